What follows belongs to an exercise in optimizing a design on an open flow for small area; a production flow would make more cautious choices.
Where RTL was checked, it was by simulation tests only, not by an equivalence proof against the original.
Order is by start time. A run may have started before the one above it ended, and the first run may already hold edits.
The series may have gaps, and a smaller design here may also do less where the tests do not look.
The RTL of runs 8 to 10 and 17 was laid out without a check of its function.

File: config.mk
export PLATFORM = sky130hd
export DESIGN_NAME = lcd_top
export DESIGN_NICKNAME = lcd_top
export VERILOG_FILES = /design/flow/design.v
export SDC_FILE = /design/flow/constraint.sdc
export NUM_CORES = 4
export LEC_CHECK = 0
export CAP_MARGIN = 20
export CORE_MARGIN = 2
export CORE_UTILIZATION = 40
export SLEW_MARGIN = 20
File: design.v
`timescale 1ns / 1ps
module lcd_controller(
    input clk,
    input rst,
    input en,
    input cmd,
    input [7:0] data,
    output reg [7:4] DB,
    output reg LCD_E,
    output reg LCD_RS,
    output LCD_RW,
    output reg busy
    );
	assign LCD_RW = 0;
  wire buffer_write;
  reg buffer_read;
  reg [7:0] buffer_data;
  reg buffer_cmd;
  wire buffer_full;
  wire buffer_empty;
  reg [8:0] memory [0:31];
  reg [4:0] head, tail;
  always @ (negedge clk, posedge rst)
    if (rst)
      tail <= 0;
    else
      if (buffer_write)
        tail <= tail + 1;
  always @ (posedge clk)
    if (buffer_write)
      memory[tail - 5'd1] <= {cmd, data};
  always @ (negedge clk, posedge rst)
    if (rst)
      head <= 0;
    else
      if (buffer_read)
        head <= head + 1;
  always @ (posedge clk, posedge rst)
    if (rst)
      {buffer_cmd, buffer_data} <= 0;
    else
      if (buffer_read)
        {buffer_cmd, buffer_data} <= memory[head - 5'd1];
  reg [6:0] count;
  always @ (posedge clk, posedge rst)
    if (rst)
      count <= 0;
    else
      case ({buffer_write, buffer_read})
        2'b10: count <= count + 1;
        2'b01: count <= count - 1;
      endcase
  assign buffer_empty = (count == 0) ? 1'b1 : 0;
  assign buffer_full = (count == 7'd31) ? 1'b1 : 0;
  reg [24:0] init_seq_count;
  reg [3:0] init_seq_state;
	reg mode_state;
	parameter INIT_MODE = 1'b0;
	parameter NORMAL_MODE = 1'b1;
  reg [7:0] data_init;
  parameter IDLE = 4'd0;
  parameter FIFTEENMS = 4'd1;
  parameter ONE = 4'd2;
  parameter TWO = 4'd3;
  parameter THREE = 4'd4;
  parameter FOUR = 4'd5;
  parameter FIVE = 4'd6;
  parameter SIX = 4'd7;
  parameter SEVEN = 4'd8;
  parameter EIGHT = 4'd9;
  parameter DONE_POWER_INIT = 4'd10;
  always @ (posedge clk, posedge rst)
    if (rst)
      init_seq_state <= IDLE;
    else
      case (init_seq_state)
        IDLE: init_seq_state <= FIFTEENMS;
        FIFTEENMS:
          if (init_seq_count == (25'd750000 - 25'd1)) init_seq_state <= ONE;
          else init_seq_state <= FIFTEENMS;
        ONE:
          if (init_seq_count == (25'd12 - 25'd1)) init_seq_state <= TWO;
          else init_seq_state <= ONE;
        TWO:
          if (init_seq_count == (25'd205000 - 25'd1)) init_seq_state <= THREE;
          else init_seq_state <= TWO;
        THREE:
          if (init_seq_count == (25'd12 - 25'd1)) init_seq_state <= FOUR;
          else init_seq_state <= THREE;
        FOUR:
          if (init_seq_count == (25'd5000 - 25'd1)) init_seq_state <= FIVE;
          else init_seq_state <= FOUR;
        FIVE:
          if (init_seq_count == (25'd12 - 25'd1)) init_seq_state <= SIX;
          else init_seq_state <= FIVE;
        SIX:
          if (init_seq_count == (25'd2000 - 25'd1)) init_seq_state <= SEVEN;
          else init_seq_state <= SIX;
        SEVEN:
          if (init_seq_count == (25'd12 - 25'd1)) init_seq_state <= EIGHT;
          else init_seq_state <= SEVEN;
        EIGHT:
          if (init_seq_count == (25'd2000 - 25'd1)) init_seq_state <= DONE_POWER_INIT;
          else init_seq_state <= EIGHT;
        default: init_seq_state <= DONE_POWER_INIT;
      endcase
  always @ (posedge clk, posedge rst)
    if (rst)
      init_seq_count <= 0;
    else
      case (init_seq_state)
        FIFTEENMS:
          if (init_seq_count == (25'd750000 - 25'd1)) init_seq_count <= 0;
          else init_seq_count <= init_seq_count + 1;
        ONE, THREE, FIVE, SEVEN:
          if (init_seq_count == (25'd12 - 25'd1)) init_seq_count <= 0;
          else init_seq_count <= init_seq_count + 1;
        TWO:
          if (init_seq_count == (25'd205000 - 25'd1)) init_seq_count <= 0;
          else init_seq_count <= init_seq_count + 1;
        FOUR:
          if (init_seq_count == (25'd5000 - 25'd1)) init_seq_count <= 0;
          else init_seq_count <= init_seq_count + 1;
        SIX, EIGHT:
          if (init_seq_count == (25'd2000 - 25'd1)) init_seq_count <= 0;
          else init_seq_count <= init_seq_count + 1;
      endcase
  reg [3:0] timing_seq_state;
  reg [16:0] timing_count;
  parameter INIT_TIMING = 4'd0;
  parameter HIGH_SETUP = 4'd1;
  parameter HIGH_HOLD = 4'd2;
  parameter ONEUS = 4'd3;
  parameter LOW_SETUP = 4'd4;
  parameter LOW_HOLD = 4'd5;
  parameter FORTYUS = 4'd6;
  parameter CLEAR_HOME_PAUSE = 4'd7;
  parameter DONE_WRITE = 4'd8;
  parameter CLEAR_CMD = 8'h01;
  parameter HOME_CMD = 7'h01;
	reg tx_init;
  always @ (posedge clk, posedge rst)
    if (rst)
      timing_seq_state <= 0;
    else
      case (timing_seq_state)
        INIT_TIMING:
          if (tx_init) timing_seq_state <= HIGH_SETUP;
          else timing_seq_state <= INIT_TIMING;
        HIGH_SETUP:
          if (timing_count == 17'd2 - 17'd1) timing_seq_state <= HIGH_HOLD;
          else timing_seq_state <= HIGH_SETUP;
        HIGH_HOLD:
          if (timing_count == 17'd12 - 17'd1) timing_seq_state <= ONEUS;
          else timing_seq_state <= HIGH_HOLD;
        ONEUS:
          if (timing_count == 17'd50 - 17'd1) timing_seq_state <= LOW_SETUP;
          else timing_seq_state <= ONEUS;
        LOW_SETUP:
          if (timing_count == 17'd2 - 17'd1) timing_seq_state <= LOW_HOLD;
          else timing_seq_state <= LOW_SETUP;
        LOW_HOLD:
          if (timing_count == 17'd12 - 17'd1) timing_seq_state <= FORTYUS;
          else timing_seq_state <= LOW_HOLD;
        FORTYUS:
          if (timing_count == 17'd2000 - 17'd1)
            case (mode_state)
              INIT_MODE:
                if ( (data_init == CLEAR_CMD) || (data_init[7:1] == HOME_CMD) )
                  timing_seq_state <= CLEAR_HOME_PAUSE;
                else
                  timing_seq_state <= DONE_WRITE;
              NORMAL_MODE:
                if ( (buffer_data == CLEAR_CMD ) || (buffer_data[7:1] == HOME_CMD) )
                  timing_seq_state <= CLEAR_HOME_PAUSE;
                else
                  timing_seq_state <= DONE_WRITE;
              default: timing_seq_state <= DONE_WRITE;
            endcase
          else
            timing_seq_state <= FORTYUS;
        CLEAR_HOME_PAUSE:
          if (timing_count == 17'd82000 - 17'd1) timing_seq_state <= DONE_WRITE;
          else timing_seq_state <= CLEAR_HOME_PAUSE;
        DONE_WRITE: timing_seq_state <= INIT_TIMING;
      endcase
  always @ (posedge clk, posedge rst)
    if (rst)
      timing_count <= 0;
    else
      case (timing_seq_state)
        HIGH_SETUP, LOW_SETUP:
          if (timing_count == 17'd2 - 17'd1) timing_count <= 0;
          else timing_count <= timing_count + 1;
        HIGH_HOLD, LOW_HOLD:
          if (timing_count == 17'd12 - 17'd1) timing_count <= 0;
          else timing_count <= timing_count + 1;
        ONEUS:
          if (timing_count == 17'd50 - 17'd1) timing_count <= 0;
          else timing_count <= timing_count + 1;
        FORTYUS:
          if (timing_count == 17'd2000 - 17'd1) timing_count <= 0;
          else timing_count <= timing_count + 1;
        CLEAR_HOME_PAUSE:
          if (timing_count == 17'd82000 - 17'd1) timing_count <= 0;
          else timing_count <= timing_count + 1;
      endcase
  reg [5:0] init_mode_state;
  reg [25:0] main_counter;
  parameter INIT = 6'd0;
  parameter FUNCTION_SET = 6'd1;
  parameter ENTRY_SET = 6'd2;
  parameter SET_DISPLAY = 6'd3;
  parameter CLEAR_DISPLAY = 6'd4;
  parameter SET_ADDR = 6'd5;
  parameter CHAR_L = 6'd6;
  parameter CHAR_C = 6'd7;
  parameter CHAR_D1 = 6'd8;
  parameter CHAR_SPACE = 6'd9;
  parameter CHAR_R = 6'd10;
  parameter CHAR_E = 6'd11;
  parameter CHAR_A = 6'd12;
  parameter CHAR_D2 = 6'd13;
  parameter CHAR_Y = 6'd14;
  parameter ONESEC = 6'd15;
  parameter CLEAR_LCD_READY = 6'd16;
  parameter DONE_INIT_MODE = 6'd17;
  parameter TIMEONESEC = 26'd500000;
  always @ (posedge clk, posedge rst)
    if (rst)
      init_mode_state <= 0;
    else
      case (init_mode_state)
        INIT:
          if (init_seq_state == DONE_POWER_INIT) init_mode_state <= FUNCTION_SET;
          else init_mode_state <= INIT;
        FUNCTION_SET:
          if (timing_seq_state == DONE_WRITE) init_mode_state <= ENTRY_SET;
          else init_mode_state <= FUNCTION_SET;
        ENTRY_SET:
          if (timing_seq_state == DONE_WRITE) init_mode_state <= SET_DISPLAY;
          else init_mode_state <= ENTRY_SET;
        SET_DISPLAY:
          if (timing_seq_state == DONE_WRITE) init_mode_state <= CLEAR_DISPLAY;
          else init_mode_state <= SET_DISPLAY;
        CLEAR_DISPLAY:
          if (timing_seq_state == DONE_WRITE) init_mode_state <= SET_ADDR;
          else init_mode_state <= CLEAR_DISPLAY;
        SET_ADDR:
          if (timing_seq_state == DONE_WRITE) init_mode_state <= CHAR_L;
          else init_mode_state <= SET_ADDR;
        CHAR_L:
          if (timing_seq_state == DONE_WRITE) init_mode_state <= CHAR_C;
          else init_mode_state <= CHAR_L;
        CHAR_C:
          if (timing_seq_state == DONE_WRITE) init_mode_state <= CHAR_D1;
          else init_mode_state <= CHAR_C;
        CHAR_D1:
          if (timing_seq_state == DONE_WRITE) init_mode_state <= CHAR_SPACE;
          else init_mode_state <= CHAR_D1;
        CHAR_SPACE:
          if (timing_seq_state == DONE_WRITE) init_mode_state <= CHAR_R;
          else init_mode_state <= CHAR_SPACE;
        CHAR_R:
          if (timing_seq_state == DONE_WRITE) init_mode_state <= CHAR_E;
          else init_mode_state <= CHAR_R;
        CHAR_E:
          if (timing_seq_state == DONE_WRITE) init_mode_state <= CHAR_A;
          else init_mode_state <= CHAR_E;
        CHAR_A:
          if (timing_seq_state == DONE_WRITE) init_mode_state <= CHAR_D2;
          else init_mode_state <= CHAR_A;
        CHAR_D2:
          if (timing_seq_state == DONE_WRITE) init_mode_state <= CHAR_Y;
          else init_mode_state <= CHAR_D2;
        CHAR_Y:
          if (timing_seq_state == DONE_WRITE) init_mode_state <= ONESEC;
          else init_mode_state <= CHAR_Y;
        ONESEC:
          if (main_counter == TIMEONESEC - 26'd1) init_mode_state <= CLEAR_LCD_READY;
          else init_mode_state <= ONESEC;
        CLEAR_LCD_READY:
          if (timing_seq_state == DONE_WRITE) init_mode_state <= DONE_INIT_MODE;
          else init_mode_state <= CLEAR_LCD_READY;
        default:
          init_mode_state <= DONE_INIT_MODE;
      endcase
  always @ (posedge clk, posedge rst)
    if (rst)
      main_counter <= 0;
    else
      case (init_mode_state)
        ONESEC:
          if (main_counter == TIMEONESEC - 26'd1) main_counter <= 0;
          else main_counter <= main_counter + 1;
        default: main_counter <= 0;
      endcase
	always @ (posedge clk, posedge rst)
		if (rst)
			mode_state <= 0;
		else
			case (mode_state)
				INIT_MODE:
					if (init_mode_state == DONE_INIT_MODE) mode_state <= NORMAL_MODE;
					else mode_state <= INIT_MODE;
				default: mode_state <= NORMAL_MODE;
			endcase
	reg normal_mode_state;
  parameter NORMAL_MODE_IDLE = 1'd0;
  parameter WRITE_DATA = 1'd1;
  always @ (posedge clk, posedge rst)
    if (rst)
      normal_mode_state <= 0;
    else
      case (normal_mode_state)
        NORMAL_MODE_IDLE:
          if (!buffer_empty)
            normal_mode_state <= WRITE_DATA;
          else
            normal_mode_state <= NORMAL_MODE_IDLE;
        WRITE_DATA:
          if (timing_seq_state == DONE_WRITE) normal_mode_state <= NORMAL_MODE_IDLE;
          else normal_mode_state <= WRITE_DATA;
        default: normal_mode_state <= NORMAL_MODE_IDLE;
      endcase
  always @ (*) begin
  	case (mode_state)
  		INIT_MODE:
        case (init_mode_state)
          FUNCTION_SET, ENTRY_SET, SET_DISPLAY, CLEAR_DISPLAY, SET_ADDR,
          CHAR_L, CHAR_C, CHAR_D1, CHAR_SPACE, CHAR_R, CHAR_E, CHAR_A, CHAR_D2,
          CHAR_Y, CLEAR_LCD_READY:
            tx_init <= 1'b1;
          default:
            tx_init <= 0;
        endcase
  		NORMAL_MODE:
  			case (normal_mode_state)
          WRITE_DATA:
  					tx_init <= 1'b1;
  				default:
  					tx_init <= 0;
  			endcase
  	endcase
  end
  always @ (*)
		case (mode_state)
			INIT_MODE:
				case (init_mode_state)
				  CHAR_L, CHAR_C, CHAR_D1, CHAR_SPACE, CHAR_R, CHAR_E, CHAR_A,
				  CHAR_D2, CHAR_Y:
            LCD_RS <= 1'b1;
				  default:
            LCD_RS <= 0;
				endcase
			NORMAL_MODE:
				case (normal_mode_state)
          WRITE_DATA:
            LCD_RS <= ~buffer_cmd;
					default:
            LCD_RS <= 0;
				endcase
		endcase
  always @ (*)
		case (init_mode_state)
		  FUNCTION_SET: data_init <= 8'h28;
		  ENTRY_SET: data_init <= 8'h06;
		  SET_DISPLAY: data_init <= 8'h0D;
		  CLEAR_DISPLAY, CLEAR_LCD_READY: data_init <= 8'h01;
		  SET_ADDR: data_init <= 8'h80;
		  CHAR_L: data_init <= 8'h4C;
		  CHAR_C: data_init <= 8'h43;
		  CHAR_D1: data_init <= 8'h44;
		  CHAR_SPACE: data_init <= 8'h20;
		  CHAR_R: data_init <= 8'h72;
		  CHAR_E: data_init <= 8'h65;
		  CHAR_A: data_init <= 8'h61;
		  CHAR_D2: data_init <= 8'h64;
		  CHAR_Y: data_init <= 8'h79;
		  default: data_init <= 0;
		endcase
  always @ (*)
		case (mode_state)
			INIT_MODE:
				case (init_mode_state)
				  INIT:
            case (init_seq_state)
              ONE, THREE, FIVE:
                DB <= 4'h3;
              SEVEN:
                DB <= 4'h2;
              default: DB <= 0;
            endcase
				  default:
            case (timing_seq_state)
              HIGH_SETUP, HIGH_HOLD: DB <= data_init[7:4];
              LOW_SETUP, LOW_HOLD: DB <= data_init[3:0];
              default: DB <= 0;
            endcase
				endcase
			NORMAL_MODE:
        case (normal_mode_state)
          WRITE_DATA:
            case (timing_seq_state)
              HIGH_SETUP, HIGH_HOLD: DB <= buffer_data[7:4];
              LOW_SETUP, LOW_HOLD: DB <= buffer_data[3:0];
              default: DB <= 0;
            endcase
          default: DB <= 0;
        endcase
		endcase
  always @ (*)
		case (mode_state)
			INIT_MODE:
				case (init_mode_state)
				  INIT:
            case (init_seq_state)
              ONE, THREE, FIVE, SEVEN:
                LCD_E <= 1'b1;
              default: LCD_E <= 0;
            endcase
				  default:
            case (timing_seq_state)
              HIGH_SETUP, LOW_SETUP: LCD_E <= 0;
              HIGH_HOLD, LOW_HOLD: LCD_E <= 1'b1;
              default: LCD_E <= 0;
            endcase
				endcase
			NORMAL_MODE:
				case (timing_seq_state)
					HIGH_SETUP, LOW_SETUP: LCD_E <= 0;
					HIGH_HOLD, LOW_HOLD: LCD_E <= 1'b1;
					default: LCD_E <= 0;
				 endcase
		endcase
  always @ (*)
		case (mode_state)
			INIT_MODE:
				case (init_mode_state)
				  DONE_INIT_MODE: busy <= 1'b0;
				  default: busy <= 1'b1;
				endcase
			NORMAL_MODE:
        if (buffer_full) busy <= 1'b1;
        else busy <= 1'b0;
		endcase
  assign buffer_write = ((en) && (!buffer_full)) ? 1'b1 : 0;
  always @ (posedge clk, posedge rst)
    if (rst)
      buffer_read <= 0;
    else
      case (mode_state)
        NORMAL_MODE:
          case (normal_mode_state)
            NORMAL_MODE_IDLE:
              if (!buffer_empty) buffer_read <= 1'b1;
              else buffer_read <= 0;
            default: buffer_read <= 0;
          endcase
        default:
          buffer_read <= 0;
      endcase
endmodule
`timescale 1ns / 1ps
module snaptest(
  input clk,
  input rst,
  input busy,
  input PS2_CLK,
  input PS2_DATA,
  output reg en,
  output reg cmd,
  output reg [7:0] data,
  output reg [7:0] LED
  );
  reg ps2cf;
  reg ps2df;
  wire en_sr_clk_filter;
  wire en_sr_data_filter;
  wire [7:0] ps2_clk_filter;
  wire [7:0] ps2_data_filter;
  shift_register_8bit S1 (
    .clk(clk),
    .rst(rst),
    .en(en_sr_clk_filter),
    .din(PS2_CLK),
    .sr(ps2_clk_filter)
    );
  shift_register_8bit S2 (
    .clk(clk),
    .rst(rst),
    .en(en_sr_data_filter),
    .din(PS2_DATA),
    .sr(ps2_data_filter)
    );
  assign en_sr_clk_filter = 1'b1;
  always @ (posedge clk, posedge rst)
    if (rst)
      ps2cf <= 1'b1;   
    else
      if (ps2_clk_filter == 8'hff) ps2cf <= 1'b1;
      else if (ps2_clk_filter == 8'h00) ps2cf <= 0;
  assign en_sr_data_filter = 1'b1;
  always @ (posedge clk, posedge rst)
    if (rst)
      ps2df <= 1'b1;   
    else
      if (ps2_data_filter == 8'hff) ps2df <= 1'b1;
      else if (ps2_data_filter == 8'h00) ps2df <= 0;
  wire en_sr_keyval1;
  wire en_sr_keyval2;
  wire en_sr_keyval3;
  wire [10:0] sr_val1;
  wire [10:0] sr_val2;
  wire [10:0] sr_val3;
  reg [7:0] keyval1;
  reg [7:0] keyval2;
  reg [7:0] keyval3;
  shift_register_11bit SE1 (
    .clk(clk),
    .rst(rst),
    .en(en_sr_keyval1),
    .din(ps2df),
    .sr(sr_val1)
    );
  shift_register_11bit SE2 (
    .clk(clk),
    .rst(rst),
    .en(en_sr_keyval2),
    .din(ps2df),
    .sr(sr_val2)
    );
  shift_register_11bit SE3 (
    .clk(clk),
    .rst(rst),
    .en(en_sr_keyval3),
    .din(ps2df),
    .sr(sr_val3)
    );
  reg [4:0] state;
  reg [3:0] bit_count;
  parameter IDLE = 5'd0;
  parameter WTCLKLO1 = 5'd1;
  parameter SHIFT1_IN = 5'd2;
  parameter WTCLKHI1 = 5'd3;
  parameter GETKEY1 = 5'd4;
  parameter WTCLKLO2 = 5'd5;
  parameter SHIFT2_IN = 5'd6;
  parameter WTCLKHI2 = 5'd7;
  parameter GETKEY2 = 5'd8;
  parameter BREAKEY = 5'd9;
  parameter WTCLKLO3 = 5'd10;
  parameter SHIFT3_IN = 5'd11;
  parameter WTCLKHI3 = 5'd12;
  parameter GETKEY3 = 5'd13;
  parameter SENDDATA = 5'd14;
  parameter SENDASCII = 5'd15;
  parameter SENDBACKSPACE = 5'd16;
  parameter SENDARROWKEY = 5'd17;
  parameter SENDCAPSLOCK = 5'd18;
  always @ (posedge clk, posedge rst) begin
    if (rst) begin
      state <= 0;
    end
    else begin
      case (state)
        IDLE:
          if (ps2df) state <= IDLE;
          else state <= WTCLKLO1;
        WTCLKLO1:
          case (ps2cf)
            1'b0: state <= SHIFT1_IN;
            1'b1:
              if (bit_count == 11) state <= GETKEY1;
              else state <= WTCLKLO1;
          endcase
        SHIFT1_IN: state <= WTCLKHI1;
        WTCLKHI1:
          if (ps2cf) state <= WTCLKLO1;
          else state <= WTCLKHI1;
        GETKEY1: state <= WTCLKLO2;
		    WTCLKLO2:
          case (ps2cf)
            1'b0: state <= SHIFT2_IN;
            1'b1:
              if (bit_count == 11) state <= GETKEY2;
              else state <= WTCLKLO2;
          endcase
        SHIFT2_IN: state <= WTCLKHI2;
        WTCLKHI2:
          if (ps2cf) state <= WTCLKLO2;
          else state <= WTCLKHI2;
        GETKEY2: state <= BREAKEY;
        BREAKEY:
          if (keyval2 == 8'hF0)
            state <= WTCLKLO3;
          else if (keyval1 == 8'hE0)
            state <= WTCLKLO1;
          else if ((keyval1 == 8'hF0) && ((keyval2 == 8'h12) || (keyval2 == 8'h59)))  
            state <= IDLE;
          else
            state <= WTCLKLO2;
        WTCLKLO3:
          case (ps2cf)
            1'b0: state <= SHIFT3_IN;
            1'b1:
              if (bit_count == 11) state <= GETKEY3;
              else state <= WTCLKLO3;
          endcase
        SHIFT3_IN: state <= WTCLKHI3;
        WTCLKHI3:
          if (ps2cf) state <= WTCLKLO3;
          else state <= WTCLKHI3;
        GETKEY3: state <= SENDDATA;
		    SENDDATA:
    			case (keyval3)
    				8'h66: state <= SENDBACKSPACE;
    				8'h75, 8'h6B, 8'h72, 8'h74: state <= SENDARROWKEY;
            8'h12, 8'h59: state <= IDLE;  
            8'h58: state <= SENDCAPSLOCK;
    				default: state <= SENDASCII;
    			endcase
        SENDASCII:
          if (keyval1 == 8'h12)
            state <= WTCLKLO2;
          else
            state <= IDLE;
		    SENDARROWKEY, SENDBACKSPACE, SENDCAPSLOCK: state <= IDLE;
		endcase
    end
  end
  always @ (posedge clk, posedge rst) begin
    if (rst) begin
      bit_count <= 0;
    end
    else begin
      case (state)
        WTCLKHI1, WTCLKHI2, WTCLKHI3:
          if (ps2cf) bit_count <= bit_count + 1;
        GETKEY1, GETKEY2, GETKEY3:
          bit_count <= 0;
        default:
          bit_count <= bit_count;
      endcase
    end
  end
  assign en_sr_keyval1 = (state == SHIFT1_IN) ? 1'b1 : 0;
  assign en_sr_keyval2 = (state == SHIFT2_IN) ? 1'b1 : 0;
  assign en_sr_keyval3 = (state == SHIFT3_IN) ? 1'b1 : 0;
  always @ (posedge clk, posedge rst) begin
    if (rst)
      keyval1 <= 0;
    else
      if (state == GETKEY1)
        keyval1 <= sr_val1[9:1];
  end
  always @ (posedge clk, posedge rst) begin
    if (rst)
      keyval2 <= 0;
    else
      if (state == GETKEY2)
        keyval2 <= sr_val2[9:1];
  end
  always @ (posedge clk, posedge rst) begin
    if (rst)
      keyval3 <= 0;
    else
      if (state == GETKEY3)
        keyval3 <= sr_val3[9:1];
  end
	reg data_ready;
	always @ (*)
		if (state == SENDDATA)
			data_ready <= 1'b1;
		else
			data_ready <= 0;
	reg [7:0] ascii;
	reg ascii_read;
	reg backspace_read;
	reg arrowkey_read;
  reg shiftkey_read;
  reg capslock_read;
  always @ (*)
    if (state == SENDCAPSLOCK)
      capslock_read <= 1'b1;
    else
      capslock_read <= 0;
  always @ (*)
    if ((state == SENDASCII) && ((keyval1 == 8'h12) || (keyval1 == 8'h59)))
      shiftkey_read <= 1'b1;
    else
      shiftkey_read <= 0;
  always @ (*)
    if (state == SENDASCII)
      ascii_read <= 1'b1;
    else
      ascii_read <= 0;
  always @ (*)
    if (state == SENDBACKSPACE)
      backspace_read <= 1'b1;
    else
      backspace_read <= 0;
  always @ (*)
    if (state == SENDARROWKEY)
      arrowkey_read <= 1'b1;
    else
      arrowkey_read <= 0;
  parameter caps_small_base = 8'h61;
	parameter caps_large_base = 8'h41;
	reg [7:0] caps_base;
	always @ (posedge clk, posedge rst)
    if (rst)
      caps_base <= caps_small_base;
    else
      if (capslock_read)
        case (caps_base)
          caps_small_base:
            if (keyval3 == 8'h58) caps_base <= caps_large_base;
            else caps_base <= caps_small_base;
          caps_large_base:
            if (keyval3 == 8'h58) caps_base <= caps_small_base;
            else caps_base <= caps_large_base;
        endcase
	always @ (posedge clk, posedge rst) begin
		if (rst) begin
			ascii <= 0;
		end
		else begin
			if (state == SENDASCII) begin
				case (keyval3)
					8'h1C:
            if (shiftkey_read)
              case (caps_base)
                caps_small_base: ascii <= (caps_large_base + 0);
                caps_large_base: ascii <= (caps_small_base + 0);
              endcase
            else
              ascii <= (caps_base + 0);	 
					8'h32:
            if (shiftkey_read)
              case (caps_base)
                caps_small_base: ascii <= (caps_large_base + 1);
                caps_large_base: ascii <= (caps_small_base + 1);
              endcase
            else
              ascii <= (caps_base + 1);	 
					8'h21:
            if (shiftkey_read)
              case (caps_base)
                caps_small_base: ascii <= (caps_large_base + 2);
                caps_large_base: ascii <= (caps_small_base + 2);
              endcase
            else
              ascii <= (caps_base + 2);	 
					8'h23:
            if (shiftkey_read)
              case (caps_base)
                caps_small_base: ascii <= (caps_large_base + 3);
                caps_large_base: ascii <= (caps_small_base + 3);
              endcase
            else
              ascii <= (caps_base + 3);	 
					8'h24:
            if (shiftkey_read)
              case (caps_base)
                caps_small_base: ascii <= (caps_large_base + 4);
                caps_large_base: ascii <= (caps_small_base + 4);
              endcase
            else
              ascii <= (caps_base + 4);	 
					8'h2B:
            if (shiftkey_read)
              case (caps_base)
                caps_small_base: ascii <= (caps_large_base + 5);
                caps_large_base: ascii <= (caps_small_base + 5);
              endcase
            else
              ascii <= (caps_base + 5);	 
					8'h34:
            if (shiftkey_read)
              case (caps_base)
                caps_small_base: ascii <= (caps_large_base + 6);
                caps_large_base: ascii <= (caps_small_base + 6);
              endcase
            else
              ascii <= (caps_base + 6);	 
					8'h33:
            if (shiftkey_read)
              case (caps_base)
                caps_small_base: ascii <= (caps_large_base + 7);
                caps_large_base: ascii <= (caps_small_base + 7);
              endcase
            else
              ascii <= (caps_base + 7);	 
					8'h43:
            if (shiftkey_read)
              case (caps_base)
                caps_small_base: ascii <= (caps_large_base + 8);
                caps_large_base: ascii <= (caps_small_base + 8);
              endcase
            else
              ascii <= (caps_base + 8);	 
					8'h3B:
            if (shiftkey_read)
              case (caps_base)
                caps_small_base: ascii <= (caps_large_base + 9);
                caps_large_base: ascii <= (caps_small_base + 9);
              endcase
            else
              ascii <= (caps_base + 9);	 
					8'h42:
            if (shiftkey_read)
              case (caps_base)
                caps_small_base: ascii <= (caps_large_base + 10);
                caps_large_base: ascii <= (caps_small_base + 10);
              endcase
            else
              ascii <= (caps_base + 10);	 
					8'h4B:
            if (shiftkey_read)
              case (caps_base)
                caps_small_base: ascii <= (caps_large_base + 11);
                caps_large_base: ascii <= (caps_small_base + 11);
              endcase
            else
              ascii <= (caps_base + 11);	 
					8'h3A:
            if (shiftkey_read)
              case (caps_base)
                caps_small_base: ascii <= (caps_large_base + 12);
                caps_large_base: ascii <= (caps_small_base + 12);
              endcase
            else
              ascii <= (caps_base + 12);	 
					8'h31:
            if (shiftkey_read)
              case (caps_base)
                caps_small_base: ascii <= (caps_large_base + 13);
                caps_large_base: ascii <= (caps_small_base + 13);
              endcase
            else
              ascii <= (caps_base + 13);	 
					8'h44:
            if (shiftkey_read)
              case (caps_base)
                caps_small_base: ascii <= (caps_large_base + 14);
                caps_large_base: ascii <= (caps_small_base + 14);
              endcase
            else
              ascii <= (caps_base + 14);	 
					8'h4D:
            if (shiftkey_read)
              case (caps_base)
                caps_small_base: ascii <= (caps_large_base + 15);
                caps_large_base: ascii <= (caps_small_base + 15);
              endcase
            else
              ascii <= (caps_base + 15);	 
					8'h15:
            if (shiftkey_read)
              case (caps_base)
                caps_small_base: ascii <= (caps_large_base + 16);
                caps_large_base: ascii <= (caps_small_base + 16);
              endcase
            else
              ascii <= (caps_base + 16);	 
					8'h2D:
            if (shiftkey_read)
              case (caps_base)
                caps_small_base: ascii <= (caps_large_base + 17);
                caps_large_base: ascii <= (caps_small_base + 17);
              endcase
            else
              ascii <= (caps_base + 17);	 
					8'h1B:
            if (shiftkey_read)
              case (caps_base)
                caps_small_base: ascii <= (caps_large_base + 18);
                caps_large_base: ascii <= (caps_small_base + 18);
              endcase
            else
              ascii <= (caps_base + 18);	 
					8'h2C:
            if (shiftkey_read)
              case (caps_base)
                caps_small_base: ascii <= (caps_large_base + 19);
                caps_large_base: ascii <= (caps_small_base + 19);
              endcase
            else
              ascii <= (caps_base + 19);	 
					8'h3C:
            if (shiftkey_read)
              case (caps_base)
                caps_small_base: ascii <= (caps_large_base + 20);
                caps_large_base: ascii <= (caps_small_base + 20);
              endcase
            else
              ascii <= (caps_base + 20);	 
					8'h2A:
            if (shiftkey_read)
              case (caps_base)
                caps_small_base: ascii <= (caps_large_base + 21);
                caps_large_base: ascii <= (caps_small_base + 21);
              endcase
            else
              ascii <= (caps_base + 21);	 
					8'h1D:
            if (shiftkey_read)
              case (caps_base)
                caps_small_base: ascii <= (caps_large_base + 22);
                caps_large_base: ascii <= (caps_small_base + 22);
              endcase
            else
              ascii <= (caps_base + 22);	 
					8'h22:
            if (shiftkey_read)
              case (caps_base)
                caps_small_base: ascii <= (caps_large_base + 23);
                caps_large_base: ascii <= (caps_small_base + 23);
              endcase
            else
              ascii <= (caps_base + 23);	 
					8'h35:
            if (shiftkey_read)
              case (caps_base)
                caps_small_base: ascii <= (caps_large_base + 24);
                caps_large_base: ascii <= (caps_small_base + 24);
              endcase
            else
              ascii <= (caps_base + 24);	 
					8'h1A:
            if (shiftkey_read)
              case (caps_base)
                caps_small_base: ascii <= (caps_large_base + 25);
                caps_large_base: ascii <= (caps_small_base + 25);
              endcase
            else
              ascii <= (caps_base + 25);	 
					8'h45, 8'h70: ascii <= 8'h30;	 
					8'h16, 8'h69: ascii <= 8'h31;	 
					8'h1E, 8'h72: ascii <= 8'h32;	 
					8'h26, 8'h7A: ascii <= 8'h33;	 
					8'h25, 8'h6B: ascii <= 8'h34;	 
					8'h2E, 8'h73: ascii <= 8'h35;	 
					8'h36, 8'h74: ascii <= 8'h36;	 
					8'h3D, 8'h6C: ascii <= 8'h37;	 
					8'h3E, 8'h75: ascii <= 8'h38;	 
					8'h46, 8'h7D: ascii <= 8'h39;	 
					8'h29: ascii <= 8'h20;
					default: ascii <= 8'h41;
				endcase
			end
		end
	end
	assign caps_lock_make_code = (keyval3 == 8'h58) ? 1'b1 : 0;
  parameter S_IDLE = 5'd0;
  parameter S_2 = 5'd2;
  parameter S_ASCII = 5'd3;
  parameter S_WRASCII1 = 5'd4;
  parameter S_WRASCII2 = 5'd5;
  parameter S_WRASCII3 = 5'd6;
  parameter S_CNT16 = 5'd7;
  parameter S_CNT32 = 5'd8;
  parameter S_BACKSPACE = 5'd9;
  parameter S_MOVEADDRLOWRIGHTA = 5'd10;
  parameter S_MOVEADDRLOWRIGHTB = 5'd11;
  parameter S_MOVEADDRLEFTA = 5'd12;
  parameter S_WRSPACE = 5'd13;
  parameter S_MOVEADDRLEFTB = 5'd14;
  parameter S_ARROWKEY = 5'd15;
  parameter S_MOVEADDRARWUP = 5'd16;
  parameter S_MOVEADDRARWDOWN = 5'd17;
  parameter S_MOVEADDRARWLEFT = 5'd18;
  parameter S_MOVEADDRARWRIGHT = 5'd19;
  reg [4:0] data_controller_state;
  reg [5:0] char_count;
  always @ (posedge clk, posedge rst)
    if (rst)
      data_controller_state <= S_IDLE;
    else
      case(data_controller_state)
        S_IDLE:
    			if (!caps_lock_make_code)
            if (char_count == 6'd32)
              data_controller_state <= S_CNT32;
            else
      				case ({busy, data_ready})
      					2'b10: data_controller_state <= S_IDLE;
      					2'b01: data_controller_state <= S_2;
      					default: data_controller_state <= S_IDLE;
      				endcase
    			else
    				data_controller_state <= S_IDLE;
        S_2:
    			if (backspace_read)
    				data_controller_state <= S_BACKSPACE;
    			else if (ascii_read)
    				data_controller_state <= S_ASCII;
    			else if (arrowkey_read)
    				data_controller_state <= S_ARROWKEY;
        S_ASCII:
          if (char_count == 6'd16)
            data_controller_state <= S_CNT16;
          else
            data_controller_state <= S_WRASCII1;
  		  S_WRASCII1: data_controller_state <= S_WRASCII2;
  		  S_WRASCII2:
    			if (!busy)
    				data_controller_state <= S_WRASCII3;
    			else
    				data_controller_state <= S_WRASCII2;
  		  S_WRASCII3: data_controller_state <= S_IDLE;
  		  S_CNT16: data_controller_state <= S_WRASCII1;
  		  S_CNT32: data_controller_state <= S_IDLE;
  		  S_BACKSPACE:
    			if (char_count == 0)
    				data_controller_state <= S_MOVEADDRLOWRIGHTA;
    			else
    				data_controller_state <= S_MOVEADDRLEFTA;
  		  S_MOVEADDRLEFTA: data_controller_state <= S_WRSPACE;
  		  S_MOVEADDRLOWRIGHTA: data_controller_state <= S_WRSPACE;
  		  S_WRSPACE:
    			if (char_count == 0)
    				data_controller_state <= S_MOVEADDRLOWRIGHTB;
    			else
    				data_controller_state <= S_MOVEADDRLEFTB;
  		  S_MOVEADDRLEFTB: data_controller_state <= S_IDLE;
  		  S_MOVEADDRLOWRIGHTB: data_controller_state <= S_IDLE;
  		  S_ARROWKEY:
          case (keyval3)
            8'h75: data_controller_state <= S_MOVEADDRARWUP;
            8'h72: data_controller_state <= S_MOVEADDRARWDOWN;
            8'h6B: data_controller_state <= S_MOVEADDRARWLEFT;
            8'h74: data_controller_state <= S_MOVEADDRARWRIGHT;
          endcase
        S_MOVEADDRARWUP: data_controller_state <= S_IDLE;
        S_MOVEADDRARWDOWN: data_controller_state <= S_IDLE;
        S_MOVEADDRARWLEFT: data_controller_state <= S_IDLE;
        S_MOVEADDRARWRIGHT: data_controller_state <= S_IDLE;
		endcase
  reg [5:0] char_count_sub;
  reg line_bit;
	always @ (*)
    if (char_count <= 6'd16)
      line_bit <= 0;
    else
      line_bit <= 1'b1;
	always @ (*)
    if (char_count <= 6'd16)
      char_count_sub <= 6'd1;
    else
      char_count_sub <= 6'd17;
  always @ (posedge clk, posedge rst)
    if (rst)
      {cmd,data} <= 0;
    else
  		case (data_controller_state)
  			S_WRASCII3: {cmd,data} <= {1'b0, ascii};
  			S_CNT16: {cmd,data} <= {1'b1, 8'hC0};
  			S_CNT32: {cmd,data} <= {1'b1, 8'h80};
  			S_MOVEADDRLEFTA,
        S_MOVEADDRLEFTB:
          {cmd, data} <= {1'b1, 1'b1, line_bit, char_count[5:0] - char_count_sub};
  			S_WRSPACE: {cmd, data} <= {1'b0, 8'h20};
  			S_MOVEADDRLOWRIGHTA, S_MOVEADDRLOWRIGHTB:
  				{cmd, data} <= {1'b1, 8'hCF};
        S_MOVEADDRARWUP, S_MOVEADDRARWDOWN:
          if (line_bit)
            {cmd, data} <= {1'b1, 1'b1, ~line_bit, char_count[5:0] - char_count_sub + 6'd1};
          else
            {cmd, data} <= {1'b1, 1'b1, ~line_bit, char_count[5:0]};
        S_MOVEADDRARWLEFT:
          if (char_count == 6'd16)
            {cmd, data} <= {1'b1, 8'h8F};
          else if (char_count == 6'd0)
            {cmd, data} <= {1'b1, 8'hCF};
          else
            {cmd, data} <= {1'b1, 1'b1, line_bit, char_count[5:0] - char_count_sub};
        S_MOVEADDRARWRIGHT:
          if (char_count == 6'd15)
            {cmd, data} <= {1'b1, 8'hC0};
          else if (char_count == 6'd31)
            {cmd, data} <= {1'b1, 8'h80};
          else
            {cmd, data} <= {1'b1, 1'b1, line_bit, char_count[5:0] - char_count_sub + 6'd2};
  		endcase
  always @ (posedge clk)
    if (rst)
      en <= 0;
    else
  		case (data_controller_state)
  			S_WRASCII3,
        S_CNT16,
        S_CNT32,
        S_MOVEADDRLEFTA,
        S_MOVEADDRLEFTB,
  			S_WRSPACE,
        S_MOVEADDRLOWRIGHTA,
        S_MOVEADDRLOWRIGHTB,
        S_MOVEADDRARWUP,
        S_MOVEADDRARWDOWN,
        S_MOVEADDRARWLEFT,
        S_MOVEADDRARWRIGHT:
  				en <= 1'b1;
  			default:
  				en <= 0;
		  endcase
	always @ (posedge clk, posedge rst) begin
		if (rst)
			char_count <= 0;
		else
			case (data_controller_state)
				S_WRASCII3: char_count <= char_count + 1;
				S_CNT32: char_count <= 0;
				S_MOVEADDRLEFTB: char_count <= char_count - 1;
        S_MOVEADDRLOWRIGHTB: char_count <= 6'd31;
        S_MOVEADDRARWUP,
        S_MOVEADDRARWDOWN:
          if (char_count > 16)
            char_count <= char_count - 6'd16;
          else
            char_count <= char_count + 6'd16;
        S_MOVEADDRARWLEFT:
          if (char_count == 6'd0)
            char_count <= 6'd31;
          else
            char_count <= char_count - 1;
        S_MOVEADDRARWRIGHT:
          if (char_count == 6'd31)
            char_count <= 0;
          else
            char_count <= char_count + 1;
			endcase
	end
	always @ (posedge clk, posedge rst) begin
    if (rst)
      LED <= 0;
    else
		  LED <= keyval1;
  end
endmodule
module shift_register_11bit(
  input clk,
  input rst,
  input en,
  input din,
  output reg [10:0] sr
  );
  always @ (posedge clk, posedge rst)
    if (rst)
      sr <= 0;
    else
      if (en)
        sr <= {din, sr[10:1]};
endmodule
module shift_register_8bit(
  input clk,
  input rst,
  input en,
  input din,
  output reg [7:0] sr
  );
  always @ (posedge clk, posedge rst)
    if (rst)
      sr <= 8'hff;
    else
      if (en)
        sr <= {din, sr[7:1]};
endmodule
`timescale 1ns / 1ps
module lcd_top(
  input clk,
  input rst,
  input PS2_CLK,
  input PS2_DATA,
  output [7:4] DB,
  output LCD_E,
  output LCD_RS,
  output LCD_RW,
  output [7:0] LED
  );
  wire busy;
  wire cmd;
  wire en;
  wire [7:0] data;
  snaptest LD1 (
    .clk(clk),
    .rst(rst),
    .busy(busy),
	 .PS2_CLK(PS2_CLK),
	 .PS2_DATA(PS2_DATA),
    .cmd(cmd),
    .en(en),
    .data(data),
	 .LED(LED)
    );
  lcd_controller LC1 (
    .clk(clk),
    .rst(rst),
    .en(en),
    .cmd(cmd),
    .data(data),
    .DB(DB),
    .LCD_E(LCD_E),
    .LCD_RS(LCD_RS),
    .LCD_RW(LCD_RW),
    .busy(busy)
    );
endmodule
File: run.sh
#!/bin/bash
# synth_recipe.tcl (not shown) runs the flow's synth.tcl, then flattens the netlist and writes it again
# the make line also repeats each setting of config.mk as NAME=value (left out here)
make -C /OpenROAD-flow-scripts/flow DESIGN_CONFIG=/design/flow/config.mk WORK_HOME=/design/flow/orfs CLKGATE_MAP_FILE= SYNTH_SCRIPT=/design/flow/synth_recipe.tcl finish
File: constraint.sdc
create_clock -name core_clock -period 20.0 [get_ports {clk}]
set_input_delay 4.0000 -clock core_clock [delete_from_list [all_inputs] [get_ports {clk}]]
set_output_delay 4.0000 -clock core_clock [all_outputs]
set_load 0.01 [all_outputs]
==> summary.md, run 1 <==
| Metric | Value |
|---|---|
| Status | `finished clean` |
| Cell Area, Synth | `~25000 sq um` |
| # DRC | `0` |
| Least-Margin Pin Slew | `between 900 and 1000 ps` |
| Netlist cell types | `93` |
| Setup TNS Final | `0 ps` |
| Slowest CP cell | `inv_8` |
| Initial DRC Count | `around 1500` |
| Cell row count | `91` |
| Die X | `253.4 um` |
| Synth Net Count | `2043` |
| Yosys top cell area share | `34.77%` |
| Warnings, synthesis | `5` |
| Core area | `61600 sq um` |
| Largest stage delay, worst path | `610 ps` |
| Vias/cell | `5.621` |
| I/O Pins | `19` |
| Worst Setup Path Type | `in2async` |
| Fillers | `around 5500` |
| Final RePlAce weighted congestion | `0.8439` |
| Starting density of the core | `approximately 40%` |
| Number of setup buffers added after CTS | `0` |
| Post-DP Area | `~26000 sq um` |
| Critical-path cell list | `clkdlybuf4s50_1, inv_8` |
| Clock root buffer | `clkbuf_16` |
| Remaining Overflow, GRT | `0` |
| Hold Path Class | `reg2reg` |
| Vias | `about 16000` |
| CTS clk-pin slew, worst paths | `60 ps` |
| TritonCTS clock tree | `yes` |
| CP delay by family, top | `buffers and inverters` |
| I/O Buffers | `17` |
| Maximum root-to-sink buffer count | `3` |
| Clk Latency, worst-skew pair | `just over 600 ps` |
| Ratio of cells with drive above 1 in the final layout | `~15%` |
| Aggregate global-route resource usage | `16.58%` |
| Most common cell in the netlist | `edfxtp_1` |
| # hold bufs at CTS | `0` |
| Largest area contributor in the netlist | `edfxtp_1` |
| Worst-case clock skew | `46.24 ps` |
| Final setup vio count | `0` |
| Vias in the first global route | `between 15000 and 20000` |
| List of most frequent post-synthesis cells | `288 x edfxtp_1, 214 x nor2_1, 198 x dfrtp_1` |
| Critical path peak fanout | `121` |
| Synth-to-layout area growth | `10.97%` |
| Worst path buffer plus inverter count | `2` |
| Die Y | `around 250 um` |
| Max-slew violation count | `0` |
| CTS H-tree depth | `2` |
| Top FF cell, synth | `edfxtp_1` |
| Worst slew margin | `33.35%` |
| DP HPWL | `34810 um` |
| Resize count post-CTS | `0` |
| CP startpoint kind | `input pin` |
| Worst setup EP type | `asynchronous set/reset pin` |
| Cts bufs inserted | `53` |
| Final ANT Viol Nets | `0` |
| First-pass GRT wire length | `between 80000 and 90000 um` |
| Nets | `2017` |
| Unrepaired setup endpoints after global routing | `no` |
| Post-synth EDFFs | `288` |
| Drt total wl | `52310 um` |
| Leading post-synthesis cells by cell area | `edfxtp_1 35%, dfrtp_1 20%, mux4_2 8.1%, nor2_1 3.2%, mux2_2 2.8%` |
| Post-synthesis sequential area ratio | `between 50 and 60%` |
| Largest net degree at the start of global routing | `122` |
| Worst path required time | `10680 ps` |
| Placement Setup Slack | `between 4000 and 5000 ps` |
| Setup ws final | `5454 ps` |
| Seq cells post-synth | `516` |
| Final Instance Area | `roughly 28000 sq um` |
| CTS sink count | `516` |
| Pre-antenna DRT Iters | `6` |
| Share of flip-flops with an asynchronous set or reset | `43.99%` |
| Wire per inst | `18.30 um` |
| Post-Syn Instances | `2003` |
| Initial antenna violation count | `1` |
| Mean post-synth cell area | `12.42 sq um` |
| Max Cap Viol | `0` |
| Die area | `64190 sq um` |
| Final hold violations | `0` |
| Critical path data arrival time | `approximately 5200 ps` |
-- final cells by class --
class                           instances  area [sq um]  share of cell area [%]
Tap cell                              837          1047                   3.794
Clock buffer                           67          1430                   5.182
Inverter                               51         198.9                  0.7208
Timing Repair Buffer                   28         269.0                  0.9747
Antenna cell                            1         2.502                0.009067
Sequential cell                       516         14380                   52.11
Clock inverter                         31         381.6                   1.383
Multi-Input combinational cell       1327          9887                   35.82
-- worst paths after layout --
check,end,from,slack [ps],cells after the start
max in group core_clock,LC1.buffer_data[6],LC1.head[0],6490,7
hold / removal,LD1.S2.sr[3],LD1.S2.sr[4],360,0
setup / recovery,LC1.head[1],rst,5450,2
hold reg to reg,LD1.S2.sr[3],LD1.S2.sr[4],360,0
setup reg to reg,LC1.buffer_data[6],LC1.head[0],6490,7
min in group asynchronous,LD1.ascii[1],rst,3990,2
-- cells by family (layout without fill, tap and decap cells) --
family                     count (synthesis)  after routing  share of synthesized area, %
AOI/OAI and AO/OA                        329            329                         8.804
DFF                                      516            516                         57.79
buffers and inverters                    160            177                         2.626
muxes                                    166            166                         11.54
xor gates and xnor gates                  89             89                         3.134
other                                      1              2                       0.01508
and+or+nand+nor                          705            705                         14.21
adders and majority gates                 37             37                         1.881
-- layout by cell type (no fill, tap or decap), drive strengths merged, types with 33 or more instances in the layout --
master    n
a21oi    85
clkbuf   67
dfrtp   198
edfxtp  288
ha       35
inv      53
mux2     63
mux4     90
nand2   148
nand3    68
nand4    33
nor2    215
nor3     50
o21ai    74
xnor2    45
xor2     44
-- sequential cells by signal (all words and copies together), names as in the netlist, 7 cells and up --
register            flops
LC1.memory            288
LC1.buffer_data         8
LD1.SE1.sr             10
LD1.keyval2             8
LD1.LED                 8
LD1.keyval1             8
LD1.SE2.sr             10
LC1.main_counter       26
LD1.SE3.sr             10
LD1.keyval3             8
LD1.S2.sr               8
LD1.data                8
LD1.ascii               7
LC1.timing_count       17
LC1.count               7
LC1.init_seq_count     25
LD1.S1.sr               8
-- metal layers --
metal  GRT usage, %  share of wire [%]  vias to the layer above  wire length, um
met4          5.511                3.0                        0             1552
met1          22.76                 44                     8002            23260
met3          2.580                5.1                      110             2660
met2          26.94                 47                      457            24830
li1               -                  -                     7497                -
met5              0                  0                        -                0
-- worst register-to-register path: cells and delay by family (launching register included) --
kind | cells | cell delay [ps]
adders and majority gates | 1 | 970
muxes | 3 | 1210
buffers and inverters | 2 | 690
AOI/OAI and AO/OA | 1 | 100
DFF | 1 | 430
-- per-stage QoR --
step                hold slack, ps  util, %  cells
finish                       364.7    44.81   2858
global route                 370.9    44.80   2857
CTS                          366.7    44.75   2856
detailed placement           356.4    41.81   2758
global placement             358.6    41.80   2758
floorplan                    351.8        -   2003
Power of run 1 is not shown: the default activity estimate is doubtful for this run.
==> run 2, diff against run 1 <==
==> design.v (replaced) <==
`timescale 1ns / 1ps
module lcd_controller(
    input clk,
    input rst,
    input en,
    input [6:0] code,
    output reg [7:4] DB,
    output reg LCD_E,
    output reg LCD_RS,
    output LCD_RW,
    output reg busy
    );
  assign LCD_RW = 1'b0;
  reg [216:0] fifo;
  reg [4:0] idx;         
  wire empty = &idx;
  wire full = (idx == 5'd30);
  wire wr = en && !full;
  wire rd;
  always @ (posedge clk)
    if (wr)
      fifo <= {fifo[209:0], code};
  always @ (posedge clk, posedge rst)
    if (rst)
      idx <= 5'd31;
    else if (wr && !rd)
      idx <= idx + 5'd1;
    else if (rd && !wr)
      idx <= idx - 5'd1;
  reg [6:5] bhi;
  reg [4:0] blo;
  always @ (posedge clk, posedge rst)
    if (rst)
      bhi <= 2'b11;
    else if (rd)
      bhi <= fifo[idx*7+5 +: 2];
  always @ (posedge clk)
    if (rd)
      blo <= fifo[idx*7 +: 5];
  wire [6:0] bc = {bhi, blo};
  wire bsp91 = !bc[6] && bc[5] && !bc[4] && bc[0];           
  wire bspD0 = bc[6] && !bc[5] && (bc[4:0] == 5'd0);         
  wire bcmd = (!bc[6] && !bc[5]) || bsp91 || bspD0;
  wire [3:0] bdhi = (!bc[6] && !bc[5]) ? {1'b1, bc[4], 2'b00} :
                    bsp91 ? 4'b1001 :
                    bspD0 ? 4'b1101 :
                    {1'b0, bc[6:4]};
  localparam P_IDLE     = 5'd0;
  localparam P_15MS     = 5'd1;
  localparam P_ONE      = 5'd2;
  localparam P_TWO      = 5'd3;
  localparam P_THREE    = 5'd4;
  localparam P_FOUR     = 5'd5;
  localparam P_FIVE     = 5'd6;
  localparam P_SIX      = 5'd7;
  localparam P_SEVEN    = 5'd8;
  localparam P_EIGHT    = 5'd9;
  localparam P_PDONE    = 5'd10;
  localparam P_ONESEC   = 5'd11;
  localparam P_DONEINIT = 5'd12;
  localparam P_NIDLE    = 5'd13;
  localparam P_NREAD    = 5'd15;
  localparam P_FUNCSET  = 5'd16;
  localparam P_ENTRY    = 5'd17;
  localparam P_DISPLAY  = 5'd18;
  localparam P_CLEAR    = 5'd19;
  localparam P_ADDR     = 5'd20;
  localparam P_CHL      = 5'd21;
  localparam P_CHC      = 5'd22;
  localparam P_CHD1     = 5'd23;
  localparam P_CHSP     = 5'd24;
  localparam P_CHR      = 5'd25;
  localparam P_CHE      = 5'd26;
  localparam P_CHA      = 5'd27;
  localparam P_CHD2     = 5'd28;
  localparam P_CHY      = 5'd29;
  localparam P_CLRRDY   = 5'd30;
  localparam P_NWRITE   = 5'd31;
  localparam T_INIT  = 4'b0000;
  localparam T_HS    = 4'b0001;
  localparam T_HH    = 4'b0011;
  localparam T_ONEUS = 4'b0010;
  localparam T_LS    = 4'b0101;
  localparam T_LH    = 4'b0111;
  localparam T_40US  = 4'b0110;
  localparam T_CHP   = 4'b0100;
  localparam T_DONE  = 4'b1000;
  reg [4:0] P;
  reg [3:0] T;
  reg [19:0] cnt;
  wire c11     = &(cnt | ~20'd11);
  wire c1      = cnt[0];
  wire c49     = &(cnt | ~20'd49);
  wire c1999   = &(cnt | ~20'd1999);
  wire c4999   = &(cnt | ~20'd4999);
  wire c81999  = &(cnt | ~20'd81999);
  wire c204999 = &(cnt | ~20'd204999);
  wire c499999 = &(cnt | ~20'd499999);
  wire c749999 = &(cnt | ~20'd749999);
  reg pterm;
  always @ (*)
    case (P)
      P_15MS: pterm = c749999;
      P_ONE, P_THREE, P_FIVE, P_SEVEN: pterm = c11;
      P_TWO: pterm = c204999;
      P_FOUR: pterm = c4999;
      P_SIX, P_EIGHT: pterm = c1999;
      P_ONESEC: pterm = c499999;
      default: pterm = 1'b0;
    endcase
  reg tterm;
  always @ (*)
    case (T)
      T_HS, T_LS: tterm = c1;
      T_HH, T_LH: tterm = c11;
      T_ONEUS: tterm = c49;
      T_40US: tterm = c1999;
      T_CHP: tterm = c81999;
      default: tterm = 1'b0;
    endcase
  wire pcount = ((P >= P_15MS) && (P <= P_EIGHT)) || (P == P_ONESEC);
  wire tcount = (T[2:0] != 3'b000);
  always @ (posedge clk, posedge rst)
    if (rst)
      cnt <= 0;
    else if ((pcount && !pterm) || (tcount && !tterm))
      cnt <= cnt + 20'd1;
    else
      cnt <= 0;
  wire tdone = T[3];
  wire tx_init = P[4] || (P == P_NREAD);
  wire clear_home = (P == P_CLEAR) || (P == P_CLRRDY);
  always @ (posedge clk, posedge rst)
    if (rst)
      T <= T_INIT;
    else
      case (T)
        T_INIT: if (tx_init) T <= T_HS;
        T_HS: if (tterm) T <= T_HH;
        T_HH: if (tterm) T <= T_ONEUS;
        T_ONEUS: if (tterm) T <= T_LS;
        T_LS: if (tterm) T <= T_LH;
        T_LH: if (tterm) T <= T_40US;
        T_40US: if (tterm) T <= clear_home ? T_CHP : T_DONE;
        T_CHP: if (tterm) T <= T_DONE;
        default: T <= T_INIT;
      endcase
  assign rd = (P == P_NREAD);
  always @ (posedge clk, posedge rst)
    if (rst)
      P <= P_IDLE;
    else
      case (P)
        P_IDLE: P <= P_15MS;
        P_15MS, P_ONE, P_TWO, P_THREE, P_FOUR, P_FIVE, P_SIX, P_SEVEN, P_EIGHT:
          if (pterm) P <= P + 5'd1;
        P_PDONE: P <= P_FUNCSET;
        P_CHY: if (tdone) P <= P_ONESEC;
        P_ONESEC: if (pterm) P <= P_CLRRDY;
        P_CLRRDY: if (tdone) P <= P_DONEINIT;
        P_DONEINIT: P <= P_NIDLE;
        P_NIDLE: if (!empty) P <= P_NREAD;
        P_NREAD: P <= P_NWRITE;
        P_NWRITE: if (tdone) P <= P_NIDLE;
        default: if (tdone) P <= P + 5'd1;    
      endcase
  reg [7:0] data_init;
  always @ (*)
    case (P)
      P_FUNCSET: data_init = 8'h28;
      P_ENTRY: data_init = 8'h06;
      P_DISPLAY: data_init = 8'h0D;
      P_CLEAR, P_CLRRDY: data_init = 8'h01;
      P_ADDR: data_init = 8'h80;
      P_CHL: data_init = 8'h4C;
      P_CHC: data_init = 8'h43;
      P_CHD1: data_init = 8'h44;
      P_CHSP: data_init = 8'h20;
      P_CHR: data_init = 8'h72;
      P_CHE: data_init = 8'h65;
      P_CHA: data_init = 8'h61;
      P_CHD2: data_init = 8'h64;
      P_CHY: data_init = 8'h79;
      default: data_init = 8'h00;
    endcase
  wire normal = (P == P_NIDLE) || (P == P_NREAD) || (P == P_NWRITE);
  wire [3:0] nib_hi = normal ? bdhi : data_init[7:4];
  wire [3:0] nib_lo = normal ? bc[3:0] : data_init[3:0];
  always @ (*) begin
    if ((P == P_ONE) || (P == P_THREE) || (P == P_FIVE))
      DB = 4'h3;
    else if (P == P_SEVEN)
      DB = 4'h2;
    else if ((T == T_HS) || (T == T_HH))
      DB = nib_hi;
    else if ((T == T_LS) || (T == T_LH))
      DB = nib_lo;
    else
      DB = 4'h0;
  end
  always @ (*)
    LCD_E = (P == P_ONE) || (P == P_THREE) || (P == P_FIVE) || (P == P_SEVEN) ||
            (T == T_HH) || (T == T_LH);
  always @ (*)
    LCD_RS = ((P >= P_CHL) && (P <= P_CHY)) ||
             (((P == P_NREAD) || (P == P_NWRITE)) && !bcmd);
  always @ (*)
    busy = (P != P_DONEINIT) && (!normal || full);
endmodule
`timescale 1ns / 1ps
module snaptest(
  input clk,
  input rst,
  input busy,
  input PS2_CLK,
  input PS2_DATA,
  output reg en,
  output reg [6:0] code,
  output reg [7:0] LED
  );
  reg cv, dv;
  reg [2:0] cr, dr;
  reg ps2cf, ps2df;
  always @ (posedge clk, posedge rst)
    if (rst) begin
      cv <= 1'b1;
      cr <= 3'd7;
      ps2cf <= 1'b1;
    end
    else begin
      if (&cr) ps2cf <= cv;
      if (PS2_CLK != cv) cr <= 3'd0;
      else if (!(&cr)) cr <= cr + 3'd1;
      cv <= PS2_CLK;
    end
  always @ (posedge clk, posedge rst)
    if (rst) begin
      dv <= 1'b1;
      dr <= 3'd7;
      ps2df <= 1'b1;
    end
    else begin
      if (&dr) ps2df <= dv;
      if (PS2_DATA != dv) dr <= 3'd0;
      else if (!(&dr)) dr <= dr + 3'd1;
      dv <= PS2_DATA;
    end
  localparam IDLE      = 5'd0;
  localparam WTCLKLO1  = 5'd4;
  localparam SHIFT1_IN = 5'd5;
  localparam WTCLKHI1  = 5'd6;
  localparam GETKEY1   = 5'd7;
  localparam WTCLKLO2  = 5'd8;
  localparam SHIFT2_IN = 5'd9;
  localparam WTCLKHI2  = 5'd10;
  localparam GETKEY2   = 5'd11;
  localparam WTCLKLO3  = 5'd12;
  localparam SHIFT3_IN = 5'd13;
  localparam WTCLKHI3  = 5'd14;
  localparam GETKEY3   = 5'd15;
  localparam WTCLKLO2A = 5'd24;    
  localparam BREAKEY   = 5'd16;
  localparam SENDDATA  = 5'd17;
  localparam SENDASCII = 5'd18;
  localparam SENDBACKSPACE = 5'd19;
  localparam SENDARROWKEY  = 5'd20;
  localparam SENDCAPSLOCK  = 5'd21;
  reg [4:0] state;
  reg [3:0] bit_count;
  reg [7:0] sh;
  reg kv3_58;    
  always @ (posedge clk, posedge rst)
    if (rst)
      state <= IDLE;
    else
      case (state)
        IDLE:
          if (!ps2df) state <= WTCLKLO1;
        WTCLKLO1:
          if (!ps2cf) state <= SHIFT1_IN;
          else if (bit_count == 4'd11) state <= GETKEY1;
        SHIFT1_IN: state <= WTCLKHI1;
        WTCLKHI1:
          if (ps2cf) state <= WTCLKLO1;
        GETKEY1: state <= WTCLKLO2A;
        WTCLKLO2A, WTCLKLO2:
          if (!ps2cf) state <= SHIFT2_IN;
          else if (bit_count == 4'd11) state <= GETKEY2;
          else state <= WTCLKLO2;
        SHIFT2_IN: state <= WTCLKHI2;
        WTCLKHI2:
          if (ps2cf) state <= WTCLKLO2;
        GETKEY2: state <= BREAKEY;
        BREAKEY:
          if (sh == 8'hF0)
            state <= WTCLKLO3;
          else if (LED == 8'hE0)
            state <= WTCLKLO1;
          else if ((LED == 8'hF0) && ((sh == 8'h12) || (sh == 8'h59)))
            state <= IDLE;
          else
            state <= WTCLKLO2;
        WTCLKLO3:
          if (!ps2cf) state <= SHIFT3_IN;
          else if (bit_count == 4'd11) state <= GETKEY3;
        SHIFT3_IN: state <= WTCLKHI3;
        WTCLKHI3:
          if (ps2cf) state <= WTCLKLO3;
        GETKEY3: state <= SENDDATA;
        SENDDATA:
          case (sh)
            8'h66: state <= SENDBACKSPACE;
            8'h75, 8'h6B, 8'h72, 8'h74: state <= SENDARROWKEY;
            8'h12, 8'h59: state <= IDLE;
            8'h58: state <= SENDCAPSLOCK;
            default: state <= SENDASCII;
          endcase
        SENDASCII:
          if (LED == 8'h12) state <= WTCLKLO2;
          else state <= IDLE;
        default: state <= IDLE;
      endcase
  wire hi_st = (state == WTCLKHI1) || (state == WTCLKHI2) || (state == WTCLKHI3);
  wire get_st = (state == GETKEY1) || (state == GETKEY2) || (state == GETKEY3);
  wire shift_st = (state == SHIFT1_IN) || (state == SHIFT2_IN) || (state == SHIFT3_IN);
  always @ (posedge clk, posedge rst)
    if (rst)
      bit_count <= 0;
    else if (get_st)
      bit_count <= 0;
    else if (hi_st && ps2cf)
      bit_count <= bit_count + 4'd1;
  always @ (posedge clk)
    if (shift_st && (bit_count != 4'd0) && (bit_count <= 4'd8))
      sh <= {ps2df, sh[7:1]};
  always @ (posedge clk, posedge rst)
    if (rst)
      LED <= 0;
    else if (state == WTCLKLO2A)
      LED <= sh;
  always @ (posedge clk, posedge rst)
    if (rst)
      kv3_58 <= 1'b0;
    else if (state == GETKEY3)
      kv3_58 <= (sh == 8'h58);
  reg caps;    
  always @ (posedge clk, posedge rst)
    if (rst)
      caps <= 1'b0;
    else if (state == SENDCAPSLOCK)
      caps <= ~caps;
  wire shift_held = (LED == 8'h12) || (LED == 8'h59);
  wire upper = caps ^ shift_held;
  reg [4:0] letter;
  reg [6:0] ascii_next;
  always @ (*) begin
    letter = 5'd0;
    case (sh)
      8'h1C: letter = 5'd1;
      8'h32: letter = 5'd2;
      8'h21: letter = 5'd3;
      8'h23: letter = 5'd4;
      8'h24: letter = 5'd5;
      8'h2B: letter = 5'd6;
      8'h34: letter = 5'd7;
      8'h33: letter = 5'd8;
      8'h43: letter = 5'd9;
      8'h3B: letter = 5'd10;
      8'h42: letter = 5'd11;
      8'h4B: letter = 5'd12;
      8'h3A: letter = 5'd13;
      8'h31: letter = 5'd14;
      8'h44: letter = 5'd15;
      8'h4D: letter = 5'd16;
      8'h15: letter = 5'd17;
      8'h2D: letter = 5'd18;
      8'h1B: letter = 5'd19;
      8'h2C: letter = 5'd20;
      8'h3C: letter = 5'd21;
      8'h2A: letter = 5'd22;
      8'h1D: letter = 5'd23;
      8'h22: letter = 5'd24;
      8'h35: letter = 5'd25;
      8'h1A: letter = 5'd26;
      default: letter = 5'd0;
    endcase
    case (sh)
      8'h45, 8'h70: ascii_next = 7'h30;
      8'h16, 8'h69: ascii_next = 7'h31;
      8'h1E, 8'h72: ascii_next = 7'h32;
      8'h26, 8'h7A: ascii_next = 7'h33;
      8'h25, 8'h6B: ascii_next = 7'h34;
      8'h2E, 8'h73: ascii_next = 7'h35;
      8'h36, 8'h74: ascii_next = 7'h36;
      8'h3D, 8'h6C: ascii_next = 7'h37;
      8'h3E, 8'h75: ascii_next = 7'h38;
      8'h46, 8'h7D: ascii_next = 7'h39;
      8'h29: ascii_next = 7'h20;
      default:
        if (letter != 5'd0) ascii_next = {1'b1, ~upper, letter};
        else ascii_next = 7'h41;
    endcase
  end
  reg [6:0] ascii;
  always @ (posedge clk)
    if (state == SENDASCII)
      ascii <= ascii_next;
  localparam S_IDLE      = 4'd0;
  localparam S_2         = 4'd1;
  localparam S_ASCII     = 4'd2;
  localparam S_WRASCII1  = 4'd3;
  localparam S_WRASCII2  = 4'd4;
  localparam S_WRASCII3  = 4'd5;
  localparam S_CNT16     = 4'd6;
  localparam S_CNT32     = 4'd7;
  localparam S_BACKSPACE = 4'd8;
  localparam S_MOVEA     = 4'd9;     
  localparam S_WRSPACE   = 4'd10;
  localparam S_MOVEB     = 4'd11;    
  localparam S_ARROWKEY  = 4'd12;
  localparam S_ARWUPDOWN = 4'd13;
  localparam S_ARWLEFT   = 4'd14;
  localparam S_ARWRIGHT  = 4'd15;
  reg [3:0] dstate;
  reg [5:0] char_count;
  always @ (posedge clk, posedge rst)
    if (rst)
      dstate <= S_IDLE;
    else
      case (dstate)
        S_IDLE:
          if (!kv3_58) begin
            if (char_count == 6'd32)
              dstate <= S_CNT32;
            else if (!busy && (state == SENDDATA))
              dstate <= S_2;
          end
        S_2:
          if (state == SENDBACKSPACE)
            dstate <= S_BACKSPACE;
          else if (state == SENDASCII)
            dstate <= S_ASCII;
          else if (state == SENDARROWKEY)
            dstate <= S_ARROWKEY;
        S_ASCII:
          if (char_count == 6'd16)
            dstate <= S_CNT16;
          else
            dstate <= S_WRASCII1;
        S_WRASCII1: dstate <= S_WRASCII2;
        S_WRASCII2:
          if (!busy) dstate <= S_WRASCII3;
        S_WRASCII3: dstate <= S_IDLE;
        S_CNT16: dstate <= S_WRASCII1;
        S_CNT32: dstate <= S_IDLE;
        S_BACKSPACE: dstate <= S_MOVEA;
        S_MOVEA: dstate <= S_WRSPACE;
        S_WRSPACE: dstate <= S_MOVEB;
        S_MOVEB: dstate <= S_IDLE;
        S_ARROWKEY:
          case (sh[1:0])
            2'b01, 2'b10: dstate <= S_ARWUPDOWN;
            2'b11: dstate <= S_ARWLEFT;
            default: dstate <= S_ARWRIGHT;
          endcase
        default: dstate <= S_IDLE;
      endcase
  wire line_bit = (char_count > 6'd16);
  wire [5:0] cc_dec = char_count - 6'd1;
  wire [5:0] cc_inc = char_count + 6'd1;
  wire cc_zero = (char_count == 6'd0);
  wire cc_16 = (char_count == 6'd16);
  always @ (posedge clk)
    case (dstate)
      S_CNT16: code <= 7'h10;
      S_CNT32: code <= 7'h00;
      S_MOVEA, S_MOVEB, S_ARWLEFT:
        if (cc_zero) code <= 7'h1F;
        else code <= {2'b00, line_bit, cc_dec[3:0]};
      S_WRSPACE: code <= 7'h20;
      S_ARWUPDOWN:
        if (cc_16) code <= 7'h40;
        else code <= {2'b00, ~line_bit, char_count[3:0]};
      S_ARWRIGHT:
        if (cc_16) code <= 7'h21;
        else code <= {2'b00, line_bit ^ (&char_count[3:0]), cc_inc[3:0]};
      default: code <= ascii;
    endcase
  always @ (posedge clk)
    if (rst)
      en <= 0;
    else
      case (dstate)
        S_WRASCII3, S_CNT16, S_CNT32, S_MOVEA, S_WRSPACE, S_MOVEB,
        S_ARWUPDOWN, S_ARWLEFT, S_ARWRIGHT:
          en <= 1'b1;
        default:
          en <= 1'b0;
      endcase
  always @ (posedge clk, posedge rst)
    if (rst)
      char_count <= 0;
    else
      case (dstate)
        S_WRASCII3: char_count <= cc_inc;
        S_CNT32: char_count <= 0;
        S_MOVEB, S_ARWLEFT: char_count <= {1'b0, cc_dec[4:0]};
        S_ARWUPDOWN:
          if (line_bit) char_count <= char_count - 6'd16;
          else char_count <= char_count + 6'd16;
        S_ARWRIGHT: char_count <= {1'b0, cc_inc[4:0]};
        default: ;
      endcase
endmodule
`timescale 1ns / 1ps
module lcd_top(
  input clk,
  input rst,
  input PS2_CLK,
  input PS2_DATA,
  output [7:4] DB,
  output LCD_E,
  output LCD_RS,
  output LCD_RW,
  output [7:0] LED
  );
  wire busy;
  wire en;
  wire [6:0] code;
  snaptest LD1 (
    .clk(clk),
    .rst(rst),
    .busy(busy),
    .PS2_CLK(PS2_CLK),
    .PS2_DATA(PS2_DATA),
    .en(en),
    .code(code),
    .LED(LED)
    );
  lcd_controller LC1 (
    .clk(clk),
    .rst(rst),
    .en(en),
    .code(code),
    .DB(DB),
    .LCD_E(LCD_E),
    .LCD_RS(LCD_RS),
    .LCD_RW(LCD_RW),
    .busy(busy)
    );
endmodule
==> run 2 against run 1 <==
Net effect: flip-flop and latch count down 191; critical path type is now reg2out; non-clock buffer count unchanged; critical endpoint is now DB[4]; design area down 35%; final cell count down 36%; global-route usage up 0.41 points; clock skew down 28 ps; first-iteration DRC count down 31%.
==> summary.md, run 2 <==
| Metric | Value |
|---|---|
| Top FF cell, synth | `edfxtp_1` |
| Critical-path cell list | `ha_1, and3_1, ha_1, nor2_1, nand2_1, a211oi_1, o22ai_1, o32ai_1, clkdlybuf4s50_1` |
| Worst slew margin | `34.33% (+0.97 points)` |
| Post-Syn Instances | `1284 (-36%)` |
| Most common cell in the netlist | `edfxtp_1` |
| Vias | `10650 (-34%)` |
| Ant. Diodes | `0 (-1)` |
| Leading post-synthesis cells by cell area | `edfxtp_1 44%, dfrtp_1 8.9%, mux4_2 8.6%, dfstp_2 2.7%, ha_1 2.6%` |
| Clk Latency, worst-skew pair | `550 ps (-70 ps)` |
| Wire per inst | `19.31 um (+5.5%)` |
| Remaining Overflow, GRT | `0 (unchanged)` |
| Commonest non-fill, non-tap cell in the layout | `edfxtp_1` |
| Largest stage delay, worst path | `670 ps (+60 ps)` |
| Hold Path Class | `reg2reg` |
| Worst setup EP type | `output pin` |
| Resize count post-CTS | `0 (unchanged)` |
| Worst Setup Path Type | `reg2out` |
| Vias/cell | `5.845 (+4.0%)` |
| Hold Startpoint | `LD1.code[2]` |
| CP delay by family, top | `simple AND/OR/NAND/NOR gates` |
| Clock root buffer | `clkbuf_16` |
| Largest net degree at the start of global routing | `218 (+79%)` |
| Flop2flop setup slack | `16480 ps (+9990 ps)` |
| List of most frequent post-synthesis cells | `237 x edfxtp_1, 91 x nand2_1, 89 x nor2_1` |
| Max Cap Viol | `0 (unchanged)` |
| Fin crit period | `7960 ps` |
| Max-slew violation count | `0 (unchanged)` |
| I/O Pins | `19 (unchanged)` |
| I/O Buffers | `17 (unchanged)` |
| Core area | `39910 sq um (-35%)` |
| Unrepaired setup endpoints after global routing | `no` |
| Cell mode on critical path | `ha_1` |
| Critical path peak fanout | `12 (-90%)` |
| Hold endpoint | `LC1.fifo[2]` |
| TritonCTS clock tree | `yes` |
| Metal2 WL | `16400 um (-34%)` |
| Top Layer Used | `met4` |
| Aggregate global-route resource usage | `16.99% (+0.41 points)` |
| Maximum root-to-sink buffer count | `3 (unchanged)` |
| Synth Net Count | `1323 (-35%)` |
| Critical path data arrival time | `3960 ps (-1260 ps)` |
| Fin crit share | `39.80%` |
| Slowest CP cell | `clkdlybuf4s50_1` |
| CTS clk-pin slew, worst paths | `70 ps (about the same)` |
| Pre-antenna DRT Iters | `5 (-1)` |
| CTS sink count | `325 (-37%)` |
| Mean post-synth cell area | `12.68 sq um (+2.1%)` |
| Initial antenna violation count | `0 (-1)` |
| Setup TNS Final | `0 ps (unchanged)` |
| Nets | `1307 (-35%)` |
| Placement Setup Slack | `12580 ps (+7796 ps)` |
| Vias in the first global route | `10390 (-35%)` |
| DP HPWL | `21850 um (-37%)` |
| CP startpoint kind | `flop` |
| # hold bufs at CTS | `0 (unchanged)` |
| First-pass GRT wire length | `57170 um (-34%)` |
| Warnings, synthesis | `2 (-3)` |
| Yosys top cell area share | `43.72% (+8.9 points)` |
| Starting density of the core | `40.79% (+0.41 points)` |
| Netlist cell types | `91 (-2.2%)` |
| Fillers | `3511 (-36%)` |
| Share of flip-flops with an asynchronous set or reset | `23.08% (-21 points)` |
| Cell row count | `73 (-20%)` |
| Final hold violations | `0 (unchanged)` |
| Final ANT Viol Nets | `0 (unchanged)` |
| Seq cells post-synth | `325 (-37%)` |
| Die area | `42330 sq um (-34%)` |
| Initial DRC Count | `1008 (-31%)` |
| Die Y | `205.7 um (-19%)` |
| Number of setup buffers added after CTS | `0 (unchanged)` |
| Met3 routed WL | `1567 um (-41%)` |
| Final RePlAce weighted congestion | `0.8932 (+5.8%)` |
| Synth-to-layout area growth | `10.68%` |
| Worst-case clock skew | `17.98 ps (-28.26 ps)` |
| Post-synth EDFFs | `237 (-18%)` |
| Cell Area, Synth | `16280 sq um (-35%)` |
| Worst path buffer plus inverter count | `1 (-1)` |
| Biggest regs | `LC1.fifo x217, LC1.cnt x20` |
| Final setup vio count | `0 (unchanged)` |
| Post-synthesis sequential area ratio | `56.97% (-0.81 points)` |
| Status | `finished clean` |
| Cts bufs inserted | `37 (-30%)` |
| Drt total wl | `35180 um (-33%)` |
| Max reg flops | `217 (-25%)` |
| Hold path depth | `0 (unchanged)` |
| Metal-1 WL | `16380 um (-30%)` |
| Max Clock Freq | `0.1256 GHz` |
| R2R depth | `12 (+5)` |
| # DRC | `0 (unchanged)` |
| Least-Margin Pin Slew | `985.1 ps (-14.59 ps)` |
| CTS H-tree depth | `2 (unchanged)` |
| Reg2Reg Launch Point | `LD1.state[2]` |
| Commonest non-fill, non-tap cells in the layout | `237 x edfxtp_1, 91 x nand2_1, 89 x nor2_1` |
| Largest area contributor in the netlist | `edfxtp_1` |
| Ratio of cells with drive above 1 in the final layout | `13.57% (-1.4 points)` |
| Worst path required time | `16000 ps (+5320 ps)` |
| Setup ws final | `12040 ps (+6587 ps)` |
| Biggest register | `LC1.fifo` |
| Die X | `205.7 um (-19%)` |
run 2: cell count changes after synthesis, sizes merged, moves of 28 or more:
| cell | before | now |
|---|---|---|
| a21oi | 85 | 57 |
| nand3 | 68 | 36 |
| edfxtp | 288 | 237 |
| clkbuf | 80 | 40 |
| mux2 | 63 | 15 |
| nor2 | 215 | 89 |
| dfrtp | 198 | 58 |
| nand2 | 148 | 93 |
| mux4 | 90 | 62 |
run 2: per-layer routing:
metal | vias up | global-route usage, %
met3 | 61 | 2.787
li1 | 4940 | -
met2 | 287 | 26.23
met5 | - | 0
met4 | 0 | 5.755
met1 | 5362 | 24.36
run 2: how the worst max path moves through the flow:
stage                     startpoint          to  slack (ps)  cells past startpoint
after floorplan           LC1.idx[0]  LC1.idx[4]        6770                     12
after global placement      LC1.P[0]       DB[4]       12580                      9
after detailed placement    LC1.P[0]       DB[4]       12580                      9
after CTS                   LC1.P[0]       DB[4]       11950                      9
after global routing        LC1.P[0]       DB[4]       11730                      9
final                       LC1.P[0]       DB[4]       12040                      9
run 2: logic make-up (layout without fill, tap and decap cells):
family	count (synthesis)	after routing	share of synthesized area, %
xor+xnor	41	41	2.252
compound gates	278	278	11.44
simple gates	384	384	12.41
mux	99	99	10.97
flops	325	325	56.97
other cells	1	1	0.02304
fa+ha+maj	35	35	2.736
buf+inv	121	134	3.197
run 2: stage by stage:
stage / util (%) / instances / hold slack [ps] / area [sq um]
after detailed placement: 42.16 / 1753 / 388.7 / 16830
after global routing: 45.14 / 1822 / 425.8 / 18020
after CTS: 45.06 / 1821 / 402.3 / 17990
final: 45.14 / 1822 / 402.6 / 18020
after global placement: 42.16 / 1753 / 395.9 / 16830
after floorplan: - / 1284 / 385.5 / 16280
run 2: final cells by class:
type	count	area, sq um	share of cell area, %
sequential	325	9279	51.50
multi-input combinational	838	6491	36.03
clock buffer	54	1061	5.889
tap	525	656.9	3.646
timing repair buffer	28	289.0	1.604
inverter	38	143.9	0.7986
clock inverter	14	96.34	0.5347
Power of run 2 is not shown: the default activity estimate is doubtful for this run.
==> run 3, diff against run 2 <==
--- a/design.v
+++ b/design.v
@@ -27,16 +27,23 @@
       idx <= idx + 5'd1;
     else if (rd && !wr)
       idx <= idx - 5'd1;
+  reg [6:0] rdat;
+  integer ri;
+  always @ (*) begin
+    rdat = 7'h00;
+    for (ri = 0; ri < 31; ri = ri + 1)
+      rdat = rdat | (fifo[ri*7 +: 7] & {7{idx == ri}});
+  end
   reg [6:5] bhi;
   reg [4:0] blo;
   always @ (posedge clk, posedge rst)
     if (rst)
       bhi <= 2'b11;
     else if (rd)
-      bhi <= fifo[idx*7+5 +: 2];
+      bhi <= rdat[6:5];
   always @ (posedge clk)
     if (rd)
-      blo <= fifo[idx*7 +: 5];
+      blo <= rdat[4:0];
   wire [6:0] bc = {bhi, blo};
   wire bsp91 = !bc[6] && bc[5] && !bc[4] && bc[0];           
   wire bspD0 = bc[6] && !bc[5] && (bc[4:0] == 5'd0);         
--- a/config.mk
+++ b/config.mk
@@ -5,7 +5,10 @@
 export SDC_FILE = /design/flow/constraint.sdc
 export NUM_CORES = 4
 export LEC_CHECK = 0
+export ABC_AREA = 1
 export CAP_MARGIN = 20
 export CORE_MARGIN = 2
-export CORE_UTILIZATION = 40
+export CORE_UTILIZATION = 60
+export CTS_BUF_LIST = sky130_fd_sc_hd__clkbuf_2 sky130_fd_sc_hd__clkbuf_4
+export CTS_CLUSTER_SIZE = 30
 export SLEW_MARGIN = 20
==> run 3 against run 2 <==
Net effect: still clean on timing, DRC and antenna; synthesized area is 4.3% lower; critical path depth grew 4; hold slack better by 4.0 ps; die area decreased by 36%; non-clock buffer count fell by 4; critical path type unchanged.
==> summary.md, run 3 <==
| Metric | Value |
|---|---|
| Hold Startpoint | `LC1.fifo[160]` |
| Critical path data arrival time | `3750 ps (-210 ps)` |
| Synth Net Count | `1650 (+25%)` |
| Max Clock Freq | `0.1291 GHz (+2.7%)` |
| # hold bufs at CTS | `0 (unchanged)` |
| List of most frequent post-synthesis cells | `436 x nand2_1, 237 x edfxtp_1, 182 x inv_1` |
| Setup TNS Final | `0 ps (unchanged)` |
| Die area | `27260 sq um (-36%)` |
| Post-Syn Instances | `1608 (+25%)` |
| Worst-case clock skew | `77.29 ps (+59.31 ps)` |
| Core area | `25330 sq um (-37%)` |
| Status | `finished clean` |
| Worst setup EP type | `output pin` |
| Vias | `12070 (+13%)` |
| Flop2flop setup slack | `15890 ps (-590 ps)` |
| Least-Margin Pin Slew | `1030 ps (+44.64 ps)` |
| TritonCTS clock tree | `yes` |
| Vias/cell | `5.746 (-1.7%)` |
| Max-slew violation count | `0 (unchanged)` |
| CP startpoint kind | `flop` |
| Final hold violations | `0 (unchanged)` |
| Synth-to-layout area growth | `10.55%` |
| I/O Buffers | `17 (unchanged)` |
| Number of setup buffers added after CTS | `0 (unchanged)` |
| Warnings, synthesis | `2 (unchanged)` |
| Max reg flops | `217 (unchanged)` |
| Drt total wl | `38550 um (+9.6%)` |
| # DRC | `0 (unchanged)` |
| Ratio of cells with drive above 1 in the final layout | `11.30% (-2.3 points)` |
| Seq cells post-synth | `325 (unchanged)` |
| Largest net degree at the start of global routing | `83 (-62%)` |
| Starting density of the core | `61.49% (+21 points)` |
| Final RePlAce weighted congestion | `0.9097 (+1.8%)` |
| R2r endpoint | `LC1.fifo[158]` |
| Commonest non-fill, non-tap cell in the layout | `nand2_1` |
| Die X | `165.1 um (-20%)` |
| Initial DRC Count | `1198 (+19%)` |
| Hold path depth | `0 (unchanged)` |
| CTS H-tree depth | `3 (+1)` |
| Worst Setup Path Type | `reg2out` |
| Pre-antenna DRT Iters | `5 (unchanged)` |
| Worst path buffer plus inverter count | `4 (+3)` |
| Fin crit share | `38.73% (-1.1 points)` |
| Non-Filler Instances | `2101 (+15%)` |
| Yosys top cell area share | `45.70% (+2.0 points)` |
| R2R depth | `8 (-4)` |
| Top FF cell, synth | `edfxtp_1` |
| Unrepaired setup endpoints after global routing | `no` |
| CTS clk-pin slew, worst paths | `70 ps (about the same)` |
| Die Y | `165.1 um (-20%)` |
| First-pass GRT wire length | `60590 um (+6.0%)` |
| Clk Latency, worst-skew pair | `700 ps (+150 ps)` |
| Post-synthesis sequential area ratio | `59.56% (+2.6 points)` |
| Max Cap Viol | `0 (unchanged)` |
| CTS sink count | `325 (unchanged)` |
| Commonest non-fill, non-tap cells in the layout | `436 x nand2_1, 237 x edfxtp_1, 181 x inv_1` |
| Hold Path Class | `reg2reg` |
| Cell Area, Synth | `15570 sq um (-4.3%)` |
| Slowest CP cell | `clkdlybuf4s50_1` |
| Initial antenna violation count | `1 (+1)` |
| Largest stage delay, worst path | `560 ps (-110 ps)` |
| Worst slew margin | `31.35% (-3.0 points)` |
| Cell row count | `58 (-21%)` |
| Remaining Overflow, GRT | `0 (unchanged)` |
| Final setup vio count | `0 (unchanged)` |
| Share of flip-flops with an asynchronous set or reset | `23.08% (unchanged)` |
| Mean post-synth cell area | `9.685 sq um (-24%)` |
| Biggest register | `LC1.fifo` |
| Critical-path cell list | `ha_1, inv_1, nor2_1, ha_1, nor2_1, inv_1, nor2_1, inv_1, nand2_1, nand2_1, a21oi_1, nor3_1, clkdlybuf4s50_1` |
| Hold endpoint | `LC1.fifo[167]` |
| CP delay by family, top | `buffers and inverters` |
| Netlist cell types | `56 (-38%)` |
| Cts bufs inserted | `83 (+120%)` |
| I/O Pins | `19 (unchanged)` |
| Wire per inst | `18.35 um (-5.0%)` |
| Aggregate global-route resource usage | `29.11% (+12 points)` |
| Most common cell in the netlist | `nand2_1` |
| Critical path peak fanout | `11 (-1)` |
| Nets | `1746 (+34%)` |
| Hold Worst Slack | `406.5 ps (+3.962 ps)` |
| Reg2Reg Launch Point | `LC1.idx[0]` |
| Worst path required time | `16000 ps (about the same)` |
| DP HPWL | `26670 um (+22%)` |
| Placed insts | `1949 (+11%)` |
| Leading post-synthesis cells by cell area | `edfxtp_1 46%, nand2_1 11%, dfrtp_1 9.3%, inv_1 4.4%, nor2_1 3.8%` |
| Largest area contributor in the netlist | `edfxtp_1` |
| Maximum root-to-sink buffer count | `3 (unchanged)` |
| Resize count post-CTS | `0 (unchanged)` |
| Fin crit period | `7747 ps (-212.9 ps)` |
| Biggest regs | `LC1.fifo x217, LC1.cnt x20` |
| Post-synth EDFFs | `237 (unchanged)` |
| Final ANT Viol Nets | `0 (unchanged)` |
| Vias in the first global route | `11680 (+12%)` |
| Clock root buffer | `clkbuf_4` |
==> run 3: cell types whose count changed in the layout (fill, tap and decap cells not counted), sizes merged, moves of 11 or more <==
cell	previous run	this run
mux4	62	0
inv	37	188
clkbuf	54	129
nand2	93	440
nand3	36	111
a21oi	57	42
nor3	23	39
nor2b	24	0
nand4	19	41
nor2	89	163
nand2b	16	0
xnor2	22	8
mux2i	22	0
mux2	15	4
==> run 3: cell families (layout without fill, tap and decap cells) <==
kind of cell	after synthesis	after routing	share of synthesized area, %
flip-flops	325	325	59.56
multiplexers	4	4	0.2892
buffers and inverters	201	363	5.110
adder cells (fa/ha/maj)	38	38	3.053
XOR/XNOR	34	34	1.912
AO/OA/AOI/OAI	192	192	7.777
other	1	2	0.02408
AND/OR/NAND/NOR	813	813	22.28
==> run 3: worst max-delay path by stage <==
stage	from	end	slack (ps)	cells past startpoint
global route	LC1.P[1]	DB[7]	11850	13
detailed placement	LC1.P[1]	DB[7]	12930	13
finish	LC1.P[1]	DB[7]	12250	13
floorplan	LC1.idx[0]	LC1.idx[3]	7850	11
global placement	LC1.P[0]	DB[4]	12980	14
CTS	LC1.P[1]	DB[7]	12230	13
==> run 3: cell type report <==
type	count	area (sq um)
sequential	325	9275
clock buffer	129	968.4
fill	2043	8110
multi-input combinational	1082	5515
antenna	1	2.502
timing repair buffer	24	222.7
tap	330	412.9
inverter	188	706.9
clock inverter	22	112.6
==> run 3: metrics by stage <==
step | utilization [%] | worst slack [ps] | cell area (sq um)
6_report | 67.98 | 12250 | 17220
5_1_grt | 67.98 | 11850 | 17220
4_1_cts | 67.97 | 12230 | 17210
3_5_place_dp | 63.70 | 12930 | 16130
3_3_place_gp | 63.70 | 12980 | 16130
2_1_floorplan | - | 7853 | 15570
==> run 3: layer usage <==
layer  share of wire [%]  GRT usage [%]
met1                  43          41.26
met2                  45          44.85
met3                 9.2          6.693
met4                 2.6          9.526
met5                   0              0
Power of run 3 is not shown: the default activity estimate is doubtful for this run.
==> run 4, diff against run 3 <==
--- a/config.mk
+++ b/config.mk
@@ -8,7 +8,6 @@
 export ABC_AREA = 1
 export CAP_MARGIN = 20
 export CORE_MARGIN = 2
-export CORE_UTILIZATION = 60
-export CTS_BUF_LIST = sky130_fd_sc_hd__clkbuf_2 sky130_fd_sc_hd__clkbuf_4
-export CTS_CLUSTER_SIZE = 30
+export CORE_UTILIZATION = 40
+export CTS_BUF_LIST = sky130_fd_sc_hd__clkbuf_4
 export SLEW_MARGIN = 20
==> run 4 against run 3 <==
Net effect: flip-flop and latch count is the same; clock skew down 9.1 ps; hold slack worse by 56 ps; synthesized area unchanged; critical path depth down 1; non-clock buffer count stayed put; register-to-register slack better by 1100 ps; first-iteration DRC count fell by 23%; die area grew 49%; utilization down 23 points; global-route usage decreased by 9.4 points; setup slack lost 150 ps.
==> summary.md, run 4 <==
| Metric | Value |
|---|---|
| Top Layer Used | `met4` |
| Metal2 WL | `17960 um (+3.3%)` |
| First-pass GRT wire length | `62510 um (+3.2%)` |
| Ratio of cells with drive above 1 in the final layout | `10.98% (-0.32 points)` |
| # DRC | `0 (unchanged)` |
| Die X | `201.3 um (+22%)` |
| Largest stage delay, worst path | `640 ps (+80 ps)` |
| Mean post-synth cell area | `9.685 sq um (unchanged)` |
| Worst slew margin | `36.60% (+5.3 points)` |
| Synth Net Count | `1650 (unchanged)` |
| Synth-to-layout area growth | `12.59%` |
| Max Clock Freq | `0.1266 GHz (-1.9%)` |
| Cell row count | `72 (+24%)` |
| Max-slew violation count | `0 (unchanged)` |
| Slowest CP cell | `dfrtp_1` |
| TritonCTS clock tree | `yes` |
| Met3 routed WL | `2565 um (-27%)` |
| Critical path data arrival time | `3900 ps (+150 ps)` |
| Fillers | `3783 (+85%)` |
| Remaining Overflow, GRT | `0 (unchanged)` |
| Cts bufs inserted | `88 (+6.0%)` |
| Fin crit period | `7898 ps (+151.1 ps)` |
| Top FF cell, synth | `edfxtp_1` |
| Max reg flops | `217 (unchanged)` |
| Drt total wl | `39660 um (+2.9%)` |
| Largest area contributor in the netlist | `edfxtp_1` |
| CTS sink count | `325 (unchanged)` |
| Max Cap Viol | `0 (unchanged)` |
| Worst path buffer plus inverter count | `3 (-1)` |
| Initial DRC Count | `920 (-23%)` |
| Register area | `9275 sq um (unchanged)` |
| Worst-case clock skew | `68.19 ps (-9.096 ps)` |
| Clk Latency, worst-skew pair | `790 ps (+90 ps)` |
| Worst path required time | `16000 ps (about the same)` |
| Final hold violations | `0 (unchanged)` |
| List of most frequent post-synthesis cells | `436 x nand2_1, 237 x edfxtp_1, 182 x inv_1` |
| Aggregate global-route resource usage | `19.66% (-9.4 points)` |
| Number of setup buffers added after CTS | `0 (unchanged)` |
| CTS H-tree depth | `3 (unchanged)` |
| Critical-path cell list | `nand2_4, nor2_1, ha_1, nor2_1, inv_1, nor2_1, inv_1, nand2_1, nand2_1, a21oi_1, nor3_1, clkdlybuf4s50_1` |
| Pre-antenna DRT Iters | `5 (unchanged)` |
| Hold Path Class | `reg2reg` |
| Vias | `11900 (-1.4%)` |
| Netlist cell types | `56 (unchanged)` |
| Unrepaired setup endpoints after global routing | `no` |
| Biggest regs | `LC1.fifo x217, LC1.cnt x20` |
| Critical path peak fanout | `12 (+1)` |
| Commonest non-fill, non-tap cell in the layout | `nand2_1` |
| Initial antenna violation count | `3 (+2)` |
| # hold bufs at CTS | `0 (unchanged)` |
| I/O Buffers | `17 (unchanged)` |
| Post-synthesis sequential area ratio | `59.56% (unchanged)` |
| CP startpoint kind | `flop` |
| Status | `finished clean` |
| Warnings, synthesis | `2 (unchanged)` |
| Fin crit share | `39.49% (+0.76 points)` |
| Cell Area, Synth | `15570 sq um (unchanged)` |
| Biggest register | `LC1.fifo` |
| Nets | `1751 (+0.29%)` |
| Resize count post-CTS | `0 (unchanged)` |
| Final ANT Viol Nets | `0 (unchanged)` |
| Worst Setup Path Type | `reg2out` |
| Post-synth EDFFs | `237 (unchanged)` |
| Multi-input gate area | `5510 sq um (about the same)` |
| CTS clk-pin slew, worst paths | `70 ps (about the same)` |
| Share of flip-flops with an asynchronous set or reset | `23.08% (unchanged)` |
| Yosys top cell area share | `45.70% (unchanged)` |
| I/O Pins | `19 (unchanged)` |
| Maximum root-to-sink buffer count | `3 (unchanged)` |
| Starting density of the core | `40.39% (-21 points)` |
| Largest net degree at the start of global routing | `218 (+160%)` |
| Least-Margin Pin Slew | `947.4 ps (-82.32 ps)` |
| Die Y | `201.3 um (+22%)` |
| Leading post-synthesis cells by cell area | `edfxtp_1 46%, nand2_1 11%, dfrtp_1 9.3%, inv_1 4.4%, nor2_1 3.8%` |
| Metal-1 WL | `17710 um (+6.5%)` |
| DP HPWL | `27100 um (+1.6%)` |
| CP delay by family, top | `simple AND/OR/NAND/NOR gates` |
| Seq cells post-synth | `325 (unchanged)` |
| Clock root buffer | `clkbuf_4` |
| Vias/cell | `5.180 (-9.9%)` |
| Most common cell in the netlist | `nand2_1` |
| Final setup vio count | `0 (unchanged)` |
| Die area | `40530 sq um (+49%)` |
| Final RePlAce weighted congestion | `0.8734 (-4.0%)` |
| Worst setup EP type | `output pin` |
| Commonest non-fill, non-tap cells in the layout | `436 x nand2_1, 237 x edfxtp_1, 181 x inv_1` |
| Wire per inst | `17.27 um (-5.9%)` |
| Vias in the first global route | `11610 (-0.62%)` |
| Post-Syn Instances | `1608 (unchanged)` |
| Cell mode on critical path | `nor2_1` |
| Setup TNS Final | `0 ps (unchanged)` |
| Core area | `38560 sq um (+52%)` |
## run 4: cell counts after synthesis
Identical to the previous run, type by type.
## run 4: layout make-up
cell class                 instances  area share, %
inverter                         188          4.032
timing repair buffer              24          1.456
clock inverter                    32          1.099
sequential                       325          52.90
antenna                            3        0.04281
multi-input combinational       1082          31.43
tap                              518          3.696
clock buffer                     125          5.352
## run 4: kinds of logic (layout without fill, tap and decap cells)
kind of cell    count (synthesis)  count (layout)  share of synthesized area [%]
simple gates                  813             813                          22.28
flops                         325             325                          59.56
buf+inv                       201             369                          5.110
compound gates                192             192                          7.777
fa+ha+maj                      38              38                          3.053
xor+xnor                       34              34                          1.912
mux                             4               4                         0.2892
other cells                     1               4                        0.02408
## run 4: routing by layer
metal  track usage, %  up-vias
li1                 -     5773
met1            26.31     5650
met2            30.61      376
met4            9.060        0
met3            4.373       99
met5                0        -
## run 4: final timing paths
kind	startpoint	endpoint	slack, ps	cells past startpoint
worst min register to register	LD1.code[2]	LC1.fifo[2]	350	0
worst max register to register	LC1.P[2]	LD1.dstate[1]	16990	13
min in group asynchronous	rst	LD1.char_count[2]	3540	2
worst min-delay path	LD1.code[2]	LC1.fifo[2]	350	0
max in group asynchronous	rst	LD1.dstate[3]	15320	3
worst max-delay path	LC1.P[2]	DB[7]	12100	12
## run 4: metrics by stage
| step | utilization, % | worst slack [ps] | hold slack [ps] | instance area, sq um | std cells |
|---|---|---|---|---|---|
| 2_1_floorplan | - | 7853 | 385.5 | 15570 | 1608 |
| 3_3_place_gp | 42.45 | 12820 | 387.0 | 16370 | 2136 |
| 3_5_place_dp | 42.45 | 12870 | 389.6 | 16370 | 2136 |
| 4_1_cts | 45.39 | 12000 | 350.4 | 17500 | 2293 |
| 5_1_grt | 45.47 | 11540 | 366.3 | 17530 | 2296 |
| 6_report | 45.48 | 12100 | 351.0 | 17530 | 2297 |
Power of run 4 is not shown: the default activity estimate is doubtful for this run.
==> run 5, diff against run 4 <==
--- a/config.mk
+++ b/config.mk
@@ -8,6 +8,8 @@
 export ABC_AREA = 1
 export CAP_MARGIN = 20
 export CORE_MARGIN = 2
-export CORE_UTILIZATION = 40
-export CTS_BUF_LIST = sky130_fd_sc_hd__clkbuf_4
+export CORE_UTILIZATION = 60
+export CTS_BUF_LIST = sky130_fd_sc_hd__clkbuf_8
+export CTS_CLUSTER_DIAMETER = 80
+export CTS_CLUSTER_SIZE = 16
 export SLEW_MARGIN = 20
==> run 5 against run 4 <==
Net effect: still clean; critical path depth up 1; synthesized cell count unchanged; register-to-register slack worse by 1100 ps; utilization up 20 points; first-iteration DRC count up 26%; sequential share of layout area up 3.1 points; global-route usage up 8.4 points; synthesized area unchanged; setup slack better by 190 ps; via count down 2.4%; wire length down 5.2%; critical path type unchanged.
==> summary.md, run 5 <==
| Metric | Value |
|---|---|
| Maximum root-to-sink buffer count | `3 (unchanged)` |
| CTS sink count | `325 (unchanged)` |
| Status | `finished clean` |
| First-pass GRT wire length | `58620 um (-6.2%)` |
| Final ANT Viol Nets | `0 (unchanged)` |
| Post-DP Area | `16130 sq um (-1.4%)` |
| I/O Pins | `19 (unchanged)` |
| Final RePlAce weighted congestion | `0.9097 (+4.2%)` |
| Worst slew margin | `31.76% (-4.8 points)` |
| Remaining Overflow, GRT | `0 (unchanged)` |
| Share of flip-flops with an asynchronous set or reset | `23.08% (unchanged)` |
| # hold bufs at CTS | `0 (unchanged)` |
| CTS H-tree depth | `1 (-2)` |
| Hold Worst Slack | `412.4 ps (+61.41 ps)` |
| Largest net degree at the start of global routing | `83 (-62%)` |
| Setup TNS Final | `0 ps (unchanged)` |
| Leading post-synthesis cells by cell area | `edfxtp_1 46%, nand2_1 11%, dfrtp_1 9.3%, inv_1 4.4%, nor2_1 3.8%` |
| Die X | `165.1 um (-18%)` |
| Vias | `11620 (-2.4%)` |
| Initial antenna violation count | `0 (-3)` |
| Drt total wl | `37600 um (-5.2%)` |
| Final Instance Area | `16560 sq um (-5.6%)` |
| Post-synth EDFFs | `237 (unchanged)` |
| Largest area contributor in the netlist | `edfxtp_1` |
| CP startpoint kind | `flop` |
| List of most frequent post-synthesis cells | `436 x nand2_1, 237 x edfxtp_1, 182 x inv_1` |
| Vias/cell | `5.829 (+13%)` |
| Worst setup EP type | `output pin` |
| Final hold violations | `0 (unchanged)` |
| Warnings, synthesis | `2 (unchanged)` |
| Cell Area, Synth | `15570 sq um (unchanged)` |
| Aggregate global-route resource usage | `28.01% (+8.4 points)` |
| Max Cap Viol | `0 (unchanged)` |
| Max-slew violation count | `0 (unchanged)` |
| Wire per inst | `18.87 um (+9.3%)` |
| Pre-antenna DRT Iters | `5 (unchanged)` |
| Cts bufs inserted | `24 (-73%)` |
| Number of setup buffers added after CTS | `0 (unchanged)` |
| Worst-case clock skew | `32.60 ps (-35.60 ps)` |
| Netlist cell types | `56 (unchanged)` |
| Least-Margin Pin Slew | `1024 ps (+76.13 ps)` |
| Unrepaired setup endpoints after global routing | `no` |
| # DRC | `0 (unchanged)` |
| Max Clock Freq | `0.1298 GHz (+2.5%)` |
| Nets | `1687 (-3.7%)` |
| Biggest regs | `LC1.fifo x217, LC1.cnt x20` |
| Synth Net Count | `1650 (unchanged)` |
| Clock root buffer | `clkbuf_8` |
| Core area | `25330 sq um (-34%)` |
| Die Y | `165.1 um (-18%)` |
| Starting density of the core | `61.49% (+21 points)` |
| Initial DRC Count | `1162 (+26%)` |
| Fin crit period | `7706 ps (-191.8 ps)` |
| Post-synthesis sequential area ratio | `59.56% (unchanged)` |
| Commonest non-fill, non-tap cell in the layout | `nand2_1` |
| Most common cell in the netlist | `nand2_1` |
| Max reg flops | `217 (unchanged)` |
| Mean post-synth cell area | `9.685 sq um (unchanged)` |
| I/O Buffers | `17 (unchanged)` |
| Clk Latency, worst-skew pair | `590 ps (-200 ps)` |
| Cell row count | `58 (-19%)` |
| CTS clk-pin slew, worst paths | `100 ps (+30 ps)` |
| Final setup vio count | `0 (unchanged)` |
| Synth-to-layout area growth | `6.307%` |
| Post-Syn Instances | `1608 (unchanged)` |
| Die area | `27260 sq um (-33%)` |
| Worst Setup Path Type | `reg2out` |
| Seq cells post-synth | `325 (unchanged)` |
| Resize count post-CTS | `0 (unchanged)` |
| Ratio of cells with drive above 1 in the final layout | `5.232% (-5.7 points)` |
| Fillers | `2069 (-45%)` |
| Finished Core Util | `65.37% (+20 points)` |
| Commonest non-fill, non-tap cells in the layout | `436 x nand2_1, 237 x edfxtp_1, 199 x inv_1` |
| Biggest register | `LC1.fifo` |
| TritonCTS clock tree | `yes` |
| Ant. Diodes | `0 (-3)` |
| Vias in the first global route | `10980 (-5.4%)` |
| Top FF cell, synth | `edfxtp_1` |
| DP HPWL | `26670 um (-1.6%)` |
| Critical path peak fanout | `11 (-1)` |
| Fin crit share | `38.53% (-0.96 points)` |
| Worst path required time | `16000 ps (about the same)` |
| Critical path data arrival time | `3710 ps (-190 ps)` |
| Yosys top cell area share | `45.70% (unchanged)` |
| Hold Path Class | `reg2reg` |
[run 5: worst paths after layout]
| kind | depth (start not counted) | to | start | slack (ps) |
|---|---|---|---|---|
| hold / removal | 0 | LC1.fifo[4] | LD1.code[4] | 410 |
| setup reg to reg | 8 | LC1.fifo[186] | LC1.idx[0] | 15890 |
| hold reg to reg | 0 | LC1.fifo[4] | LD1.code[4] | 410 |
| min in group asynchronous | 2 | LD1.char_count[4] | rst | 3690 |
| max in group asynchronous | 3 | LC1.cnt[9] | rst | 15180 |
| setup / recovery | 13 | DB[7] | LC1.P[1] | 12290 |
[run 5: layout make-up]
cell class                 count  area [sq um]  area share (%)
sequential                   325          9275           56.02
multi-input combinational   1082          5515           33.31
inverter                     188         706.9           4.270
tap                          330         412.9           2.494
clock buffer                  25         344.1           2.078
timing repair buffer          24         222.7           1.345
clock inverter                19         78.83          0.4761
[run 5: stage by stage]
step,setup WS (ps),instances
floorplan,7853,1608
global placement,12980,1949
detailed placement,12930,1949
CTS,12290,1993
global route,11910,1993
finish,12290,1993
[run 5: cells by family (layout without fill, tap and decap cells)]
| group | count (synthesis) | after routing | synth area share, % |
|---|---|---|---|
| DFF | 325 | 325 | 59.56 |
| buffers and inverters | 201 | 256 | 5.110 |
| and+or+nand+nor | 813 | 813 | 22.28 |
| adders and majority gates | 38 | 38 | 3.053 |
| other | 1 | 1 | 0.02408 |
| AOI/OAI and AO/OA | 192 | 192 | 7.777 |
| xor gates and xnor gates | 34 | 34 | 1.912 |
| muxes | 4 | 4 | 0.2892 |
[run 5: per-layer routing]
metal	track usage, %	vias up	part of all wire (%)
met3	4.995	63	7.8
met2	43.84	454	45
met5	0	-	0
met1	41.00	5544	45
met4	6.996	0	2.2
li1	-	5557	-
[run 5: worst max-delay path: stages, from the launching register on]
cell and delay, ps:
dfrtp_1 450, ha_1 300, inv_1 90, nor2_1 260, ha_1 480, nor2_1 110
inv_1 130, nor2_1 120, inv_1 220, nand2_1 90, nand2_1 70, a21oi_1 40
nor3_1 200, clkdlybuf4s50_1 560
Power of run 5 is not shown: the default activity estimate is doubtful for this run.
==> run 6, diff against run 5 <==
--- a/config.mk
+++ b/config.mk
@@ -9,7 +9,7 @@
 export CAP_MARGIN = 20
 export CORE_MARGIN = 2
 export CORE_UTILIZATION = 60
-export CTS_BUF_LIST = sky130_fd_sc_hd__clkbuf_8
-export CTS_CLUSTER_DIAMETER = 80
-export CTS_CLUSTER_SIZE = 16
+export CTS_BUF_LIST = sky130_fd_sc_hd__clkbuf_4
+export CTS_CLUSTER_DIAMETER = 60
+export CTS_CLUSTER_SIZE = 10
 export SLEW_MARGIN = 20
==> run 6 against run 5 <==
Net effect: still clean on timing, DRC and antenna; synthesized area unchanged; clock skew up 8.2 ps; sequential share of layout area down 0.27 points; via count up 1.0%; wire length up 0.39%; synthesized cell count unchanged; count of clock-buffer cells in the layout up 31; critical endpoint unchanged; largest cell class unchanged; highest routed layer unchanged.
==> summary.md, run 6 <==
| Metric | Value |
|---|---|
| Status | `finished clean` |
| Cts bufs inserted | `39 (+63%)` |
| Critical path peak fanout | `11 (unchanged)` |
| Max reg flops | `217 (unchanged)` |
| Drt total wl | `37750 um (+0.39%)` |
| List of most frequent post-synthesis cells | `436 x nand2_1, 237 x edfxtp_1, 182 x inv_1` |
| CP startpoint kind | `flop` |
| CTS sink count | `325 (unchanged)` |
| Warnings, synthesis | `2 (unchanged)` |
| Setup ws final | `12230 ps (-64.10 ps)` |
| Die X | `165.1 um (unchanged)` |
| Mean post-synth cell area | `9.685 sq um (unchanged)` |
| Core area | `25330 sq um (unchanged)` |
| Initial antenna violation count | `1 (+1)` |
| Yosys top cell area share | `45.70% (unchanged)` |
| Post-synth EDFFs | `237 (unchanged)` |
| Register area | `9275 sq um (unchanged)` |
| Worst-case clock skew | `40.78 ps (+8.186 ps)` |
| Vias | `11740 (+1.0%)` |
| Number of setup buffers added after CTS | `0 (unchanged)` |
| Maximum root-to-sink buffer count | `3 (unchanged)` |
| Fin crit period | `7770 ps (+64.10 ps)` |
| Leading post-synthesis cells by cell area | `edfxtp_1 46%, nand2_1 11%, dfrtp_1 9.3%, inv_1 4.4%, nor2_1 3.8%` |
| Grt peak-use layer | `met2` |
| Non-Filler Instances | `2012 (+0.95%)` |
| Synth Net Count | `1650 (unchanged)` |
| Final hold violations | `0 (unchanged)` |
| Placement Setup Slack | `12930 ps (unchanged)` |
| Wire per inst | `18.76 um (-0.55%)` |
| Met2 GRT Util | `43.71% (-0.13 points)` |
| # DRC | `0 (unchanged)` |
| Ratio of cells with drive above 1 in the final layout | `7.198% (+2.0 points)` |
| Final ANT Viol Nets | `0 (unchanged)` |
| Largest area contributor in the netlist | `edfxtp_1` |
| Die area | `27260 sq um (unchanged)` |
| GRT met1 Usage | `41.43% (+0.43 points)` |
| Hold Worst Slack | `415.4 ps (+2.967 ps)` |
| Remaining Overflow, GRT | `0 (unchanged)` |
| Most common cell in the netlist | `nand2_1` |
| Vias in the first global route | `11160 (+1.6%)` |
| First-pass GRT wire length | `59170 um (+0.94%)` |
| Setup TNS Final | `0 ps (unchanged)` |
| Resize count post-CTS | `0 (unchanged)` |
| Clock root buffer | `clkbuf_4` |
| Multi-input gate area | `5515 sq um (unchanged)` |
| Post-Syn Instances | `1608 (unchanged)` |
| Cell row count | `58 (unchanged)` |
| Biggest register | `LC1.fifo` |
| Vias/cell | `5.833 (about the same)` |
| CP delay by family, top | `buffers and inverters` |
| CTS H-tree depth | `2 (+1)` |
| # hold bufs at CTS | `0 (unchanged)` |
| Max Cap Viol | `0 (unchanged)` |
| Fillers | `2078 (+0.43%)` |
| Nets | `1702 (+0.89%)` |
| Die Y | `165.1 um (unchanged)` |
| Worst path buffer plus inverter count | `4 (unchanged)` |
| Worst path required time | `16000 ps (about the same)` |
| Met3 usage | `5.694% (+0.70 points)` |
| Placed insts | `1949 (unchanged)` |
| TritonCTS clock tree | `yes` |
| Final setup vio count | `0 (unchanged)` |
| Seq cells post-synth | `325 (unchanged)` |
| Fin crit share | `38.85% (+0.32 points)` |
| Top FF cell, synth | `edfxtp_1` |
| Biggest regs | `LC1.fifo x217, LC1.cnt x20` |
| DP HPWL | `26670 um (unchanged)` |
| Post-synthesis sequential area ratio | `59.56% (unchanged)` |
| Final RePlAce weighted congestion | `0.9097 (unchanged)` |
| Unrepaired setup endpoints after global routing | `no` |
| Hold Path Class | `reg2reg` |
| Clk Latency, worst-skew pair | `670 ps (+80 ps)` |
| Critical-path cell list | `ha_1, inv_1, nor2_1, ha_1, nor2_1, inv_1, nor2_1, inv_1, nand2_1, nand2_1, a21oi_1, nor3_1, clkdlybuf4s50_1` |
| I/O Buffers | `17 (unchanged)` |
| Netlist cell types | `56 (unchanged)` |
| Starting density of the core | `61.49% (unchanged)` |
| Max-slew violation count | `0 (unchanged)` |
| CTS clk-pin slew, worst paths | `110 ps (about the same)` |
| Cell Area, Synth | `15570 sq um (unchanged)` |
| Pre-antenna DRT Iters | `5 (unchanged)` |
| Synth-to-layout area growth | `6.821%` |
| Worst slew margin | `31.38% (-0.38 points)` |
| Initial DRC Count | `1256 (+8.1%)` |
| Share of flip-flops with an asynchronous set or reset | `23.08% (unchanged)` |
| Commonest non-fill, non-tap cells in the layout | `436 x nand2_1, 237 x edfxtp_1, 181 x inv_1` |
| Commonest non-fill, non-tap cell in the layout | `nand2_1` |
| Worst Setup Path Type | `reg2out` |
| Largest net degree at the start of global routing | `83 (unchanged)` |
| Largest stage delay, worst path | `560 ps (about the same)` |
| Aggregate global-route resource usage | `28.35% (+0.33 points)` |
| Slowest CP cell | `clkdlybuf4s50_1` |
| Critical path data arrival time | `3770 ps (+60 ps)` |
| Max Clock Freq | `0.1287 GHz (-0.82%)` |
| Worst setup EP type | `output pin` |
| I/O Pins | `19 (unchanged)` |
| Least-Margin Pin Slew | `1029 ps (+5.721 ps)` |
[run 6: cell counts after synthesis]
No cell type changed its count.
[run 6: final cells by class]
| cell class | instances | area share, % |
|---|---|---|
| Timing Repair Buffer | 24 | 1.339 |
| Clock buffer | 56 | 2.527 |
| Tap cell | 330 | 2.482 |
| Sequential cell | 325 | 55.75 |
| Antenna cell | 1 | 0.01504 |
| Multi-Input combinational cell | 1082 | 33.15 |
| Clock inverter | 6 | 0.4813 |
| Inverter | 188 | 4.249 |
[run 6: final timing paths]
check	start	to	slack, ps	depth (start not counted)
worst max-delay path	LC1.P[1]	DB[7]	12230	13
worst min-delay path	LD1.code[4]	LC1.fifo[4]	420	0
worst max register to register	LC1.idx[0]	LC1.fifo[130]	15910	8
worst min register to register	LD1.code[4]	LC1.fifo[4]	420	0
max in group asynchronous	rst	LD1.LED[1]	15240	3
min in group asynchronous	rst	LD1.char_count[4]	3630	2
[run 6: stage by stage]
| step | utilization (%) | area [sq um] |
|---|---|---|
| finish | 65.69 | 16640 |
| global route | 65.69 | 16640 |
| CTS | 65.68 | 16630 |
| detailed placement | 63.70 | 16130 |
| global placement | 63.70 | 16130 |
| floorplan | - | 15570 |
[run 6: cell families (layout without fill, tap and decap cells)]
group | after synthesis | in the layout | share of synthesized area (%)
xor+xnor | 34 | 34 | 1.912
compound gates | 192 | 192 | 7.777
buf+inv | 201 | 274 | 5.110
flops | 325 | 325 | 59.56
other cells | 1 | 2 | 0.02408
fa+ha+maj | 38 | 38 | 3.053
simple gates | 813 | 813 | 22.28
mux | 4 | 4 | 0.2892
[run 6: per-layer routing]
layer	routed length (um)	up-vias
met1	16920	5551
met3	3086	76
met4	838	0
li1	-	5620
met5	0	-
met2	16900	489
Power of run 6 is not shown: the default activity estimate is doubtful for this run.
==> run 7, diff against run 6 <==
==> flow/run.sh (new file) <==
#!/bin/bash
# Layout flow: the standard synthesis, then the combinational logic of the
# synthesized netlist is mapped again with a stronger ABC script (registers
# are kept as they are), then the standard layout steps.
set -euo pipefail
W=$PWD
FD=$W/flow
R=$W/orfs/results/$FLOW_PLATFORM/lcd_top/base
LIB=$FLOW_HOME/platforms/$FLOW_PLATFORM/lib/sky130_fd_sc_hd__tt_025C_1v80.lib
YOSYS=$FLOW_HOME/../tools/install/yosys/bin/yosys
[ -x "$YOSYS" ] || YOSYS=yosys

# 1. standard synthesis
bash standard.sh synth > $W/flow_synth.log 2>&1

# 2. remap the combinational logic
cp $R/1_2_yosys.v $W/synth_standard.v
SEQ=$(grep -o "sky130_fd_sc_hd__[a-z0-9_]*" $W/synth_standard.v | sort -u | grep -E "__(df|edf|sdf|dl|conb)" | tr '\n' ' ')
sed "s#@LIB@#$LIB#g; s#@SEQ@#$SEQ#g; s#@IN@#$W/synth_standard.v#g; s#@OUT@#$W/synth_remapped.v#g; s#@ABC@#$FD/remap.abc#g" \
  $FD/remap.ys > $W/remap.ys
ok=0
if $YOSYS -s $W/remap.ys > $W/yosys_remap.log 2>&1; then
  sed "s#@LIB@#$LIB#g; s#@GOLD@#$W/synth_standard.v#g; s#@GATE@#$W/synth_remapped.v#g" $FD/equiv.ys > $W/equiv.ys
  if $YOSYS -s $W/equiv.ys > $W/yosys_equiv.log 2>&1; then ok=1; fi
fi
if [ $ok = 1 ]; then
  cp $W/synth_remapped.v $R/1_2_yosys.v
  rm -f $R/1_synth.odb $R/1_synth.sdc
  echo "remapped netlist in use" > $W/remap_status.txt
else
  echo "remap failed; standard netlist in use" > $W/remap_status.txt
fi

# 3. standard layout steps
bash standard.sh "BUFFER_PORTS_ARGS=-buffer_cell sky130_fd_sc_hd__buf_1" \
  "CTS_ARGS=$(cat $FD/cts_args.txt)" finish > $W/flow_layout.log 2>&1
==> flow/cts_args.txt (new file) <==
-sink_clustering_enable -repair_clock_nets -dont_use_dummy_load -sink_clustering_size 16 -sink_clustering_max_diameter 80 -buf_list sky130_fd_sc_hd__clkbuf_8
==> flow/equiv.ys (new file) <==
read_liberty -ignore_miss_func @LIB@
read_verilog -sv @GOLD@
rename lcd_top gold
read_verilog -sv @GATE@
rename lcd_top gate
flatten gold gate
opt_clean
async2sync
equiv_make gold gate eq
hierarchy -top eq
equiv_simple -seq 2
equiv_induct
equiv_status -assert
==> flow/remap.abc (new file) <==
strash; &get -n; &deepsyn -T 20; &dch -f; &nf -a -R 1000; &put; topo
==> flow/remap.ys (new file) <==
read_liberty -ignore_miss_func @LIB@
blackbox @SEQ@
read_verilog -sv @IN@
hierarchy -top lcd_top
flatten
opt_clean
abc -liberty @LIB@ -dont_use *lpflow* -dont_use *probe* -script @ABC@
opt_clean -purge
stat -liberty @LIB@
write_verilog -noattr -noexpr -nohex -nodec @OUT@
==> standard.sh (new file) <==
#!/bin/bash
# synth_recipe.tcl (not shown) runs the flow's synth.tcl, then flattens the netlist and writes it again
# the make line also repeats each setting of config.mk as NAME=value (left out here)
make -C /OpenROAD-flow-scripts/flow DESIGN_CONFIG=/design/flow/config.mk WORK_HOME=/design/flow/orfs CLKGATE_MAP_FILE= SYNTH_SCRIPT=/design/flow/synth_recipe.tcl "${@:-finish}"
--- a/config.mk
+++ b/config.mk
@@ -9,7 +9,4 @@
 export CAP_MARGIN = 20
 export CORE_MARGIN = 2
 export CORE_UTILIZATION = 60
-export CTS_BUF_LIST = sky130_fd_sc_hd__clkbuf_4
-export CTS_CLUSTER_DIAMETER = 60
-export CTS_CLUSTER_SIZE = 10
 export SLEW_MARGIN = 20
removed: run.sh
==> run 7 against run 6 <==
Net effect: via count fell by 22%; design area fell by 13%; die area fell by 13%; utilization fell by 1.3 points; synthesized cell count fell by 34%; critical path type unchanged; largest cell class unchanged.
==> summary.md, run 7 <==
| Metric | Value |
|---|---|
| Critical path data arrival time | `2450 ps (-1320 ps)` |
| Remaining Overflow, GRT | `0 (unchanged)` |
| Maximum root-to-sink buffer count | `3 (unchanged)` |
| Biggest register | `LC1.fifo` |
| Mean post-synth cell area | `12.80 sq um (+32%)` |
| Setup TNS Final | `0 ps (unchanged)` |
| Final RePlAce weighted congestion | `0.8924 (-1.9%)` |
| Core area | `22430 sq um (-11%)` |
| DP HPWL | `21940 um (-18%)` |
| CP startpoint kind | `flop` |
| Vias | `9208 (-22%)` |
| Placed insts | `1376 (-29%)` |
| Met3 routed WL | `2693 um (-13%)` |
| TritonCTS clock tree | `yes` |
| Vias/cell | `6.577 (+13%)` |
| I/O Pins | `19 (unchanged)` |
| Warnings, synthesis | `2 (unchanged)` |
| Top Layer Used | `met4` |
| Worst setup EP type | `output pin` |
| CTS H-tree depth | `1 (-1)` |
| Ant. Diodes | `0 (-1)` |
| Metal-1 WL | `13440 um (-21%)` |
| Final ANT Viol Nets | `0 (unchanged)` |
| Final setup vio count | `0 (unchanged)` |
| Initial antenna violation count | `0 (-1)` |
| Pre-antenna DRT Iters | `8 (+3)` |
| Cell row count | `55 (-5.2%)` |
| Worst Setup Path Type | `reg2out` |
| Worst-case clock skew | `64.56 ps (+23.78 ps)` |
| Least-Margin Pin Slew | `1162 ps (+132.4 ps)` |
| Ratio of cells with drive above 1 in the final layout | `5.112% (-2.1 points)` |
| Die area | `23850 sq um (-13%)` |
| Commonest non-fill, non-tap cell in the layout | `edfxtp_1` |
| Final hold violations | `0 (unchanged)` |
| Status | `finished clean` |
| Clk Latency, worst-skew pair | `570 ps (-100 ps)` |
| Biggest regs | `LC1.fifo x217, LC1.cnt x20` |
| Unrepaired setup endpoints after global routing | `no` |
| Critical path peak fanout | `17 (+6)` |
| Clock root buffer | `clkbuf_8` |
| Worst slew margin | `22.27% (-9.1 points)` |
| Aggregate global-route resource usage | `27.72% (-0.63 points)` |
| # DRC | `0 (unchanged)` |
| Max Cap Viol | `0 (unchanged)` |
| Setup ws final | `13550 ps (+1325 ps)` |
| Metal2 WL | `15590 um (-7.8%)` |
| Starting density of the core | `60.54% (-0.96 points)` |
| Synth Net Count | `1065 (-35%)` |
| Resize count post-CTS | `0 (unchanged)` |
| Placement Setup Slack | `14100 ps (+1174 ps)` |
| Cts bufs inserted | `24 (-38%)` |
| Number of setup buffers added after CTS | `0 (unchanged)` |
| Max reg flops | `217 (unchanged)` |
| Drt total wl | `32910 um (-13%)` |
| Max-slew violation count | `0 (unchanged)` |
| Vias in the first global route | `8870 (-21%)` |
| Wire per inst | `23.51 um (+25%)` |
| Largest net degree at the start of global routing | `95 (+14%)` |
| Commonest non-fill, non-tap cells in the layout | `237 x edfxtp_1, 121 x nor2_1, 88 x nand2_1` |
| CTS clk-pin slew, worst paths | `110 ps (about the same)` |
| # hold bufs at CTS | `0 (unchanged)` |
| Synth-to-layout area growth | `6.385%` |
| Cell Area, Synth | `13580 sq um (-13%)` |
| I/O Buffers | `17 (unchanged)` |
| Nets | `1121 (-34%)` |
| First-pass GRT wire length | `50710 um (-14%)` |
| Non-Filler Instances | `1400 (-30%)` |
| Worst path required time | `16000 ps (about the same)` |
| Die Y | `154.4 um (-6.5%)` |
| Hold Path Class | `reg2reg` |
| Fin crit share | `32.23% (-6.6 points)` |
| Initial DRC Count | `1109 (-12%)` |
| Post-Syn Instances | `1061 (-34%)` |
| Die X | `154.4 um (-6.5%)` |
| Hold Worst Slack | `393.0 ps (-22.44 ps)` |
| Fin crit period | `6445 ps (-1325 ps)` |
| Max Clock Freq | `0.1551 GHz (+21%)` |
| CTS sink count | `325 (unchanged)` |
[run 7: per-layer routing]
metal  up-vias  track usage, %
met5         -               0
met4         0           8.995
met3        75           4.259
met2       428           45.32
met1      4442           38.81
li1       4263               -
[run 7: worst max-delay path, cell delays in order, from the launching register on]
cell      delay, ps
dfrtp_1         560
and2_0          310
nand2_1          90
o211ai_1        110
a21oi_1         230
or2_0           180
nand3b_1         90
a31oi_1         200
buf_1           160
[run 7: path summary, 6_finish.rpt]
path                        startpoint  depth (start not counted)  slack, ps      endpoint
max in group asynchronous          rst                          3      15570    LD1.LED[0]
hold reg to reg            LD1.code[2]                          0        390   LC1.fifo[2]
setup reg to reg            LC1.idx[0]                          5      16460  LC1.fifo[10]
hold / removal             LD1.code[2]                          0        390   LC1.fifo[2]
min in group asynchronous          rst                          2       3420      LC1.P[1]
setup / recovery              LC1.P[3]                          8      13550         DB[6]
[run 7: cell type report]
| class | instances | area [sq um] |
|---|---|---|
| fillers | 1713 | 7986 |
| flip-flops and latches | 325 | 9275 |
| multi-input cells | 720 | 4255 |
| clock buffers | 24 | 330.3 |
| well taps | 285 | 356.6 |
| inverters | 16 | 61.31 |
| repair buffers | 30 | 168.9 |
[run 7: stage by stage]
step	util (%)	instance area (sq um)
after floorplan	-	13580
after detailed placement	62.88	14110
after global routing	64.40	14450
after CTS	64.36	14440
after global placement	62.88	14110
final	64.40	14450
Power of run 7 is not shown: the default activity estimate is doubtful for this run.
==> run 8, diff against run 7 <==
--- a/design.v
+++ b/design.v
@@ -12,9 +12,10 @@
     );
   assign LCD_RW = 1'b0;
   reg [216:0] fifo;
-  reg [4:0] idx;         
-  wire empty = &idx;
-  wire full = (idx == 5'd30);
+  reg [4:0] nidx;        
+  wire [4:0] idx = ~nidx;
+  wire empty = (nidx == 5'd0);
+  wire full = (nidx == 5'd1);
   wire wr = en && !full;
   wire rd;
   always @ (posedge clk)
@@ -22,11 +23,11 @@
       fifo <= {fifo[209:0], code};
   always @ (posedge clk, posedge rst)
     if (rst)
-      idx <= 5'd31;
+      nidx <= 5'd0;
     else if (wr && !rd)
-      idx <= idx + 5'd1;
+      nidx <= nidx - 5'd1;
     else if (rd && !wr)
-      idx <= idx - 5'd1;
+      nidx <= nidx + 5'd1;
   reg [6:0] rdat;
   integer ri;
   always @ (*) begin
@@ -34,16 +35,17 @@
     for (ri = 0; ri < 31; ri = ri + 1)
       rdat = rdat | (fifo[ri*7 +: 7] & {7{idx == ri}});
   end
-  reg [6:5] bhi;
+  reg [6:5] nbhi;
   reg [4:0] blo;
   always @ (posedge clk, posedge rst)
     if (rst)
-      bhi <= 2'b11;
+      nbhi <= 2'b00;
     else if (rd)
-      bhi <= rdat[6:5];
+      nbhi <= ~rdat[6:5];
   always @ (posedge clk)
     if (rd)
       blo <= rdat[4:0];
+  wire [6:5] bhi = ~nbhi;
   wire [6:0] bc = {bhi, blo};
   wire bsp91 = !bc[6] && bc[5] && !bc[4] && bc[0];           
   wire bspD0 = bc[6] && !bc[5] && (bc[4:0] == 5'd0);         
@@ -127,10 +129,8 @@
     endcase
   wire pcount = ((P >= P_15MS) && (P <= P_EIGHT)) || (P == P_ONESEC);
   wire tcount = (T[2:0] != 3'b000);
-  always @ (posedge clk, posedge rst)
-    if (rst)
-      cnt <= 0;
-    else if ((pcount && !pterm) || (tcount && !tterm))
+  always @ (posedge clk)
+    if (!rst && ((pcount && !pterm) || (tcount && !tterm)))
       cnt <= cnt + 20'd1;
     else
       cnt <= 0;
@@ -222,35 +222,37 @@
   input PS2_CLK,
   input PS2_DATA,
   output reg en,
-  output reg [6:0] code,
+  output [6:0] entry,
   output reg [7:0] LED
   );
-  reg cv, dv;
-  reg [2:0] cr, dr;
-  reg ps2cf, ps2df;
+  reg ncv, ndv;           
+  reg [2:0] ncr, ndr;     
+  reg nps2cf, nps2df;     
+  wire ps2cf = !nps2cf;
+  wire ps2df = !nps2df;
   always @ (posedge clk, posedge rst)
     if (rst) begin
-      cv <= 1'b1;
-      cr <= 3'd7;
-      ps2cf <= 1'b1;
+      ncv <= 1'b0;
+      ncr <= 3'd0;
+      nps2cf <= 1'b0;
     end
     else begin
-      if (&cr) ps2cf <= cv;
-      if (PS2_CLK != cv) cr <= 3'd0;
-      else if (!(&cr)) cr <= cr + 3'd1;
-      cv <= PS2_CLK;
+      if (ncr == 3'd0) nps2cf <= ncv;
+      if (PS2_CLK == ncv) ncr <= 3'd7;
+      else if (ncr != 3'd0) ncr <= ncr - 3'd1;
+      ncv <= !PS2_CLK;
     end
   always @ (posedge clk, posedge rst)
     if (rst) begin
-      dv <= 1'b1;
-      dr <= 3'd7;
-      ps2df <= 1'b1;
+      ndv <= 1'b0;
+      ndr <= 3'd0;
+      nps2df <= 1'b0;
     end
     else begin
-      if (&dr) ps2df <= dv;
-      if (PS2_DATA != dv) dr <= 3'd0;
-      else if (!(&dr)) dr <= dr + 3'd1;
-      dv <= PS2_DATA;
+      if (ndr == 3'd0) nps2df <= ndv;
+      if (PS2_DATA == ndv) ndr <= 3'd7;
+      else if (ndr != 3'd0) ndr <= ndr - 3'd1;
+      ndv <= !PS2_DATA;
     end
   localparam IDLE      = 5'd0;
   localparam WTCLKLO1  = 5'd4;
@@ -330,10 +332,8 @@
   wire hi_st = (state == WTCLKHI1) || (state == WTCLKHI2) || (state == WTCLKHI3);
   wire get_st = (state == GETKEY1) || (state == GETKEY2) || (state == GETKEY3);
   wire shift_st = (state == SHIFT1_IN) || (state == SHIFT2_IN) || (state == SHIFT3_IN);
-  always @ (posedge clk, posedge rst)
-    if (rst)
-      bit_count <= 0;
-    else if (get_st)
+  always @ (posedge clk)
+    if (rst || get_st)
       bit_count <= 0;
     else if (hi_st && ps2cf)
       bit_count <= bit_count + 4'd1;
@@ -408,10 +408,6 @@
         else ascii_next = 7'h41;
     endcase
   end
-  reg [6:0] ascii;
-  always @ (posedge clk)
-    if (state == SENDASCII)
-      ascii <= ascii_next;
   localparam S_IDLE      = 4'd0;
   localparam S_2         = 4'd1;
   localparam S_ASCII     = 4'd2;
@@ -429,6 +425,7 @@
   localparam S_ARWLEFT   = 4'd14;
   localparam S_ARWRIGHT  = 4'd15;
   reg [3:0] dstate;
+  reg [6:0] code;
   reg [5:0] char_count;
   always @ (posedge clk, posedge rst)
     if (rst)
@@ -479,7 +476,6 @@
   wire cc_16 = (char_count == 6'd16);
   always @ (posedge clk)
     case (dstate)
-      S_CNT16: code <= 7'h10;
       S_CNT32: code <= 7'h00;
       S_MOVEA, S_MOVEB, S_ARWLEFT:
         if (cc_zero) code <= 7'h1F;
@@ -491,8 +487,11 @@
       S_ARWRIGHT:
         if (cc_16) code <= 7'h21;
         else code <= {2'b00, line_bit ^ (&char_count[3:0]), cc_inc[3:0]};
-      default: code <= ascii;
+      S_WRASCII3, S_CNT16: ;
+      default:
+        if (state == SENDASCII) code <= ascii_next;
     endcase
+  assign entry = (dstate == S_WRASCII1) ? 7'h10 : code;
   always @ (posedge clk)
     if (rst)
       en <= 0;
@@ -541,7 +540,7 @@
     .PS2_CLK(PS2_CLK),
     .PS2_DATA(PS2_DATA),
     .en(en),
-    .code(code),
+    .entry(code),
     .LED(LED)
     );
   lcd_controller LC1 (
--- a/config.mk
+++ b/config.mk
@@ -9,4 +9,6 @@
 export CAP_MARGIN = 20
 export CORE_MARGIN = 2
 export CORE_UTILIZATION = 60
+export GPL_ROUTABILITY_DRIVEN = 0
+export GPL_TIMING_DRIVEN = 0
 export SLEW_MARGIN = 20
==> run 8 against run 7 <==
Net effect: synthesized cell count rose by 0.38%; wire length fell by 1.4%; synthesized area fell by 1.8%; sequential share of layout area fell by 1.7 points; non-clock buffer count rose by 4; clock skew fell by 36 ps; count of clock-buffer cells in the layout fell by 1; hold slack improved by 53 ps; design area fell by 0.45%; register-to-register slack improved by 330 ps; global-route usage fell by 0.39 points.
==> summary.md, run 8 <==
| Metric | Value |
|---|---|
| Setup TNS Final | `0 ps (unchanged)` |
| Die area | `23440 sq um (-1.7%)` |
| Mean post-synth cell area | `12.52 sq um (-2.2%)` |
| Ant. Diodes | `0 (unchanged)` |
| Vias | `9406 (+2.2%)` |
| Biggest regs | `LC1.fifo x217, LC1.cnt x20` |
| Final ANT Viol Nets | `0 (unchanged)` |
| Max Cap Viol | `0 (unchanged)` |
| I/O Pins | `19 (unchanged)` |
| # DRC | `0 (unchanged)` |
| Critical path peak fanout | `20 (+3)` |
| Hold endpoint | `LC1.fifo[91]` |
| Commonest non-fill, non-tap cells in the layout | `237 x edfxtp_1, 112 x nand2_1, 108 x nor2_1` |
| Aggregate global-route resource usage | `27.33% (-0.39 points)` |
| Cell Area, Synth | `13340 sq um (-1.8%)` |
| Resize count post-CTS | `0 (unchanged)` |
| Warnings, synthesis | `2 (unchanged)` |
| Ratio of cells with drive above 1 in the final layout | `4.724% (-0.39 points)` |
| Synth-to-layout area growth | `7.833%` |
| Vias in the first global route | `8727 (-1.6%)` |
| CP startpoint kind | `flop` |
| TritonCTS clock tree | `yes` |
| Wire per inst | `23.16 um (-1.5%)` |
| Die Y | `153.1 um (-0.87%)` |
| Worst Setup Path Type | `reg2out` |
| Critical path data arrival time | `2660 ps (+210 ps)` |
| Cts bufs inserted | `23 (-4.2%)` |
| Largest net degree at the start of global routing | `40 (-58%)` |
| Largest stage delay, worst path | `690 ps (+130 ps)` |
| Flop2flop setup slack | `16790 ps (+330 ps)` |
| Die X | `153.1 um (-0.87%)` |
| Max-slew violation count | `0 (unchanged)` |
| Remaining Overflow, GRT | `0 (unchanged)` |
| CTS sink count | `318 (-2.2%)` |
| CTS H-tree depth | `1 (unchanged)` |
| Biggest register | `LC1.fifo` |
| Fin crit share | `33.30% (+1.1 points)` |
| Starting density of the core | `61.12% (+0.58 points)` |
| R2R depth | `12 (+7)` |
| Number of setup buffers added after CTS | `0 (unchanged)` |
| Vias/cell | `6.709 (+2.0%)` |
| Initial antenna violation count | `0 (unchanged)` |
| Hold Startpoint | `LC1.fifo[84]` |
| Clock root buffer | `clkbuf_8` |
| CTS clk-pin slew, worst paths | `100 ps (about the same)` |
| Worst setup EP type | `output pin` |
| Initial DRC Count | `1303 (+17%)` |
| Final setup vio count | `0 (unchanged)` |
| Nets | `1128 (+0.62%)` |
| # hold bufs at CTS | `0 (unchanged)` |
| Final hold violations | `0 (unchanged)` |
| Least-Margin Pin Slew | `1181 ps (+19.30 ps)` |
| Post-Syn Instances | `1065 (+0.38%)` |
| Status | `finished clean` |
| Drt total wl | `32470 um (-1.4%)` |
| Clk Latency, worst-skew pair | `570 ps (about the same)` |
| Hold Worst Slack | `446.1 ps (+53.15 ps)` |
| Worst path buffer plus inverter count | `1 (unchanged)` |
| DP HPWL | `21830 um (-0.53%)` |
| Max Clock Freq | `0.1501 GHz (-3.2%)` |
| Pre-antenna DRT Iters | `8 (unchanged)` |
| Reg2Reg Launch Point | `LD1.state[4]` |
| CP delay by family, top | `flip-flops` |
| Hold path depth | `0 (unchanged)` |
| Worst slew margin | `20.98% (-1.3 points)` |
| Critical-path cell list | `and3_1, nand2_1, a21o_1, a31oi_1, o311ai_0, o31ai_1, buf_1` |
| I/O Buffers | `17 (unchanged)` |
| Worst path required time | `16000 ps (about the same)` |
| Slowest CP cell | `dfrtp_1` |
| First-pass GRT wire length | `49850 um (-1.7%)` |
| Fin crit period | `6660 ps (+214.9 ps)` |
| Unrepaired setup endpoints after global routing | `no` |
| Hold Path Class | `reg2reg` |
| Maximum root-to-sink buffer count | `3 (unchanged)` |
| Core area | `21820 sq um (-2.7%)` |
| Worst-case clock skew | `28.64 ps (-35.92 ps)` |
| Finished Core Util | `65.90% (+1.5 points)` |
| Max reg flops | `217 (unchanged)` |
| Cell row count | `54 (-1.8%)` |
| Commonest non-fill, non-tap cell in the layout | `edfxtp_1` |
| Synth Net Count | `1069 (+0.38%)` |
-- run 8: cell count changes in the layout (fill, tap and decap cells not counted), moves of 8 or more --
cell     delta
a21oi_1     -8
dfstp_2    -17
dfxtp_1    +17
nand2_1    +24
nor2_1     -13
nor3_2      +9
o21ai_0    +10
-- run 8: worst register-to-register path, cell delays in order (launching register included) --
cell and delay (ps):
dfrtp_1 440, nand2b_1 230, and2_0 210, nor3_2 280, buf_4 250, buf_4 210
mux2i_1 540, xnor2_1 150, o22ai_1 350, nand2_1 100, o31ai_1 90, a21oi_1 110
o21ai_0 170
-- run 8: worst max path at each step --
stage                 from     endpoint  slack [ps]  cells past startpoint
4_1_cts           LC1.P[0]        DB[4]       13340                      7
6_report          LC1.P[0]        DB[4]       13340                      7
5_1_grt           LC1.P[1]        DB[6]       13090                      6
2_1_floorplan  LC1.nidx[2]  LC1.nidx[0]        8140                      5
3_3_place_gp   LC1.nidx[3]  LC1.nidx[0]        4310                      5
3_5_place_dp      LC1.P[0]        DB[4]       13960                      7
-- run 8: metal layers --
metal	vias to the layer above	global-route usage [%]	share of wire, %
li1	4293	-	-
met1	4512	42.69	43
met2	535	39.20	43
met3	66	5.727	11
met4	0	7.672	2.8
met5	-	0	0
-- run 8: area by class of cell --
cell class	count	area (sq um)
Clock buffer	23	316.6
Fill cell	1650	7441
Inverter	17	65.06
Multi-Input combinational cell	730	4338
Sequential cell	318	8994
Tap cell	280	350.3
Timing Repair Buffer	34	319.1
-- run 8: per-stage QoR --
stage / area [sq um] / setup slack (ps) / instances
6_report: 14380 / 13340 / 1402
5_1_grt: 14380 / 13090 / 1402
4_1_cts: 14380 / 13340 / 1402
3_5_place_dp: 14060 / 13960 / 1379
3_3_place_gp: 13750 / 4312 / 1362
2_1_floorplan: 13340 / 8143 / 1065
Power of run 8 is not shown: the default activity estimate is doubtful for this run.
==> run 9, diff against run 8 <==
--- a/config.mk
+++ b/config.mk
@@ -6,9 +6,7 @@
 export NUM_CORES = 4
 export LEC_CHECK = 0
 export ABC_AREA = 1
-export CAP_MARGIN = 20
+export CAP_MARGIN = 0
 export CORE_MARGIN = 2
 export CORE_UTILIZATION = 60
-export GPL_ROUTABILITY_DRIVEN = 0
-export GPL_TIMING_DRIVEN = 0
-export SLEW_MARGIN = 20
+export SLEW_MARGIN = 0
==> run 9 against run 8 <==
Net effect: global-route usage decreased by 0.17 points; hold slack hardly changed; maximum frequency is 0.59% higher; synthesized area unchanged; die area unchanged; count of clock-buffer cells in the layout unchanged; flip-flop and latch count is the same; critical path depth unchanged; setup slack better by 39 ps; synthesized cell count unchanged.
==> summary.md, run 9 <==
| Metric | Value |
|---|---|
| CTS clk-pin slew, worst paths | `100 ps (about the same)` |
| Largest net degree at the start of global routing | `218 (+450%)` |
| CTS sink count | `318 (unchanged)` |
| CP startpoint kind | `flop` |
| # DRC | `0 (unchanged)` |
| Ant. Diodes | `0 (unchanged)` |
| Hold Path Class | `reg2reg` |
| Max-slew violation count | `0 (unchanged)` |
| Warnings, synthesis | `2 (unchanged)` |
| Worst setup EP type | `output pin` |
| Initial DRC Count | `1182 (-9.3%)` |
| Final hold violations | `0 (unchanged)` |
| Mean post-synth cell area | `12.52 sq um (unchanged)` |
| Critical-path cell list | `and3_1, nand2_1, a21o_1, a31oi_1, o311ai_0, o31ai_1, buf_1` |
| CP delay by family, top | `flip-flops` |
| Die Y | `153.1 um (unchanged)` |
| I/O Buffers | `17 (unchanged)` |
| Fin crit share | `33.11% (-0.19 points)` |
| I/O Pins | `19 (unchanged)` |
| First-pass GRT wire length | `49690 um (-0.33%)` |
| Critical path data arrival time | `2620 ps (-40 ps)` |
| Pre-antenna DRT Iters | `6 (-2)` |
| Cts bufs inserted | `23 (unchanged)` |
| Final setup vio count | `0 (unchanged)` |
| Worst slew margin | `16.21% (-4.8 points)` |
| Starting density of the core | `61.12% (unchanged)` |
| Max Cap Viol | `0 (unchanged)` |
| CTS H-tree depth | `1 (unchanged)` |
| Wire per inst | `23.30 um (+0.63%)` |
| Least-Margin Pin Slew | `1252 ps (+71.23 ps)` |
| Cell Area, Synth | `13340 sq um (unchanged)` |
| Register area | `8994 sq um (unchanged)` |
| Core area | `21820 sq um (unchanged)` |
| Clock root buffer | `clkbuf_8` |
| Vias in the first global route | `8735 (+0.092%)` |
| Drt total wl | `32480 um (about the same)` |
| Resize count post-CTS | `0 (unchanged)` |
| Setup TNS Final | `0 ps (unchanged)` |
| Final RePlAce weighted congestion | `between 0.8 and 0.9` |
| Die area | `23440 sq um (unchanged)` |
| Vias/cell | `6.709 (about the same)` |
| Aggregate global-route resource usage | `27.15% (-0.17 points)` |
| Number of setup buffers added after CTS | `0 (unchanged)` |
| Commonest non-fill, non-tap cell in the layout | `edfxtp_1` |
| Finished Core Util | `65.03% (-0.88 points)` |
| Biggest register | `LC1.fifo` |
| Max reg flops | `217 (unchanged)` |
| Status | `finished clean` |
| Clk Latency, worst-skew pair | `570 ps (about the same)` |
| Biggest regs | `LC1.fifo x217, LC1.cnt x20` |
| DP HPWL | `21290 um (-2.5%)` |
| Slowest CP cell | `dfrtp_1` |
| Worst Setup Path Type | `reg2out` |
| Largest stage delay, worst path | `700 ps (about the same)` |
| Remaining Overflow, GRT | `0 (unchanged)` |
| Commonest non-fill, non-tap cells in the layout | `237 x edfxtp_1, 112 x nand2_1, 110 x nor2_1` |
| Ratio of cells with drive above 1 in the final layout | `3.680% (-1.0 points)` |
| Worst-case clock skew | `22.43 ps (-6.218 ps)` |
| Worst path required time | `16000 ps (about the same)` |
| Nets | `1120 (-0.71%)` |
| Fillers | `1699 (+3.0%)` |
| Initial antenna violation count | `0 (unchanged)` |
| Final ANT Viol Nets | `0 (unchanged)` |
| # hold bufs at CTS | `0 (unchanged)` |
| Cell row count | `54 (unchanged)` |
| Synth Net Count | `1069 (unchanged)` |
| Post-Syn Instances | `1065 (unchanged)` |
| Hold Worst Slack | `445.9 ps (-0.2310 ps)` |
| Fin crit period | `6621 ps (-38.90 ps)` |
| Worst path buffer plus inverter count | `1 (unchanged)` |
| Vias | `9353 (-0.56%)` |
| Synth-to-layout area growth | `6.398%` |
| Unrepaired setup endpoints after global routing | `no` |
| Critical path peak fanout | `20 (unchanged)` |
| Maximum root-to-sink buffer count | `3 (unchanged)` |
| Die X | `153.1 um (unchanged)` |
| TritonCTS clock tree | `yes` |
| Multi-input gate area | `4323 sq um (-0.35%)` |
| Max Clock Freq | `0.1510 GHz (+0.59%)` |
## run 9: worst register-to-register path, cell delays in order (launching register included)
cell,delay (ps)
dfrtp_1,530
a21oi_1,310
clkinv_1,120
nand2_1,190
nor2_1,100
o21ai_0,910
nand2_1,180
a32oi_1,280
o21ai_0,120
a21oi_1,160
nand2_1,100
## run 9: layout make-up
cell class	instances	area share, %
Clock buffer	23	2.231
Tap cell	280	2.469
Sequential cell	318	63.38
Multi-Input combinational cell	730	30.46
Inverter	17	0.4497
Timing Repair Buffer	26	1.014
## run 9: stage by stage
step / setup slack [ps] / cell area [sq um] / std cells
6_report: 13380 / 14190 / 1394
5_1_grt: 13160 / 14190 / 1394
4_1_cts: 13400 / 14190 / 1394
3_5_place_dp: 14020 / 13870 / 1371
3_3_place_gp: 14080 / 13870 / 1371
2_1_floorplan: 8143 / 13340 / 1065
## run 9: metal layers
metal  vias up  routed length, um  global-route usage (%)
met3        62               3567                   6.890
met5         -                  0                       0
li1       4272                  -                       -
met2       477              13790                   40.11
met1      4542              14240                   40.83
met4         0                884                   6.922
## run 9: final timing paths
kind	start	endpoint	slack (ps)	cells past startpoint
worst max-delay path	LC1.P[0]	DB[4]	13380	7
worst min-delay path	LC1.fifo[172]	LC1.fifo[179]	450	0
worst max register to register	LD1.dstate[3]	LD1.code[1]	16760	10
worst min register to register	LC1.fifo[172]	LC1.fifo[179]	450	0
max in group asynchronous	rst	LD1.char_count[0]	15950	3
min in group asynchronous	rst	LD1.ndv	3600	3
Power of run 9 is not shown: the default activity estimate is doubtful for this run.
==> run 10, diff against run 9 <==
--- a/config.mk
+++ b/config.mk
@@ -9,4 +9,6 @@
 export CAP_MARGIN = 0
 export CORE_MARGIN = 2
 export CORE_UTILIZATION = 60
+export GPL_ROUTABILITY_DRIVEN = 0
+export GPL_TIMING_DRIVEN = 0
 export SLEW_MARGIN = 0
==> run 10 against run 9 <==
Net effect: utilization up 0.49 points; first-iteration DRC count decreased by 6.5%; global-route usage down 0.098 points; hold slack lost 47 ps; design area rose by 0.76%; via count is 1.0% lower; maximum frequency is 0.25% lower; synthesized cell count unchanged; critical path type unchanged; critical endpoint unchanged; largest cell class unchanged; highest routed layer unchanged.
==> summary.md, run 10 <==
| Metric | Value |
|---|---|
| Largest net degree at the start of global routing | `41 (-81%)` |
| Max Cap Viol | `0 (unchanged)` |
| Hold Startpoint | `LC1.fifo[89]` |
| CTS sink count | `318 (unchanged)` |
| Setup TNS Final | `0 ps (unchanged)` |
| Resize count post-CTS | `0 (unchanged)` |
| Vias/cell | `6.637 (-1.1%)` |
| Initial DRC Count | `1105 (-6.5%)` |
| Post-Syn Instances | `1065 (unchanged)` |
| Commonest non-fill, non-tap cells in the layout | `237 x edfxtp_1, 112 x nand2_1, 110 x nor2_1` |
| # hold bufs at CTS | `0 (unchanged)` |
| Hold Worst Slack | `399.0 ps (-46.86 ps)` |
| Hold path depth | `0 (unchanged)` |
| Maximum root-to-sink buffer count | `3 (unchanged)` |
| Critical path peak fanout | `20 (unchanged)` |
| Final setup vio count | `0 (unchanged)` |
| Biggest regs | `LC1.fifo x217, LC1.cnt x20` |
| R2R depth | `9 (-1)` |
| Cell row count | `54 (unchanged)` |
| Least-Margin Pin Slew | `1368 ps (+115.4 ps)` |
| Core area | `21820 sq um (unchanged)` |
| Fin crit share | `33.19% (+0.084 points)` |
| I/O Buffers | `17 (unchanged)` |
| Final ANT Viol Nets | `0 (unchanged)` |
| Flop2flop setup slack | `16670 ps (-90 ps)` |
| Vias | `9259 (-1.0%)` |
| Starting density of the core | `61.12% (unchanged)` |
| # DRC | `0 (unchanged)` |
| Max Clock Freq | `0.1506 GHz (-0.25%)` |
| Biggest register | `LC1.fifo` |
| Placed insts | `1372 (+0.073%)` |
| Reg2Reg Launch Point | `LC1.nidx[2]` |
| Max reg flops | `217 (unchanged)` |
| Die area | `23440 sq um (unchanged)` |
| Hold Path Class | `reg2reg` |
| Hold endpoint | `LC1.fifo[96]` |
| Vias in the first global route | `8606 (-1.5%)` |
| CP startpoint kind | `flop` |
| Nets | `1121 (+0.089%)` |
| I/O Pins | `19 (unchanged)` |
| Cell Area, Synth | `13340 sq um (unchanged)` |
| Clk Latency, worst-skew pair | `590 ps (+20 ps)` |
| Fin crit period | `6638 ps (+16.70 ps)` |
| Final hold violations | `0 (unchanged)` |
| Ratio of cells with drive above 1 in the final layout | `3.767% (+0.086 points)` |
| Max-slew violation count | `0 (unchanged)` |
| Worst path required time | `16000 ps (about the same)` |
| CTS H-tree depth | `1 (unchanged)` |
| Wire per inst | `22.86 um (-1.9%)` |
| Worst setup EP type | `output pin` |
| Number of setup buffers added after CTS | `0 (unchanged)` |
| Ant. Diodes | `0 (unchanged)` |
| Die X | `153.1 um (unchanged)` |
| Cts bufs inserted | `23 (unchanged)` |
| Status | `finished clean` |
| Worst-case clock skew | `75.72 ps (+53.29 ps)` |
| Die Y | `153.1 um (unchanged)` |
| Remaining Overflow, GRT | `0 (unchanged)` |
| Commonest non-fill, non-tap cell in the layout | `edfxtp_1` |
| Initial antenna violation count | `0 (unchanged)` |
| Finished Core Util | `65.52% (+0.49 points)` |
| TritonCTS clock tree | `yes` |
| Warnings, synthesis | `2 (unchanged)` |
| CTS clk-pin slew, worst paths | `100 ps (about the same)` |
| Synth-to-layout area growth | `7.204%` |
| R2r endpoint | `LD1.dstate[0]` |
| Worst slew margin | `8.489% (-7.7 points)` |
| Non-Filler Instances | `1395 (+0.072%)` |
| DP HPWL | `21460 um (+0.83%)` |
| Synth Net Count | `1069 (unchanged)` |
| First-pass GRT wire length | `49290 um (-0.81%)` |
| Critical path data arrival time | `2640 ps (+20 ps)` |
| Aggregate global-route resource usage | `27.06% (-0.098 points)` |
| Worst Setup Path Type | `reg2out` |
| Unrepaired setup endpoints after global routing | `no` |
| Drt total wl | `31890 um (-1.8%)` |
| Clock root buffer | `clkbuf_8` |
| Pre-antenna DRT Iters | `6 (unchanged)` |
| Mean post-synth cell area | `12.52 sq um (unchanged)` |
-- run 10: cell count changes in the layout (fill, tap and decap cells not counted), sizes merged --
cell and delta:
buf +1, clkinv +1, inv -1
-- run 10: per-layer routing --
metal / track usage, % / up-vias / wire length [um]
met4: 7.672 / 0 / 763
met1: 42.90 / 4465 / 13950
met3: 5.756 / 59 / 3339
met5: 0 / - / 0
li1: - / 4272 / -
met2: 38.07 / 463 / 13840
-- run 10: how the worst max path moves through the flow --
stage	startpoint	endpoint	cells after the start
floorplan	LC1.nidx[2]	LC1.nidx[0]	5
global placement	LC1.nidx[3]	LC1.nidx[0]	5
detailed placement	LC1.P[0]	DB[4]	7
CTS	LC1.P[0]	DB[4]	7
global route	LC1.P[1]	DB[6]	6
finish	LC1.P[0]	DB[4]	7
-- run 10: stage by stage --
step | cell area, sq um | setup slack, ps
2_1_floorplan | 13340 | 8143
3_3_place_gp | 13750 | 4312
3_5_place_dp | 13980 | 13960
4_1_cts | 14300 | 13370
5_1_grt | 14300 | 13070
6_report | 14300 | 13360
-- run 10: critical path, cell delays in order (launching register included) --
cell,delay [ps]
dfrtp_1,690
and3_1,420
nand2_1,220
a21o_1,200
a31oi_1,140
o311ai_0,150
o31ai_1,120
buf_1,180
-- run 10: cell type report --
cell class,instances,area [sq um]
multi-input combinational,730,4323
tap,280,350.3
fill,1696,7525
timing repair buffer,27,250.2
inverter,17,65.06
sequential,318,8994
clock buffer,23,316.6
Power of run 10 is not shown: the default activity estimate is doubtful for this run.
==> run 11, diff against run 10 <==
--- a/design.v
+++ b/design.v
@@ -11,16 +11,11 @@
     output reg busy
     );
   assign LCD_RW = 1'b0;
-  reg [216:0] fifo;
   reg [4:0] nidx;        
-  wire [4:0] idx = ~nidx;
   wire empty = (nidx == 5'd0);
   wire full = (nidx == 5'd1);
   wire wr = en && !full;
   wire rd;
-  always @ (posedge clk)
-    if (wr)
-      fifo <= {fifo[209:0], code};
   always @ (posedge clk, posedge rst)
     if (rst)
       nidx <= 5'd0;
@@ -28,28 +23,64 @@
       nidx <= nidx - 5'd1;
     else if (rd && !wr)
       nidx <= nidx + 5'd1;
-  reg [6:0] rdat;
-  integer ri;
-  always @ (*) begin
-    rdat = 7'h00;
-    for (ri = 0; ri < 31; ri = ri + 1)
-      rdat = rdat | (fifo[ri*7 +: 7] & {7{idx == ri}});
-  end
-  reg [6:5] nbhi;
-  reg [4:0] blo;
-  always @ (posedge clk, posedge rst)
-    if (rst)
-      nbhi <= 2'b00;
-    else if (rd)
-      nbhi <= ~rdat[6:5];
-  always @ (posedge clk)
-    if (rd)
-      blo <= rdat[4:0];
-  wire [6:5] bhi = ~nbhi;
-  wire [6:0] bc = {bhi, blo};
+  reg [223:0] ring;
+  wire [6:0] rlast = ring[223:217];
+  reg [4:0] pc, rh, rt;
+  wire rempty = (rh == rt);
+  reg [34:0] pend;
+  reg [2:0] pq;
+  reg [6:0] pend_old;
+  always @ (*)
+    case (pq)
+      3'd2: pend_old = pend[13:7];
+      3'd3: pend_old = pend[20:14];
+      3'd4: pend_old = pend[27:21];
+      3'd5: pend_old = pend[34:28];
+      default: pend_old = pend[6:0];
+    endcase
+  reg [6:0] bc;
+  reg bv;        
+  reg bcmd;      
+  wire bc_busy;
   wire bsp91 = !bc[6] && bc[5] && !bc[4] && bc[0];           
   wire bspD0 = bc[6] && !bc[5] && (bc[4:0] == 5'd0);         
-  wire bcmd = (!bc[6] && !bc[5]) || bsp91 || bspD0;
+  wire bc_cmd = (!bc[6] && !bc[5]) || bsp91 || bspD0;
+  wire fetch_ok = !bc_busy && !bv;
+  wire s_valid = (pq != 3'd0) || wr;
+  wire [6:0] s_val = (pq != 3'd0) ? pend_old : code;
+  wire f_ring = fetch_ok && !rempty && (pc == rh);
+  wire f_src = fetch_ok && rempty && s_valid;
+  wire ins = s_valid && !f_src && (pc == rt);
+  wire s_taken = f_src || ins;
+  wire pop = s_taken && (pq != 3'd0);
+  wire push = wr && !(s_taken && (pq == 3'd0));
+  always @ (posedge clk)
+    ring <= {ring[216:0], ins ? s_val : rlast};
+  always @ (posedge clk, posedge rst)
+    if (rst) begin
+      pc <= 5'd0;
+      rh <= 5'd0;
+      rt <= 5'd0;
+      pq <= 3'd0;
+      bv <= 1'b0;
+      bcmd <= 1'b0;
+    end
+    else begin
+      pc <= pc - 5'd1;
+      if (ins || rempty) rt <= rt - 5'd1;
+      if (f_ring || (rempty && !ins)) rh <= rh - 5'd1;
+      pq <= pq - {2'b0, pop} + {2'b0, push};
+      bv <= (bv && !rd) || f_ring || f_src;
+      if (rd) bcmd <= bc_cmd;
+    end
+  always @ (posedge clk)
+    if (push)
+      pend <= {pend[27:0], code};
+  always @ (posedge clk)
+    if (f_ring)
+      bc <= rlast;
+    else if (f_src)
+      bc <= s_val;
   wire [3:0] bdhi = (!bc[6] && !bc[5]) ? {1'b1, bc[4], 2'b00} :
                     bsp91 ? 4'b1001 :
                     bspD0 ? 4'b1101 :
@@ -153,6 +184,8 @@
         default: T <= T_INIT;
       endcase
   assign rd = (P == P_NREAD);
+  assign bc_busy = (P == P_NREAD) ||
+    ((P == P_NWRITE) && ((T == T_HS) || (T == T_HH) || (T == T_ONEUS) || (T == T_LS) || (T == T_LH)));
   always @ (posedge clk, posedge rst)
     if (rst)
       P <= P_IDLE;
--- a/config.mk
+++ b/config.mk
@@ -9,6 +9,4 @@
 export CAP_MARGIN = 0
 export CORE_MARGIN = 2
 export CORE_UTILIZATION = 60
-export GPL_ROUTABILITY_DRIVEN = 0
-export GPL_TIMING_DRIVEN = 0
 export SLEW_MARGIN = 0
==> run 11 against run 10 <==
Net effect: utilization shrank 0.88 points; still clean; maximum frequency fell by 1.5%; die area decreased by 4.7%; synthesized area shrank 4.8%.
==> summary.md, run 11 <==
| Metric | Value |
|---|---|
| Max Cap Viol | `0 (unchanged)` |
| R2R depth | `12 (+3)` |
| Warnings, synthesis | `2 (unchanged)` |
| Setup TNS Final | `0 ps (unchanged)` |
| I/O Buffers | `17 (unchanged)` |
| Max reg flops | `224 (+3.2%)` |
| Ant. Diodes | `0 (unchanged)` |
| Vias | `8090 (-13%)` |
| DP HPWL | `15610 um (-27%)` |
| CP endpoint | `DB[4]` |
| Vias in the first global route | `7760 (-9.8%)` |
| Grt peak-use layer | `met2` |
| Maximum root-to-sink buffer count | `3 (unchanged)` |
| Biggest regs | `LC1.ring x224, LC1.pend x35, LC1.cnt x20` |
| Vias/cell | `5.758 (-13%)` |
| Crit. Startpoint | `LC1.P[1]` |
| Cts bufs inserted | `27 (+17%)` |
| Worst path required time | `16000 ps (about the same)` |
| Worst setup EP type | `output pin` |
| CTS H-tree depth | `1 (unchanged)` |
| Pre-antenna DRT Iters | `5 (-1)` |
| Mean post-synth cell area | `11.72 sq um (-6.4%)` |
| CTS clk-pin slew, worst paths | `110 ps (about the same)` |
| Initial antenna violation count | `1 (+1)` |
| Synth-to-layout area growth | `6.367%` |
| Critical path peak fanout | `19 (-5.0%)` |
| Worst-case clock skew | `33.88 ps (-41.84 ps)` |
| Max-slew violation count | `0 (unchanged)` |
| Remaining Overflow, GRT | `0 (unchanged)` |
| Drt total wl | `23350 um (-27%)` |
| First-pass GRT wire length | `39450 um (-20%)` |
| Fillers | `1678 (-1.1%)` |
| Aggregate global-route resource usage | `21.70% (-5.4 points)` |
| Initial DRC Count | `487 (-56%)` |
| Clk Latency, worst-skew pair | `570 ps (-20 ps)` |
| Register area | `8523 sq um (-5.2%)` |
| TritonCTS clock tree | `yes` |
| Multi-input gate area | `4099 sq um (-5.2%)` |
| Unrepaired setup endpoints after global routing | `no` |
| Worst Setup Path Type | `reg2out` |
| Starting density of the core | `60.77% (-0.34 points)` |
| Reg2Reg Launch Point | `LD1.state[2]` |
| CTS sink count | `380 (+19%)` |
| Least-Margin Pin Slew | `1079 ps (-288.3 ps)` |
| Worst slew margin | `28.05% (+20 points)` |
| Flop2flop setup slack | `16570 ps (-100 ps)` |
| GRT met1 Usage | `31.77% (-11 points)` |
| Ratio of cells with drive above 1 in the final layout | `2.832% (-0.93 points)` |
| Core area | `20890 sq um (-4.3%)` |
| Max Clock Freq | `0.1484 GHz (-1.5%)` |
| Critical path data arrival time | `2740 ps (+100 ps)` |
| Hold path depth | `0 (unchanged)` |
| Cell row count | `53 (-1.9%)` |
| Hold Worst Slack | `319.5 ps (-79.51 ps)` |
| CP startpoint kind | `flop` |
| Biggest register | `LC1.ring` |
| Synth Net Count | `1087 (+1.7%)` |
| Met2 GRT Util | `33.81% (-4.3 points)` |
| Clock root buffer | `clkbuf_8` |
| Number of setup buffers added after CTS | `0 (unchanged)` |
| # hold bufs at CTS | `0 (unchanged)` |
| Final ANT Viol Nets | `0 (unchanged)` |
| Largest net degree at the start of global routing | `67 (+63%)` |
| Die X | `149.5 um (-2.4%)` |
| Status | `finished clean` |
| Wire per inst | `16.62 um (-27%)` |
| I/O Pins | `19 (unchanged)` |
| Hold Path Class | `reg2reg` |
| # DRC | `0 (unchanged)` |
| Fin crit period | `6740 ps (+101.6 ps)` |
| Final setup vio count | `0 (unchanged)` |
| Commonest non-fill, non-tap cell in the layout | `dfxtp_1` |
| Die area | `22340 sq um (-4.7%)` |
| Die Y | `149.5 um (-2.4%)` |
| Nets | `1136 (+1.3%)` |
| Final hold violations | `0 (unchanged)` |
| Final RePlAce weighted congestion | `around 0.93` |
| Resize count post-CTS | `0 (unchanged)` |
| Met3 usage | `2.835% (-2.9 points)` |
| Fin crit share | `33.70% (+0.51 points)` |
| Post-Syn Instances | `1083 (+1.7%)` |
| Commonest non-fill, non-tap cells in the layout | `254 x dfxtp_1, 91 x nand2_1, 89 x nor2_1` |
| Cell Area, Synth | `12690 sq um (-4.8%)` |
==> run 11: cell types whose count changed in the layout (fill, tap and decap cells not counted), moves of 18 or more <==
cell      change
dfxtp_1     +224
edfxtp_1    -180
a22oi_1      -25
a222oi_1     -22
nand2_1      -21
nor2_1       -21
dfrtp_1      +18
==> run 11: worst max-delay path: stages, from the launching register on <==
cell,delay (ps)
dfrtp_1,710
nor2b_1,230
nor2_1,190
nand2_1,100
a2111oi_0,460
a221oi_1,120
o21ai_0,180
buf_1,170
==> run 11: cell type report <==
cell class | count | area share, %
sequential | 380 | 63.12
multi-input combinational | 682 | 30.36
clock buffer | 27 | 2.752
tap | 275 | 2.548
timing repair buffer | 20 | 0.6394
inverter | 21 | 0.5838
==> run 11: per-layer routing <==
| layer | vias to the layer above | wire, um | part of all wire, % |
|---|---|---|---|
| met5 | - | 13 | 0.056 |
| met2 | 206 | 10410 | 45 |
| met1 | 3859 | 11130 | 48 |
| met3 | 47 | 1118 | 4.8 |
| met4 | 2 | 680 | 2.9 |
| li1 | 3976 | - | - |
==> run 11: worst min-delay path by stage <==
stage                        startpoint            end
final                     LC1.ring[162]  LC1.ring[169]
after global routing      LC1.ring[119]  LC1.ring[126]
after floorplan            LC1.ring[93]  LC1.ring[100]
after CTS                 LC1.ring[162]  LC1.ring[169]
after global placement     LC1.ring[92]   LC1.ring[99]
after detailed placement    LC1.ring[6]   LC1.ring[13]
==> run 11: through the flow <==
| stage | instance area, sq um | util, % | setup slack [ps] | cells |
|---|---|---|---|---|
| 2_1_floorplan | 12690 | - | 13130 | 1083 |
| 3_3_place_gp | 13130 | 62.86 | 13930 | 1378 |
| 3_5_place_dp | 13130 | 62.86 | 13890 | 1378 |
| 4_1_cts | 13500 | 64.64 | 13240 | 1405 |
| 5_1_grt | 13500 | 64.64 | 12980 | 1405 |
| 6_report | 13500 | 64.64 | 13260 | 1405 |
Power of run 11 is not shown: the default activity estimate is doubtful for this run.
==> run 12, diff against run 11 <==
--- a/design.v
+++ b/design.v
@@ -11,22 +11,12 @@
     output reg busy
     );
   assign LCD_RW = 1'b0;
-  reg [4:0] nidx;        
-  wire empty = (nidx == 5'd0);
-  wire full = (nidx == 5'd1);
-  wire wr = en && !full;
+  wire wr;
   wire rd;
-  always @ (posedge clk, posedge rst)
-    if (rst)
-      nidx <= 5'd0;
-    else if (wr && !rd)
-      nidx <= nidx - 5'd1;
-    else if (rd && !wr)
-      nidx <= nidx + 5'd1;
   reg [223:0] ring;
   wire [6:0] rlast = ring[223:217];
-  reg [4:0] pc, rh, rt;
-  wire rempty = (rh == rt);
+  reg [4:0] eh, et;
+  wire rempty = (eh == et);
   reg [34:0] pend;
   reg [2:0] pq;
   reg [6:0] pend_old;
@@ -41,6 +31,10 @@
   reg [6:0] bc;
   reg bv;        
   reg bcmd;      
+  wire [4:0] rcount = eh - et;
+  wire empty = rempty && !bv && (pq == 3'd0);
+  wire full = ((rcount + {4'b0, bv} + {2'b0, pq}) == 5'd31);
+  assign wr = en && !full;
   wire bc_busy;
   wire bsp91 = !bc[6] && bc[5] && !bc[4] && bc[0];           
   wire bspD0 = bc[6] && !bc[5] && (bc[4:0] == 5'd0);         
@@ -48,9 +42,9 @@
   wire fetch_ok = !bc_busy && !bv;
   wire s_valid = (pq != 3'd0) || wr;
   wire [6:0] s_val = (pq != 3'd0) ? pend_old : code;
-  wire f_ring = fetch_ok && !rempty && (pc == rh);
+  wire f_ring = fetch_ok && !rempty && (eh == 5'd0);
   wire f_src = fetch_ok && rempty && s_valid;
-  wire ins = s_valid && !f_src && (pc == rt);
+  wire ins = s_valid && !f_src && (et == 5'd0);
   wire s_taken = f_src || ins;
   wire pop = s_taken && (pq != 3'd0);
   wire push = wr && !(s_taken && (pq == 3'd0));
@@ -58,17 +52,15 @@
     ring <= {ring[216:0], ins ? s_val : rlast};
   always @ (posedge clk, posedge rst)
     if (rst) begin
-      pc <= 5'd0;
-      rh <= 5'd0;
-      rt <= 5'd0;
+      eh <= 5'd0;
+      et <= 5'd0;
       pq <= 3'd0;
       bv <= 1'b0;
       bcmd <= 1'b0;
     end
     else begin
-      pc <= pc - 5'd1;
-      if (ins || rempty) rt <= rt - 5'd1;
-      if (f_ring || (rempty && !ins)) rh <= rh - 5'd1;
+      if (!(ins || rempty)) et <= et + 5'd1;
+      if (!(f_ring || (rempty && !ins))) eh <= eh + 5'd1;
       pq <= pq - {2'b0, pop} + {2'b0, push};
       bv <= (bv && !rd) || f_ring || f_src;
       if (rd) bcmd <= bc_cmd;
==> run 12 against run 11 <==
Net effect: first-iteration DRC count up 26%; wire length down 3.8%; global-route usage down 0.15 points; die area down 3.4%; maximum frequency up 3.8%; flip-flop and latch count down 10; setup slack better by 250 ps.
==> summary.md, run 12 <==
| Metric | Value |
|---|---|
| Status | `finished clean` |
| Least-Margin Pin Slew | `844.5 ps (-234.8 ps)` |
| Vias | `7997 (-1.1%)` |
| Initial antenna violation count | `0 (-1)` |
| Worst path required time | `16000 ps (about the same)` |
| I/O Buffers | `17 (unchanged)` |
| Worst setup EP type | `output pin` |
| Synth-to-layout area growth | `6.523%` |
| Die Y | `146.9 um (-1.7%)` |
| # DRC | `0 (unchanged)` |
| Final ANT Viol Nets | `0 (unchanged)` |
| Pre-antenna DRT Iters | `5 (unchanged)` |
| Setup TNS Final | `0 ps (unchanged)` |
| Max-slew violation count | `0 (unchanged)` |
| # hold bufs at CTS | `0 (unchanged)` |
| Starting density of the core | `60.77% (about the same)` |
| Fin crit period | `6490 ps (-249.9 ps)` |
| Critical path data arrival time | `2490 ps (-250 ps)` |
| Reg2Reg Launch Point | `LD1.state[3]` |
| Die X | `146.9 um (-1.7%)` |
| Largest net degree at the start of global routing | `58 (-13%)` |
| First-pass GRT wire length | `38510 um (-2.4%)` |
| Worst slew margin | `43.70% (+16 points)` |
| Commonest non-fill, non-tap cell in the layout | `dfxtp_1` |
| Max Clock Freq | `0.1541 GHz (+3.8%)` |
| Nets | `1127 (-0.79%)` |
| CTS H-tree depth | `1 (unchanged)` |
| Worst Setup Path Type | `reg2out` |
| Vias/cell | `5.749 (-0.15%)` |
| Biggest regs | `LC1.ring x224, LC1.pend x35, LC1.cnt x20` |
| Mean post-synth cell area | `11.41 sq um (-2.6%)` |
| Aggregate global-route resource usage | `21.55% (-0.15 points)` |
| Ant. Diodes | `0 (unchanged)` |
| Synth Net Count | `1078 (-0.83%)` |
| Cell Area, Synth | `12260 sq um (-3.4%)` |
| Final RePlAce weighted congestion | `0.8945 (-4.0%)` |
| Clock root buffer | `clkbuf_8` |
| Critical path peak fanout | `19 (unchanged)` |
| Warnings, synthesis | `2 (unchanged)` |
| Finished Core Util | `64.73% (+0.091 points)` |
| CTS clk-pin slew, worst paths | `90 ps (-20 ps)` |
| I/O Pins | `19 (unchanged)` |
| Number of setup buffers added after CTS | `0 (unchanged)` |
| Maximum root-to-sink buffer count | `3 (unchanged)` |
| TritonCTS clock tree | `yes` |
| Biggest register | `LC1.ring` |
| Vias in the first global route | `7640 (-1.5%)` |
| CP startpoint kind | `flop` |
| Final setup vio count | `0 (unchanged)` |
| Remaining Overflow, GRT | `0 (unchanged)` |
| Ratio of cells with drive above 1 in the final layout | `2.855% (+0.023 points)` |
| Commonest non-fill, non-tap cells in the layout | `254 x dfxtp_1, 108 x nand2_1, 91 x nor2_1` |
| Initial DRC Count | `612 (+26%)` |
| Die area | `21590 sq um (-3.4%)` |
| Post-Syn Instances | `1074 (-0.83%)` |
| Cell row count | `52 (-1.9%)` |
| DP HPWL | `15080 um (-3.4%)` |
| Max Cap Viol | `0 (unchanged)` |
| Worst-case clock skew | `38.41 ps (+4.536 ps)` |
| Crit. Startpoint | `LC1.P[1]` |
| Drt total wl | `22470 um (-3.8%)` |
| Hold Path Class | `reg2reg` |
| Hold Worst Slack | `316.0 ps (-3.540 ps)` |
| Fin crit share | `32.45% (-1.2 points)` |
| Core area | `20170 sq um (-3.4%)` |
| Hold Startpoint | `LC1.ring[61]` |
| Cts bufs inserted | `27 (unchanged)` |
| Clk Latency, worst-skew pair | `570 ps (about the same)` |
| Wire per inst | `16.15 um (-2.8%)` |
| Resize count post-CTS | `0 (unchanged)` |
| Final hold violations | `0 (unchanged)` |
| Max reg flops | `224 (unchanged)` |
| CTS sink count | `370 (-2.6%)` |
| Unrepaired setup endpoints after global routing | `no` |
## run 12: path summary, 6_finish.rpt
kind | endpoint | depth (start not counted) | slack [ps]
max in group asynchronous | LC1.pq[1] | 3 | 15760
min in group asynchronous | LD1.char_count[1] | 2 | 3290
worst max register to register | flop | 14 | 16040
worst max-delay path | LCD_RS | 5 | 13510
worst min-delay path | LC1.ring[68] | 0 | 320
worst min register to register | LC1.ring[68] | 0 | 320
## run 12: final cells by class
cell class / instances / area (sq um)
Fill cell: 1633 / 7113
Inverter: 25 / 93.84
Timing Repair Buffer: 20 / 86.33
Clock buffer: 27 / 371.6
Multi-Input combinational cell: 679 / 3894
Tap cell: 270 / 337.8
Sequential cell: 370 / 8273
## run 12: metrics by stage
step / cell area, sq um / worst slack (ps) / std cells
2_1_floorplan: 12260 / 13190 / 1074
3_3_place_gp: 12680 / 14140 / 1364
3_5_place_dp: 12680 / 14120 / 1364
4_1_cts: 13060 / 13480 / 1391
5_1_grt: 13060 / 13300 / 1391
6_report: 13060 / 13510 / 1391
## run 12: worst max-delay path, cell delays in order, from the launching register on
cell     delay (ps)
dfrtp_1         720
nand2_1         230
nand3_1         200
o22ai_1         130
or4b_1          530
buf_1           140
## run 12: routing by layer
layer	vias up	share of wire (%)	track usage, %
met4	0	2.0	4.904
met1	3810	47	31.58
li1	3939	-	-
met2	211	46	34.74
met3	37	4.7	2.888
met5	-	0	0
Power of run 12 is not shown: the default activity estimate is doubtful for this run.
==> run 13, diff against run 12 <==
--- a/design.v
+++ b/design.v
@@ -17,57 +17,55 @@
   wire [6:0] rlast = ring[223:217];
   reg [4:0] eh, et;
   wire rempty = (eh == et);
-  reg [34:0] pend;
-  reg [2:0] pq;
+  reg [20:0] pend;
+  reg [1:0] pq;
   reg [6:0] pend_old;
   always @ (*)
     case (pq)
-      3'd2: pend_old = pend[13:7];
-      3'd3: pend_old = pend[20:14];
-      3'd4: pend_old = pend[27:21];
-      3'd5: pend_old = pend[34:28];
+      2'd2: pend_old = pend[13:7];
+      2'd3: pend_old = pend[20:14];
       default: pend_old = pend[6:0];
     endcase
   reg [6:0] bc;
   reg bv;        
   reg bcmd;      
   wire [4:0] rcount = eh - et;
-  wire empty = rempty && !bv && (pq == 3'd0);
-  wire full = ((rcount + {4'b0, bv} + {2'b0, pq}) == 5'd31);
+  wire empty = rempty && !bv && (pq == 2'd0);
+  wire full = ((rcount + {4'b0, bv} + {3'b0, pq}) == 5'd31);
   assign wr = en && !full;
   wire bc_busy;
   wire bsp91 = !bc[6] && bc[5] && !bc[4] && bc[0];           
   wire bspD0 = bc[6] && !bc[5] && (bc[4:0] == 5'd0);         
   wire bc_cmd = (!bc[6] && !bc[5]) || bsp91 || bspD0;
   wire fetch_ok = !bc_busy && !bv;
-  wire s_valid = (pq != 3'd0) || wr;
-  wire [6:0] s_val = (pq != 3'd0) ? pend_old : code;
+  wire s_valid = (pq != 2'd0) || wr;
+  wire [6:0] s_val = (pq != 2'd0) ? pend_old : code;
   wire f_ring = fetch_ok && !rempty && (eh == 5'd0);
   wire f_src = fetch_ok && rempty && s_valid;
   wire ins = s_valid && !f_src && (et == 5'd0);
   wire s_taken = f_src || ins;
-  wire pop = s_taken && (pq != 3'd0);
-  wire push = wr && !(s_taken && (pq == 3'd0));
+  wire pop = s_taken && (pq != 2'd0);
+  wire push = wr && !(s_taken && (pq == 2'd0));
   always @ (posedge clk)
     ring <= {ring[216:0], ins ? s_val : rlast};
   always @ (posedge clk, posedge rst)
     if (rst) begin
       eh <= 5'd0;
       et <= 5'd0;
-      pq <= 3'd0;
+      pq <= 2'd0;
       bv <= 1'b0;
       bcmd <= 1'b0;
     end
     else begin
       if (!(ins || rempty)) et <= et + 5'd1;
       if (!(f_ring || (rempty && !ins))) eh <= eh + 5'd1;
-      pq <= pq - {2'b0, pop} + {2'b0, push};
+      pq <= pq - {1'b0, pop} + {1'b0, push};
       bv <= (bv && !rd) || f_ring || f_src;
       if (rd) bcmd <= bc_cmd;
     end
   always @ (posedge clk)
     if (push)
-      pend <= {pend[27:0], code};
+      pend <= {pend[13:0], code};
   always @ (posedge clk)
     if (f_ring)
       bc <= rlast;
@@ -494,24 +492,20 @@
           endcase
         default: dstate <= S_IDLE;
       endcase
-  wire line_bit = (char_count > 6'd16);
-  wire [5:0] cc_dec = char_count - 6'd1;
-  wire [5:0] cc_inc = char_count + 6'd1;
-  wire cc_zero = (char_count == 6'd0);
+  wire [4:0] cc_dec = char_count[4:0] - 5'd1;
+  wire [4:0] cc_inc = char_count[4:0] + 5'd1;
   wire cc_16 = (char_count == 6'd16);
   always @ (posedge clk)
     case (dstate)
       S_CNT32: code <= 7'h00;
-      S_MOVEA, S_MOVEB, S_ARWLEFT:
-        if (cc_zero) code <= 7'h1F;
-        else code <= {2'b00, line_bit, cc_dec[3:0]};
+      S_MOVEA, S_MOVEB, S_ARWLEFT: code <= {2'b00, cc_dec};
       S_WRSPACE: code <= 7'h20;
       S_ARWUPDOWN:
         if (cc_16) code <= 7'h40;
-        else code <= {2'b00, ~line_bit, char_count[3:0]};
+        else code <= {2'b00, ~char_count[4], char_count[3:0]};
       S_ARWRIGHT:
         if (cc_16) code <= 7'h21;
-        else code <= {2'b00, line_bit ^ (&char_count[3:0]), cc_inc[3:0]};
+        else code <= {2'b00, cc_inc};
       S_WRASCII3, S_CNT16: ;
       default:
         if (state == SENDASCII) code <= ascii_next;
@@ -533,13 +527,13 @@
       char_count <= 0;
     else
       case (dstate)
-        S_WRASCII3: char_count <= cc_inc;
+        S_WRASCII3: char_count <= char_count + 6'd1;
         S_CNT32: char_count <= 0;
-        S_MOVEB, S_ARWLEFT: char_count <= {1'b0, cc_dec[4:0]};
+        S_MOVEB, S_ARWLEFT: char_count <= {1'b0, cc_dec};
         S_ARWUPDOWN:
-          if (line_bit) char_count <= char_count - 6'd16;
-          else char_count <= char_count + 6'd16;
-        S_ARWRIGHT: char_count <= {1'b0, cc_inc[4:0]};
+          if (cc_16) char_count <= 6'd32;
+          else char_count <= {1'b0, ~char_count[4], char_count[3:0]};
+        S_ARWRIGHT: char_count <= {1'b0, cc_inc};
         default: ;
       endcase
 endmodule
==> run 13 against run 12 <==
Net effect: design area is 4.7% lower; flip-flop and latch count down 15; maximum frequency fell by 1.7%; global-route usage fell by 0.37 points; final cell count fell by 3.5%; still clean; setup slack worse by 110 ps; highest routed layer unchanged; synthesized area shrank 4.8%; count of clock-buffer cells in the layout down 1; hold slack got worse by 5.1 ps; utilization is 0.15 points lower.
==> summary.md, run 13 <==
| Metric | Value |
|---|---|
| Status | `finished clean` |
| CP delay by family, top | `simple AND/OR/NAND/NOR gates` |
| Critical path data arrival time | `2600 ps (+110 ps)` |
| Setup TNS Final | `0 ps (unchanged)` |
| Vias in the first global route | `7156 (-6.3%)` |
| Fillers | `1555 (-4.8%)` |
| Worst path buffer plus inverter count | `2 (+1)` |
| Biggest regs | `LC1.ring x224, LC1.pend x21, LC1.cnt x20` |
| I/O Pins | `19 (unchanged)` |
| Critical path peak fanout | `12 (-7)` |
| Largest net degree at the start of global routing | `61 (+5.2%)` |
| # hold bufs at CTS | `0 (unchanged)` |
| Worst setup EP type | `output pin` |
| Cell Area, Synth | `11670 sq um (-4.8%)` |
| Initial antenna violation count | `0 (unchanged)` |
| I/O Buffers | `17 (unchanged)` |
| Fin crit period | `6602 ps (+112.4 ps)` |
| Synth-to-layout area growth | `6.659%` |
| CTS clk-pin slew, worst paths | `90 ps (about the same)` |
| Worst slew margin | `22.84% (-21 points)` |
| Die Y | `143.5 um (-2.4%)` |
| Final hold violations | `0 (unchanged)` |
| CTS H-tree depth | `1 (unchanged)` |
| Aggregate global-route resource usage | `21.18% (-0.37 points)` |
| Final setup vio count | `0 (unchanged)` |
| Commonest non-fill, non-tap cell in the layout | `dfxtp_1` |
| Max Clock Freq | `0.1515 GHz (-1.7%)` |
| Post-Syn Instances | `1032 (-3.9%)` |
| Largest stage delay, worst path | `570 ps (-150 ps)` |
| R2R depth | `13 (-1)` |
| Resize count post-CTS | `0 (unchanged)` |
| Die area | `20580 sq um (-4.7%)` |
| # DRC | `0 (unchanged)` |
| Final ANT Viol Nets | `0 (unchanged)` |
| Ratio of cells with drive above 1 in the final layout | `2.878% (+0.024 points)` |
| Non-Filler Instances | `1342 (-3.5%)` |
| Commonest non-fill, non-tap cells in the layout | `254 x dfxtp_1, 108 x nor2_1, 92 x nand2_1` |
| Final Instance Area | `12450 sq um (-4.7%)` |
| Vias/cell | `5.619 (-2.3%)` |
| Cts bufs inserted | `26 (-3.7%)` |
| Biggest register | `LC1.ring` |
| Drt total wl | `21280 um (-5.3%)` |
| Ant. Diodes | `0 (unchanged)` |
| Pre-antenna DRT Iters | `5 (unchanged)` |
| Critical-path cell list | `clkinv_1, nor2_1, nor2_1, o21ai_0, a21oi_1, a311oi_1, o21ai_0, buf_1` |
| Max-slew violation count | `0 (unchanged)` |
| Cell row count | `51 (-1.9%)` |
| Number of setup buffers added after CTS | `0 (unchanged)` |
| Starting density of the core | `60.55% (-0.22 points)` |
| CTS sink count | `355 (-4.1%)` |
| TritonCTS clock tree | `yes` |
| Worst-case clock skew | `37.01 ps (-1.397 ps)` |
| Worst Setup Path Type | `reg2out` |
| Remaining Overflow, GRT | `0 (unchanged)` |
| Max reg flops | `224 (unchanged)` |
| Final RePlAce weighted congestion | `0.8788 (-1.8%)` |
| CP startpoint kind | `flop` |
| Initial DRC Count | `430 (-30%)` |
| Critical path depth | `8 (+3)` |
| Warnings, synthesis | `2 (unchanged)` |
| DP HPWL | `14450 um (-4.2%)` |
| Worst path required time | `16000 ps (about the same)` |
| Core area | `19270 sq um (-4.5%)` |
| Clk Latency, worst-skew pair | `550 ps (-20 ps)` |
| Slowest CP cell | `dfrtp_1` |
| Hold Worst Slack | `310.9 ps (-5.092 ps)` |
| Die X | `143.5 um (-2.4%)` |
| Synth Net Count | `1036 (-3.9%)` |
| Placed insts | `1316 (-3.5%)` |
| Post-DP Area | `12090 sq um (-4.7%)` |
| Hold Path Class | `reg2reg` |
| Hold path depth | `0 (unchanged)` |
| Vias | `7541 (-5.7%)` |
| Maximum root-to-sink buffer count | `3 (unchanged)` |
| Fin crit share | `33.01% (+0.56 points)` |
| Clock root buffer | `clkbuf_8` |
| Nets | `1083 (-3.9%)` |
| Least-Margin Pin Slew | `1157 ps (+312.9 ps)` |
| Mean post-synth cell area | `11.31 sq um (-0.92%)` |
| First-pass GRT wire length | `35340 um (-8.2%)` |
| Wire per inst | `15.86 um (-1.8%)` |
| Unrepaired setup endpoints after global routing | `no` |
| Max Cap Viol | `0 (unchanged)` |
run 13: final timing paths:
kind | from | end | slack [ps]
min in group asynchronous | rst | LD1.char_count[1] | 3790
setup reg to reg | LD1.state[3] | flop | 16730
max in group asynchronous | rst | LC1.bcmd | 15700
setup / recovery | LC1.P[4] | DB[4] | 13400
hold reg to reg | LC1.ring[100] | LC1.ring[107] | 310
hold / removal | LC1.ring[100] | LC1.ring[107] | 310
run 13: worst register-to-register path, stage by stage (launching register included):
cell and delay [ps]:
dfrtp_1 470, nor2_1 150, or2_0 330, nor3_2 190, buf_4 270, clkinv_1 180
a21oi_1 340, o21ai_0 190, nor2_1 220, or3_1 180, o211ai_1 160, a21boi_0 280
nor3_1 70, o21ai_0 160
run 13: stage by stage:
stage,utilization [%],setup slack (ps)
global placement,62.73,13910
detailed placement,62.73,13960
global route,64.58,13100
CTS,64.58,13380
floorplan,-,13520
finish,64.58,13400
run 13: area by class of cell:
type | count | area, sq um | area share (%)
well taps | 265 | 331.6 | 2.664
inverters | 22 | 82.58 | 0.6635
flip-flops and latches | 355 | 7828 | 62.89
multi-input cells | 655 | 3767 | 30.27
repair buffers | 19 | 78.83 | 0.6334
clock buffers | 26 | 357.8 | 2.875
run 13: metal layers:
layer  vias to the layer above  part of all wire [%]  GRT usage [%]
li1                       3756                     -              -
met1                      3516                    47          29.52
met2                       226                    45          34.71
met3                        43                   4.6          2.866
met4                         0                   3.0          6.656
met5                         -                     0              0
Power of run 13 is not shown: the default activity estimate is doubtful for this run.
==> run 14, diff against run 13 <==
--- a/design.v
+++ b/design.v
@@ -17,35 +17,32 @@
   wire [6:0] rlast = ring[223:217];
   reg [4:0] eh, et;
   wire rempty = (eh == et);
-  reg [20:0] pend;
+  reg [13:0] pend;
   reg [1:0] pq;
-  reg [6:0] pend_old;
-  always @ (*)
-    case (pq)
-      2'd2: pend_old = pend[13:7];
-      2'd3: pend_old = pend[20:14];
-      default: pend_old = pend[6:0];
-    endcase
+  reg dup;
+  wire [6:0] pend_old = (pq == 2'd2) ? pend[13:7] : pend[6:0];
   reg [6:0] bc;
   reg bv;        
   reg bcmd;      
   wire [4:0] rcount = eh - et;
-  wire empty = rempty && !bv && (pq == 2'd0);
-  wire full = ((rcount + {4'b0, bv} + {3'b0, pq}) == 5'd31);
+  wire empty = rempty && !bv && (pq == 2'd0) && !dup;
+  wire full = ((rcount + {4'b0, bv} + {3'b0, pq} + {4'b0, dup}) == 5'd31);
   assign wr = en && !full;
   wire bc_busy;
   wire bsp91 = !bc[6] && bc[5] && !bc[4] && bc[0];           
   wire bspD0 = bc[6] && !bc[5] && (bc[4:0] == 5'd0);         
   wire bc_cmd = (!bc[6] && !bc[5]) || bsp91 || bspD0;
   wire fetch_ok = !bc_busy && !bv;
-  wire s_valid = (pq != 2'd0) || wr;
-  wire [6:0] s_val = (pq != 2'd0) ? pend_old : code;
+  wire s_valid = (pq != 2'd0) || dup || wr;
+  wire [6:0] s_val = (pq != 2'd0) ? pend_old : dup ? pend[13:7] : code;
   wire f_ring = fetch_ok && !rempty && (eh == 5'd0);
   wire f_src = fetch_ok && rempty && s_valid;
   wire ins = s_valid && !f_src && (et == 5'd0);
   wire s_taken = f_src || ins;
   wire pop = s_taken && (pq != 2'd0);
-  wire push = wr && !(s_taken && (pq == 2'd0));
+  wire undup = s_taken && (pq == 2'd0) && dup;
+  wire push = wr && !(s_taken && (pq == 2'd0) && !dup);
+  wire set_dup = push && (pq == 2'd2) && !pop;
   always @ (posedge clk)
     ring <= {ring[216:0], ins ? s_val : rlast};
   always @ (posedge clk, posedge rst)
@@ -53,19 +50,22 @@
       eh <= 5'd0;
       et <= 5'd0;
       pq <= 2'd0;
+      dup <= 1'b0;
       bv <= 1'b0;
       bcmd <= 1'b0;
     end
     else begin
       if (!(ins || rempty)) et <= et + 5'd1;
       if (!(f_ring || (rempty && !ins))) eh <= eh + 5'd1;
-      pq <= pq - {1'b0, pop} + {1'b0, push};
+      if (set_dup) dup <= 1'b1;
+      else if (undup) dup <= 1'b0;
+      if (!set_dup) pq <= pq - {1'b0, pop} + {1'b0, push};
       bv <= (bv && !rd) || f_ring || f_src;
       if (rd) bcmd <= bc_cmd;
     end
   always @ (posedge clk)
-    if (push)
-      pend <= {pend[13:0], code};
+    if (push && !set_dup)
+      pend <= {pend[6:0], code};
   always @ (posedge clk)
     if (f_ring)
       bc <= rlast;
==> flow/remap.abc (replaced) <==
strash; &get -n; &deepsyn -I 2 -T 100; &dch -f; &nf -a -R 1000; &put; topo
==> run 14 against run 13 <==
Net effect: first-iteration DRC count rose by 4.0%; wire length shrank 3.2%; count of clock-buffer cells in the layout is 1 lower; flip-flop and latch count down 6; critical path depth decreased by 3; clock skew fell by 13 ps; global-route usage fell by 0.22 points; critical endpoint is now DB[7].
==> summary.md, run 14 <==
| Metric | Value |
|---|---|
| Remaining Overflow, GRT | `0 (unchanged)` |
| Slowest CP cell | `dfrtp_1` |
| Vias/cell | `5.669 (+0.89%)` |
| CTS clk-pin slew, worst paths | `90 ps (about the same)` |
| Post-Syn Instances | `1029 (-0.29%)` |
| Initial DRC Count | `447 (+4.0%)` |
| Worst path required time | `16000 ps (about the same)` |
| Ant. Diodes | `0 (unchanged)` |
| Post-DP Area | `11830 sq um (-2.2%)` |
| Critical path peak fanout | `21 (+9)` |
| Setup TNS Final | `0 ps (unchanged)` |
| Commonest non-fill, non-tap cells in the layout | `254 x dfxtp_1, 110 x nor2_1, 91 x nand2_1` |
| Number of setup buffers added after CTS | `0 (unchanged)` |
| Worst setup EP type | `output pin` |
| Largest stage delay, worst path | `730 ps (+160 ps)` |
| Aggregate global-route resource usage | `20.96% (-0.22 points)` |
| Finished Core Util | `65.06% (+0.48 points)` |
| CP startpoint kind | `flop` |
| Cell row count | `50 (-2.0%)` |
| Initial antenna violation count | `0 (unchanged)` |
| R2R depth | `13 (unchanged)` |
| Biggest regs | `LC1.ring x224, LC1.cnt x20, LC1.pend x14` |
| Grt peak-use layer | `met2` |
| CTS H-tree depth | `1 (unchanged)` |
| Wire per inst | `15.76 um (-0.58%)` |
| Synth-to-layout area growth | `6.294%` |
| CP delay by family, top | `compound AO/OA/AOI/OAI gates` |
| Worst-case clock skew | `24.02 ps (-12.99 ps)` |
| Starting density of the core | `61.21% (+0.66 points)` |
| Die Y | `142.1 um (-0.92%)` |
| Clk Latency, worst-skew pair | `550 ps (about the same)` |
| Max reg flops | `224 (unchanged)` |
| Max Clock Freq | `0.1555 GHz (+2.6%)` |
| Warnings, synthesis | `2 (unchanged)` |
| Maximum root-to-sink buffer count | `3 (unchanged)` |
| Flop2flop setup slack | `15910 ps (-820 ps)` |
| Fillers | `1470 (-5.5%)` |
| Final Instance Area | `12170 sq um (-2.2%)` |
| Ratio of cells with drive above 1 in the final layout | `2.703% (-0.18 points)` |
| Cts bufs inserted | `25 (-3.8%)` |
| Die X | `142.1 um (-0.92%)` |
| Synth Net Count | `1033 (-0.29%)` |
| Final hold violations | `0 (unchanged)` |
| # DRC | `0 (unchanged)` |
| Reg2Reg Launch Point | `LD1.state[2]` |
| Final setup vio count | `0 (unchanged)` |
| Unrepaired setup endpoints after global routing | `no` |
| I/O Buffers | `17 (unchanged)` |
| Least-Margin Pin Slew | `1141 ps (-16.47 ps)` |
| Biggest register | `LC1.ring` |
| Worst slew margin | `23.53% (+0.68 points)` |
| First-pass GRT wire length | `34530 um (-2.3%)` |
| Vias | `7410 (-1.7%)` |
| Critical path data arrival time | `2430 ps (-170 ps)` |
| Met3 usage | `2.759% (-0.11 points)` |
| TritonCTS clock tree | `yes` |
| Hold Startpoint | `LC1.ring[0]` |
| Resize count post-CTS | `0 (unchanged)` |
| Fin crit period | `6432 ps (-170.4 ps)` |
| Drt total wl | `20600 um (-3.2%)` |
| Hold endpoint | `LC1.ring[7]` |
| # hold bufs at CTS | `0 (unchanged)` |
| Vias in the first global route | `7028 (-1.8%)` |
| Core area | `18710 sq um (-2.9%)` |
| Final RePlAce weighted congestion | `0.8913 (+1.4%)` |
| Final ANT Viol Nets | `0 (unchanged)` |
| Mean post-synth cell area | `11.13 sq um (-1.6%)` |
| Critical-path cell list | `o21ai_0, a21oi_1, a41oi_1, a311oi_1, buf_1` |
| CTS sink count | `349 (-1.7%)` |
| Nets | `1079 (-0.37%)` |
| Status | `finished clean` |
| I/O Pins | `19 (unchanged)` |
| Pre-antenna DRT Iters | `6 (+1)` |
| Die area | `20200 sq um (-1.8%)` |
| Cell Area, Synth | `11450 sq um (-1.9%)` |
| Hold path depth | `0 (unchanged)` |
| Worst path buffer plus inverter count | `1 (-1)` |
| Max Cap Viol | `0 (unchanged)` |
| Largest net degree at the start of global routing | `62 (+1.6%)` |
| DP HPWL | `13760 um (-4.8%)` |
| Max-slew violation count | `0 (unchanged)` |
| GRT met1 Usage | `30.83% (+1.3 points)` |
| Met2 GRT Util | `33.21% (-1.5 points)` |
| Worst Setup Path Type | `reg2out` |
| Fin crit share | `32.16% (-0.85 points)` |
| Hold Path Class | `reg2reg` |
| Commonest non-fill, non-tap cell in the layout | `dfxtp_1` |
| Clock root buffer | `clkbuf_8` |
==> run 14: metrics by stage <==
step                      hold slack [ps]  std cells  setup WS (ps)
after floorplan                     309.6       1029          13180
after global placement              310.0       1282          14190
after detailed placement            312.1       1282          14140
after CTS                           315.8       1307          13540
after global routing                304.8       1307          13360
final                               318.2       1307          13570
==> run 14: worst max path at each step <==
stage               from          end  cells past startpoint
5_1_grt         LC1.P[0]        DB[7]                      5
4_1_cts        LC1.bc[0]        DB[7]                      6
2_1_floorplan        rst  LC1.cnt[10]                      3
3_3_place_gp    LC1.P[0]        DB[7]                      5
6_report        LC1.P[0]        DB[7]                      5
3_5_place_dp   LC1.bc[0]        DB[7]                      6
==> run 14: area by class of cell <==
type / instances / area, sq um / area share (%)
Timing Repair Buffer: 19 / 78.83 / 0.6477
Sequential cell: 349 / 7642 / 62.79
Inverter: 21 / 78.83 / 0.6477
Clock buffer: 25 / 344.1 / 2.827
Multi-Input combinational cell: 659 / 3734 / 30.68
Tap cell: 234 / 292.8 / 2.406
==> run 14: worst reg2reg max path: stages (launching register included) <==
cell       delay [ps]
dfrtp_1           440
nor2_1            150
or2_0             240
nand4bb_1         610
clkinv_1          530
nand2_1           230
a21boi_0          540
nand2_1           190
nor2_1            140
o221ai_1          140
o31a_1            330
o32ai_1           230
o21ai_0           120
o41ai_1            90
==> run 14: per-layer routing <==
layer,vias to the layer above,share of wire (%),wire length (um)
li1,3742,-,-
met1,3477,49,10130
met2,163,44,9158
met3,28,4.6,944
met4,0,1.8,372
met5,-,0,0
Power of run 14 is not shown: the default activity estimate is doubtful for this run.
==> run 15, diff against run 14 <==
==> flow/cts_args.txt (replaced) <==
-sink_clustering_enable -repair_clock_nets -dont_use_dummy_load -sink_clustering_size 16 -sink_clustering_max_diameter 80 -buf_list {sky130_fd_sc_hd__clkbuf_4 sky130_fd_sc_hd__clkbuf_8}
==> flow/remap.abc (replaced) <==
strash; &get -n; &deepsyn -T 20; &dch -f; &nf -a -R 1000; &put; topo
==> run 15 against run 14 <==
Net effect: still clean on timing, DRC and antenna; global-route usage fell by 0.091 points; setup slack worse by 480 ps; maximum frequency is 7.0% lower; final cell count up 1.4%; synthesized area is essentially flat; flip-flop and latch count unchanged; design area is essentially flat.
==> summary.md, run 15 <==
| Metric | Value |
|---|---|
| Status | `finished clean` |
| First-pass GRT wire length | `34460 um (-0.20%)` |
| Critical-path cell list | `and2_0, nand2_1, nor2_1, o21ai_0, nand2_1, o21ai_0, nor2_1, buf_1` |
| Clock root buffer | `clkbuf_8` |
| Ratio of cells with drive above 1 in the final layout | `2.566% (-0.14 points)` |
| Biggest register | `LC1.ring` |
| Fillers | `1506 (+2.4%)` |
| Largest stage delay, worst path | `670 ps (-60 ps)` |
| CP delay by family, top | `simple AND/OR/NAND/NOR gates` |
| Ant. Diodes | `0 (unchanged)` |
| Critical path peak fanout | `17 (-19%)` |
| Worst setup EP type | `output pin` |
| Worst Setup Path Type | `reg2out` |
| Synth Net Count | `1051 (+1.7%)` |
| Max reg flops | `224 (unchanged)` |
| Worst path required time | `16000 ps (about the same)` |
| Placement Setup Slack | `13700 ps (-444.0 ps)` |
| Nets | `1097 (+1.7%)` |
| Worst path buffer plus inverter count | `1 (unchanged)` |
| Fin crit share | `34.57% (+2.4 points)` |
| Vias | `7569 (+2.1%)` |
| Cts bufs inserted | `25 (unchanged)` |
| Starting density of the core | `61.27% (about the same)` |
| Cell Area, Synth | `11460 sq um (about the same)` |
| Max Cap Viol | `0 (unchanged)` |
| Setup ws final | `13090 ps (-482.8 ps)` |
| Hold Path Class | `reg2reg` |
| CP startpoint kind | `flop` |
| GRT met1 Usage | `30.18% (-0.65 points)` |
| Vias in the first global route | `7121 (+1.3%)` |
| Critical path data arrival time | `2910 ps (+480 ps)` |
| R2R depth | `8 (-5)` |
| Max-slew violation count | `0 (unchanged)` |
| Slowest CP cell | `dfrtp_1` |
| Commonest non-fill, non-tap cells in the layout | `254 x dfxtp_1, 129 x nor2_1, 119 x nand2_1` |
| Met3 usage | `2.725% (-0.034 points)` |
| # DRC | `0 (unchanged)` |
| Mean post-synth cell area | `10.95 sq um (-1.6%)` |
| # hold bufs at CTS | `0 (unchanged)` |
| Final setup vio count | `0 (unchanged)` |
| CTS sink count | `349 (unchanged)` |
| Clk Latency, worst-skew pair | `550 ps (about the same)` |
| Warnings, synthesis | `2 (unchanged)` |
| Initial antenna violation count | `0 (unchanged)` |
| Initial DRC Count | `446 (-0.22%)` |
| Post-Syn Instances | `1047 (+1.7%)` |
| Pre-antenna DRT Iters | `5 (-1)` |
| I/O Pins | `19 (unchanged)` |
| Met2 GRT Util | `33.33% (+0.13 points)` |
| I/O Buffers | `17 (unchanged)` |
| Cell row count | `50 (unchanged)` |
| Worst-case clock skew | `14.35 ps (-9.677 ps)` |
| Critical path depth | `8 (+3)` |
| Die area | `20220 sq um (about the same)` |
| Aggregate global-route resource usage | `20.87% (-0.091 points)` |
| Fin crit period | `6915 ps (+482.8 ps)` |
| Final RePlAce weighted congestion | `0.9071 (+1.8%)` |
| Grt peak-use layer | `met2` |
| Hold path depth | `0 (unchanged)` |
| Setup TNS Final | `0 ps (unchanged)` |
| DP HPWL | `14170 um (+3.0%)` |
| Unrepaired setup endpoints after global routing | `no` |
| CTS clk-pin slew, worst paths | `90 ps (about the same)` |
| Max Clock Freq | `0.1446 GHz (-7.0%)` |
| Final ANT Viol Nets | `0 (unchanged)` |
| Resize count post-CTS | `0 (unchanged)` |
| Synth-to-layout area growth | `6.245% (about the same)` |
| TritonCTS clock tree | `yes` |
| Final hold violations | `0 (unchanged)` |
| Core area | `18710 sq um (unchanged)` |
| Maximum root-to-sink buffer count | `3 (unchanged)` |
| Die X | `142.2 um (about the same)` |
| Remaining Overflow, GRT | `0 (unchanged)` |
| Biggest regs | `LC1.ring x224, LC1.cnt x20, LC1.pend x14` |
| Largest net degree at the start of global routing | `60 (-3.2%)` |
| Die Y | `142.2 um (about the same)` |
| CTS H-tree depth | `1 (unchanged)` |
| Commonest non-fill, non-tap cell in the layout | `dfxtp_1` |
| Number of setup buffers added after CTS | `0 (unchanged)` |
| Wire per inst | `15.55 um (-1.3%)` |
| Least-Margin Pin Slew | `863.8 ps (-277.1 ps)` |
| Drt total wl | `20610 um (about the same)` |
| Worst slew margin | `42.38% (+19 points)` |
| Vias/cell | `5.712 (+0.76%)` |
## run 15: cell types whose count changed in the layout (fill, tap and decap cells not counted), moves of 8 or more
| cell | delta |
|---|---|
| nand3_1 | +8 |
| nor2b_1 | -17 |
| nand2_1 | +28 |
| nor2_1 | +19 |
| a22o_1 | -8 |
| mux2_1 | +11 |
| a21oi_1 | -8 |
## run 15: routing by layer
metal	routed length, um	vias up
li1	-	3780
met2	9276	206
met4	434	0
met1	9939	3542
met3	957	41
met5	0	-
## run 15: final timing paths
| path | from | to | slack [ps] |
|---|---|---|---|
| worst min register to register | LC1.ring[119] | LC1.ring[126] | 320 |
| worst max register to register | LC1.P[2] | LC1.pend[9] | 16310 |
| worst min-delay path | LC1.ring[119] | LC1.ring[126] | 320 |
| min in group asynchronous | rst | LC1.T[0] | 3850 |
| worst max-delay path | LC1.P[2] | DB[6] | 13090 |
| max in group asynchronous | rst | LD1.ncr[1] | 15640 |
## run 15: metrics by stage
| step | instance area (sq um) | utilization [%] | hold WS, ps | cells |
|---|---|---|---|---|
| after floorplan | 11460 | - | 309.6 | 1047 |
| after global placement | 11830 | 63.26 | 309.5 | 1300 |
| after detailed placement | 11830 | 63.26 | 312.1 | 1300 |
| after CTS | 12180 | 65.10 | 320.0 | 1325 |
| after global routing | 12180 | 65.10 | 327.6 | 1325 |
| final | 12180 | 65.10 | 318.7 | 1325 |
## run 15: area by class of cell
cell class	count	area, sq um	share of cell area [%]
sequential	349	7642	62.76
multi-input combinational	678	3744	30.74
clock buffer	25	344.1	2.826
tap	234	292.8	2.404
timing repair buffer	19	78.83	0.6473
inverter	20	75.07	0.6165
Power of run 15 is not shown: the default activity estimate is doubtful for this run.
==> run 16, diff against run 15 <==
==> flow/cts_args.txt (replaced) <==
-sink_clustering_enable -repair_clock_nets -dont_use_dummy_load -sink_clustering_size 20 -sink_clustering_max_diameter 90 -buf_list sky130_fd_sc_hd__clkbuf_8
==> run 16 against run 15 <==
Net effect: still clean; highest routed layer unchanged; final cell count shrank 0.30%; count of clock-buffer cells in the layout is 4 lower; setup slack lost 22 ps; critical path type unchanged; synthesized area stayed put; maximum frequency decreased by 0.32%; wire length up 0.16%; synthesized cell count unchanged; largest cell class unchanged; hold slack lost 11 ps; die area stayed put; global-route usage about the same; first-iteration DRC count increased by 4.0%.
==> summary.md, run 16 <==
| Metric | Value |
|---|---|
| Worst setup EP type | `output pin` |
| I/O Pins | `19 (unchanged)` |
| Hold Startpoint | `LC1.ring[82]` |
| Critical path data arrival time | `2940 ps (+30 ps)` |
| Fin crit share | `34.69% (+0.11 points)` |
| Final RePlAce weighted congestion | `0.9071 (unchanged)` |
| Flop2flop setup slack | `16310 ps (about the same)` |
| Critical path peak fanout | `17 (unchanged)` |
| Core area | `18710 sq um (unchanged)` |
| Mean post-synth cell area | `10.95 sq um (unchanged)` |
| Initial DRC Count | `464 (+4.0%)` |
| Slowest CP cell | `dfrtp_1` |
| I/O Buffers | `17 (unchanged)` |
| Die X | `142.2 um (unchanged)` |
| Warnings, synthesis | `2 (unchanged)` |
| Worst path buffer plus inverter count | `1 (unchanged)` |
| Hold path depth | `0 (unchanged)` |
| Worst Setup Path Type | `reg2out` |
| Unrepaired setup endpoints after global routing | `no` |
| Resize count post-CTS | `0 (unchanged)` |
| Vias in the first global route | `7088 (-0.46%)` |
| Die area | `20220 sq um (unchanged)` |
| Worst path required time | `16000 ps (about the same)` |
| CTS clk-pin slew, worst paths | `110 ps (+20 ps)` |
| Cts bufs inserted | `21 (-16%)` |
| Drt total wl | `20640 um (+0.16%)` |
| Post-Syn Instances | `1047 (unchanged)` |
| Vias | `7554 (-0.20%)` |
| # DRC | `0 (unchanged)` |
| Pre-antenna DRT Iters | `5 (unchanged)` |
| Nets | `1093 (-0.36%)` |
| R2r endpoint | `LC1.pend[8]` |
| Maximum root-to-sink buffer count | `3 (unchanged)` |
| CP startpoint kind | `flop` |
| Vias/cell | `5.718 (+0.10%)` |
| Die Y | `142.2 um (unchanged)` |
| Worst slew margin | `43.27% (+0.89 points)` |
| Biggest register | `LC1.ring` |
| R2R depth | `8 (unchanged)` |
| Critical-path cell list | `and2_0, nand2_1, nor2_1, o21ai_0, nand2_1, o21ai_0, nor2_1, buf_1` |
| Final ANT Viol Nets | `0 (unchanged)` |
| # hold bufs at CTS | `0 (unchanged)` |
| Largest stage delay, worst path | `680 ps (about the same)` |
| Wire per inst | `15.63 um (+0.47%)` |
| Non-Filler Instances | `1321 (-0.30%)` |
| Max Cap Viol | `0 (unchanged)` |
| Synth Net Count | `1051 (unchanged)` |
| Commonest non-fill, non-tap cell in the layout | `dfxtp_1` |
| Cell row count | `50 (unchanged)` |
| Cell Area, Synth | `11460 sq um (unchanged)` |
| DP HPWL | `14170 um (unchanged)` |
| First-pass GRT wire length | `34420 um (-0.12%)` |
| Final hold violations | `0 (unchanged)` |
| Fin crit period | `6937 ps (+22.30 ps)` |
| Starting density of the core | `61.27% (unchanged)` |
| Clk Latency, worst-skew pair | `550 ps (about the same)` |
| Max Clock Freq | `0.1442 GHz (-0.32%)` |
| Number of setup buffers added after CTS | `0 (unchanged)` |
| Max reg flops | `224 (unchanged)` |
| Max-slew violation count | `0 (unchanged)` |
| Final setup vio count | `0 (unchanged)` |
| Commonest non-fill, non-tap cells in the layout | `254 x dfxtp_1, 129 x nor2_1, 119 x nand2_1` |
| Least-Margin Pin Slew | `850.5 ps (-13.29 ps)` |
| Placed insts | `1300 (unchanged)` |
| Ratio of cells with drive above 1 in the final layout | `2.208% (-0.36 points)` |
| Ant. Diodes | `0 (unchanged)` |
| Worst-case clock skew | `25.43 ps (+11.08 ps)` |
| Setup TNS Final | `0 ps (unchanged)` |
| Initial antenna violation count | `0 (unchanged)` |
| Largest net degree at the start of global routing | `60 (unchanged)` |
| Biggest regs | `LC1.ring x224, LC1.cnt x20, LC1.pend x14` |
| CTS H-tree depth | `1 (unchanged)` |
| Remaining Overflow, GRT | `0 (unchanged)` |
| Hold Path Class | `reg2reg` |
| TritonCTS clock tree | `yes` |
| Hold endpoint | `LC1.ring[89]` |
| Reg2Reg Launch Point | `LC1.P[2]` |
| Status | `finished clean` |
| CP delay by family, top | `simple AND/OR/NAND/NOR gates` |
| Aggregate global-route resource usage | `20.85% (-0.022 points)` |
| CTS sink count | `349 (unchanged)` |
| Synth-to-layout area growth | `5.764%` |
| Clock root buffer | `clkbuf_8` |
==> run 16: cell count changes in the layout (fill, tap and decap cells not counted), sizes merged <==
cell,previous run,this run
clkbuf,25,21
==> run 16: layout make-up <==
class                      instances  area, sq um
tap                              234        292.8
sequential                       349         7642
inverter                          20        75.07
fill                            1498         6584
clock buffer                      21        289.0
timing repair buffer              19        78.83
multi-input combinational        678         3744
==> run 16: how the worst max path moves through the flow <==
| stage | start | endpoint | slack, ps | cells past startpoint |
|---|---|---|---|---|
| 6_report | LC1.P[2] | DB[6] | 13060 | 8 |
| 5_1_grt | LC1.P[2] | DB[6] | 12740 | 8 |
| 4_1_cts | LC1.P[2] | DB[6] | 13080 | 8 |
| 3_5_place_dp | LC1.P[2] | DB[6] | 13700 | 8 |
| 3_3_place_gp | LC1.P[3] | DB[6] | 13750 | 8 |
| 2_1_floorplan | rst | LC1.cnt[16] | 13430 | 4 |
==> run 16: layer usage <==
metal / wire (um) / vias up / share of wire (%) / global-route usage [%]
li1: - / 3772 / - / -
met1: 9757 / 3539 / 47 / 30.16
met2: 9397 / 205 / 46 / 33.26
met3: 1002 / 38 / 4.9 / 2.927
met4: 485 / 0 / 2.3 / 5.737
met5: 0 / - / 0 / 0
==> run 16: per-stage QoR <==
stage                     area, sq um  utilization (%)  hold WS, ps  setup WS, ps
final                           12120            64.80        307.7         13060
after global placement          11830            63.26        309.5         13750
after detailed placement        11830            63.26        312.1         13700
after CTS                       12120            64.80        312.1         13080
after floorplan                 11460                -        309.6         13430
after global routing            12120            64.80        324.3         12740
Power of run 16 is not shown: the default activity estimate is doubtful for this run.
==> run 17, diff against run 16 <==
--- a/design.v
+++ b/design.v
@@ -13,8 +13,8 @@
   assign LCD_RW = 1'b0;
   wire wr;
   wire rd;
-  reg [223:0] ring;
-  wire [6:0] rlast = ring[223:217];
+  reg [216:0] ring;
+  wire [6:0] rlast = ring[216:210];
   reg [4:0] eh, et;
   wire rempty = (eh == et);
   reg [13:0] pend;
@@ -24,7 +24,8 @@
   reg [6:0] bc;
   reg bv;        
   reg bcmd;      
-  wire [4:0] rcount = eh - et;
+  wire [4:0] rdiff = eh - et;
+  wire [4:0] rcount = (eh >= et) ? rdiff : rdiff - 5'd1;    
   wire empty = rempty && !bv && (pq == 2'd0) && !dup;
   wire full = ((rcount + {4'b0, bv} + {3'b0, pq} + {4'b0, dup}) == 5'd31);
   assign wr = en && !full;
@@ -37,14 +38,14 @@
   wire [6:0] s_val = (pq != 2'd0) ? pend_old : dup ? pend[13:7] : code;
   wire f_ring = fetch_ok && !rempty && (eh == 5'd0);
   wire f_src = fetch_ok && rempty && s_valid;
-  wire ins = s_valid && !f_src && (et == 5'd0);
+  wire ins = s_valid && !f_src && (et == 5'd0) && (rcount != 5'd30);
   wire s_taken = f_src || ins;
   wire pop = s_taken && (pq != 2'd0);
   wire undup = s_taken && (pq == 2'd0) && dup;
   wire push = wr && !(s_taken && (pq == 2'd0) && !dup);
   wire set_dup = push && (pq == 2'd2) && !pop;
   always @ (posedge clk)
-    ring <= {ring[216:0], ins ? s_val : rlast};
+    ring <= {ring[209:0], ins ? s_val : rlast};
   always @ (posedge clk, posedge rst)
     if (rst) begin
       eh <= 5'd0;
@@ -55,8 +56,8 @@
       bcmd <= 1'b0;
     end
     else begin
-      if (!(ins || rempty)) et <= et + 5'd1;
-      if (!(f_ring || (rempty && !ins))) eh <= eh + 5'd1;
+      if (!(ins || rempty)) et <= (et == 5'd30) ? 5'd0 : et + 5'd1;
+      if (!(f_ring || (rempty && !ins))) eh <= (eh == 5'd30) ? 5'd0 : eh + 5'd1;
       if (set_dup) dup <= 1'b1;
       else if (undup) dup <= 1'b0;
       if (!set_dup) pq <= pq - {1'b0, pop} + {1'b0, push};
==> flow/cts_args.txt (replaced) <==
-sink_clustering_enable -repair_clock_nets -dont_use_dummy_load -sink_clustering_size 16 -sink_clustering_max_diameter 80 -buf_list sky130_fd_sc_hd__clkbuf_8
==> flow/remap.abc (replaced) <==
strash; &get -n; &deepsyn -I 2 -T 100; &dch -f; &nf -a -R 1000; &put; topo
==> run 17 against run 16 <==
Net effect: still clean; utilization barely moved; setup slack improved by 540 ps; final cell count stayed put; count of clock-buffer cells in the layout is 4 higher; wire length grew 0.79%; die area fell by 0.91%; global-route usage up 0.28 points; synthesized area is 0.94% lower; via count decreased by 1.5%; non-clock buffer count unchanged; hold slack better by 3.0 ps; flip-flop and latch count fell by 7; critical path type unchanged.
==> summary.md, run 17 <==
| Metric | Value |
|---|---|
| Status | `finished clean` |
| Initial DRC Count | `466 (+0.43%)` |
| Nets | `1093 (unchanged)` |
| Starting density of the core | `60.90% (-0.37 points)` |
| Vias | `7440 (-1.5%)` |
| CP startpoint kind | `flop` |
| Commonest non-fill, non-tap cells in the layout | `247 x dfxtp_1, 124 x nor2_1, 98 x nand2_1` |
| Placement Setup Slack | `14020 ps (+322.0 ps)` |
| # hold bufs at CTS | `0 (unchanged)` |
| First-pass GRT wire length | `34530 um (+0.32%)` |
| # DRC | `0 (unchanged)` |
| Worst-case clock skew | `26.52 ps (+1.085 ps)` |
| Final setup vio count | `0 (unchanged)` |
| Final hold violations | `0 (unchanged)` |
| Setup ws final | `13600 ps (+541.1 ps)` |
| CTS clk-pin slew, worst paths | `90 ps (-20 ps)` |
| Ratio of cells with drive above 1 in the final layout | `2.668% (+0.46 points)` |
| Synth Net Count | `1047 (-0.38%)` |
| TritonCTS clock tree | `yes` |
| Cell row count | `50 (unchanged)` |
| Setup TNS Final | `0 ps (unchanged)` |
| I/O Pins | `19 (unchanged)` |
| Die area | `20040 sq um (-0.91%)` |
| Cell Area, Synth | `11350 sq um (-0.94%)` |
| Ant. Diodes | `0 (unchanged)` |
| Resize count post-CTS | `0 (unchanged)` |
| Worst slew margin | `23.82% (-19 points)` |
| CTS H-tree depth | `1 (unchanged)` |
| Worst setup EP type | `output pin` |
| DP HPWL | `14040 um (-0.88%)` |
| Largest net degree at the start of global routing | `62 (+3.3%)` |
| Biggest register | `LC1.ring` |
| Least-Margin Pin Slew | `1131 ps (+280.2 ps)` |
| Warnings, synthesis | `2 (unchanged)` |
| Hold Path Class | `reg2reg` |
| Vias in the first global route | `7003 (-1.2%)` |
| Max reg flops | `217 (-3.1%)` |
| Die X | `141.6 um (-0.46%)` |
| Vias/cell | `5.632 (-1.5%)` |
| Clock root buffer | `clkbuf_8` |
| Post-Syn Instances | `1043 (-0.38%)` |
| Worst path required time | `16000 ps (about the same)` |
| Final ANT Viol Nets | `0 (unchanged)` |
| Fin crit period | `6396 ps (-541.1 ps)` |
| Critical path data arrival time | `2400 ps (-540 ps)` |
| Fillers | `1527 (+1.9%)` |
| Biggest regs | `LC1.ring x217, LC1.cnt x20, LC1.pend x14` |
| Wire per inst | `15.75 um (+0.79%)` |
| Mean post-synth cell area | `10.89 sq um (-0.56%)` |
| Aggregate global-route resource usage | `21.13% (+0.28 points)` |
| Worst Setup Path Type | `reg2out` |
| Max Clock Freq | `0.1564 GHz (+8.5%)` |
| Post-DP Area | `11730 sq um (-0.87%)` |
| Initial antenna violation count | `0 (unchanged)` |
| Fin crit share | `31.98% (-2.7 points)` |
| Maximum root-to-sink buffer count | `3 (unchanged)` |
| Commonest non-fill, non-tap cell in the layout | `dfxtp_1` |
| Unrepaired setup endpoints after global routing | `no` |
| Critical path peak fanout | `20 (+3)` |
| Max-slew violation count | `0 (unchanged)` |
| Pre-antenna DRT Iters | `5 (unchanged)` |
| I/O Buffers | `17 (unchanged)` |
| Remaining Overflow, GRT | `0 (unchanged)` |
| Number of setup buffers added after CTS | `0 (unchanged)` |
| Final RePlAce weighted congestion | `0.9058 (-0.14%)` |
| Finished Core Util | `64.77% (about the same)` |
| Cts bufs inserted | `25 (+19%)` |
| Core area | `18640 sq um (-0.33%)` |
| CTS sink count | `342 (-2.0%)` |
| Max Cap Viol | `0 (unchanged)` |
| Clk Latency, worst-skew pair | `550 ps (about the same)` |
| Drt total wl | `20810 um (+0.79%)` |
| Final Instance Area | `12070 sq um (-0.39%)` |
| Synth-to-layout area growth | `6.348%` |
| Die Y | `141.6 um (-0.46%)` |
==> run 17: cell types whose count changed in the layout (fill, tap and decap cells not counted), sizes merged, moves of 8 or more <==
cell and change:
nand2 -21, a21oi +35, mux2 -9, and3 -11
a22o +8, nand3 -11, o22ai -9
==> run 17: layout make-up <==
class,count,area (sq um),share of cell area [%]
Tap cell,234,292.8,2.425
Clock buffer,25,344.1,2.850
Multi-Input combinational cell,676,3762,31.16
Timing Repair Buffer,19,78.83,0.6528
Inverter,25,93.84,0.7772
Sequential cell,342,7502,62.13
==> run 17: routing by layer <==
layer	routed length [um]	global-route usage (%)	vias to the layer above
met1	9953	30.38	3459
li1	-	-	3755
met3	976	3.341	36
met2	9438	33.75	190
met5	0	0	-
met4	436	5.789	0
==> run 17: worst max-delay path, cell delays in order (launching register included) <==
cell and delay, ps:
dfrtp_1 710, or2_0 310, nor2_1 100, a211o_1 380, o21ai_0 200, buf_1 180
==> run 17: final timing paths <==
kind / from / end / slack (ps) / cells after the start
worst max-delay path: LC1.P[0] / DB[4] / 13600 / 5
worst min-delay path: LC1.ring[187] / LC1.ring[194] / 310 / 0
worst max register to register: LD1.state[2] / flop / 16160 / 15
worst min register to register: LC1.ring[187] / LC1.ring[194] / 310 / 0
max in group asynchronous: rst / LD1.LED[6] / 15810 / 3
min in group asynchronous: rst / LD1.ndr[1] / 3660 / 3
==> run 17: metrics by stage <==
| stage | cells | hold WS [ps] |
|---|---|---|
| floorplan | 1043 | 309.6 |
| global placement | 1296 | 310.4 |
| detailed placement | 1296 | 312.1 |
| CTS | 1321 | 308.2 |
| global route | 1321 | 309.8 |
| finish | 1321 | 310.7 |
Power of run 17 is not shown: the default activity estimate is doubtful for this run.
==> run 18, diff against run 17 <==
--- a/design.v
+++ b/design.v
@@ -119,15 +119,15 @@
   reg [4:0] P;
   reg [3:0] T;
   reg [19:0] cnt;
-  wire c11     = &(cnt | ~20'd11);
-  wire c1      = cnt[0];
-  wire c49     = &(cnt | ~20'd49);
-  wire c1999   = &(cnt | ~20'd1999);
-  wire c4999   = &(cnt | ~20'd4999);
-  wire c81999  = &(cnt | ~20'd81999);
-  wire c204999 = &(cnt | ~20'd204999);
-  wire c499999 = &(cnt | ~20'd499999);
-  wire c749999 = &(cnt | ~20'd749999);
+  wire c1      = ((cnt & 20'h00001) == 20'h00001);    
+  wire c11     = ((cnt & 20'h00400) == 20'h00400);    
+  wire c49     = ((cnt & 20'h09300) == 20'h08100);    
+  wire c1999   = ((cnt & 20'h1F8A0) == 20'h0B820);    
+  wire c4999   = ((cnt & 20'h320BE) == 20'h0002A);    
+  wire c81999  = ((cnt & 20'h9F3F7) == 20'h82170);    
+  wire c204999 = ((cnt & 20'hFDF3F) == 20'hB8D15);    
+  wire c499999 = ((cnt & 20'hFFEDF) == 20'h5928A);    
+  wire c749999 = ((cnt & 20'hDFFFF) == 20'h15248);    
   reg pterm;
   always @ (*)
     case (P)
@@ -153,7 +153,7 @@
   wire tcount = (T[2:0] != 3'b000);
   always @ (posedge clk)
     if (!rst && ((pcount && !pterm) || (tcount && !tterm)))
-      cnt <= cnt + 20'd1;
+      cnt <= {cnt[18:0], ~(cnt[19] ^ cnt[16])};
     else
       cnt <= 0;
   wire tdone = T[3];
==> flow/cts_args.txt (replaced) <==
-sink_clustering_enable -repair_clock_nets -dont_use_dummy_load -sink_clustering_size 18 -sink_clustering_max_diameter 90 -buf_list sky130_fd_sc_hd__clkbuf_8
==> run 18 against run 17 <==
Net effect: still clean; clock skew down 1.1 ps; via count down 1.2%; non-clock buffer count down 1; final cell count down 3.6%; flip-flop and latch count unchanged; hold slack better by 14 ps; setup slack worse by 44 ps; sequential share of layout area up 0.38 points; first-iteration DRC count down 17%; design area down 0.61%; count of clock-buffer cells in the layout down 2; largest cell class unchanged; highest routed layer unchanged.
==> summary.md, run 18 <==
| Metric | Value |
|---|---|
| Max Clock Freq | `0.1553 GHz (-0.68%)` |
| Max-slew violation count | `0 (unchanged)` |
| I/O Buffers | `17 (unchanged)` |
| Hold endpoint | `LC1.ring[194]` |
| Vias | `7349 (-1.2%)` |
| Flop2flop setup slack | `15350 ps (-810 ps)` |
| Hold Path Class | `reg2reg` |
| Vias/cell | `5.773 (+2.5%)` |
| TritonCTS clock tree | `yes` |
| Warnings, synthesis | `2 (unchanged)` |
| Aggregate global-route resource usage | `20.93% (-0.19 points)` |
| Final RePlAce weighted congestion | `0.8639 (-4.6%)` |
| Post-Syn Instances | `998 (-4.3%)` |
| Max reg flops | `217 (unchanged)` |
| Pre-antenna DRT Iters | `5 (unchanged)` |
| Worst Setup Path Type | `reg2out` |
| Number of setup buffers added after CTS | `0 (unchanged)` |
| Reg2Reg Launch Point | `LC1.et[0]` |
| Remaining Overflow, GRT | `0 (unchanged)` |
| Setup TNS Final | `0 ps (unchanged)` |
| Worst path required time | `16000 ps (about the same)` |
| R2r endpoint | `LC1.pend[6]` |
| Wire per inst | `15.95 um (+1.3%)` |
| Max Cap Viol | `0 (unchanged)` |
| # hold bufs at CTS | `0 (unchanged)` |
| Least-Margin Pin Slew | `1138 ps (+7.568 ps)` |
| Drt total wl | `20300 um (-2.4%)` |
| Worst-case clock skew | `25.40 ps (-1.118 ps)` |
| Synth-to-layout area growth | `6.060%` |
| Unrepaired setup endpoints after global routing | `no` |
| First-pass GRT wire length | `34440 um (-0.26%)` |
| Maximum root-to-sink buffer count | `3 (unchanged)` |
| Critical path peak fanout | `14 (-30%)` |
| Die X | `141.3 um (-0.17%)` |
| Worst setup EP type | `output pin` |
| Final setup vio count | `0 (unchanged)` |
| GRT met1 Usage | `32.03% (+1.6 points)` |
| Die area | `19970 sq um (-0.33%)` |
| Synth Net Count | `1002 (-4.3%)` |
| Starting density of the core | `60.90% (about the same)` |
| Cell Area, Synth | `11310 sq um (-0.34%)` |
| Fin crit period | `6440 ps (+44.10 ps)` |
| Commonest non-fill, non-tap cells in the layout | `247 x dfxtp_1, 104 x nor2_1, 76 x nand2_1` |
| Commonest non-fill, non-tap cell in the layout | `dfxtp_1` |
| Clock root buffer | `clkbuf_8` |
| Hold Startpoint | `LC1.ring[187]` |
| Cts bufs inserted | `23 (-8.0%)` |
| CTS clk-pin slew, worst paths | `100 ps (about the same)` |
| CP startpoint kind | `flop` |
| Initial DRC Count | `385 (-17%)` |
| Met3 usage | `2.767% (-0.57 points)` |
| Biggest regs | `LC1.ring x217, LC1.cnt x20, LC1.pend x14` |
| Largest net degree at the start of global routing | `60 (-3.2%)` |
| Met2 GRT Util | `31.66% (-2.1 points)` |
| Die Y | `141.3 um (-0.17%)` |
| # DRC | `0 (unchanged)` |
| Nets | `1045 (-4.4%)` |
| Critical path data arrival time | `2440 ps (+40 ps)` |
| Grt peak-use layer | `met1` |
| Core area | `18580 sq um (-0.34%)` |
| Final hold violations | `0 (unchanged)` |
| Final Instance Area | `12000 sq um (-0.61%)` |
| Final ANT Viol Nets | `0 (unchanged)` |
| Hold path depth | `0 (unchanged)` |
| Biggest register | `LC1.ring` |
| Post-DP Area | `11680 sq um (-0.39%)` |
| Clk Latency, worst-skew pair | `530 ps (-20 ps)` |
| DP HPWL | `13640 um (-2.9%)` |
| Ant. Diodes | `0 (unchanged)` |
| R2R depth | `12 (-3)` |
| Cell row count | `50 (unchanged)` |
| Vias in the first global route | `6883 (-1.7%)` |
| Ratio of cells with drive above 1 in the final layout | `2.502% (-0.17 points)` |
| I/O Pins | `19 (unchanged)` |
| Worst slew margin | `24.11% (+0.29 points)` |
| CTS sink count | `342 (unchanged)` |
| Mean post-synth cell area | `11.34 sq um (+4.2%)` |
| Resize count post-CTS | `0 (unchanged)` |
| Fin crit share | `32.20% (+0.22 points)` |
| Initial antenna violation count | `0 (unchanged)` |
| Status | `finished clean` |
| CTS H-tree depth | `1 (unchanged)` |
[run 18: how the worst max path moves through the flow]
stage,start,slack [ps],end
after floorplan,rst,13890,LD1.bit_count[2]
after global placement,LC1.P[3],14110,DB[4]
after detailed placement,LC1.P[3],14140,DB[4]
after CTS,LC1.P[1],13530,DB[4]
after global routing,LC1.P[1],13330,DB[4]
final,LC1.P[3],13560,DB[4]
[run 18: worst max-delay path, cell delays in order, from the launching register on]
cell	delay, ps
dfrtp_1	540
and2_0	370
a2111oi_0	470
nand2_1	200
o22ai_1	180
buf_1	170
[run 18: metrics by stage]
step                      setup WS (ps)  utilization (%)  instances  hold WS (ps)
after floorplan                   13890                -        998         309.6
after global placement            14110            62.88       1250         310.1
after detailed placement          14140            62.88       1250         312.1
after CTS                         13530            64.59       1273         322.7
after global routing              13330            64.59       1273         338.8
final                             13560            64.59       1273         324.4
[run 18: per-layer routing]
metal / share of wire, % / vias up
met5: 0 / -
met4: 2.8 / 0
met3: 4.7 / 38
met2: 43 / 181
met1: 50 / 3495
li1: - / 3635
[run 18: area by class of cell]
class / count / area [sq um]
clock buffers: 23 / 316.6
fillers: 1468 / 6580
inverters: 26 / 97.59
multi-input cells: 630 / 3720
flip-flops and latches: 342 / 7502
well taps: 234 / 292.8
repair buffers: 18 / 71.32
Power of run 18 is not shown: the default activity estimate is doubtful for this run.
==> run 19, diff against run 18 <==
==> flow/cts_args.txt (replaced) <==
-sink_clustering_enable -repair_clock_nets -dont_use_dummy_load -sink_clustering_size 16 -sink_clustering_max_diameter 80 -buf_list sky130_fd_sc_hd__clkbuf_8
==> run 19 against run 18 <==
Net effect: setup slack got worse by 16 ps; die area is the same; highest routed layer unchanged; wire length up 0.32%; global-route usage rose by 0.26 points; count of clock-buffer cells in the layout is 2 higher; synthesized area is the same; flip-flop and latch count is the same; largest cell class unchanged; design area increased by 0.23%; non-clock buffer count is the same.
==> summary.md, run 19 <==
| Metric | Value |
|---|---|
| Status | `finished clean` |
| Synth Net Count | `1002 (unchanged)` |
| Die area | `19970 sq um (unchanged)` |
| Ant. Diodes | `0 (unchanged)` |
| Cts bufs inserted | `25 (+8.7%)` |
| Fin crit period | `6456 ps (+15.70 ps)` |
| Hold path depth | `0 (unchanged)` |
| Die X | `141.3 um (unchanged)` |
| Synth-to-layout area growth | `6.303%` |
| Final RePlAce weighted congestion | `0.8639 (unchanged)` |
| Biggest register | `LC1.ring` |
| TritonCTS clock tree | `yes` |
| Max reg flops | `217 (unchanged)` |
| Number of setup buffers added after CTS | `0 (unchanged)` |
| Clock root buffer | `clkbuf_8` |
| Vias in the first global route | `6940 (+0.83%)` |
| Fillers | `1467 (-0.068%)` |
| Critical path data arrival time | `2460 ps (+20 ps)` |
| Maximum root-to-sink buffer count | `3 (unchanged)` |
| Commonest non-fill, non-tap cells in the layout | `247 x dfxtp_1, 104 x nor2_1, 76 x nand2_1` |
| Wire per inst | `15.97 um (+0.16%)` |
| Unrepaired setup endpoints after global routing | `no` |
| Least-Margin Pin Slew | `1126 ps (-12.72 ps)` |
| Reg2Reg Launch Point | `LC1.et[0]` |
| Hold Path Class | `reg2reg` |
| I/O Pins | `19 (unchanged)` |
| Drt total wl | `20370 um (+0.32%)` |
| Cell Area, Synth | `11310 sq um (unchanged)` |
| CTS sink count | `342 (unchanged)` |
| Worst slew margin | `24.96% (+0.85 points)` |
| Fin crit share | `32.28% (+0.079 points)` |
| Resize count post-CTS | `0 (unchanged)` |
| Flop2flop setup slack | `15390 ps (+40 ps)` |
| Hold Startpoint | `LC1.ring[163]` |
| Worst-case clock skew | `29.84 ps (+4.446 ps)` |
| DP HPWL | `13640 um (unchanged)` |
| Mean post-synth cell area | `11.34 sq um (unchanged)` |
| Vias/cell | `5.765 (-0.13%)` |
| Commonest non-fill, non-tap cell in the layout | `dfxtp_1` |
| Clk Latency, worst-skew pair | `550 ps (+20 ps)` |
| Aggregate global-route resource usage | `21.20% (+0.26 points)` |
| Initial antenna violation count | `0 (unchanged)` |
| Critical path peak fanout | `16 (+2)` |
| # hold bufs at CTS | `0 (unchanged)` |
| Ratio of cells with drive above 1 in the final layout | `2.690% (+0.19 points)` |
| Worst path required time | `16000 ps (about the same)` |
| Setup TNS Final | `0 ps (unchanged)` |
| R2R depth | `12 (unchanged)` |
| Max Clock Freq | `0.1549 GHz (-0.24%)` |
| I/O Buffers | `17 (unchanged)` |
| Hold endpoint | `LC1.ring[170]` |
| CTS H-tree depth | `1 (unchanged)` |
| Post-Syn Instances | `998 (unchanged)` |
| Largest net degree at the start of global routing | `60 (unchanged)` |
| Biggest regs | `LC1.ring x217, LC1.cnt x20, LC1.pend x14` |
| Max Cap Viol | `0 (unchanged)` |
| Cell row count | `50 (unchanged)` |
| Pre-antenna DRT Iters | `5 (unchanged)` |
| CTS clk-pin slew, worst paths | `100 ps (about the same)` |
| Final hold violations | `0 (unchanged)` |
| Vias | `7351 (+0.027%)` |
| # DRC | `0 (unchanged)` |
| Final setup vio count | `0 (unchanged)` |
| Final ANT Viol Nets | `0 (unchanged)` |
| CP startpoint kind | `flop` |
| Max-slew violation count | `0 (unchanged)` |
| First-pass GRT wire length | `34700 um (+0.76%)` |
| Die Y | `141.3 um (unchanged)` |
| Worst setup EP type | `output pin` |
| Core area | `18580 sq um (unchanged)` |
| Worst Setup Path Type | `reg2out` |
| R2r endpoint | `LC1.pend[6]` |
| Initial DRC Count | `429 (+11%)` |
| Nets | `1047 (+0.19%)` |
| Starting density of the core | `60.90% (unchanged)` |
| Remaining Overflow, GRT | `0 (unchanged)` |
| Warnings, synthesis | `2 (unchanged)` |
[run 19: worst max-delay path by stage]
stage | start | end | slack (ps) | cells after the start
3_3_place_gp | LC1.P[3] | DB[4] | 14110 | 5
2_1_floorplan | rst | LD1.bit_count[2] | 13890 | 3
3_5_place_dp | LC1.P[3] | DB[4] | 14140 | 5
6_report | LC1.P[1] | DB[4] | 13540 | 6
4_1_cts | LC1.bc[1] | DB[4] | 13530 | 7
5_1_grt | LC1.P[1] | DB[4] | 13330 | 6
[run 19: final cells by class]
cell class	instances	area, sq um	share of cell area [%]
Clock buffer	25	344.1	2.861
Inverter	26	97.59	0.8114
Multi-Input combinational cell	630	3720	30.93
Sequential cell	342	7502	62.37
Tap cell	234	292.8	2.434
Timing Repair Buffer	18	71.32	0.5929
[run 19: metrics by stage]
stage          setup slack [ps]  hold slack (ps)  cell area, sq um  std cells  utilization (%)
6_report                  13540            317.0             12030       1275            64.73
5_1_grt                   13330            309.3             12030       1275            64.73
4_1_cts                   13530            307.4             12030       1275            64.73
3_5_place_dp              14140            312.1             11680       1250            62.88
3_3_place_gp              14110            310.1             11680       1250            62.88
2_1_floorplan             13890            309.6             11310        998                -
[run 19: worst max-delay path, cell delays in order (launching register included)]
cell       delay, ps
dfrtp_1          570
nand2_1          190
nor2_1            70
a2111oi_0        530
nand2_1          200
o22ai_1          180
buf_1            170
[run 19: layer usage]
layer / vias to the layer above / global-route usage (%) / part of all wire [%]
li1: 3630 / - / -
met1: 3502 / 31.96 / 49
met2: 176 / 31.86 / 44
met3: 43 / 3.206 / 4.5
met4: 0 / 6.789 / 2.7
met5: - / 0 / 0
Power of run 19 is not shown: the default activity estimate is doubtful for this run.
==> run 20, diff against run 19 <==
==> flow/cts_args.txt (replaced) <==
-sink_clustering_enable -repair_clock_nets -dont_use_dummy_load -sink_clustering_size 18 -sink_clustering_max_diameter 90 -buf_list sky130_fd_sc_hd__clkbuf_8
==> flow/remap.abc (replaced) <==
strash; &get -n; &deepsyn -T 20; &put; dch -f; amap; strash; dch -f; amap; topo
==> run 20 against run 19 <==
Net effect: setup slack worse by 970 ps; non-clock buffer count rose by 3; still clean on timing, DRC and antenna; via count rose by 6.7%; hold slack improved by 5.5 ps; clock skew is 2.2 ps lower; highest routed layer unchanged; sequential share of layout area grew 0.61 points; synthesized cell count increased by 9.6%; critical endpoint is now DB[7].
==> summary.md, run 20 <==
| Metric | Value |
|---|---|
| I/O Buffers | `17 (unchanged)` |
| Vias | `7842 (+6.7%)` |
| Final setup vio count | `0 (unchanged)` |
| Critical path peak fanout | `9 (-7)` |
| Commonest non-fill, non-tap cells in the layout | `247 x dfxtp_1, 182 x nor2_1, 142 x clkinv_1` |
| First-pass GRT wire length | `35920 um (+3.5%)` |
| Fin crit share | `37.14% (+4.9 points)` |
| I/O Pins | `19 (unchanged)` |
| Synth-to-layout area growth | `6.143%` |
| Post-Syn Instances | `1094 (+9.6%)` |
| Initial DRC Count | `510 (+19%)` |
| Number of setup buffers added after CTS | `0 (unchanged)` |
| Pre-antenna DRT Iters | `7 (+2)` |
| Cell Area, Synth | `11220 sq um (-0.82%)` |
| Biggest register | `LC1.ring` |
| Cts bufs inserted | `22 (-12%)` |
| Reg2Reg Launch Point | `LC1.P[3]` |
| Hold Path Class | `reg2reg` |
| Remaining Overflow, GRT | `0 (unchanged)` |
| Resize count post-CTS | `0 (unchanged)` |
| Worst setup EP type | `output pin` |
| Ant. Diodes | `0 (unchanged)` |
| Drt total wl | `21740 um (+6.7%)` |
| Critical path data arrival time | `3430 ps (+970 ps)` |
| Max Clock Freq | `0.1346 GHz (-13%)` |
| Setup TNS Final | `0 ps (unchanged)` |
| Max reg flops | `217 (unchanged)` |
| Vias in the first global route | `7461 (+7.5%)` |
| Clk Latency, worst-skew pair | `540 ps (about the same)` |
| CTS clk-pin slew, worst paths | `120 ps (+20 ps)` |
| Flop2flop setup slack | `15000 ps (-390 ps)` |
| Final hold violations | `0 (unchanged)` |
| Die area | `19810 sq um (-0.80%)` |
| R2R depth | `14 (+2)` |
| Status | `finished clean` |
| R2r endpoint | `LC1.ring[5]` |
| Fin crit period | `7428 ps (+972.0 ps)` |
| Worst slew margin | `18.11% (-6.9 points)` |
| Least-Margin Pin Slew | `1218 ps (+92.42 ps)` |
| Synth Net Count | `1098 (+9.6%)` |
| Unrepaired setup endpoints after global routing | `no` |
| Core area | `18520 sq um (-0.34%)` |
| Worst Setup Path Type | `reg2out` |
| Hold path depth | `0 (unchanged)` |
| Initial antenna violation count | `1 (+1)` |
| Max-slew violation count | `0 (unchanged)` |
| CTS sink count | `342 (unchanged)` |
| Vias/cell | `5.720 (-0.79%)` |
| # DRC | `0 (unchanged)` |
| # hold bufs at CTS | `0 (unchanged)` |
| Warnings, synthesis | `2 (unchanged)` |
| Starting density of the core | `60.60% (-0.29 points)` |
| Die X | `140.8 um (-0.40%)` |
| Maximum root-to-sink buffer count | `3 (unchanged)` |
| Max Cap Viol | `0 (unchanged)` |
| Nets | `1143 (+9.2%)` |
| Clock root buffer | `clkbuf_8` |
| Cell row count | `50 (unchanged)` |
| Worst-case clock skew | `27.68 ps (-2.167 ps)` |
| DP HPWL | `15380 um (+13%)` |
| Ratio of cells with drive above 1 in the final layout | `2.375% (-0.32 points)` |
| Mean post-synth cell area | `10.26 sq um (-9.5%)` |
| CP startpoint kind | `flop` |
| Wire per inst | `15.86 um (-0.73%)` |
| TritonCTS clock tree | `yes` |
| Final ANT Viol Nets | `0 (unchanged)` |
| Aggregate global-route resource usage | `22.14% (+0.94 points)` |
| Die Y | `140.8 um (-0.40%)` |
| Final RePlAce weighted congestion | `0.9358 (+8.3%)` |
| Biggest regs | `LC1.ring x217, LC1.cnt x20, LC1.pend x14` |
| Hold endpoint | `LC1.ring[20]` |
| Commonest non-fill, non-tap cell in the layout | `dfxtp_1` |
| CTS H-tree depth | `1 (unchanged)` |
| Hold Startpoint | `LC1.ring[13]` |
| Worst path required time | `16000 ps (about the same)` |
| Largest net degree at the start of global routing | `42 (-30%)` |
## run 20: final cells by class
cell class | instances | area (sq um)
Clock buffer | 22 | 302.8
Fill cell | 1507 | 6606
Inverter | 143 | 536.8
Multi-Input combinational cell | 609 | 3183
Sequential cell | 342 | 7502
Tap cell | 234 | 292.8
Timing Repair Buffer | 21 | 93.84
## run 20: stage by stage
stage / worst slack, ps / instances / util, % / hold WS [ps] / cell area (sq um)
6_report: 12570 / 1371 / 64.32 / 322.5 / 11910
5_1_grt: 12230 / 1371 / 64.32 / 333.8 / 11910
2_1_floorplan: 13240 / 1094 / - / 309.6 / 11220
3_5_place_dp: 13270 / 1349 / 62.69 / 312.1 / 11610
4_1_cts: 12630 / 1371 / 64.32 / 330.9 / 11910
3_3_place_gp: 13300 / 1349 / 62.69 / 309.9 / 11610
## run 20: per-layer routing
metal,vias up,part of all wire (%),wire [um],track usage (%)
met5,-,0,0,0
li1,3889,-,-,-
met3,52,5.4,1183,3.668
met2,255,46,10010,36.48
met1,3646,45,9770,29.86
met4,0,3.6,782,8.158
## run 20: how the worst max path moves through the flow
stage	startpoint	to	slack, ps	cells past startpoint
6_report	LC1.P[3]	DB[7]	12570	11
3_3_place_gp	LC1.P[3]	DB[7]	13300	11
3_5_place_dp	LC1.P[3]	DB[7]	13270	11
2_1_floorplan	rst	LC1.cnt[0]	13240	3
4_1_cts	LC1.P[3]	DB[7]	12630	11
5_1_grt	LC1.P[3]	DB[7]	12230	11
## run 20: critical path: stages, from the launching register on
cell,delay [ps]
dfrtp_1,530
clkinv_1,200
nor2_1,400
clkinv_1,240
nor2_1,220
clkinv_1,180
nor2_1,250
clkinv_1,160
nor2_1,140
a211oi_1,70
a2111oi_0,300
buf_1,190
Power of run 20 is not shown: the default activity estimate is doubtful for this run.
==> run 21, diff against run 20 <==
--- a/config.mk
+++ b/config.mk
@@ -8,5 +8,5 @@
 export ABC_AREA = 1
 export CAP_MARGIN = 0
 export CORE_MARGIN = 2
-export CORE_UTILIZATION = 60
+export CORE_UTILIZATION = 70
 export SLEW_MARGIN = 0
==> run 21 against run 20 <==
Net effect: critical endpoint unchanged; die area fell by 14%; highest routed layer unchanged; critical path type unchanged; maximum frequency rose by 1.5%; utilization rose by 11 points; global-route usage rose by 4.5 points; synthesized cell count did not move.
==> summary.md, run 21 <==
| Metric | Value |
|---|---|
| DP HPWL | `15700 um (+2.0%)` |
| CTS H-tree depth | `1 (unchanged)` |
| Finished Core Util | `75.34% (+11 points)` |
| Resize count post-CTS | `0 (unchanged)` |
| Die Y | `130.6 um (-7.2%)` |
| Number of setup buffers added after CTS | `0 (unchanged)` |
| Max Clock Freq | `0.1366 GHz (+1.5%)` |
| Final RePlAce weighted congestion | `0.9846 (+5.2%)` |
| Wire per inst | `16.39 um (+3.4%)` |
| Initial antenna violation count | `1 (unchanged)` |
| Warnings, synthesis | `2 (unchanged)` |
| Synth Net Count | `1098 (unchanged)` |
| Remaining Overflow, GRT | `0 (unchanged)` |
| CP endpoint | `DB[7]` |
| Critical path peak fanout | `9 (unchanged)` |
| Ant. Diodes | `0 (unchanged)` |
| Cts bufs inserted | `22 (unchanged)` |
| Fin crit period | `7319 ps (-109.1 ps)` |
| Hold Path Class | `reg2reg` |
| Core area | `15770 sq um (-15%)` |
| Clk Latency, worst-skew pair | `530 ps (about the same)` |
| R2r endpoint | `LC1.ring[0]` |
| First-pass GRT wire length | `36370 um (+1.2%)` |
| Unrepaired setup endpoints after global routing | `no` |
| Mean post-synth cell area | `10.26 sq um (unchanged)` |
| Critical-path cell list | `clkinv_1, nor2_1, clkinv_1, nor2_1, clkinv_1, nor2_1, clkinv_1, nor2_1, a211oi_1, a2111oi_0, buf_1` |
| Die X | `130.6 um (-7.2%)` |
| Max reg flops | `217 (unchanged)` |
| Largest stage delay, worst path | `530 ps (about the same)` |
| Reg2Reg Launch Point | `LC1.P[3]` |
| Fin crit share | `36.59% (-0.55 points)` |
| Final setup vio count | `0 (unchanged)` |
| I/O Pins | `19 (unchanged)` |
| Setup TNS Final | `0 ps (unchanged)` |
| Worst Setup Path Type | `reg2out` |
| Initial DRC Count | `852 (+67%)` |
| Max Cap Viol | `0 (unchanged)` |
| R2R depth | `14 (unchanged)` |
| Starting density of the core | `71.16% (+11 points)` |
| Vias in the first global route | `7601 (+1.9%)` |
| Slowest CP cell | `dfrtp_1` |
| Ratio of cells with drive above 1 in the final layout | `2.289% (-0.086 points)` |
| Aggregate global-route resource usage | `26.60% (+4.5 points)` |
| Commonest non-fill, non-tap cell in the layout | `dfxtp_1` |
| Maximum root-to-sink buffer count | `3 (unchanged)` |
| Synth-to-layout area growth | `5.876%` |
| Drt total wl | `22160 um (+1.9%)` |
| TritonCTS clock tree | `yes` |
| Cell Area, Synth | `11220 sq um (unchanged)` |
| Commonest non-fill, non-tap cells in the layout | `247 x dfxtp_1, 182 x nor2_1, 142 x clkinv_1` |
| # DRC | `0 (unchanged)` |
| Final ANT Viol Nets | `0 (unchanged)` |
| Biggest register | `LC1.ring` |
| Largest net degree at the start of global routing | `62 (+48%)` |
| Least-Margin Pin Slew | `1087 ps (-131.0 ps)` |
| Biggest regs | `LC1.ring x217, LC1.cnt x20, LC1.pend x14` |
| # hold bufs at CTS | `0 (unchanged)` |
| Final hold violations | `0 (unchanged)` |
| Cell row count | `46 (-8.0%)` |
| Die area | `17060 sq um (-14%)` |
| Worst path required time | `16000 ps (about the same)` |
| Clock root buffer | `clkbuf_8` |
| Nets | `1142 (-0.087%)` |
| Flop2flop setup slack | `15180 ps (+180 ps)` |
| CP startpoint kind | `flop` |
| Final Instance Area | `11880 sq um (-0.25%)` |
| Post-Syn Instances | `1094 (unchanged)` |
| CTS clk-pin slew, worst paths | `120 ps (about the same)` |
| Critical path data arrival time | `3320 ps (-110 ps)` |
| Vias | `7954 (+1.4%)` |
| Pre-antenna DRT Iters | `7 (unchanged)` |
| Max-slew violation count | `0 (unchanged)` |
| CTS sink count | `342 (unchanged)` |
| Worst-case clock skew | `20.78 ps (-6.900 ps)` |
| Worst setup EP type | `output pin` |
| Vias/cell | `5.883 (+2.9%)` |
| Post-DP Area | `11580 sq um (-0.26%)` |
| Crit. Startpoint | `LC1.P[3]` |
| I/O Buffers | `17 (unchanged)` |
| Status | `finished clean` |
| Worst slew margin | `26.91% (+8.8 points)` |
[run 21: per-stage QoR]
step | hold slack (ps) | setup WS [ps] | std cells
3_3_place_gp | 311.4 | 13440 | 1330
5_1_grt | 336.3 | 12350 | 1352
2_1_floorplan | 309.6 | 13240 | 1094
3_5_place_dp | 312.1 | 13360 | 1330
6_report | 325.0 | 12680 | 1352
4_1_cts | 330.3 | 12740 | 1352
[run 21: metal layers]
layer | global-route usage [%] | wire length, um | up-vias
li1 | - | - | 3884
met1 | 35.76 | 9387 | 3638
met2 | 45.10 | 10690 | 361
met3 | 3.583 | 1404 | 71
met4 | 9.136 | 680 | 0
met5 | 0 | 0 | -
[run 21: worst min path at each step]
| stage | from | cells past startpoint | slack (ps) | to |
|---|---|---|---|---|
| after floorplan | LC1.ring[93] | 0 | 310 | LC1.ring[100] |
| after global placement | LC1.ring[94] | 0 | 310 | LC1.ring[101] |
| after detailed placement | LC1.ring[129] | 0 | 310 | LC1.ring[136] |
| after CTS | LC1.ring[81] | 0 | 330 | LC1.ring[88] |
| after global routing | LC1.ring[18] | 0 | 340 | LC1.ring[25] |
| final | LC1.ring[2] | 0 | 330 | LC1.ring[9] |
[run 21: cell type report]
class	count	area, sq um
sequential	342	7502
fill	1052	3889
multi-input combinational	609	3183
inverter	143	536.8
clock buffer	22	302.8
tap	216	270.3
timing repair buffer	20	86.33
[run 21: worst max-delay path: cells and delay by family (launching register included)]
family	cells	cell delay [ps]
AOI/OAI and AO/OA	2	410
buffers and inverters	5	940
DFF	1	530
and+or+nand+nor	4	910
Power of run 21 is not shown: the default activity estimate is doubtful for this run.

## separate check: timing with driven ports
Ports are ideal in the flow. The routed layouts listed here were re-timed in OpenROAD. Step 1: set_driving_cell puts a clkbuf_16 on clk and a buf_2 on each other input, an assumption about the parent block. Step 2 adds t to the input delays and takes it off the output delays; t is the mean of the earliest and latest rising clock arrival at the registers after step 1. Input paths then give back, and output paths get back, about the clock's delay inside the block. Slacks: ideal / step 1 / step 2; pairs: ideal / step 1.
| run | t, ns | setup slack, ns | worst slew at a driven data input, ns |
|---|---|---|---|
| run 2 | 0.601 | 12.040 / 11.984 / 12.586 | 0.04 |
| run 3 | 0.709 | 12.253 / 12.208 / 12.917 | 0.03 |
| run 4 | 0.802 | 12.102 / 12.050 / 12.853 | 0.07 |
| run 5 | 0.621 | 12.294 / 12.250 / 12.871 | 0.03 |
| run 6 | 0.684 | 12.230 / 12.189 / 12.874 | 0.03 |
| run 7 | 0.582 | 13.554 / 13.511 / 14.093 | 0.05 |
| run 8 | 0.594 | 13.340 / 13.297 / 13.891 | 0.03 |
| run 9 | 0.598 | 13.378 / 13.335 / 13.933 | 0.03 |
| run 10 | 0.598 | 13.362 / 13.318 / 13.916 | 0.03 |
| run 11 | 0.588 | 13.260 / 13.221 / 13.809 | 0.03 |
| run 12 | 0.591 | 13.510 / 13.468 / 14.059 | 0.03 |
| run 13 | 0.575 | 13.398 / 13.358 / 13.933 | 0.03 |
| run 14 | 0.579 | 13.568 / 13.529 / 14.107 | 0.03 |
| run 15 | 0.583 | 13.085 / 13.041 / 13.624 | 0.03 |
| run 16 | 0.574 | 13.063 / 13.023 / 13.596 | 0.03 |
| run 17 | 0.574 | 13.604 / 13.565 / 14.107 | 0.03 |
| run 18 | 0.564 | 13.560 / 13.520 / 14.084 | 0.03 |
| run 19 | 0.578 | 13.544 / 13.503 / 14.080 | 0.03 |
| run 20 | 0.569 | 12.572 / 12.533 / 13.102 | 0.03 |
| run 21 | 0.564 | 12.681 / 12.640 / 13.204 | 0.03 |
After both steps setup and hold are still met in every run listed.
